This design comes from an exercise in tuning for small area, a short achievable clock period and few clock cycles on the open sky130 flow, not from production work. In this exercise RTL edits were held to simulation tests only and were not proved equivalent to the original. Runs are listed by start time; runs that overlapped did not see each other's results, and the first one shown may already differ from the original design. The series may have gaps, and a smaller design here may also do less where the tests do not look. Power is estimated from default activity; no workload was simulated.

**design/flow/design.v**
```verilog
module ALU(
    input  [31:0] src1,
    input  [31:0] src2,
    input  [3:0]  ALU_control,
    output reg [31:0] result
);
always @(*) begin
    case (ALU_control)
        4'b0000: result = src1 & src2;        
        4'b0001: result = src1 | src2;        
        4'b0010: result = src1 + src2;        
        4'b0110: result = src1 - src2;        
        4'b0111: result = ($signed(src1) < $signed(src2)) ? 32'd1 : 32'd0;   
        default: result = 32'hDEAD_BEEF;      
    endcase
end
endmodule
module Sign_Extend(
    input  [15:0] data_i,
    output [31:0] data_o
);
assign data_o = {{16{data_i[15]}}, data_i};
endmodule
module Decoder(
    input  [5:0] instr_op_i,
    output reg       RegWrite_o,
    output reg       MemtoReg_o,          
    output reg       MemRead_o,
    output reg       MemWrite_o,
    output reg       ALUSrc_o,            
    output reg [1:0] ALUOp_o,             
    output reg       Branch_o
);
always @(*) begin
    RegWrite_o = 0;
    MemtoReg_o = 0;
    MemRead_o  = 0;
    MemWrite_o = 0;
    ALUSrc_o   = 0;
    ALUOp_o    = 2'b00;
    Branch_o   = 0;
    case (instr_op_i)
        6'b000000: begin
            RegWrite_o = 1;
            ALUSrc_o   = 0;
            ALUOp_o    = 2'b10;
        end
        6'b100011: begin
            RegWrite_o = 1;
            MemtoReg_o = 1;
            MemRead_o  = 1;
            ALUSrc_o   = 1;
            ALUOp_o    = 2'b00;
        end
        6'b101011: begin
            MemWrite_o = 1;
            ALUSrc_o   = 1;
            ALUOp_o    = 2'b00;
        end
        6'b001000: begin
            RegWrite_o = 1;
            ALUSrc_o   = 1;
            ALUOp_o    = 2'b00;
        end
        6'b000100: begin    
            Branch_o = 1;
        end
        default: begin
        end
    endcase
end
endmodule
module Reg_File(
    input         clk,
    input         rst,
    input  [4:0]  RSaddr_i,
    input  [4:0]  RTaddr_i,
    output [31:0] RSdata_o,
    output [31:0] RTdata_o,
    input  [4:0]  RDaddr_i,
    input  [31:0] RDdata_i,
    input         RegWrite_i
);
reg [31:0] registers[0:31];      
assign RSdata_o =
    (RegWrite_i && (RSaddr_i == RDaddr_i) && RDaddr_i != 0)
        ? RDdata_i
        : registers[RSaddr_i];
assign RTdata_o =
    (RegWrite_i && (RTaddr_i == RDaddr_i) && RDaddr_i != 0)
        ? RDdata_i
        : registers[RTaddr_i];
integer i;
always @(posedge clk or posedge rst) begin
    if (rst) begin
        for (i = 0; i < 32; i = i + 1)
            registers[i] <= 32'b0;
    end else begin
        if (RegWrite_i && (RDaddr_i != 5'b0))       
            registers[RDaddr_i] <= RDdata_i;
    end
end
endmodule
module IF(
    input         clk,
    input         rst,
    input         PC_Write,         
    input         Branch_i,             
    input         Zero_i,               
    input  [31:0] branch_target_i,      
    output [31:0] instr_o,          
    output [31:0] pc_plus4_o,        
    output branch_taken_o,
    output [31:0] imem_addr_o,      
    input  [31:0] imem_rdata_i      
);
reg  [31:0] pc_reg;
wire branch_taken = Branch_i & Zero_i;
assign branch_taken_o = branch_taken;
wire [31:0] pc_next = (branch_taken) ?
                      branch_target_i :    
                      pc_reg + 32'd4;      
always @(posedge clk or posedge rst) begin
    if (rst)
        pc_reg <= 32'b0;
    else if (PC_Write)
        pc_reg <= pc_next;    
end
assign imem_addr_o = pc_reg;        
assign instr_o     = imem_rdata_i;
assign pc_plus4_o = pc_reg + 32'd4;
endmodule
module IF_ID(
    input         clk,
    input         rst,
    input         IF_ID_Write,       
    input  [31:0] instr_i,          
    input  [31:0] pc_i,             
    output reg [31:0] instr_o,     
    output reg [31:0] pc_o         
);
always @(posedge clk or posedge rst) begin
    if (rst) begin
        instr_o <= 32'b0;
        pc_o    <= 32'b0;
    end
    else if (IF_ID_Write) begin
        instr_o <= instr_i;
        pc_o    <= pc_i;
    end
end
endmodule
module ID(
    input         clk,
    input         rst,
    input  [31:0] instr_i,       
    input  [31:0] pc_plus4_i,    
    input         WB_RegWrite_i,  
    input  [4:0]  WB_WriteAddr_i, 
    input  [31:0] WB_WriteData_i, 
    output        RegWrite_o,      
    output        MemtoReg_o,      
    output        MemRead_o,       
    output        MemWrite_o,      
    output [1:0]  ALUOp_o,         
    output        ALUSrc_o,        
    output [31:0] rs_data_o,       
    output [31:0] rt_data_o,       
    output [31:0] imm_o,           
    output [5:0]  funct_o,         
    output [4:0]  rs_addr_o,       
    output [4:0]  rt_addr_o,       
    output [4:0]  rd_addr_o,       
    output        Branch_o,
    output        Zero_o,               
    output [31:0] branch_target_o       
);
wire [5:0] opcode  = instr_i[31:26];
wire [4:0] rs      = instr_i[25:21];
wire [4:0] rt      = instr_i[20:16];
wire [4:0] rd      = instr_i[15:11];
wire [5:0] funct   = instr_i[5:0];
wire [15:0] imm16  = instr_i[15:0];
Decoder DEC(
    .instr_op_i(opcode),
    .RegWrite_o(RegWrite_o),
    .MemtoReg_o(MemtoReg_o),
    .MemRead_o(MemRead_o),
    .MemWrite_o(MemWrite_o),
    .ALUSrc_o(ALUSrc_o),
    .ALUOp_o(ALUOp_o),
    .Branch_o(Branch_o)
);
Reg_File RF(
    .clk      (clk),
    .rst      (rst),
    .RSaddr_i   (rs),
    .RTaddr_i   (rt),
    .RDaddr_i   (WB_WriteAddr_i),
    .RDdata_i   (WB_WriteData_i),
    .RegWrite_i (WB_RegWrite_i),
    .RSdata_o   (rs_data_o),
    .RTdata_o   (rt_data_o)
);
Sign_Extend SE(
    .data_i(imm16),
    .data_o(imm_o)
);
assign Zero_o = (rs_data_o == rt_data_o);
assign branch_target_o = pc_plus4_i + (imm_o << 2);
assign funct_o   = funct;
assign rs_addr_o = rs;
assign rt_addr_o = rt;
assign rd_addr_o = rd;
endmodule
module ID_EX(
    input    clk,
    input    rst,
    input ID_EX_Flush,       
    input RegWrite_i, MemtoReg_i, MemRead_i, MemWrite_i,
    input [1:0] ALUOp_i,                                
    input ALUSrc_i,                                     
    input [31:0] rs_i, rt_i, imm_i,                   
    input [5:0]  funct_i,                             
    input [4:0]  rs_addr_i, rt_addr_i, rd_addr_i,     
    output reg RegWrite_o, MemtoReg_o, MemRead_o, MemWrite_o,
    output reg [1:0] ALUOp_o,
    output reg ALUSrc_o,
    output reg [31:0] rs_o, rt_o, imm_o,
    output reg [5:0]  funct_o,
    output reg [4:0]  rs_addr_o, rt_addr_o, rd_addr_o
);
always @(posedge clk or posedge rst) begin
    if (rst) begin
        {RegWrite_o, MemtoReg_o, MemRead_o, MemWrite_o} <= 0;
        ALUOp_o    <= 0;
        ALUSrc_o   <= 0;
        funct_o    <= 0;
        rs_o       <= 0;
        rt_o       <= 0;
        imm_o      <= 0;
        rs_addr_o  <= 0;
        rt_addr_o  <= 0;
        rd_addr_o  <= 0;
    end else if (ID_EX_Flush) begin
        {RegWrite_o, MemtoReg_o, MemRead_o, MemWrite_o} <= 0;
        ALUOp_o    <= 0;
        ALUSrc_o   <= 0;
        funct_o    <= 0;
        rs_o       <= 0;
        rt_o       <= 0;
        imm_o      <= 0;
        rs_addr_o  <= 0;
        rt_addr_o  <= 0;
        rd_addr_o  <= 0;
    end else begin
        RegWrite_o <= RegWrite_i;
        MemtoReg_o <= MemtoReg_i;
        MemRead_o  <= MemRead_i;
        MemWrite_o <= MemWrite_i;
        ALUOp_o    <= ALUOp_i;
        ALUSrc_o   <= ALUSrc_i;
        funct_o    <= funct_i;
        rs_o       <= rs_i;
        rt_o       <= rt_i;
        imm_o      <= imm_i;
        rs_addr_o  <= rs_addr_i;
        rt_addr_o  <= rt_addr_i;
        rd_addr_o  <= rd_addr_i;
    end
end
endmodule
module Forwarding_Unit(
    input  [4:0] ID_EX_rs,           
    input  [4:0] ID_EX_rt,           
    input        EX_MEM_RegWrite,
    input  [4:0] EX_MEM_rd,           
    input        MEM_WB_RegWrite,
    input  [4:0] MEM_WB_rd,           
    output reg [1:0] ForwardA,
    output reg [1:0] ForwardB
);
always @(*) begin
    ForwardA = 2'b00;
    ForwardB = 2'b00;
    if (EX_MEM_RegWrite &&
        (EX_MEM_rd != 0) &&
        (EX_MEM_rd == ID_EX_rs)) begin
        ForwardA = 2'b10;
    end
    else if (MEM_WB_RegWrite &&
             (MEM_WB_rd != 0) &&
             (MEM_WB_rd == ID_EX_rs)) begin
        ForwardA = 2'b01;
    end
    if (EX_MEM_RegWrite &&
        (EX_MEM_rd != 0) &&
        (EX_MEM_rd == ID_EX_rt)) begin
        ForwardB = 2'b10;
    end
    else if (MEM_WB_RegWrite &&
             (MEM_WB_rd != 0) &&
             (MEM_WB_rd == ID_EX_rt)) begin
        ForwardB = 2'b01;
    end
end
endmodule
module Hazard_Detection_Unit(
    input        ID_EX_MemRead,     
    input  [4:0] ID_EX_rt,          
    input  [4:0] IF_ID_rs,          
    input  [4:0] IF_ID_rt,          
    output reg   PC_Write,          
    output reg   IF_ID_Write,       
    output reg   ID_EX_Flush,        
    input IF_ID_isBranch,
    input ID_EX_RegWrite,
    input [4:0] ID_EX_writeReg,
    input EX_MEM_RegWrite,
    input [4:0] EX_MEM_writeReg,
    input MEM_WB_RegWrite,
    input [4:0] MEM_WB_writeReg
);
always @(*) begin
    PC_Write    = 1;
    IF_ID_Write = 1;
    ID_EX_Flush = 0;
    if (ID_EX_MemRead &&
       ((ID_EX_rt == IF_ID_rs) || (ID_EX_rt == IF_ID_rt))) begin     
        PC_Write    = 0;    
        IF_ID_Write = 0;    
        ID_EX_Flush = 1;    
    end
    if (IF_ID_isBranch &&
        ID_EX_RegWrite &&
        (ID_EX_writeReg != 0) &&
        ((ID_EX_writeReg == IF_ID_rs) || (ID_EX_writeReg == IF_ID_rt)))
    begin
        PC_Write    = 0;
        IF_ID_Write = 0;
        ID_EX_Flush = 1;
    end
    if (IF_ID_isBranch &&
        EX_MEM_RegWrite &&
        (EX_MEM_writeReg != 0) &&
        ((EX_MEM_writeReg == IF_ID_rs) || (EX_MEM_writeReg == IF_ID_rt)))
    begin
        PC_Write    = 0;
        IF_ID_Write = 0;
        ID_EX_Flush = 1;
    end
    if (IF_ID_isBranch &&
        MEM_WB_RegWrite &&
        (MEM_WB_writeReg != 0) &&
        ((MEM_WB_writeReg == IF_ID_rs) || (MEM_WB_writeReg == IF_ID_rt)))
    begin
        PC_Write    = 0;
        IF_ID_Write = 0;
        ID_EX_Flush = 1;
    end
end
endmodule
module EX(
    input         RegWrite_i,
    input         MemtoReg_i,
    input         MemRead_i,
    input         MemWrite_i,
    input  [1:0]  ALUOp_i,
    input         ALUSrc_i,              
    input  [31:0] rs_data_i,
    input  [31:0] rt_data_i,
    input  [31:0] imm_i,
    input  [5:0]  funct_i,
    input  [4:0]  rs_addr_i,
    input  [4:0]  rt_addr_i,
    input  [4:0]  rd_addr_i,
    input  [31:0] EXMEM_ALU_i,           
    input  [31:0] MEMWB_WriteData_i,     
    input  [1:0]  ForwardA_i,
    input  [1:0]  ForwardB_i,
    output        RegWrite_o,
    output        MemtoReg_o,
    output        MemRead_o,
    output        MemWrite_o,
    output [4:0]  rs_addr_o,             
    output [4:0]  rt_addr_o,             
    output [31:0] ALU_result_o,
    output [31:0] rt_data_o,             
    output [4:0]  dest_reg_o             
);
assign rs_addr_o = rs_addr_i;            
assign rt_addr_o = rt_addr_i;            
reg [31:0] ALU_src1;
always @(*) begin
    case (ForwardA_i)
        2'b00: ALU_src1 = rs_data_i;           
        2'b10: ALU_src1 = EXMEM_ALU_i;         
        2'b01: ALU_src1 = MEMWB_WriteData_i;   
        default: ALU_src1 = rs_data_i;
    endcase
end
reg [31:0] rt_forwarded;
always @(*) begin
    case (ForwardB_i)
        2'b00: rt_forwarded = rt_data_i;      
        2'b10: rt_forwarded = EXMEM_ALU_i;                  
        2'b01: rt_forwarded = MEMWB_WriteData_i;            
        default: rt_forwarded = rt_data_i;
    endcase
end
wire [31:0] ALU_src2 = ALUSrc_i ? imm_i : rt_forwarded;
reg [3:0] ALU_control;
always @(*) begin
    case (ALUOp_i)
        2'b00: ALU_control = 4'b0010;   
        2'b10: begin                    
            case (funct_i)
                6'b100000: ALU_control = 4'b0010;  
                6'b100010: ALU_control = 4'b0110;  
                6'b100100: ALU_control = 4'b0000;  
                6'b100101: ALU_control = 4'b0001;  
                6'b101010: ALU_control = 4'b0111;  
                default:   ALU_control = 4'b0010;
            endcase
        end
        default: ALU_control = 4'b0010;
    endcase
end
wire [31:0] ALU_result;
ALU alu(
    .src1(ALU_src1),
    .src2(ALU_src2),
    .ALU_control(ALU_control),
    .result(ALU_result)
);
wire [4:0] dest_reg = (ALUOp_i == 2'b10) ? rd_addr_i : rt_addr_i;
assign RegWrite_o    = RegWrite_i;
assign MemtoReg_o    = MemtoReg_i;
assign MemRead_o     = MemRead_i;
assign MemWrite_o    = MemWrite_i;
assign ALU_result_o  = ALU_result;
assign rt_data_o     = rt_forwarded;      
assign dest_reg_o    = dest_reg;
endmodule
module EX_MEM(
    input clk, rst,
    input RegWrite_i, MemtoReg_i, MemRead_i, MemWrite_i,
    input [31:0] ALU_i,     
    input [31:0] rt_i,      
    input [4:0]  rd_i,      
    output reg RegWrite_o, MemtoReg_o, MemRead_o, MemWrite_o,
    output reg [31:0] ALU_o,
    output reg [31:0] rt_o,
    output reg [4:0]  rd_o
);
always @(posedge clk or posedge rst) begin
    if (rst) begin
        {RegWrite_o, MemtoReg_o, MemRead_o, MemWrite_o} <= 0;
        ALU_o <= 0;
        rt_o  <= 0;
        rd_o  <= 0;
    end else begin
        RegWrite_o <= RegWrite_i;
        MemtoReg_o <= MemtoReg_i;
        MemRead_o  <= MemRead_i;
        MemWrite_o <= MemWrite_i;
        ALU_o <= ALU_i;
        rt_o  <= rt_i;
        rd_o  <= rd_i;
    end
end
endmodule
module MEM(
    input         clk,
    input         rst,
    input         RegWrite_i,
    input         MemtoReg_i,
    input         MemRead_i,
    input         MemWrite_i,
    input  [31:0] ALU_result_i,    
    input  [31:0] rt_data_i,       
    input  [4:0]  dest_reg_i,      
    output        RegWrite_o,      
    output        MemtoReg_o,      
    output [31:0] read_data_o,     
    output [31:0] ALU_result_o,    
    output [4:0]  dest_reg_o,      
    output [31:0] dmem_addr_o,
    output [31:0] dmem_wdata_o,
    output        dmem_we_o,
    input  [31:0] dmem_rdata_i
);
assign dmem_addr_o  = ALU_result_i;    
assign dmem_wdata_o = rt_data_i;
assign dmem_we_o    = MemWrite_i;
assign read_data_o  = (MemRead_i) ? dmem_rdata_i : 32'b0;
assign RegWrite_o   = RegWrite_i;        
assign MemtoReg_o   = MemtoReg_i;        
assign ALU_result_o = ALU_result_i;      
assign dest_reg_o   = dest_reg_i;        
endmodule
module MEM_WB(
    input clk, rst,
    input RegWrite_i, MemtoReg_i,
    input [31:0] read_data_i,       
    input [31:0] ALU_i,             
    input [4:0]  rd_i,              
    output reg RegWrite_o, MemtoReg_o,
    output reg [31:0] read_data_o,
    output reg [31:0] ALU_o,
    output reg [4:0]  rd_o
);
always @(posedge clk or posedge rst) begin
    if (rst) begin
        RegWrite_o <= 0;
        MemtoReg_o <= 0;
        read_data_o <= 0;
        ALU_o <= 0;
        rd_o <= 0;
    end else begin
        RegWrite_o <= RegWrite_i;
        MemtoReg_o <= MemtoReg_i;
        read_data_o <= read_data_i;
        ALU_o <= ALU_i;
        rd_o <= rd_i;
    end
end
endmodule
module WB(
    input         RegWrite_i,        
    input         MemtoReg_i,        
    input  [31:0] read_data_i,       
    input  [31:0] ALU_result_i,      
    input  [4:0]  dest_reg_i,        
    output        WB_RegWrite_o,     
    output [4:0]  WB_WriteAddr_o,    
    output [31:0] WB_WriteData_o     
);
assign WB_WriteData_o = (MemtoReg_i) ? read_data_i : ALU_result_i;       
assign WB_RegWrite_o  = RegWrite_i;     
assign WB_WriteAddr_o = dest_reg_i;     
endmodule
module CPU(
    input         clk,
    input         rst,
    output [31:0] imem_addr,
    input  [31:0] imem_rdata,
    output [31:0] dmem_addr,
    output [31:0] dmem_wdata,
    output        dmem_we,
    input  [31:0] dmem_rdata,
    output        wb_en,
    output [4:0]  wb_addr,
    output [31:0] wb_data
);
wire [4:0]  WB_WriteAddr;
wire [31:0] WB_WriteData;
wire        EX_RegWrite_pass;
wire        EX_MemtoReg_pass;
wire        EX_MemRead_pass;
wire        EX_MemWrite_pass;
wire [4:0]  EX_rs_addr_pass;
wire [4:0]  EX_rt_addr_pass;
wire        MEM_RegWrite_pass;
wire        MEM_MemtoReg_pass;
wire [31:0] MEM_ALU_result_pass;
wire [4:0]  MEM_WriteAddr_pass;
wire [31:0] IF_instr;
wire [31:0] IF_pc_plus4;
wire        PC_Write;
wire        Branch;
wire        Zero;
wire [31:0] branch_target;
wire branch_taken_o;
wire [31:0] ID_instr;
wire [31:0] ID_pc_plus4;
wire        IF_ID_Write;
wire        ID_RegWrite;
wire        ID_MemtoReg;
wire        ID_MemRead;
wire        ID_MemWrite;
wire [1:0]  ID_ALUOp;
wire        ID_ALUSrc;
wire [31:0] ID_rs_data;
wire [31:0] ID_rt_data;
wire [31:0] ID_imm;
wire [5:0]  ID_funct;
wire [4:0]  ID_rs_addr;
wire [4:0]  ID_rt_addr;
wire [4:0]  ID_rd_addr;
wire ID_EX_Flush;
wire        EX_RegWrite;
wire        EX_MemtoReg;
wire        EX_MemRead;
wire        EX_MemWrite;
wire [1:0]  EX_ALUOp;
wire        EX_ALUSrc;
wire [31:0] EX_rs_data;
wire [31:0] EX_rt_data;
wire [31:0] EX_imm;
wire [5:0]  EX_funct;
wire [4:0]  EX_rs_addr;
wire [4:0]  EX_rt_addr;
wire [4:0]  EX_rd_addr;
wire [1:0] ForwardA;
wire [1:0] ForwardB;
wire [31:0] EX_ALU_result;
wire [31:0] EX_rt_forwarded;
wire [4:0]  EX_dest_reg;
wire        MEM_RegWrite;
wire        MEM_MemtoReg;
wire        MEM_MemRead;
wire        MEM_MemWrite;
wire [31:0] MEM_ALU_result;
wire [31:0] MEM_rt_data;
wire [4:0]  MEM_WriteAddr;
wire [31:0] MEM_ReadData;
wire        WB_RegWrite;
wire        WB_MemtoReg;
wire [31:0] WB_ReadData;
wire [31:0] WB_ALU_result;
wire        WB_RegWrite_sig;
wire [4:0]  WB_WriteAddr_sig;
IF IF_stage(
    .clk(clk),
    .rst(rst),
    .PC_Write(PC_Write),
    .Branch_i(Branch),
    .Zero_i(Zero),
    .branch_target_i(branch_target),
    .instr_o(IF_instr),
    .pc_plus4_o(IF_pc_plus4),
    .branch_taken_o(branch_taken_o),
    .imem_addr_o(imem_addr),
    .imem_rdata_i(imem_rdata)
);
IF_ID IF_ID_reg(
    .clk(clk),
    .rst(rst),
    .IF_ID_Write(IF_ID_Write),
    .instr_i(IF_instr),
    .pc_i(IF_pc_plus4),
    .instr_o(ID_instr),
    .pc_o(ID_pc_plus4)
);
ID ID_stage(
    .clk(clk),
    .rst(rst),
    .instr_i(ID_instr),
    .pc_plus4_i(ID_pc_plus4),
    .WB_RegWrite_i(WB_RegWrite),
    .WB_WriteAddr_i(WB_WriteAddr),
    .WB_WriteData_i(WB_WriteData),
    .RegWrite_o(ID_RegWrite),
    .MemtoReg_o(ID_MemtoReg),
    .MemRead_o(ID_MemRead),
    .MemWrite_o(ID_MemWrite),
    .ALUOp_o(ID_ALUOp),
    .ALUSrc_o(ID_ALUSrc),
    .rs_data_o(ID_rs_data),
    .rt_data_o(ID_rt_data),
    .imm_o(ID_imm),
    .funct_o(ID_funct),
    .rs_addr_o(ID_rs_addr),
    .rt_addr_o(ID_rt_addr),
    .rd_addr_o(ID_rd_addr),
    .Branch_o(Branch),
    .Zero_o(Zero),
    .branch_target_o(branch_target)
);
Hazard_Detection_Unit hazard(
    .ID_EX_MemRead(EX_MemRead),
    .ID_EX_rt(EX_rt_addr),
    .IF_ID_rs(ID_rs_addr),
    .IF_ID_rt(ID_rt_addr),
    .PC_Write(PC_Write),
    .IF_ID_Write(IF_ID_Write),
    .ID_EX_Flush(ID_EX_Flush),
    .IF_ID_isBranch(Branch),
    .ID_EX_RegWrite(EX_RegWrite),
    .ID_EX_writeReg(EX_dest_reg),
    .EX_MEM_RegWrite(MEM_RegWrite),
    .EX_MEM_writeReg(MEM_WriteAddr),
    .MEM_WB_RegWrite(WB_RegWrite),
    .MEM_WB_writeReg(WB_WriteAddr)
);
ID_EX ID_EX_reg(
    .clk(clk),
    .rst(rst),
    .ID_EX_Flush(ID_EX_Flush),
    .RegWrite_i(ID_RegWrite),
    .MemtoReg_i(ID_MemtoReg),
    .MemRead_i(ID_MemRead),
    .MemWrite_i(ID_MemWrite),
    .ALUOp_i(ID_ALUOp),
    .ALUSrc_i(ID_ALUSrc),
    .rs_i(ID_rs_data),
    .rt_i(ID_rt_data),
    .imm_i(ID_imm),
    .funct_i(ID_funct),
    .rs_addr_i(ID_rs_addr),
    .rt_addr_i(ID_rt_addr),
    .rd_addr_i(ID_rd_addr),
    .RegWrite_o(EX_RegWrite),
    .MemtoReg_o(EX_MemtoReg),
    .MemRead_o(EX_MemRead),
    .MemWrite_o(EX_MemWrite),
    .ALUOp_o(EX_ALUOp),
    .ALUSrc_o(EX_ALUSrc),
    .rs_o(EX_rs_data),
    .rt_o(EX_rt_data),
    .imm_o(EX_imm),
    .funct_o(EX_funct),
    .rs_addr_o(EX_rs_addr),
    .rt_addr_o(EX_rt_addr),
    .rd_addr_o(EX_rd_addr)
);
Forwarding_Unit forward(
    .ID_EX_rs(EX_rs_addr),
    .ID_EX_rt(EX_rt_addr),
    .EX_MEM_RegWrite(MEM_RegWrite),
    .EX_MEM_rd(MEM_WriteAddr),
    .MEM_WB_RegWrite(WB_RegWrite),
    .MEM_WB_rd(WB_WriteAddr),
    .ForwardA(ForwardA),
    .ForwardB(ForwardB)
);
EX EX_stage(
    .RegWrite_i(EX_RegWrite),
    .MemtoReg_i(EX_MemtoReg),
    .MemRead_i(EX_MemRead),
    .MemWrite_i(EX_MemWrite),
    .ALUOp_i(EX_ALUOp),
    .ALUSrc_i(EX_ALUSrc),
    .rs_data_i(EX_rs_data),
    .rt_data_i(EX_rt_data),
    .imm_i(EX_imm),
    .funct_i(EX_funct),
    .rs_addr_i(EX_rs_addr),
    .rt_addr_i(EX_rt_addr),
    .rd_addr_i(EX_rd_addr),
    .EXMEM_ALU_i(MEM_ALU_result),
    .MEMWB_WriteData_i(WB_WriteData),
    .ForwardA_i(ForwardA),
    .ForwardB_i(ForwardB),
    .RegWrite_o(EX_RegWrite_pass),
    .MemtoReg_o(EX_MemtoReg_pass),
    .MemRead_o(EX_MemRead_pass),
    .MemWrite_o(EX_MemWrite_pass),
    .rs_addr_o(EX_rs_addr_pass),
    .rt_addr_o(EX_rt_addr_pass),
    .ALU_result_o(EX_ALU_result),
    .rt_data_o(EX_rt_forwarded),
    .dest_reg_o(EX_dest_reg)
);
EX_MEM EX_MEM_reg(
    .clk(clk),
    .rst(rst),
    .RegWrite_i(EX_RegWrite_pass),
    .MemtoReg_i(EX_MemtoReg_pass),
    .MemRead_i(EX_MemRead_pass),
    .MemWrite_i(EX_MemWrite_pass),
    .ALU_i(EX_ALU_result),
    .rt_i(EX_rt_forwarded),
    .rd_i(EX_dest_reg),
    .RegWrite_o(MEM_RegWrite),
    .MemtoReg_o(MEM_MemtoReg),
    .MemRead_o(MEM_MemRead),
    .MemWrite_o(MEM_MemWrite),
    .ALU_o(MEM_ALU_result),
    .rt_o(MEM_rt_data),
    .rd_o(MEM_WriteAddr)
);
MEM MEM_stage(
    .clk(clk),
    .rst(rst),
    .RegWrite_i(MEM_RegWrite),
    .MemtoReg_i(MEM_MemtoReg),
    .MemRead_i(MEM_MemRead),
    .MemWrite_i(MEM_MemWrite),
    .ALU_result_i(MEM_ALU_result),
    .rt_data_i(MEM_rt_data),
    .dest_reg_i(MEM_WriteAddr),
    .RegWrite_o(MEM_RegWrite_pass),
    .MemtoReg_o(MEM_MemtoReg_pass),
    .read_data_o(MEM_ReadData),
    .ALU_result_o(MEM_ALU_result_pass),
    .dest_reg_o(MEM_WriteAddr_pass),
    .dmem_addr_o(dmem_addr),
    .dmem_wdata_o(dmem_wdata),
    .dmem_we_o(dmem_we),
    .dmem_rdata_i(dmem_rdata)
);
MEM_WB MEM_WB_reg(
    .clk(clk),
    .rst(rst),
    .RegWrite_i(MEM_RegWrite_pass),
    .MemtoReg_i(MEM_MemtoReg_pass),
    .read_data_i(MEM_ReadData),
    .ALU_i(MEM_ALU_result_pass),
    .rd_i(MEM_WriteAddr_pass),
    .RegWrite_o(WB_RegWrite),
    .MemtoReg_o(WB_MemtoReg),
    .read_data_o(WB_ReadData),
    .ALU_o(WB_ALU_result),
    .rd_o(WB_WriteAddr)
);
WB WB_stage(
    .RegWrite_i(WB_RegWrite),
    .MemtoReg_i(WB_MemtoReg),
    .read_data_i(WB_ReadData),
    .ALU_result_i(WB_ALU_result),
    .dest_reg_i(WB_WriteAddr),
    .WB_RegWrite_o(WB_RegWrite_sig),
    .WB_WriteAddr_o(WB_WriteAddr_sig),
    .WB_WriteData_o(WB_WriteData)
);
assign wb_en   = WB_RegWrite;
assign wb_addr = WB_WriteAddr;
assign wb_data = WB_WriteData;
endmodule
```
**design/flow/run.sh**
```bash
#!/bin/bash
# synth_recipe.tcl (not shown) runs the flow's synth.tcl, then flattens the netlist and writes it again
# the make line also repeats each setting of config.mk as NAME=value (left out here)
make -C /OpenROAD-flow-scripts/flow DESIGN_CONFIG=/design/flow/config.mk WORK_HOME=/design/flow/orfs CLKGATE_MAP_FILE= SYNTH_SCRIPT=/design/flow/synth_recipe.tcl finish
```
**design/flow/config.mk**
```make
export PLATFORM = sky130hd
export DESIGN_NAME = CPU
export DESIGN_NICKNAME = CPU
export VERILOG_FILES = /design/flow/design.v
export SDC_FILE = /design/flow/constraint.sdc
export NUM_CORES = 4
export LEC_CHECK = 0
export CAP_MARGIN = 20
export CORE_MARGIN = 2
export CORE_UTILIZATION = 25
export PLACE_DENSITY = 0.4
export SLEW_MARGIN = 20
```
**design/flow/constraint.sdc**
```tcl
create_clock -name core_clock -period 8.5 [get_ports {clk}]
set_input_delay 1.7000 -clock core_clock [delete_from_list [all_inputs] [get_ports {clk}]]
set_output_delay 1.7000 -clock core_clock [all_outputs]
set_load 0.01 [all_outputs]
```
==> impl_metrics.toml, run 1 <==
[worst_setup_path]
critPathKind = "flip-flop to flip-flop"
slowest_delay_ps = 690
path_delay_family = "compound AO/OA/AOI/OAI gates"
cp_num_buf_inv = 3
cp_slowest_cell = "o41ai_1"
rrSetupSlack_ps = 1210
cp.required_ps = 9240
path_cells = "buf_4, or4_1, o21ai_2, nor4_2, buf_4, o21ai_0, o21ai_0, mux2i_1, fa_1, nor2b_1, o21ai_0, a21oi_1, o41ai_1, buf_4, a31oi_1, o41ai_1, o21ai_1, a221oi_1, o21bai_1, a21oi_1, o221ai_1, a22o_1"
crit_path_end_kind = "flip-flop"
start_kind = "flip-flop"
r2r-start = "MEM_WB_reg.rd_o[2]$_DFF_PP0_"
arrival_ps = 8030
worstRegToRegCells = 22
r2r-end = "EX_MEM_reg.ALU_o[28]$_DFF_PP0_"
crit_fanout = 62

[yosys]
synth_warnings = 12
seq_area_frac_synth = 0.481
syn_area_um2 = 70600
synth.area.top_cells = "dfrtp_1, a22oi_1, a21oi_1, nor2_1, o21ai_0"
ys_seq_elements = 1358
synth_edf_count = 0
syn_inst = 7931
yosys.area.top_type_share = 0.481
synthFlopType = "dfrtp_1"
synth.avg_cell_area_um2 = 8.90
synth_area_leader_cell = "dfrtp_1"
async_flop_share = 1.00
synth.distinct_cells = 98

[finish]
nets = 8103
multi_input_area_um2 = 34100
final_cell_mix = "dfrtp_1, nor2_1, nand2_1"
drive_gt1_frac = 0.104
final_cell_area_um2 = 83800
nFillCells = 29688
largest_reg_flops = 1024
final_util = 0.298
largest-register = "ID_stage.RF.registers"
layout_commonest_cell = "dfrtp_1"
syn_to_final_growth_pct = 18.7
seqCellArea_um2 = 34000

[grt]
globalRouteTotalUtil = 0.297
overflow = 0
grt_pass1_wl_mm = 589
grt_start_max_net_pins = 165
grt_antenna_before_repair = 56
grt_pass1_vias = 66148

[drt]
antenna_left = 0
drt-initial-drc-count = 10824
drc = 0
routed_wl_mm = 438
firstDrtPassIters = 6
post_drt_wl_per_cell_um = 37.0
via_count = 70487
viasPerCell = 5.96

[place]
portBuffers = 200
place_area_um2 = 78000
gp_congestion = 0.973
place_hpwl_mm = 288

[clock_network]
ctsResizeCount = 0
clk_pin_slew_worst_paths_ps = 60
cts_tree = "yes"
cts_buffers = 167
cts_sinks = 1358
cts_setup_buffers = 0
clk_path_buf_depth = 3
clk_latency_ps = 890
cts-root-buf = "clkbuf_16"
postCtsHoldBufs = 0
htree_levels = 4

[die]
start_util = 0.251
placementRows = 195
die_area_um2 = 287000
fp.dieH_um = 535
ios = 201
die_w_um = 535
core_um2 = 282000

[timing]
clock_skew_ps = 64.8
rsz0062_at_grt = "no"
finalHoldViolations = 0
worstMarginPinSlew_ps = 1330
clock.fmax_mhz = 137
relSlewSlack = 0.108
worst_hold_slack_ps = 386
finalCriticalPeriod_ps = 7290
min_period_over_period = 0.858
finalSetupViolations = 0
slew_viol_final = 0
tns_ps = 0

[job]
maxCapViolCount = 0

[hold_path]
holdPathEnd = "MEM_WB_reg.RegWrite_o$_DFF_PP0_"
min-delay-path-class = "flip-flop to flip-flop"
hold_depth = 0
hp-start = "EX_MEM_reg.RegWrite_o$_DFF_PP0_"

[power_and_ir_drop]
power.density_nw_per_um2 = 212
total_leakage_power_nw = 37.0
vdd_drop_max_uv = 238

[status]
status = "complete, no violations"
worst max-delay path by stage:
| stage | endpoint | slack (ps) | startpoint | cells after the start |
|---|---|---|---|---|
| after CTS | EX_MEM_reg.ALU_o[28]$_DFF_PP0_ | 1240 | MEM_WB_reg.rd_o[3]$_DFF_PP0_ | 23 |
| after floorplan | EX_MEM_reg.ALU_o[0]$_DFF_PP0_ | -11990 | rst | 1 |
| after detailed placement | EX_MEM_reg.ALU_o[28]$_DFF_PP0_ | 1330 | MEM_WB_reg.rd_o[3]$_DFF_PP0_ | 23 |
| after global routing | EX_MEM_reg.ALU_o[28]$_DFF_PP0_ | 560 | MEM_WB_reg.rd_o[1]$_DFF_PP0_ | 21 |
| final | EX_MEM_reg.ALU_o[28]$_DFF_PP0_ | 1210 | MEM_WB_reg.rd_o[2]$_DFF_PP0_ | 22 |
| after global placement | EX_MEM_reg.ALU_o[28]$_DFF_PP0_ | 1230 | MEM_WB_reg.rd_o[3]$_DFF_PP0_ | 23 |
worst reg2reg max path, stage by stage (launching register included):
cell,delay [ps]
dfrtp_1,390
buf_4,310
or4_1,180
o21ai_2,150
nor4_2,530
buf_4,550
o21ai_0,160
o21ai_0,260
mux2i_1,260
fa_1,520
nor2b_1,160
o21ai_0,250
a21oi_1,170
o41ai_1,500
buf_4,250
a31oi_1,190
o41ai_1,690
o21ai_1,240
a221oi_1,540
o21bai_1,150
a21oi_1,320
o221ai_1,180
a22o_1,210
cells in the mapped netlist, drive strengths merged (14+ instances only):
master,count
dfrtp,1358
nor2,957
nand2,819
a21oi,790
o21ai,626
a22oi,595
clkbuf,515
and3,351
buf,204
inv,167
nand3,162
nand4,143
ha,129
a2111oi,95
xnor2,88
a221oi,75
mux2i,66
nor3,63
a22o,62
o22ai,55
nor4,52
xor2,51
and2,50
a21o,35
nor2b,28
or4,28
nand2b,26
or3,26
o21a,24
mux2,21
nand3b,21
a221o,18
o221ai,18
o21bai,16
a211oi,15
o211ai,14
layer usage:
metal	wire (um)	global-route usage	part of all wire
met3	47800	0.0835	0.11
met1	179000	0.397	0.41
met2	181000	0.426	0.41
met5	284	0.00316	0.00065
met4	30100	0.171	0.069
cell families after synthesis:
group / count (synthesis) / share of synthesized area
simple gates: 2776 / 0.183
compound gates: 2553 / 0.229
flops: 1358 / 0.481
buf+inv: 886 / 0.0530
xor+xnor: 139 / 0.0172
fa+ha+maj: 132 / 0.0237
mux: 87 / 0.0127
final cells by class:
class                      count  area share
inverter                     167     0.00752
tap                         3743      0.0559
sequential                  1358       0.406
timing repair buffer         524      0.0560
clock inverter                62     0.00925
multi-input combinational   5687       0.407
antenna                       32    0.000955
clock buffer                 245      0.0579
report_power, final:
group	total [mW]	switching, mW	leakage, nW	internal (mW)
registers	7.36	0.493	18.5	6.87
logic	2.89	1.96	15.7	0.924
clock network	7.51	3.24	2.77	4.27
total	17.8	5.70	37.0	12.1
per-stage QoR:
stage | cells | power [mW] | setup slack [ps]
finish | 11818 | 17.8 | 1210
global route | 11793 | 18.3 | 564
CTS | 11781 | 17.8 | 1240
detailed placement | 11474 | 10.3 | 1330
global placement | 11474 | 10.3 | 1230
floorplan | 7931 | 8.81 | -11990
Testbench counts, summed over its fixed seeds: cycles 42,907.
==> inputs of run 2 (changes only) <==
==> design/flow/design.v (replaced) <==
module CPU(
    input         clk,
    input         rst,
    output [31:0] imem_addr,
    input  [31:0] imem_rdata,
    output [31:0] dmem_addr,
    output [31:0] dmem_wdata,
    output        dmem_we,
    input  [31:0] dmem_rdata,
    output        wb_en,
    output [4:0]  wb_addr,
    output [31:0] wb_data
);
reg  [31:2] pc;
reg  [31:0] e_a, e_b, e_s;       
reg  [4:0]  e_dest;
reg         e_wr, e_ld, e_st, e_br;
reg         e_sub, e_and, e_or, e_slt;
reg         e_fam, e_faw, e_fbm, e_fbw, e_fsm, e_fsw;
reg  [31:0] m_alu, m_sd;
reg  [4:0]  m_dest;
reg         m_wr, m_ld, m_st;
reg  [31:0] w_data;
reg  [4:0]  w_dest;
reg         w_wr;
reg  [31:1] rv;
wire [31:0] ins = imem_rdata;
wire [5:0]  op  = ins[31:26];
wire [4:0]  rs  = ins[25:21];
wire [4:0]  rt  = ins[20:16];
wire [4:0]  rd  = ins[15:11];
wire [5:0]  fn  = ins[5:0];
wire [31:0] simm = {{16{ins[15]}}, ins[15:0]};
wire is_r    = (op == 6'b000000);
wire is_addi = (op == 6'b001000);
wire is_lw   = (op == 6'b100011);
wire is_sw   = (op == 6'b101011);
wire is_beq  = (op == 6'b000100);
wire [4:0] dest   = is_r ? rd : rt;
wire       wr     = (is_r | is_addi | is_lw) & (dest != 5'd0);
wire       use_rs = is_r | is_addi | is_lw | is_sw | is_beq;
wire       use_rt = is_r | is_sw | is_beq;
wire       b_rt   = is_r | is_beq;        
wire stall = e_ld & ((use_rs & (rs == e_dest)) | (use_rt & (rt == e_dest)));
wire [32*32-1:0] rflat;
wire [31:1]      rs_sel, rt_sel;
reg  [31:0]      rs_v, rt_v;
wire [31:0] wd = m_ld ? dmem_rdata : m_alu;      
genvar g;
generate
    for (g = 1; g < 32; g = g + 1) begin : RF
        reg [31:0] q;
        always @(posedge clk)
            if (m_wr && m_dest == g)
                q <= wd;
        assign rflat[g*32 +: 32] = q;
        assign rs_sel[g] = rv[g] & (rs == g);
        assign rt_sel[g] = rv[g] & (rt == g);
    end
endgenerate
assign rflat[31:0] = 32'd0;
integer k;
always @(*) begin
    rs_v = 32'd0;
    rt_v = 32'd0;
    for (k = 1; k < 32; k = k + 1) begin
        rs_v = rs_v | ({32{rs_sel[k]}} & rflat[k*32 +: 32]);
        rt_v = rt_v | ({32{rt_sel[k]}} & rflat[k*32 +: 32]);
    end
end
always @(posedge clk or posedge rst) begin
    if (rst)
        rv <= 31'd0;
    else if (m_wr)
        rv[m_dest] <= 1'b1;
end
wire [31:0] A = e_fam ? m_alu : (e_faw ? w_data : e_a);
wire [31:0] B = e_fbm ? m_alu : (e_fbw ? w_data : e_b);
wire [31:0] S = e_fsm ? m_alu : (e_fsw ? w_data : e_s);
wire [31:0] Bx  = B ^ {32{e_sub}};
wire [31:0] sum = A + Bx + {31'd0, e_sub};
wire        lt  = (A[31] ^ B[31]) ? A[31] : sum[31];
wire [31:0] res = e_and ? (A & B) :
                  e_or  ? (A | B) :
                  e_slt ? {31'd0, lt} : sum;
wire        taken = e_br & (A == B);
wire [31:2] tgt   = pc + S[29:0];     
always @(posedge clk or posedge rst) begin
    if (rst)
        pc <= 30'd0;
    else if (taken)
        pc <= tgt;
    else if (!stall)
        pc <= pc + 30'd1;
end
always @(posedge clk or posedge rst) begin
    if (rst) begin
        e_wr <= 1'b0;
        e_ld <= 1'b0;
        e_st <= 1'b0;
        e_br <= 1'b0;
    end else if (stall) begin
        e_wr <= 1'b0;
        e_ld <= 1'b0;
        e_st <= 1'b0;
        e_br <= 1'b0;
    end else begin
        e_wr <= wr;
        e_ld <= is_lw & (dest != 5'd0);
        e_st <= is_sw;
        e_br <= is_beq;
    end
end
always @(posedge clk) begin
    e_a    <= rs_v;
    e_b    <= b_rt ? rt_v : simm;
    e_s    <= is_beq ? simm : rt_v;
    e_dest <= dest;
    e_sub  <= is_r & ((fn == 6'b100010) | (fn == 6'b101010));
    e_and  <= is_r & (fn == 6'b100100);
    e_or   <= is_r & (fn == 6'b100101);
    e_slt  <= is_r & (fn == 6'b101010);
    e_fam  <= e_wr & (e_dest == rs);
    e_faw  <= m_wr & (m_dest == rs);
    e_fbm  <= b_rt & e_wr & (e_dest == rt);
    e_fbw  <= b_rt & m_wr & (m_dest == rt);
    e_fsm  <= is_sw & e_wr & (e_dest == rt);
    e_fsw  <= is_sw & m_wr & (m_dest == rt);
end
always @(posedge clk or posedge rst) begin
    if (rst) begin
        m_wr <= 1'b0;
        m_st <= 1'b0;
    end else begin
        m_wr <= e_wr;
        m_st <= e_st;
    end
end
always @(posedge clk) begin
    m_alu  <= res;
    m_sd   <= S;
    m_dest <= e_dest;
    m_ld   <= e_ld;
end
always @(posedge clk or posedge rst) begin
    if (rst)
        w_wr <= 1'b0;
    else
        w_wr <= m_wr;
end
always @(posedge clk) begin
    w_data <= wd;
    w_dest <= m_dest;
end
assign imem_addr  = {pc, 2'b00};
assign dmem_addr  = m_alu;
assign dmem_wdata = m_sd;
assign dmem_we    = m_st;
assign wb_en      = w_wr;
assign wb_addr    = w_dest;
assign wb_data    = w_data;
endmodule
==> impl_metrics.toml, run 2 <==
[worst_setup_path]
crit_path_start = "e_fbw$_DFF_P_"
arrival_ps = 7270
start_kind = "flip-flop"
crit_fanout = 23
crit_path_end_kind = "flip-flop"
critPathKind = "flip-flop to flip-flop"
r2r-start = "e_fbw$_DFF_P_"
cp.required_ps = 9210

[drt]
via_count = 46545
drc = 0
firstDrtPassIters = 9
drt-initial-drc-count = 8002
antenna_left = 0
post_drt_wl_per_cell_um = 40.4
viasPerCell = 6.06
routed_wl_mm = 311

[clock_network]
htree_levels = 4
clk_path_buf_depth = 3
cts_setup_buffers = 0
clk_latency_ps = 820
ctsResizeCount = 0
cts-root-buf = "clkbuf_16"
cts_tree = "yes"
cts_sinks = 1278
cts_buffers = 144
postCtsHoldBufs = 0
clk_pin_slew_worst_paths_ps = 60

[finish]
final_util = 0.299
drive_gt1_frac = 0.116
final_cell_area_um2 = 67800
largest-register = "RF.q"
syn_to_final_growth_pct = 19.0
final_cell_mix = "edfxtp_1, a22oi_1, nand3_1"
nets = 4754
layout_commonest_cell = "edfxtp_1"
largest_reg_flops = 992

[power_and_ir_drop]
total_leakage_power_nw = 23.5
seqPwrFrac = 0.484
swShare = 0.239
p_comb_frac = 0.058
power.switching_mw = 3.46
p_int_mw = 11.0
vdd_drop_max_uv = 191
power.density_nw_per_um2 = 214
clkPwrFrac = 0.457

[die]
core_um2 = 227000
fp.dieH_um = 482
placementRows = 175
start_util = 0.251
die_area_um2 = 232000
die_w_um = 482
ios = 201

[grt]
grt_start_max_net_pins = 69
overflow = 0
gr-max-usage-layer = "met2"
grt_pass1_vias = 44426
grt_use_met3 = 0.0768
grt_use_met1 = 0.336
globalRouteTotalUtil = 0.260
grt_pass1_wl_mm = 409
grt_antenna_before_repair = 32
grt_use_met2 = 0.394

[yosys]
synth_compound_area_frac = 0.184
syn_inst = 4414
seq_area_frac_synth = 0.629
ys_seq_elements = 1278
synth_top_family_by_area = "compound AO/OA/AOI/OAI gates"
synth_area_leader_cell = "edfxtp_1"
async_flop_share = 0.0532
syn_area_um2 = 57000
post-synth-top-count-cell = "edfxtp_1"
synthTopCellsByCount = "edfxtp_1, a22oi_1, clkbuf_1"
synth.distinct_cells = 79
synth.area.top_cells = "edfxtp_1, dfxtp_1, a22oi_1, dfrtp_1, ha_1"
synthXorXnorAreaFrac = 0.0169
synth.avg_cell_area_um2 = 12.9
synth_simple_gate_area_frac = 0.0823
synth_edf_count = 992
synth_warnings = 1
synthFlopType = "edfxtp_1"
muxShareOfSynthArea = 0.0270
yosys.area.top_type_share = 0.522
synth_adder_area_share = 0.0303

[timing]
finalSetupViolations = 0
finalCriticalPeriod_ps = 6560
finalHoldViolations = 0
min_period_over_period = 0.772
worstMarginPinSlew_ps = 1250
rsz0062_at_grt = "no"
clock.fmax_mhz = 152
slew_viol_final = 0
clock_skew_ps = 32.4
tns_ps = 0
worst_hold_slack_ps = 349
relSlewSlack = 0.167

[place]
place_hpwl_mm = 181
portBuffers = 198
place_area_um2 = 62900
gp_congestion = 0.875

[hold_path]
min-delay-path-class = "flip-flop to flip-flop"
hp-start = "e_st$_DFF_PP0_"

[job]
maxCapViolCount = 0

[status]
status = "complete, no violations"
==> run 2: per-layer routing <==
layer,part of all wire,up-vias
met5,0.00019,-
met4,0.059,10
met3,0.12,993
met2,0.43,3860
met1,0.39,23750
li1,-,17932
==> run 2: final cells by class <==
cell class                 instances  area [um2]
tap                             3009        3760
timing repair buffer             343        3190
clock inverter                    84         997
fill                           22718      159000
clock buffer                     180        3880
sequential                      1278       35900
antenna                            7        17.5
multi-input combinational       2689       19700
inverter                          95         358
==> run 2: through the flow <==
| step | worst slack (ps) | instances | total power, mW |
|---|---|---|---|
| 2_1_floorplan | 3520 | 4415 | 7.51 |
| 3_3_place_gp | 1780 | 7412 | 7.99 |
| 3_5_place_dp | 1840 | 7414 | 7.98 |
| 4_1_cts | 1830 | 7678 | 14.5 |
| 5_1_grt | 1610 | 7678 | 14.8 |
| 6_report | 1940 | 7685 | 14.5 |
==> run 2: path summary, 6_finish.rpt <==
path	cells past startpoint	end	slack [ps]
worst max-delay path	21	pc[25]$_DFFE_PP0P_	1940
worst min-delay path	0	m_st$_DFF_PP0_	350
worst max register to register	21	pc[25]$_DFFE_PP0P_	1940
worst min register to register	0	m_st$_DFF_PP0_	350
max in group asynchronous	3	rv[14]$_DFFE_PP0P_	6580
min in group asynchronous	3	pc[12]$_DFFE_PP0P_	1430
==> run 2: critical path: stages, from the launching register on <==
cell	delay [ps]
dfxtp_2	920
buf_4	310
mux2i_1	200
nor2_1	60
a21oi_1	270
ha_1	280
nor4_1	510
nand4_1	340
nor2_2	450
nand2_1	120
or2_2	330
ha_1	200
a21oi_1	170
nor2_1	90
o41ai_1	570
o21ai_0	310
a21oi_1	490
nand2b_1	200
a21oi_1	90
o21ai_0	200
a21oi_1	100
o31ai_1	220
==> run 2: logic make-up after synthesis <==
| logic type | count (synthesis) |
|---|---|
| flops | 1278 |
| other cells | 1 |
| fa+ha+maj | 137 |
| compound gates | 1376 |
| xor+xnor | 110 |
| mux | 147 |
| simple gates | 917 |
| buf+inv | 448 |
==> run 2: power by group through the flow <==
stage | Sequential (mW) | Clock (mW) | Combinational (mW)
3_3_place_gp | 7.16 | 0 | 0.830
4_1_cts | 7.02 | 6.67 | 0.829
2_1_floorplan | 7.11 | 0 | 0.400
5_1_grt | 7.03 | 6.90 | 0.902
6_report | 7.02 | 6.63 | 0.845
3_5_place_dp | 7.16 | 0 | 0.828
Testbench counts for the RTL of run 2, summed over its fixed seeds: cycles 35,517.
==> inputs of run 3 (changes only) <==
--- a/design/flow/config.mk
+++ b/design/flow/config.mk
@@ -7,6 +7,8 @@
 export LEC_CHECK = 0
+export ABC_CLOCK_PERIOD_IN_PS = 2500
 export CAP_MARGIN = 20
 export CORE_MARGIN = 2
-export CORE_UTILIZATION = 25
-export PLACE_DENSITY = 0.4
+export CORE_UTILIZATION = 45
+export PLACE_DENSITY = 0.55
+export SETUP_SLACK_MARGIN = 5
 export SLEW_MARGIN = 20
==> impl_metrics.toml, run 3 <==
[finish]
multi_input_area_um2 = 21500
nFillCells = 10306
seqCellArea_um2 = 36000
final_cell_area_um2 = 69300
largest_reg_flops = 992
nets = 4868
drive_gt1_frac = 0.206
syn_to_final_growth_pct = 21.5
largest-register = "RF.q"
layout_commonest_cell = "edfxtp_1"
final_cell_mix = "edfxtp_1, a22oi_1, nand3_1"

[drt]
drc = 0
firstDrtPassIters = 10
via_count = 47455
post_drt_wl_per_cell_um = 43.7
viasPerCell = 7.37
drt-initial-drc-count = 9435
antenna_left = 0
routed_wl_mm = 281

[die]
die_w_um = 360
fp.dieH_um = 360
placementRows = 130
core_um2 = 126000
die_area_um2 = 130000
start_util = 0.453
ios = 201

[clock_network]
cts_sinks = 1278
clk_path_buf_depth = 3
htree_levels = 4
cts-root-buf = "clkbuf_16"
clk_latency_ps = 800
cts_tree = "yes"
clk_pin_slew_worst_paths_ps = 60
cts_buffers = 138

[power_and_ir_drop]
power.density_nw_per_um2 = 204
total_leakage_power_nw = 24.5
vdd_drop_max_uv = 222

[timing]
relSlewSlack = 0.164
finalCriticalPeriod_ps = 4710
rsz0062_at_grt = "yes"
finalSetupViolations = 0
slew_viol_final = 0
worstMarginPinSlew_ps = 1250
min_period_over_period = 0.554
tns_ps = 0
finalHoldViolations = 0
clock.fmax_mhz = 212
clock_skew_ps = 31.7

[place]
gp_congestion = 0.912
place_hpwl_mm = 147
place_area_um2 = 61800
portBuffers = 198

[worst_setup_path]
crit_fanout = 21
cp_num_buf_inv = 2
arrival_ps = 5370
crit_path_end_kind = "flip-flop"
crit_top_cell = "a21o_1"
cp_slowest_cell = "dfxtp_4"
worstRegToRegCells = 21
path_cells = "buf_12, mux2i_1, nor2_1, a21oi_2, ha_1, nor4_4, nand4_1, nor2_4, buf_12, and3_1, ha_2, a21o_1, a21o_1, a21oi_1, or3b_2, o211a_1, o21bai_4, a21o_1, a21oi_2, xor2_1, o21ai_1"
slowest_delay_ps = 390
cp_num_cells = 21
path_delay_family = "compound AO/OA/AOI/OAI gates"
cp.required_ps = 9160
critPathKind = "flip-flop to flip-flop"
start_kind = "flip-flop"

[yosys]
syn_area_um2 = 57000
synth_warnings = 1
ys_seq_elements = 1278
synth.avg_cell_area_um2 = 12.9
syn_inst = 4414
synth.distinct_cells = 79
synth_edf_count = 992
synth.area.top_cells = "edfxtp_1, dfxtp_1, a22oi_1, dfrtp_1, ha_1"
yosys.area.top_type_share = 0.522
async_flop_share = 0.0532
synthFlopType = "edfxtp_1"
synth_area_leader_cell = "edfxtp_1"
seq_area_frac_synth = 0.629
synthTopCellsByCount = "edfxtp_1, a22oi_1, clkbuf_1"
post-synth-top-count-cell = "edfxtp_1"

[grt]
grt_antenna_before_repair = 19
grt_start_max_net_pins = 69
globalRouteTotalUtil = 0.417
grt_pass1_wl_mm = 371
overflow = 0
grt_pass1_vias = 44445

[status]
status = "complete, no violations"

[hold_path]
hold_depth = 0
min-delay-path-class = "flip-flop to flip-flop"

[job]
maxCapViolCount = 0
[run 3: cell counts after synthesis]
Identical to the previous run, type by type.
[run 3: report_power, final]
part | switching [mW] | total (mW) | internal, mW | leakage (nW)
Clock | 2.63 | 6.15 | 3.52 | 2.16
Combinational | 0.581 | 0.931 | 0.350 | 10.6
Sequential | 0.116 | 7.02 | 6.91 | 11.6
Total | 3.33 | 14.1 | 10.8 | 24.5
[run 3: cell type report]
cell class,instances,share of cell area
inverters,95,0.00515
clock inverters,74,0.0112
flip-flops and latches,1278,0.519
repair buffers,454,0.0698
clock buffers,174,0.0539
multi-input cells,2698,0.311
well taps,1650,0.0298
diodes,12,0.000433
[run 3: through the flow]
| step | util | worst slack, ps | total power [mW] | instances | hold slack [ps] |
|---|---|---|---|---|---|
| finish | 0.551 | 3790 | 14.1 | 6435 | 349 |
| global placement | 0.491 | 2450 | 7.96 | 6033 | 341 |
| global route | 0.551 | 3570 | 14.4 | 6426 | 358 |
| detailed placement | 0.491 | 2370 | 7.96 | 6033 | 341 |
| floorplan | - | 4340 | 7.53 | 4415 | 329 |
| CTS | 0.541 | 3830 | 14.0 | 6356 | 354 |
[run 3: repair_timing]
item | CTS | global route
resized for setup | 350 | 176
setup endpoints to repair | 265 | 172
setup buffers | 66 | 61
pin swaps | 40 | 70
cloned | 9 | 6
hold buffers | 0 | 0
[run 3: kinds of logic after synthesis]
| family | count (synthesis) | share of synthesized area |
|---|---|---|
| AO/OA/AOI/OAI | 1376 | 0.184 |
| XOR/XNOR | 110 | 0.0169 |
| adder cells (fa/ha/maj) | 137 | 0.0303 |
| buffers and inverters | 448 | 0.0307 |
| flip-flops | 1278 | 0.629 |
| multiplexers | 147 | 0.0270 |
| other | 1 | 0.0000658 |
| AND/OR/NAND/NOR | 917 | 0.0823 |
[run 3: layer usage]
metal	routed length [um]	up-vias	global-route usage	share of wire
met5	330	-	0.00444	0.0012
met4	23600	21	0.268	0.084
met3	45900	1314	0.164	0.16
met2	116000	4690	0.609	0.41
met1	94900	23231	0.516	0.34
li1	-	18199	-	-
[run 3: final timing paths]
path | start | endpoint | slack [ps]
max | e_fbw$_DFF_P_ | pc[26]$_DFFE_PP0P_ | 3790
max reg2reg | e_fbw$_DFF_P_ | pc[26]$_DFFE_PP0P_ | 3790
min in group asynchronous | rst | pc[17]$_DFFE_PP0P_ | 1520
min reg2reg | e_st$_DFF_PP0_ | m_st$_DFF_PP0_ | 350
max in group asynchronous | rst | pc[2]$_DFFE_PP0P_ | 6290
min | e_st$_DFF_PP0_ | m_st$_DFF_PP0_ | 350
==> inputs of run 4 (changes only) <==
--- a/design/flow/design.v
+++ b/design/flow/design.v
@@ -14,3 +14,5 @@
 reg  [31:2] pc;
-reg  [31:0] e_a, e_b, e_s;       
+reg  [31:0] e_a, e_b;            
+reg  [15:0] e_imm;               
+reg  [31:2] e_tgt;               
 reg  [4:0]  e_dest;
@@ -18,3 +20,5 @@
 reg         e_sub, e_and, e_or, e_slt;
-reg         e_fam, e_faw, e_fbm, e_fbw, e_fsm, e_fsw;
+reg         e_fam, e_faw, e_fae;           
+reg         e_fbm, e_fbw, e_fbe;           
+reg         e_bi;                          
 reg  [31:0] m_alu, m_sd;
@@ -43,2 +47,4 @@
 wire       b_rt   = is_r | is_beq;        
+wire [31:2] pc1   = pc + 30'd1;
+wire [31:2] tgt_d = pc1 + simm[29:0];    
 wire stall = e_ld & ((use_rs & (rs == e_dest)) | (use_rt & (rt == e_dest)));
@@ -76,7 +82,14 @@
 end
-wire [31:0] A = e_fam ? m_alu : (e_faw ? w_data : e_a);
-wire [31:0] B = e_fbm ? m_alu : (e_fbw ? w_data : e_b);
-wire [31:0] S = e_fsm ? m_alu : (e_fsw ? w_data : e_s);
+wire fam = e_wr & (e_dest == rs);
+wire faw = m_wr & (m_dest == rs) & ~fam;
+wire fbm = e_wr & (e_dest == rt);
+wire fbw = m_wr & (m_dest == rt) & ~fbm;
+wire [31:0] eimm = {{16{e_imm[15]}}, e_imm};
+wire [31:0] A = ({32{e_fam}} & m_alu) | ({32{e_faw}} & w_data) | ({32{e_fae}} & e_a);
+wire [31:0] S = ({32{e_fbm}} & m_alu) | ({32{e_fbw}} & w_data) | ({32{e_fbe}} & e_b);
+wire [31:0] B = ({32{e_fbm & ~e_bi}} & m_alu) | ({32{e_fbw & ~e_bi}} & w_data) |
+                ({32{e_fbe & ~e_bi}} & e_b) | ({32{e_bi}} & eimm);
 wire [31:0] Bx  = B ^ {32{e_sub}};
-wire [31:0] sum = A + Bx + {31'd0, e_sub};
+wire [32:0] sum1 = {A, 1'b1} + {Bx, e_sub};    
+wire [31:0] sum  = sum1[32:1];
 wire        lt  = (A[31] ^ B[31]) ? A[31] : sum[31];
@@ -86,3 +99,2 @@
 wire        taken = e_br & (A == B);
-wire [31:2] tgt   = pc + S[29:0];     
 always @(posedge clk or posedge rst) begin
@@ -91,5 +103,5 @@
     else if (taken)
-        pc <= tgt;
+        pc <= e_tgt;
     else if (!stall)
-        pc <= pc + 30'd1;
+        pc <= pc1;
 end
@@ -115,4 +127,6 @@
     e_a    <= rs_v;
-    e_b    <= b_rt ? rt_v : simm;
-    e_s    <= is_beq ? simm : rt_v;
+    e_b    <= rt_v;
+    e_imm  <= ins[15:0];
+    e_tgt  <= tgt_d;
+    e_bi   <= ~b_rt;
     e_dest <= dest;
@@ -122,8 +136,8 @@
     e_slt  <= is_r & (fn == 6'b101010);
-    e_fam  <= e_wr & (e_dest == rs);
-    e_faw  <= m_wr & (m_dest == rs);
-    e_fbm  <= b_rt & e_wr & (e_dest == rt);
-    e_fbw  <= b_rt & m_wr & (m_dest == rt);
-    e_fsm  <= is_sw & e_wr & (e_dest == rt);
-    e_fsw  <= is_sw & m_wr & (m_dest == rt);
+    e_fam  <= fam;
+    e_faw  <= faw;
+    e_fae  <= ~fam & ~faw;
+    e_fbm  <= fbm;
+    e_fbw  <= fbw;
+    e_fbe  <= ~fbm & ~fbw;
 end
==> impl_metrics.toml, run 4 <==
[place]
place_hpwl_mm = 139
portBuffers = 198
place_area_um2 = 61200
dp.cells = 5919
gp_congestion = 0.930

[finish]
final_cell_area_um2 = 68700
final_cell_mix = "edfxtp_1, a22oi_1, a22o_1"
nFillCells = 10270
largest-register = "RF.q"
syn_to_final_growth_pct = 21.3
nets = 4779
drive_gt1_frac = 0.204
layout_commonest_cell = "edfxtp_1"
largest_reg_flops = 992
layoutNonFillerInstCount = 6358

[drt]
routed_wl_mm = 273
drc = 0
antenna_left = 0
post_drt_wl_per_cell_um = 42.9
firstDrtPassIters = 13
viasPerCell = 7.46
drt-initial-drc-count = 10256
via_count = 47439

[yosys]
seq_area_frac_synth = 0.639
synthFlopType = "edfxtp_1"
synth.avg_cell_area_um2 = 13.2
syn_area_um2 = 56600
synthTopCellsByCount = "edfxtp_1, a22oi_1, clkbuf_1"
synth_warnings = 1
syn_inst = 4288
synth.area.top_cells = "edfxtp_1, dfxtp_1, a22oi_1, a221oi_1, a22o_1"
post-synth-top-count-cell = "edfxtp_1"
ys_seq_elements = 1293
synth.distinct_cells = 72
async_flop_share = 0.0526
yosys.area.top_type_share = 0.527
synth_area_leader_cell = "edfxtp_1"
synth_edf_count = 992

[timing]
worstMarginPinSlew_ps = 1180
clock_skew_ps = 40.6
min_period_over_period = 0.453
finalHoldViolations = 0
finalCriticalPeriod_ps = 3850
worst_hold_slack_ps = 342
tns_ps = 0
clock.fmax_mhz = 260
rsz0062_at_grt = "yes"
slew_viol_final = 0
relSlewSlack = 0.214
finalSetupViolations = 0

[die]
core_um2 = 125000
ios = 201
start_util = 0.452
die_area_um2 = 129000
placementRows = 130
fp.dieH_um = 359
die_w_um = 359

[grt]
grt_start_max_net_pins = 69
gr-max-usage-layer = "met2"
globalRouteTotalUtil = 0.413
grt_antenna_before_repair = 20
grt_pass1_wl_mm = 361
grt_use_met2 = 0.587
grt_use_met1 = 0.513
grt_pass1_vias = 43857
grt_use_met3 = 0.177
overflow = 0

[worst_setup_path]
r2r-start = "e_fbm$_DFF_P_"
crit_fanout = 4
start_kind = "flip-flop"
critPathKind = "flip-flop to flip-flop"
path_cells = "buf_12, buf_16, a22oi_2, nand2_1, mux2_4, xor2_1, ha_1, a211o_1, a21oi_4, a21oi_4, buf_6, a211o_4, nand3_2, o211a_1, a211o_1, xnor2_1, a221oi_1, a21oi_1"
cp_slowest_cell = "dfxtp_4"
rrSetupSlack_ps = 4650
cp.required_ps = 9120
critPathCapture = "m_alu[28]$_DFF_P_"
crit_path_start = "e_fbm$_DFF_P_"
arrival_ps = 4470
r2r-end = "m_alu[28]$_DFF_P_"
crit_path_end_kind = "flip-flop"
slowest_delay_ps = 360
worstRegToRegCells = 18

[clock_network]
htree_levels = 4
clk_pin_slew_worst_paths_ps = 60
clk_path_buf_depth = 3
cts-root-buf = "clkbuf_16"
cts_tree = "yes"
clk_latency_ps = 800
cts_buffers = 140
cts_sinks = 1293

[power_and_ir_drop]
vdd_drop_max_uv = 236
power.density_nw_per_um2 = 211
total_leakage_power_nw = 24.6

[status]
status = "complete, no violations"

[hold_path]
min-delay-path-class = "flip-flop to flip-flop"

[job]
maxCapViolCount = 0
==> run 4: cell types whose count changed after synthesis, sizes merged, moves of 56 or more <==
cell	change
a22oi	-98
mux2i	-91
a221oi	+76
a22o	+67
o21a	-67
nand3	-63
xor2	+62
buf	-56
==> run 4: kinds of logic (layout without fill, tap and decap cells) <==
group                      count (synthesis)  count (layout)  synth area share
adders and majority gates                138             138            0.0307
and+or+nand+nor                          864             867            0.0793
buffers and inverters                    449             851            0.0300
xor gates and xnor gates                 172             172            0.0266
muxes                                     56              56            0.0110
AOI/OAI and AO/OA                       1315            1315             0.183
other                                      1              16         0.0000663
DFF                                     1293            1293             0.639
==> run 4: final cells by class <==
class | instances | area [um2] | area share
timing repair buffer | 471 | 4450 | 0.0648
clock inverter | 65 | 736 | 0.0107
clock buffer | 196 | 4000 | 0.0582
multi-input combinational | 2550 | 20700 | 0.301
tap | 1650 | 2060 | 0.0301
inverter | 119 | 448 | 0.00652
antenna | 14 | 35.0 | 0.000510
sequential | 1293 | 36200 | 0.528
==> run 4: worst min path at each step <==
stage / start / to / slack, ps / cells after the start
floorplan: m_dest[4]$_DFF_P_ / w_dest[4]$_DFF_P_ / 330 / 0
global route: e_st$_DFF_PP0_ / m_st$_DFF_PP0_ / 350 / 0
finish: e_st$_DFF_PP0_ / m_st$_DFF_PP0_ / 340 / 0
CTS: e_st$_DFF_PP0_ / m_st$_DFF_PP0_ / 340 / 0
global placement: e_st$_DFF_PP0_ / m_st$_DFF_PP0_ / 340 / 0
detailed placement: e_st$_DFF_PP0_ / m_st$_DFF_PP0_ / 350 / 0
==> run 4: metal layers <==
layer | routed length [um] | vias to the layer above
met5 | 354 | -
met3 | 45600 | 1615
li1 | - | 17925
met4 | 23900 | 20
met1 | 92600 | 22844
met2 | 111000 | 5035
==> run 4: power by group <==
part / internal (mW) / switching, mW
clock network: 3.63 / 2.68
logic: 0.423 / 0.621
registers: 7.01 / 0.140
total: 11.1 / 3.44
==> run 4: metrics by stage <==
step / setup slack [ps] / util / power, mW
after floorplan: 4780 / - / 7.73
after global placement: 3540 / 0.489 / 8.14
after detailed placement: 3450 / 0.489 / 8.15
after CTS: 4660 / 0.538 / 14.4
after global routing: 4530 / 0.548 / 14.8
final: 4650 / 0.548 / 14.5
==> run 4: timing repair <==
action,CTS,global route
setup endpoints to repair,211,152
cloned,5,2
hold buffers,0,0
buffers inserted,97,59
pin swaps,57,91
resized for setup,257,203
==> run 4: critical path: cells and delay by family, from the launching register on <==
| family | cells | cell delay [ps] |
|---|---|---|
| muxes | 1 | 300 |
| DFF | 1 | 360 |
| and+or+nand+nor | 2 | 160 |
| AOI/OAI and AO/OA | 9 | 1870 |
| adders and majority gates | 1 | 360 |
| xor gates and xnor gates | 2 | 250 |
| buffers and inverters | 3 | 390 |
Testbench counts for the RTL of run 4, summed over its fixed seeds: cycles 35,517.
==> inputs of run 5 (changes only) <==
--- a/design/flow/config.mk
+++ b/design/flow/config.mk
@@ -12,3 +12,3 @@
 export PLACE_DENSITY = 0.55
-export SETUP_SLACK_MARGIN = 5
+export SETUP_SLACK_MARGIN = 4
 export SLEW_MARGIN = 20
==> impl_metrics.toml, run 5 <==
[yosys]
synth.area.top_cells = "edfxtp_1, dfxtp_1, a22oi_1, a221oi_1, a22o_1"
synth_top_family_by_area = "compound AO/OA/AOI/OAI gates"
synth_warnings = 1
yosys.area.top_type_share = 0.527
synth.avg_cell_area_um2 = 13.2
synth_edf_count = 992
async_flop_share = 0.0526
ys_seq_elements = 1293
post-synth-top-count-cell = "edfxtp_1"
synth_simple_gate_area_frac = 0.0793
synthXorXnorAreaFrac = 0.0266
syn_inst = 4288
muxShareOfSynthArea = 0.0110
syn_area_um2 = 56600
synth_area_leader_cell = "edfxtp_1"
synth.distinct_cells = 72
synth_adder_area_share = 0.0307
seq_area_frac_synth = 0.639
synthTopCellsByCount = "edfxtp_1, a22oi_1, clkbuf_1"
synthFlopType = "edfxtp_1"
synth_compound_area_frac = 0.183

[drt]
viasPerCell = 7.44
drt-initial-drc-count = 10288
via_count = 45984
drc = 0
post_drt_wl_per_cell_um = 42.4
antenna_left = 0
firstDrtPassIters = 12
routed_wl_mm = 262

[hold_path]
min-delay-path-class = "flip-flop to flip-flop"
holdPathEnd = "m_st$_DFF_PP0_"
hp-start = "e_st$_DFF_PP0_"
hold_depth = 0

[timing]
min_period_over_period = 0.522
relSlewSlack = 0.179
clock.fmax_mhz = 225
tns_ps = 0
worstMarginPinSlew_ps = 1230
slew_viol_final = 0
finalHoldViolations = 0
clock_skew_ps = 36.9
finalSetupViolations = 0
finalCriticalPeriod_ps = 4440
rsz0062_at_grt = "no"

[worst_setup_path]
critPathKind = "primary input to flip-flop"
crit_path_start = "imem_rdata[17]"
start_kind = "primary input"
worstRegToRegCells = 14
crit_fanout = 18
rrSetupSlack_ps = 4170
r2r-end = "m_alu[20]$_DFF_P_"
r2r-start = "e_bi$_DFF_P_"
arrival_ps = 5180
crit_path_end_kind = "flip-flop"
cp.required_ps = 9240

[finish]
multi_input_area_um2 = 19100
layoutNonFillerInstCount = 6183
nets = 4608
largest_reg_flops = 992
seqCellArea_um2 = 36200
layout_commonest_cell = "edfxtp_1"
nFillCells = 10575
final_cell_mix = "edfxtp_1, a22oi_1, a221oi_1"
largest-register = "RF.q"
syn_to_final_growth_pct = 15.3
drive_gt1_frac = 0.108

[grt]
grt_use_met2 = 0.581
grt_pass1_vias = 42940
grt_use_met3 = 0.174
grt_antenna_before_repair = 17
globalRouteTotalUtil = 0.399
grt_pass1_wl_mm = 351
grt_use_met1 = 0.490
grt_start_max_net_pins = 69
overflow = 0
gr-max-usage-layer = "met2"

[die]
core_um2 = 125000
ios = 201
die_area_um2 = 129000
fp.dieH_um = 359
start_util = 0.452
die_w_um = 359
placementRows = 130

[power_and_ir_drop]
total_leakage_power_nw = 23.1
vdd_drop_max_uv = 215
power.density_nw_per_um2 = 219

[clock_network]
htree_levels = 4
cts_tree = "yes"
clk_latency_ps = 810
clk_pin_slew_worst_paths_ps = 60
clk_path_buf_depth = 3
cts_buffers = 141
cts-root-buf = "clkbuf_16"
postCtsHoldBufs = 0
cts_sinks = 1293

[status]
status = "complete, no violations"

[place]
dp.cells = 5911
portBuffers = 198
place_hpwl_mm = 138
gp_congestion = 0.939

[job]
maxCapViolCount = 0
## run 5: cell count changes in the layout (fill, tap and decap cells not counted), sizes merged
cell / change
dlygate4sd2: -24
and3: -3
clkinvlp: +5
bufinv: +2
inv: -1
diode: -2
bufbuf: -3
clkinv: +13
clkbuf: -27
clkdlybuf4s15: -2
clkdlybuf4s50: +55
dlymetal6s2s: -18
buf: -170
## run 5: cell families (layout without fill, tap and decap cells)
| logic type | count (synthesis) | in the layout |
|---|---|---|
| compound gates | 1315 | 1315 |
| flops | 1293 | 1293 |
| simple gates | 864 | 864 |
| buf+inv | 449 | 681 |
| xor+xnor | 172 | 172 |
| fa+ha+maj | 138 | 138 |
| mux | 56 | 56 |
| other cells | 1 | 14 |
## run 5: cell type report
| type | instances | area share |
|---|---|---|
| antenna | 12 | 0.000460 |
| tap | 1650 | 0.0317 |
| multi-input combinational | 2547 | 0.293 |
| clock inverter | 84 | 0.0132 |
| clock buffer | 176 | 0.0579 |
| inverter | 119 | 0.00687 |
| sequential | 1293 | 0.555 |
| timing repair buffer | 302 | 0.0424 |
## run 5: stage by stage
| stage | power, mW | util | hold WS, ps | instance area (um2) | setup slack, ps |
|---|---|---|---|---|---|
| after floorplan | 7.70 | - | 329 | 56600 | 4450 |
| after global routing | 14.6 | 0.520 | 355 | 65200 | 4010 |
| after detailed placement | 8.13 | 0.483 | 336 | 60500 | 3480 |
| after global placement | 8.13 | 0.483 | 336 | 60500 | 3530 |
| final | 14.3 | 0.521 | 355 | 65200 | 4060 |
| after CTS | 14.2 | 0.520 | 354 | 65200 | 4010 |
## run 5: how the worst max path moves through the flow
stage                              to  slack, ps  cells after the start
floorplan           e_tgt[30]$_DFF_P_       4450                     12
global placement    e_tgt[30]$_DFF_P_       3530                     13
detailed placement  e_tgt[30]$_DFF_P_       3480                     13
CTS                 e_tgt[31]$_DFF_P_       4010                     17
global route        e_tgt[31]$_DFF_P_       4010                     18
finish                e_b[19]$_DFF_P_       4060                      9
## run 5: critical path: stages
cell and delay [ps]:
clkdlybuf4s50_1 730, nor2b_1 360, nor2b_1 270, and3_2 950
buf_4 590, a22o_1 200, a221oi_1 50, nand4_1 140
or3_1 130
## run 5: metal layers
metal | up-vias | wire [um]
met4 | 22 | 19700
met1 | 22295 | 90100
li1 | 17562 | -
met2 | 4676 | 109000
met3 | 1429 | 42500
met5 | - | 529
## run 5: what timing repair did
| item | 4_1_cts | 5_1_grt |
|---|---|---|
| setup buffers | 0 | 0 |
| pin swaps | 0 | 1 |
| gates resized for setup | 1 | 5 |
| gates cloned | 0 | 0 |
| setup endpoints to repair | 1 | 4 |
## run 5: power by group
part | leakage [nW] | switching (mW) | internal (mW) | total (mW)
Combinational | 9.18 | 0.547 | 0.333 | 0.881
Clock | 2.23 | 2.68 | 3.55 | 6.23
Sequential | 11.7 | 0.141 | 7.01 | 7.15
Total | 23.1 | 3.37 | 10.9 | 14.3
==> inputs of run 6 (changes only) <==
--- a/design/flow/design.v
+++ b/design/flow/design.v
@@ -22,3 +22,4 @@
 reg         e_fbm, e_fbw, e_fbe;           
-reg         e_bi;                          
+reg         e_bm, e_bw, e_be, e_bi;        
+reg         e_add;                         
 reg  [31:0] m_alu, m_sd;
@@ -48,3 +49,12 @@
 wire [31:2] pc1   = pc + 30'd1;
-wire [31:2] tgt_d = pc1 + simm[29:0];    
+wire [16:0] tgt_lo = {1'b0, pc[17:2]} + {1'b0, ins[15:0]} + 17'd1;
+wire [31:18] pch_p = pc[31:18] + 14'd1;
+wire [31:18] pch_m = pc[31:18] - 14'd1;
+wire [31:18] tgt_hi = ( tgt_lo[16] & ~ins[15]) ? pch_p :
+                      (~tgt_lo[16] &  ins[15]) ? pch_m : pc[31:18];
+wire [31:2] tgt_d = {tgt_hi, tgt_lo[15:0]};
+wire sub_d = is_r & ((fn == 6'b100010) | (fn == 6'b101010));
+wire and_d = is_r & (fn == 6'b100100);
+wire or_d  = is_r & (fn == 6'b100101);
+wire slt_d = is_r & (fn == 6'b101010);
 wire stall = e_ld & ((use_rs & (rs == e_dest)) | (use_rt & (rt == e_dest)));
@@ -89,12 +99,12 @@
 wire [31:0] S = ({32{e_fbm}} & m_alu) | ({32{e_fbw}} & w_data) | ({32{e_fbe}} & e_b);
-wire [31:0] B = ({32{e_fbm & ~e_bi}} & m_alu) | ({32{e_fbw & ~e_bi}} & w_data) |
-                ({32{e_fbe & ~e_bi}} & e_b) | ({32{e_bi}} & eimm);
-wire [31:0] Bx  = B ^ {32{e_sub}};
+wire [31:0] mx = m_alu  ^ {32{e_sub}};
+wire [31:0] wx = w_data ^ {32{e_sub}};
+wire [31:0] Bx = ({32{e_bm}} & mx) | ({32{e_bw}} & wx) |
+                 ({32{e_be}} & e_b) | ({32{e_bi}} & eimm);
 wire [32:0] sum1 = {A, 1'b1} + {Bx, e_sub};    
 wire [31:0] sum  = sum1[32:1];
-wire        lt  = (A[31] ^ B[31]) ? A[31] : sum[31];
-wire [31:0] res = e_and ? (A & B) :
-                  e_or  ? (A | B) :
-                  e_slt ? {31'd0, lt} : sum;
-wire        taken = e_br & (A == B);
+wire        lt   = (A[31] == Bx[31]) ? A[31] : sum[31];
+wire [31:0] res  = ({32{e_add}} & sum) | ({32{e_and}} & (A & Bx)) |
+                   ({32{e_or}} & (A | Bx)) | {31'd0, e_slt & lt};
+wire        taken = e_br & (A == Bx);
 always @(posedge clk or posedge rst) begin
@@ -127,3 +137,3 @@
     e_a    <= rs_v;
-    e_b    <= rt_v;
+    e_b    <= rt_v ^ {32{sub_d}};
     e_imm  <= ins[15:0];
@@ -131,7 +141,11 @@
     e_bi   <= ~b_rt;
+    e_bm   <= b_rt & fbm;
+    e_bw   <= b_rt & fbw;
+    e_be   <= b_rt & ~fbm & ~fbw;
+    e_add  <= ~and_d & ~or_d & ~slt_d;
     e_dest <= dest;
-    e_sub  <= is_r & ((fn == 6'b100010) | (fn == 6'b101010));
-    e_and  <= is_r & (fn == 6'b100100);
-    e_or   <= is_r & (fn == 6'b100101);
-    e_slt  <= is_r & (fn == 6'b101010);
+    e_sub  <= sub_d;
+    e_and  <= and_d;
+    e_or   <= or_d;
+    e_slt  <= slt_d;
     e_fam  <= fam;
==> design/flow/flow/run.sh (new file) <==
#!/bin/bash
# The standard layout (standard.sh: ORFS synthesis to finish, unchanged
# synthesis), with three changes to how it is laid out:
#  - the port buffers are a plain buffer (buf_2), not the delay buffer that
#    buffer_ports picks by default;
#  - gate sizing may change a cell's footprint (MATCH_CELL_FOOTPRINT=0);
#  - (setup margin as given in config.mk)
# make's full output goes to standard.log; ORFS keeps each step's log under
# orfs/logs.
cd "$(dirname "$0")/.."
bash standard.sh \
    "BUFFER_PORTS_ARGS=-buffer_cell sky130_fd_sc_hd__buf_2" \
    MATCH_CELL_FOOTPRINT=0 \
    finish > standard.log 2>&1
==> design/flow/standard.sh (new file) <==
#!/bin/bash
# synth_recipe.tcl (not shown) runs the flow's synth.tcl, then flattens the netlist and writes it again
# the make line also repeats each setting of config.mk as NAME=value (left out here)
make -C /OpenROAD-flow-scripts/flow DESIGN_CONFIG=/design/flow/config.mk WORK_HOME=/design/flow/orfs CLKGATE_MAP_FILE= SYNTH_SCRIPT=/design/flow/synth_recipe.tcl "${@:-finish}"
--- a/design/flow/config.mk
+++ b/design/flow/config.mk
@@ -10,5 +10,5 @@
 export CORE_MARGIN = 2
-export CORE_UTILIZATION = 45
-export PLACE_DENSITY = 0.55
-export SETUP_SLACK_MARGIN = 4
+export CORE_UTILIZATION = 40
+export PLACE_DENSITY = 0.5
+export SETUP_SLACK_MARGIN = 5
 export SLEW_MARGIN = 20
removed: design/flow/run.sh
==> impl_metrics.toml, run 6 <==
[job]
maxCapViolCount = 0

[finish]
nets = 4635
syn_to_final_growth_pct = 18.6
layout_commonest_cell = "edfxtp_1"
final_cell_area_um2 = 66900
largest_reg_flops = 992
largest-register = "RF.q"
seqCellArea_um2 = 36300
nFillCells = 12183
multi_input_area_um2 = 19900
final_cell_mix = "edfxtp_1, a22oi_1, dfxtp_1"
drive_gt1_frac = 0.221

[yosys]
synth_area_leader_cell = "edfxtp_1"
yosys.area.top_type_share = 0.528
synth_warnings = 1
ys_seq_elements = 1297
syn_area_um2 = 56400
seq_area_frac_synth = 0.643
post-synth-top-count-cell = "edfxtp_1"
syn_inst = 4243
synthTopCellsByCount = "edfxtp_1, a22oi_1, clkbuf_1"
synth_edf_count = 992
async_flop_share = 0.0524
synth.area.top_cells = "edfxtp_1, dfxtp_1, a22oi_1, a221oi_1, a22o_1"
synth.avg_cell_area_um2 = 13.3
synth.distinct_cells = 82
synthFlopType = "edfxtp_1"

[hold_path]
min-delay-path-class = "flip-flop to flip-flop"
hold_depth = 0
hp-start = "e_st$_DFF_PP0_"
holdPathEnd = "m_st$_DFF_PP0_"

[drt]
antenna_left = 0
routed_wl_mm = 281
drc = 0
firstDrtPassIters = 12
viasPerCell = 7.30
via_count = 47214
drt-initial-drc-count = 9554
post_drt_wl_per_cell_um = 43.5

[grt]
overflow = 0
grt_start_max_net_pins = 69
globalRouteTotalUtil = 0.379
grt_antenna_before_repair = 22
grt_pass1_vias = 43787
grt_pass1_wl_mm = 373

[clock_network]
clk_path_buf_depth = 3
postCtsHoldBufs = 0
clk_pin_slew_worst_paths_ps = 50
cts-root-buf = "clkbuf_16"
clk_latency_ps = 810
cts_tree = "yes"
cts_sinks = 1297
htree_levels = 4
cts_buffers = 142

[timing]
relSlewSlack = 0.222
tns_ps = 0
clock_skew_ps = 42.4
finalHoldViolations = 0
clock.fmax_mhz = 260
slew_viol_final = 0
finalCriticalPeriod_ps = 3840
rsz0062_at_grt = "yes"
min_period_over_period = 0.452
finalSetupViolations = 0
worstMarginPinSlew_ps = 1170

[die]
die_w_um = 379
placementRows = 137
die_area_um2 = 144000
ios = 201
start_util = 0.404
fp.dieH_um = 379
core_um2 = 140000

[worst_setup_path]
rrSetupSlack_ps = 4660
path_cells = "buf_12, clkinvlp_4, clkbuf_16, buf_12, o221a_2, nor2_2, a221o_1, ha_4, inv_1, o211a_1, or4_4, a211oi_4, nor2b_2, o311a_1, or4_4, o211ai_2"
slowest_delay_ps = 510
critPathKind = "flip-flop to flip-flop"
worstRegToRegCells = 16
crit_path_end_kind = "flip-flop"
crit_fanout = 6
cp_num_cells = 16
cp.required_ps = 9220
cp_slowest_cell = "or4_4"
start_kind = "flip-flop"
r2r-end = "m_alu[25]$_DFF_P_"
cp_num_buf_inv = 5
arrival_ps = 4560
path_delay_family = "compound AO/OA/AOI/OAI gates"
r2r-start = "e_bw$_DFF_P_"

[place]
gp_congestion = 0.934
portBuffers = 198
place_hpwl_mm = 151
place_area_um2 = 60000

[status]
status = "complete, no violations"

[power_and_ir_drop]
vdd_drop_max_uv = 242
power.density_nw_per_um2 = 213
total_leakage_power_nw = 23.4
[run 6: cell count changes after synthesis, moves of 27 or more]
cell and change:
buf_2 +39, nor3_1 +48, a221o_1 +30, a21oi_1 -33, a222oi_1 +34, o221ai_1 +41
clkbuf_1 -28, nand3_1 +29, or3_1 -27, ha_1 -42, xor2_1 -65
[run 6: worst register-to-register path: stages (launching register included)]
cell and delay, ps:
dfxtp_4 360, buf_12 140, clkinvlp_4 190, clkbuf_16 230, buf_12 130, o221a_2 280
nor2_2 120, a221o_1 190, ha_4 200, inv_1 70, o211a_1 170, or4_4 510
a211oi_4 300, nor2b_2 80, o311a_1 310, or4_4 430, o211ai_2 70
[run 6: how the worst max path moves through the flow]
stage	to	from
CTS	m_alu[25]$_DFF_P_	e_bw$_DFF_P_
detailed placement	m_alu[31]$_DFF_P_	e_bm$_DFF_P_
global route	m_alu[25]$_DFF_P_	e_bw$_DFF_P_
finish	m_alu[25]$_DFF_P_	e_bw$_DFF_P_
floorplan	e_tgt[30]$_DFF_P_	imem_rdata[0]
global placement	m_alu[31]$_DFF_P_	e_bm$_DFF_P_
[run 6: kinds of logic after synthesis]
group,after synthesis,share of synthesized area
XOR/XNOR,133,0.0207
multiplexers,48,0.00945
AO/OA/AOI/OAI,1340,0.194
AND/OR/NAND/NOR,845,0.0785
other,1,0.0000665
flip-flops,1297,0.643
buffers and inverters,482,0.0335
adder cells (fa/ha/maj),97,0.0218
[run 6: power by group]
| part | switching [mW] | internal [mW] |
|---|---|---|
| sequential | 0.148 | 7.02 |
| clock | 2.67 | 3.56 |
| combinational | 0.560 | 0.272 |
| total | 3.38 | 10.8 |
[run 6: cell type report]
| class | instances | share of cell area |
|---|---|---|
| sequential | 1297 | 0.542 |
| multi-input combinational | 2475 | 0.298 |
| clock buffer | 198 | 0.0598 |
| timing repair buffer | 423 | 0.0470 |
| tap | 1876 | 0.0351 |
| clock inverter | 64 | 0.00971 |
| inverter | 133 | 0.00799 |
| antenna | 5 | 0.000187 |
[run 6: repair_timing]
action / in CTS / in global routing
endpoints found under the setup margin: 165 / 151
setup buffers: 57 / 22
cloned: 7 / 7
hold endpoints to repair: 0 / 0
pin swaps: 51 / 42
resized for setup: 192 / 130
[run 6: routing by layer]
metal  track usage  vias to the layer above  share of wire
li1              -                    17866              -
met2         0.547                     4730           0.41
met5       0.00652                        -         0.0012
met3         0.150                     1379           0.15
met4         0.233                       20          0.081
met1         0.475                    23219           0.35
[run 6: stage by stage]
| step | instances | utilization | total power, mW | hold WS (ps) | setup slack, ps |
|---|---|---|---|---|---|
| 6_report | 6471 | 0.479 | 14.2 | 356 | 4660 |
| 5_1_grt | 6466 | 0.479 | 14.6 | 365 | 4590 |
| 4_1_cts | 6437 | 0.473 | 14.2 | 357 | 4750 |
| 3_5_place_dp | 6111 | 0.429 | 8.02 | 344 | 3480 |
| 3_3_place_gp | 6111 | 0.429 | 8.01 | 339 | 3540 |
| 2_1_floorplan | 4244 | - | 7.66 | 329 | 4750 |
Testbench counts for the RTL of run 6, summed over its fixed seeds: cycles 35,517.
==> inputs of run 7 (changes only) <==
--- a/design/flow/flow/run.sh
+++ b/design/flow/flow/run.sh
@@ -6,3 +6,3 @@
 #  - gate sizing may change a cell's footprint (MATCH_CELL_FOOTPRINT=0);
-#  - (setup margin as given in config.mk)
+#  - repair_timing aims 5.4 ns below the clock period
 # make's full output goes to standard.log; ORFS keeps each step's log under
@@ -12,3 +12,3 @@
     "BUFFER_PORTS_ARGS=-buffer_cell sky130_fd_sc_hd__buf_2" \
-    MATCH_CELL_FOOTPRINT=0 \
+    MATCH_CELL_FOOTPRINT=0 SETUP_SLACK_MARGIN=5.4 \
     finish > standard.log 2>&1
==> impl_metrics.toml, run 7 <==
[status]
status = "complete, no violations"

[yosys]
synth_simple_gate_area_frac = 0.0785
synth_top_family_by_area = "compound AO/OA/AOI/OAI gates"
synth_warnings = 1
synth.distinct_cells = 82
seq_area_frac_synth = 0.643
synthFlopType = "edfxtp_1"
muxShareOfSynthArea = 0.00945
synth_area_leader_cell = "edfxtp_1"
post-synth-top-count-cell = "edfxtp_1"
synth.avg_cell_area_um2 = 13.3
synthTopCellsByCount = "edfxtp_1, a22oi_1, clkbuf_1"
async_flop_share = 0.0524
syn_inst = 4243
synthXorXnorAreaFrac = 0.0207
ys_seq_elements = 1297
synth_adder_area_share = 0.0218
synth_edf_count = 992
syn_area_um2 = 56400
yosys.area.top_type_share = 0.528
synth_compound_area_frac = 0.194
synth.area.top_cells = "edfxtp_1, dfxtp_1, a22oi_1, a221oi_1, a22o_1"

[drt]
drc = 0
routed_wl_mm = 299
firstDrtPassIters = 10
via_count = 48668
post_drt_wl_per_cell_um = 45.3
drt-initial-drc-count = 9364
antenna_left = 0
viasPerCell = 7.38

[worst_setup_path]
critPathCapture = "m_alu[25]$_DFF_P_"
worstRegToRegCells = 14
crit_fanout = 16
arrival_ps = 4480
critPathKind = "flip-flop to flip-flop"
r2r-start = "e_bm$_DFF_P_"
crit_path_end_kind = "flip-flop"
crit_path_start = "e_bm$_DFF_P_"
start_kind = "flip-flop"
cp.required_ps = 9230
rrSetupSlack_ps = 4750
r2r-end = "m_alu[25]$_DFF_P_"

[power_and_ir_drop]
vdd_drop_max_uv = 163
p_int_mw = 10.9
clkPwrFrac = 0.438
power.switching_mw = 3.48
p_comb_frac = 0.064
power.density_nw_per_um2 = 203
power.total_mw = 14.4
swShare = 0.241
seqPwrFrac = 0.498
total_leakage_power_nw = 24.9

[die]
die_w_um = 379
fp.dieH_um = 379
start_util = 0.404
core_um2 = 140000
ios = 201
die_area_um2 = 144000
placementRows = 137

[timing]
finalSetupViolations = 0
tns_ps = 0
min_period_over_period = 0.441
clock_skew_ps = 31.7
finalCriticalPeriod_ps = 3750
rsz0062_at_grt = "yes"
slew_viol_final = 0
finalHoldViolations = 0
worst_hold_slack_ps = 347
worstMarginPinSlew_ps = 1220
relSlewSlack = 0.186
clock.fmax_mhz = 267
setup_ws_ps = 4750

[clock_network]
cts_buffers = 140
clk_latency_ps = 810
cts_tree = "yes"
clk_pin_slew_worst_paths_ps = 60
cts_sinks = 1297
htree_levels = 4
clk_path_buf_depth = 3
cts-root-buf = "clkbuf_16"

[place]
portBuffers = 198
dp.cells = 6085
dpl_worst_slack_ps = 3890
gp_congestion = 0.924
place_hpwl_mm = 147

[finish]
drive_gt1_frac = 0.311
layoutNonFillerInstCount = 6599
final_cell_mix = "edfxtp_1, a22oi_1, buf_4"
largest_reg_flops = 992
nFillCells = 11727
layout_commonest_cell = "edfxtp_1"
syn_to_final_growth_pct = 25.6
seqCellArea_um2 = 36400
nets = 4753
largest-register = "RF.q"
multi_input_area_um2 = 21500

[hold_path]
min-delay-path-class = "flip-flop to flip-flop"

[grt]
grt_pass1_wl_mm = 391
grt_start_max_net_pins = 69
grt_antenna_before_repair = 17
grt_pass1_vias = 45086
overflow = 0
globalRouteTotalUtil = 0.402

[job]
maxCapViolCount = 0
## run 7: final cells by class
type,count,area share
antenna,15,0.000530
clock buffer,180,0.0552
clock inverter,80,0.0110
inverter,133,0.00841
multi-input combinational,2471,0.304
sequential,1297,0.514
tap,1876,0.0331
timing repair buffer,546,0.0735
timing repair inverter,1,0.000159
## run 7: timing repair
action	in CTS	in global routing
pin swaps	81	87
resized for setup	518	141
endpoints found under the setup margin	259	181
hold buffers	0	0
buffers inserted	148	65
cloned	19	7
## run 7: cell families (layout without fill, tap and decap cells)
logic type / count (synthesis) / in the layout
adders and majority gates: 97 / 97
and+or+nand+nor: 845 / 849
muxes: 48 / 48
buffers and inverters: 482 / 940
xor gates and xnor gates: 133 / 133
AOI/OAI and AO/OA: 1340 / 1342
other: 1 / 17
DFF: 1297 / 1297
## run 7: stage by stage
stage                     area, um2  utilization
after global routing          70800        0.507
after floorplan               59300            -
after global placement        61300        0.439
after detailed placement      61300        0.439
after CTS                     69400        0.497
final                         70800        0.507
## run 7: worst max-delay path, cell delays in order (launching register included)
cell	delay (ps)
dfxtp_4	360
buf_12	130
clkbuf_16	190
a221oi_2	230
nor2_1	60
a221o_1	320
ha_4	330
nand2_1	80
o211a_1	290
or4_4	500
a211oi_4	280
nor2b_2	80
o311a_1	290
or4_4	430
o211ai_2	90
## run 7: worst min-delay path by stage
stage                       from                 to  slack, ps  cells after the start
2_1_floorplan  m_dest[3]$_DFF_P_  w_dest[3]$_DFF_P_        330                      0
3_3_place_gp      e_st$_DFF_PP0_     m_st$_DFF_PP0_        330                      0
3_5_place_dp      e_st$_DFF_PP0_     m_st$_DFF_PP0_        330                      0
4_1_cts           e_st$_DFF_PP0_     m_st$_DFF_PP0_        350                      0
5_1_grt           e_st$_DFF_PP0_     m_st$_DFF_PP0_        370                      0
6_report          e_st$_DFF_PP0_     m_st$_DFF_PP0_        350                      0
## run 7: routing by layer
layer	part of all wire	vias up	wire (um)	global-route usage
li1	-	18143	-	-
met2	0.42	5018	124000	0.582
met1	0.34	24047	103000	0.494
met4	0.083	14	24700	0.261
met3	0.16	1446	47100	0.163
met5	0.00067	-	199	0.00343
## run 7: power groups by stage
stage / combinational [mW] / clock (mW) / sequential [mW]
global route: 0.980 / 6.57 / 7.17
global placement: 0.756 / 0 / 7.30
detailed placement: 0.759 / 0 / 7.30
CTS: 0.860 / 6.32 / 7.16
finish: 0.928 / 6.31 / 7.17
floorplan: 0.450 / 0 / 7.25
==> inputs of run 8 (changes only) <==
--- a/design/flow/design.v
+++ b/design/flow/design.v
@@ -14,4 +14,5 @@
 reg  [31:2] pc;
-reg  [31:0] e_a, e_b;            
-reg  [15:0] e_imm;               
+reg  [31:0] e_a;                 
+reg  [31:0] e_b;                 
+reg  [31:0] e_s;                 
 reg  [31:2] e_tgt;               
@@ -20,5 +21,5 @@
 reg         e_sub, e_and, e_or, e_slt;
-reg         e_fam, e_faw, e_fae;           
-reg         e_fbm, e_fbw, e_fbe;           
-reg         e_bm, e_bw, e_be, e_bi;        
+reg         e_fam;                         
+reg         e_fbm;                         
+reg         e_bm;                          
 reg         e_add;                         
@@ -96,9 +97,7 @@
 wire fbw = m_wr & (m_dest == rt) & ~fbm;
-wire [31:0] eimm = {{16{e_imm[15]}}, e_imm};
-wire [31:0] A = ({32{e_fam}} & m_alu) | ({32{e_faw}} & w_data) | ({32{e_fae}} & e_a);
-wire [31:0] S = ({32{e_fbm}} & m_alu) | ({32{e_fbw}} & w_data) | ({32{e_fbe}} & e_b);
+wire [31:0] rt_fw = fbw ? wd : rt_v;
+wire [31:0] A = e_fam ? m_alu : e_a;
+wire [31:0] S = e_fbm ? m_alu : e_s;
 wire [31:0] mx = m_alu  ^ {32{e_sub}};
-wire [31:0] wx = w_data ^ {32{e_sub}};
-wire [31:0] Bx = ({32{e_bm}} & mx) | ({32{e_bw}} & wx) |
-                 ({32{e_be}} & e_b) | ({32{e_bi}} & eimm);
+wire [31:0] Bx = e_bm ? mx : e_b;
 wire [32:0] sum1 = {A, 1'b1} + {Bx, e_sub};    
@@ -136,10 +135,7 @@
 always @(posedge clk) begin
-    e_a    <= rs_v;
-    e_b    <= rt_v ^ {32{sub_d}};
-    e_imm  <= ins[15:0];
+    e_a    <= faw ? wd : rs_v;
+    e_b    <= b_rt ? (rt_fw ^ {32{sub_d}}) : simm;
+    e_s    <= rt_fw;
     e_tgt  <= tgt_d;
-    e_bi   <= ~b_rt;
     e_bm   <= b_rt & fbm;
-    e_bw   <= b_rt & fbw;
-    e_be   <= b_rt & ~fbm & ~fbw;
     e_add  <= ~and_d & ~or_d & ~slt_d;
@@ -151,7 +147,3 @@
     e_fam  <= fam;
-    e_faw  <= faw;
-    e_fae  <= ~fam & ~faw;
     e_fbm  <= fbm;
-    e_fbw  <= fbw;
-    e_fbe  <= ~fbm & ~fbw;
 end
--- a/design/flow/flow/run.sh
+++ b/design/flow/flow/run.sh
@@ -6,3 +6,3 @@
 #  - gate sizing may change a cell's footprint (MATCH_CELL_FOOTPRINT=0);
-#  - repair_timing aims 5.4 ns below the clock period
+#  - (setup margin as given in config.mk)
 # make's full output goes to standard.log; ORFS keeps each step's log under
@@ -12,3 +12,3 @@
     "BUFFER_PORTS_ARGS=-buffer_cell sky130_fd_sc_hd__buf_2" \
-    MATCH_CELL_FOOTPRINT=0 SETUP_SLACK_MARGIN=5.4 \
+    MATCH_CELL_FOOTPRINT=0 \
     finish > standard.log 2>&1
==> impl_metrics.toml, run 8 <==
[worst_setup_path]
crit_top_cell = "a22oi_1"
crit_path_start = "imem_rdata[24]"
r2r-end = "e_b[10]$_DFF_P_"
arrival_ps = 4290
critPathCapture = "e_a[2]$_DFF_P_"
r2r-start = "m_ld$_DFF_P_"
cp_slowest_cell = "buf_6"
start_kind = "primary input"
critPathKind = "primary input to flip-flop"
crit_path_end_kind = "flip-flop"
cp.required_ps = 9130
rrSetupSlack_ps = 4920
slowest_delay_ps = 530
crit_fanout = 21
worstRegToRegCells = 7
path_cells = "buf_2, nor2b_2, and3_4, buf_6, a22oi_1, nand2_1, nor2_1, nand4_1, nor4_2, a22oi_1"

[timing]
finalSetupViolations = 0
setup_ws_ps = 4840
rsz0062_at_grt = "yes"
relSlewSlack = 0.184
tns_ps = 0
finalCriticalPeriod_ps = 3660
clock_skew_ps = 44.3
worstMarginPinSlew_ps = 1220
finalHoldViolations = 0
slew_viol_final = 0
min_period_over_period = 0.430
clock.fmax_mhz = 274

[drt]
post_drt_wl_per_cell_um = 43.6
drt-initial-drc-count = 9801
routed_wl_mm = 298
via_count = 48505
antenna_left = 0
firstDrtPassIters = 13
viasPerCell = 7.11
drc = 0

[die]
placementRows = 138
fp.dieH_um = 383
ios = 201
die_area_um2 = 146000
die_w_um = 383
core_um2 = 142000
start_util = 0.404

[yosys]
synthFlopType = "edfxtp_1"
synth.avg_cell_area_um2 = 12.7
async_flop_share = 0.0521
ys_seq_elements = 1306
synth_warnings = 1
post-synth-top-count-cell = "edfxtp_1"
syn_inst = 4500
syn_area_um2 = 57300
synth_edf_count = 992
yosys.area.top_type_share = 0.520
synth.distinct_cells = 90
synth.area.top_cells = "edfxtp_1, a22oi_1, dfxtp_1, dfrtp_1, nand2_1"
synthTopCellsByCount = "edfxtp_1, a22oi_1, nand2_1"
seq_area_frac_synth = 0.635
synth_area_leader_cell = "edfxtp_1"

[power_and_ir_drop]
clkPwrFrac = 0.435
total_leakage_power_nw = 24.8
power.density_nw_per_um2 = 221
power.switching_mw = 3.82
p_int_mw = 11.5
seqPwrFrac = 0.479
swShare = 0.249
p_comb_frac = 0.086
vdd_drop_max_uv = 263

[grt]
overflow = 0
grt_start_max_net_pins = 69
grt_pass1_vias = 45101
globalRouteTotalUtil = 0.392
grt_antenna_before_repair = 24
grt_pass1_wl_mm = 390

[clock_network]
clk_pin_slew_worst_paths_ps = 60
clk_latency_ps = 830
cts-root-buf = "clkbuf_16"
cts_tree = "yes"
postCtsHoldBufs = 0
cts_sinks = 1306
htree_levels = 4
clk_path_buf_depth = 3
cts_buffers = 147

[place]
gp_congestion = 0.916
dpl_worst_slack_ps = 3280
portBuffers = 198
place_hpwl_mm = 160

[job]
maxCapViolCount = 0

[finish]
layout_commonest_cell = "edfxtp_1"
largest-register = "RF.q"
nets = 4961
drive_gt1_frac = 0.223
syn_to_final_growth_pct = 20.7
nFillCells = 12464
final_cell_mix = "edfxtp_1, a22oi_1, nand2_1"
largest_reg_flops = 992

[status]
status = "complete, no violations"

[hold_path]
min-delay-path-class = "flip-flop to flip-flop"
[run 8: cell count changes after synthesis, sizes merged, moves of 64 or more]
| cell | delta |
|---|---|
| nand3 | -119 |
| clkbuf | -64 |
| a22o | -158 |
| a222oi | -64 |
| a22oi | +332 |
| a221oi | -197 |
| nand2 | +246 |
| mux2i | +79 |
[run 8: metal layers]
layer	vias to the layer above	routed length, um	GRT usage
li1	18373	-	-
met1	23682	104000	0.484
met2	4879	121000	0.567
met3	1548	44500	0.150
met4	23	27100	0.265
met5	-	423	0.00430
[run 8: how the worst min path moves through the flow]
stage	startpoint	to	cells past startpoint
2_1_floorplan	m_dest[3]$_DFF_P_	w_dest[3]$_DFF_P_	0
3_5_place_dp	e_st$_DFF_PP0_	m_st$_DFF_PP0_	0
6_report	e_st$_DFF_PP0_	m_st$_DFF_PP0_	0
5_1_grt	e_st$_DFF_PP0_	m_st$_DFF_PP0_	0
4_1_cts	e_st$_DFF_PP0_	m_st$_DFF_PP0_	0
3_3_place_gp	e_st$_DFF_PP0_	m_st$_DFF_PP0_	0
[run 8: critical path, delay by kind of cell]
| family | cells | cell delay, ps |
|---|---|---|
| AOI/OAI and AO/OA | 2 | 640 |
| buffers and inverters | 2 | 720 |
| and+or+nand+nor | 6 | 1200 |
[run 8: power groups by stage]
stage	Combinational [mW]	Clock [mW]	Sequential [mW]
2_1_floorplan	0.720	0	7.40
3_3_place_gp	1.14	0	7.46
3_5_place_dp	1.15	0	7.46
4_1_cts	1.24	6.66	7.33
5_1_grt	1.42	6.91	7.35
6_report	1.31	6.65	7.33
[run 8: per-stage QoR]
step / std cells / cell area, um2 / util / hold WS [ps] / power, mW
global placement: 6368 / 60700 / 0.428 / 335 / 8.60
detailed placement: 6369 / 60700 / 0.428 / 346 / 8.61
global route: 6811 / 69200 / 0.487 / 363 / 15.7
floorplan: 4501 / 57600 / - / 329 / 8.12
finish: 6821 / 69200 / 0.488 / 356 / 15.3
CTS: 6741 / 67900 / 0.478 / 359 / 15.2
[run 8: cell families (layout without fill, tap and decap cells)]
logic type      count (synthesis)  after routing  share of synthesized area
compound gates               1321           1322                      0.172
xor+xnor                      146            146                     0.0223
fa+ha+maj                      97             97                     0.0214
buf+inv                       472            885                     0.0344
flops                        1306           1306                      0.635
mux                           127            127                     0.0231
other cells                     1             12                  0.0000654
simple gates                 1030           1036                     0.0910
[run 8: what timing repair did]
| item | CTS | global route |
|---|---|---|
| setup buffers | 89 | 64 |
| resized for setup | 297 | 155 |
| gates cloned | 11 | 6 |
| setup endpoints to repair | 199 | 133 |
| pin swaps | 47 | 59 |
[run 8: layout make-up]
type                    instances  area, um2  share of cell area
diodes                         10       25.0            0.000362
clock buffers                 191       4050              0.0585
clock inverters                81        915              0.0132
inverters                     130        513             0.00741
multi-input cells            2730      20900               0.303
flip-flops and latches       1306      36400               0.527
well taps                    1890       2360              0.0342
repair buffers                482       3950              0.0570
repair inverters                1       5.00           0.0000723
Testbench counts for the RTL of run 8, summed over its fixed seeds: cycles 35,517.
==> inputs of run 9 (changes only) <==
--- a/design/flow/design.v
+++ b/design/flow/design.v
@@ -62,5 +62,7 @@
 wire [32*32-1:0] rflat;
-wire [31:1]      rs_sel, rt_sel;
+wire [31:1]      rs_sel, rt_sel, rv_eff;
 reg  [31:0]      rs_v, rt_v;
 wire [31:0] wd = m_ld ? dmem_rdata : m_alu;      
+wire        rs_w = m_wr & (m_dest == rs);        
+wire        rt_w = m_wr & (m_dest == rt);
 genvar g;
@@ -73,4 +75,5 @@
         assign rflat[g*32 +: 32] = q;
-        assign rs_sel[g] = rv[g] & (rs == g);
-        assign rt_sel[g] = rv[g] & (rt == g);
+        assign rv_eff[g] = rv[g] & ~(m_wr && m_dest == g);
+        assign rs_sel[g] = rv_eff[g] & (rs == g);
+        assign rt_sel[g] = rv_eff[g] & (rt == g);
     end
@@ -80,4 +83,4 @@
 always @(*) begin
-    rs_v = 32'd0;
-    rt_v = 32'd0;
+    rs_v = {32{rs_w}} & wd;
+    rt_v = {32{rt_w}} & wd;
     for (k = 1; k < 32; k = k + 1) begin
@@ -94,6 +97,3 @@
 wire fam = e_wr & (e_dest == rs);
-wire faw = m_wr & (m_dest == rs) & ~fam;
 wire fbm = e_wr & (e_dest == rt);
-wire fbw = m_wr & (m_dest == rt) & ~fbm;
-wire [31:0] rt_fw = fbw ? wd : rt_v;
 wire [31:0] A = e_fam ? m_alu : e_a;
@@ -135,5 +135,5 @@
 always @(posedge clk) begin
-    e_a    <= faw ? wd : rs_v;
-    e_b    <= b_rt ? (rt_fw ^ {32{sub_d}}) : simm;
-    e_s    <= rt_fw;
+    e_a    <= rs_v;
+    e_b    <= b_rt ? (rt_v ^ {32{sub_d}}) : simm;
+    e_s    <= rt_v;
     e_tgt  <= tgt_d;
==> impl_metrics.toml, run 9 <==
[status]
status = "complete, no violations"

[grt]
grt_antenna_before_repair = 12
grt_use_met2 = 0.547
overflow = 0
grt_pass1_vias = 44118
grt_use_met1 = 0.471
grt_start_max_net_pins = 69
grt_use_met3 = 0.157
grt_pass1_wl_mm = 376
gr-max-usage-layer = "met2"
globalRouteTotalUtil = 0.377

[finish]
nets = 4779
drive_gt1_frac = 0.247
multi_input_area_um2 = 20900
seqCellArea_um2 = 36500
largest-register = "RF.q"
largest_reg_flops = 992
final_cell_mix = "edfxtp_1, a22oi_1, dfxtp_1"
syn_to_final_growth_pct = 22.2
layout_commonest_cell = "edfxtp_1"
nFillCells = 12174

[power_and_ir_drop]
seqPwrFrac = 0.496
clkPwrFrac = 0.450
power.switching_mw = 3.33
swShare = 0.234
total_leakage_power_nw = 23.8
power.density_nw_per_um2 = 206
p_comb_frac = 0.053
vdd_drop_max_uv = 200
p_int_mw = 10.9

[die]
fp.dieH_um = 380
ios = 201
die_area_um2 = 144000
die_w_um = 380
core_um2 = 140000
start_util = 0.404
placementRows = 137

[clock_network]
htree_levels = 4
clk_path_buf_depth = 3
cts-root-buf = "clkbuf_16"
clk_pin_slew_worst_paths_ps = 60
cts_tree = "yes"
clk_latency_ps = 810
postCtsHoldBufs = 0
cts_sinks = 1306
cts_buffers = 143

[place]
place_hpwl_mm = 149
gp_congestion = 0.939
portBuffers = 198

[timing]
clock.fmax_mhz = 273
finalHoldViolations = 0
finalSetupViolations = 0
worst_hold_slack_ps = 363
worstMarginPinSlew_ps = 1210
clock_skew_ps = 32.6
finalCriticalPeriod_ps = 3660
min_period_over_period = 0.431
tns_ps = 0
rsz0062_at_grt = "yes"
relSlewSlack = 0.183
slew_viol_final = 0

[yosys]
ys_seq_elements = 1306
synth_edf_count = 992
synth_warnings = 1
post-synth-top-count-cell = "edfxtp_1"
synthFlopType = "edfxtp_1"
yosys.area.top_type_share = 0.527
syn_inst = 4256
syn_area_um2 = 56600
seq_area_frac_synth = 0.644
synth.avg_cell_area_um2 = 13.3
async_flop_share = 0.0521
synthTopCellsByCount = "edfxtp_1, a22oi_1, dfxtp_1"
synth.area.top_cells = "edfxtp_1, a22oi_1, dfxtp_1, dfrtp_1, ha_1"
synth_area_leader_cell = "edfxtp_1"
synth.distinct_cells = 79

[worst_setup_path]
path_cells = "buf_6, nor2_1, nand2_2, nor3_4, buf_4, a22oi_1, nand4_1, or4_4, mux2i_1, nand2_1"
crit_fanout = 16
cp_slowest_cell = "nor3_4"
critPathKind = "primary input to flip-flop"
crit_path_start = "imem_rdata[18]"
arrival_ps = 4310
worstRegToRegCells = 11
cp.required_ps = 9140
rrSetupSlack_ps = 4940
path_delay_family = "simple AND/OR/NAND/NOR gates"
start_kind = "primary input"
crit_path_end_kind = "flip-flop"
cp_num_buf_inv = 2
cp_num_cells = 10
r2r-end = "e_a[27]$_DFF_P_"
slowest_delay_ps = 650
r2r-start = "m_wr$_DFF_PP0_"
critPathCapture = "e_b[27]$_DFF_P_"

[drt]
firstDrtPassIters = 8
routed_wl_mm = 285
drt-initial-drc-count = 9132
viasPerCell = 7.16
via_count = 47369
antenna_left = 0
drc = 0
post_drt_wl_per_cell_um = 43.1

[hold_path]
hold_depth = 0
min-delay-path-class = "flip-flop to flip-flop"

[job]
maxCapViolCount = 0
## run 9: cells by family (layout without fill, tap and decap cells)
| group | count (synthesis) | count (layout) | synth area share |
|---|---|---|---|
| buf+inv | 385 | 853 | 0.0285 |
| xor+xnor | 146 | 146 | 0.0226 |
| simple gates | 856 | 856 | 0.0823 |
| compound gates | 1342 | 1347 | 0.178 |
| flops | 1306 | 1306 | 0.644 |
| other cells | 1 | 16 | 0.0000663 |
| fa+ha+maj | 99 | 99 | 0.0222 |
| mux | 121 | 121 | 0.0230 |
## run 9: through the flow
step	area, um2	std cells	utilization	total power, mW	setup WS (ps)
final	69100	6620	0.494	14.3	4840
after global routing	69100	6607	0.494	14.5	4850
after CTS	67400	6521	0.482	14.2	4980
after detailed placement	60800	6192	0.434	7.84	3460
after global placement	60700	6191	0.434	7.84	3490
after floorplan	57100	4257	-	7.56	4650
## run 9: power groups by stage
stage	sequential [mW]	clock, mW	combinational (mW)
after floorplan	7.18	0	0.382
after global placement	7.20	0	0.638
after detailed placement	7.20	0	0.643
after CTS	7.07	6.42	0.694
after global routing	7.08	6.65	0.808
final	7.07	6.42	0.760
## run 9: worst min path at each step
stage                            startpoint           endpoint  slack (ps)
after floorplan           m_dest[4]$_DFF_P_  w_dest[4]$_DFF_P_         330
after global placement       e_st$_DFF_PP0_     m_st$_DFF_PP0_         350
after detailed placement     e_st$_DFF_PP0_     m_st$_DFF_PP0_         350
after CTS                    e_st$_DFF_PP0_     m_st$_DFF_PP0_         370
after global routing         e_st$_DFF_PP0_     m_st$_DFF_PP0_         370
final                        e_st$_DFF_PP0_     m_st$_DFF_PP0_         360
## run 9: layer usage
layer | vias up | share of wire | wire [um]
met5 | - | 0.0023 | 669
met4 | 24 | 0.079 | 22400
met3 | 1432 | 0.16 | 45000
met2 | 4692 | 0.41 | 117000
met1 | 23249 | 0.35 | 100000
li1 | 17972 | - | -
## run 9: final cells by class
cell class,instances,share of cell area
Timing Repair Buffer,485,0.0602
Tap cell,1876,0.0340
Clock inverter,68,0.0110
Timing Repair inverter,1,0.0000724
Inverter,106,0.00621
Antenna cell,14,0.000507
Sequential cell,1306,0.528
Multi-Input combinational cell,2571,0.303
Clock buffer,193,0.0576
## run 9: timing repair
action	in CTS	in global routing
resized for setup	312	218
gates cloned	12	8
pin swaps	32	73
setup endpoints to repair	196	113
hold endpoints to repair	0	0
buffers inserted	56	77
Testbench counts for the RTL of run 9, summed over its fixed seeds: cycles 35,517.
==> inputs of run 10 (changes only) <==
--- a/design/flow/config.mk
+++ b/design/flow/config.mk
@@ -11,2 +11,4 @@
 export CORE_UTILIZATION = 40
+export CTS_BUF_LIST = sky130_fd_sc_hd__clkbuf_4 sky130_fd_sc_hd__clkbuf_8
+export CTS_CLUSTER_SIZE = 40
 export PLACE_DENSITY = 0.5
==> impl_metrics.toml, run 10 <==
[finish]
largest_reg_flops = 992
layout_commonest_cell = "edfxtp_1"
syn_to_final_growth_pct = 20.8
final_cell_mix = "edfxtp_1, a22oi_1, clkbuf_8"
layoutNonFillerInstCount = 6737
drive_gt1_frac = 0.264
nets = 4826
largest-register = "RF.q"
final_cell_area_um2 = 68300

[place]
portBuffers = 198
place_hpwl_mm = 149
gp_congestion = 0.939
place_area_um2 = 60800
dp.cells = 6192
dpl_worst_slack_ps = 3460

[clock_network]
cts_buffers = 217
cts-root-buf = "clkbuf_8"
postCtsHoldBufs = 0
cts_tree = "yes"
cts_sinks = 1306
clk_pin_slew_worst_paths_ps = 60
clk_latency_ps = 1020
htree_levels = 4
clk_path_buf_depth = 3

[yosys]
synth.area.top_cells = "edfxtp_1, a22oi_1, dfxtp_1, dfrtp_1, ha_1"
synth_compound_area_frac = 0.178
synthTopCellsByCount = "edfxtp_1, a22oi_1, dfxtp_1"
synth_simple_gate_area_frac = 0.0823
synth.distinct_cells = 79
synthFlopType = "edfxtp_1"
synth_top_family_by_area = "compound AO/OA/AOI/OAI gates"
synth_edf_count = 992
syn_inst = 4256
muxShareOfSynthArea = 0.0230
synth_warnings = 1
synthXorXnorAreaFrac = 0.0226
syn_area_um2 = 56600
ys_seq_elements = 1306
seq_area_frac_synth = 0.644
async_flop_share = 0.0521
synth_adder_area_share = 0.0222
synth_area_leader_cell = "edfxtp_1"
yosys.area.top_type_share = 0.527
post-synth-top-count-cell = "edfxtp_1"
synth.avg_cell_area_um2 = 13.3

[timing]
finalSetupViolations = 0
rsz0062_at_grt = "yes"
slew_viol_final = 0
min_period_over_period = 0.440
relSlewSlack = 0.239
worstMarginPinSlew_ps = 1140
finalHoldViolations = 0
clock.fmax_mhz = 268
clock_skew_ps = 84.4
setup_ws_ps = 4760
tns_ps = 0
finalCriticalPeriod_ps = 3740

[drt]
met3_length_mm = 44.5
via_count = 47614
highest_layer = "met5"
drt-initial-drc-count = 9253
routed_wl_mm = 283
wl_met2_mm = 118
antenna_left = 0
firstDrtPassIters = 9
viasPerCell = 7.07
post_drt_wl_per_cell_um = 42.1
drc = 0
met1_length_mm = 99.8

[hold_path]
min-delay-path-class = "flip-flop to flip-flop"

[die]
core_um2 = 140000
ios = 201
die_w_um = 380
fp.dieH_um = 380
placementRows = 137
die_area_um2 = 144000
start_util = 0.404

[worst_setup_path]
crit_top_cell = "or3_1"
slowest_delay_ps = 520
path_cells = "clkbuf_4, or3_1, nor4_2, buf_4, buf_6, a22o_1, a221oi_1, nand4_1, or3_1"
rrSetupSlack_ps = 4780
crit_path_end_kind = "flip-flop"
crit_path_start = "imem_rdata[21]"
r2r-end = "e_a[27]$_DFF_P_"
start_kind = "primary input"
worstRegToRegCells = 11
cp.required_ps = 9330
cp_slowest_cell = "or3_1"
critPathKind = "primary input to flip-flop"
r2r-start = "m_wr$_DFF_PP0_"
arrival_ps = 4570
critPathCapture = "e_a[27]$_DFF_P_"
crit_fanout = 22

[power_and_ir_drop]
power.total_mw = 14.0
total_leakage_power_nw = 23.7
power.density_nw_per_um2 = 205
vdd_drop_max_uv = 130

[grt]
grt_pass1_vias = 44588
grt_start_max_net_pins = 69
overflow = 0
grt_antenna_before_repair = 17
globalRouteTotalUtil = 0.375
grt_pass1_wl_mm = 375

[job]
maxCapViolCount = 0

[status]
status = "complete, no violations"
[run 10: cell counts after synthesis]
No cell type changed its count.
[run 10: cells by family after synthesis]
| logic type | Yosys count |
|---|---|
| compound gates | 1342 |
| xor+xnor | 146 |
| fa+ha+maj | 99 |
| buf+inv | 385 |
| flops | 1306 |
| mux | 121 |
| other cells | 1 |
| simple gates | 856 |
[run 10: cell type report]
type	count	area [um2]
clock inverter	104	1030
tap	1876	2350
antenna	10	25.0
timing repair inverter	1	5.00
sequential	1306	36500
multi-input combinational	2569	20700
inverter	106	427
clock buffer	305	3770
fill	12341	71600
timing repair buffer	460	3550
[run 10: timing repair]
item / CTS / global route
gates cloned: 7 / 5
pin swaps: 34 / 53
setup endpoints to repair: 189 / 122
buffers inserted: 49 / 65
gates resized for setup: 212 / 183
[run 10: worst min path at each step]
stage	end	slack, ps	start	cells after the start
3_3_place_gp	m_st$_DFF_PP0_	350	e_st$_DFF_PP0_	0
3_5_place_dp	m_st$_DFF_PP0_	350	e_st$_DFF_PP0_	0
2_1_floorplan	w_dest[4]$_DFF_P_	330	m_dest[4]$_DFF_P_	0
6_report	m_st$_DFF_PP0_	320	e_st$_DFF_PP0_	0
5_1_grt	m_st$_DFF_PP0_	320	e_st$_DFF_PP0_	0
4_1_cts	m_st$_DFF_PP0_	310	e_st$_DFF_PP0_	0
[run 10: routing by layer]
metal | vias to the layer above | track usage
met5 | - | 0.0132
met4 | 23 | 0.205
met3 | 1386 | 0.164
met2 | 4769 | 0.543
met1 | 23335 | 0.468
li1 | 18101 | -
[run 10: where the power goes]
group	switching [mW]	leakage (nW)	internal, mW
Combinational	0.486	9.33	0.254
Clock	2.81	2.54	3.42
Sequential	0.0903	11.8	6.98
Total	3.38	23.7	10.7
[run 10: stage by stage]
stage	hold slack, ps	util
finish	320	0.488
global route	322	0.488
CTS	314	0.478
detailed placement	352	0.434
global placement	350	0.434
floorplan	326	-
[run 10: critical path, delay by kind of cell]
family                 cells  cell delay, ps
AOI/OAI and AO/OA          2             270
buffers and inverters      3            1150
and+or+nand+nor            4            1420
==> inputs of run 11 (changes only) <==
--- a/design/flow/config.mk
+++ b/design/flow/config.mk
@@ -11,4 +11,4 @@
 export CORE_UTILIZATION = 40
-export CTS_BUF_LIST = sky130_fd_sc_hd__clkbuf_4 sky130_fd_sc_hd__clkbuf_8
-export CTS_CLUSTER_SIZE = 40
+export CTS_BUF_LIST = sky130_fd_sc_hd__clkbuf_8
+export CTS_CLUSTER_SIZE = 25
 export PLACE_DENSITY = 0.5
==> impl_metrics.toml, run 11 <==
[yosys]
synthTopCellsByCount = "edfxtp_1, a22oi_1, dfxtp_1"
syn_area_um2 = 56600
seq_area_frac_synth = 0.644
synthFlopType = "edfxtp_1"
synth_edf_count = 992
ys_seq_elements = 1306
syn_inst = 4256
synth_warnings = 1
synth.area.top_cells = "edfxtp_1, a22oi_1, dfxtp_1, dfrtp_1, ha_1"
synth.distinct_cells = 79
post-synth-top-count-cell = "edfxtp_1"
synth.avg_cell_area_um2 = 13.3
async_flop_share = 0.0521
yosys.area.top_type_share = 0.527
synth_area_leader_cell = "edfxtp_1"

[finish]
largest_reg_flops = 992
drive_gt1_frac = 0.252
seqCellArea_um2 = 36500
syn_to_final_growth_pct = 20.6
final_cell_mix = "edfxtp_1, a22oi_1, clkbuf_8"
multi_input_area_um2 = 20700
layout_commonest_cell = "edfxtp_1"
layoutNonFillerInstCount = 6759
final_util = 0.488
nets = 4840
largest-register = "RF.q"
nFillCells = 12358

[drt]
post_drt_wl_per_cell_um = 42.1
routed_wl_mm = 284
drc = 0
firstDrtPassIters = 9
drt-initial-drc-count = 9217
viasPerCell = 7.08
antenna_left = 0
via_count = 47879

[power_and_ir_drop]
vdd_drop_max_uv = 131
power.density_nw_per_um2 = 202
total_leakage_power_nw = 23.8

[grt]
grt_antenna_before_repair = 19
grt_pass1_wl_mm = 375
globalRouteTotalUtil = 0.375
grt_pass1_vias = 44489
overflow = 0
grt_start_max_net_pins = 69

[timing]
min_period_over_period = 0.427
worstMarginPinSlew_ps = 1140
rsz0062_at_grt = "yes"
clock.fmax_mhz = 276
clock_skew_ps = 79.5
relSlewSlack = 0.237
finalHoldViolations = 0
finalCriticalPeriod_ps = 3630
tns_ps = 0
slew_viol_final = 0
finalSetupViolations = 0

[clock_network]
cts_tree = "yes"
postCtsHoldBufs = 0
clk_latency_ps = 1020
clk_pin_slew_worst_paths_ps = 70
cts-root-buf = "clkbuf_8"
cts_buffers = 217
clk_path_buf_depth = 3
cts_sinks = 1306
htree_levels = 4

[hold_path]
hold_depth = 0
min-delay-path-class = "flip-flop to flip-flop"
hp-start = "e_st$_DFF_PP0_"
holdPathEnd = "m_st$_DFF_PP0_"

[place]
dp.cells = 6192
gp_congestion = 0.939
place_hpwl_mm = 149
portBuffers = 198

[worst_setup_path]
critPathKind = "primary input to flip-flop"
r2r-end = "e_a[7]$_DFF_P_"
crit_path_end_kind = "flip-flop"
worstRegToRegCells = 10
cp.required_ps = 9350
cp_num_buf_inv = 3
slowest_delay_ps = 500
arrival_ps = 4480
path_delay_family = "simple AND/OR/NAND/NOR gates"
crit_fanout = 20
start_kind = "primary input"
rrSetupSlack_ps = 4900
cp_slowest_cell = "or3_1"
path_cells = "clkbuf_4, or3_1, nor4b_2, buf_4, buf_6, a22oi_1, nand4_1, or4_1"
r2r-start = "m_dest[2]$_DFF_P_"

[job]
maxCapViolCount = 0

[die]
die_area_um2 = 144000
ios = 201
start_util = 0.404
die_w_um = 380
placementRows = 137
fp.dieH_um = 380
core_um2 = 140000

[status]
status = "complete, no violations"
[run 11: cell counts after synthesis]
No cell type changed its count.
[run 11: power breakdown]
group	internal, mW	switching (mW)
sequential	6.98	0.0904
combinational	0.255	0.485
clock	3.12	2.82
[run 11: final cells by class]
class,count,area share
antenna,18,0.000661
multi-input combinational,2570,0.304
timing repair inverter,1,0.0000734
tap,1876,0.0344
timing repair buffer,473,0.0537
clock buffer,237,0.0478
sequential,1306,0.535
clock inverter,172,0.0188
inverter,106,0.00626
[run 11: per-stage QoR]
step / cell area, um2 / hold WS [ps] / worst slack (ps) / power [mW]
floorplan: 57100 / 326 / 4650 / 7.56
global placement: 60700 / 350 / 3490 / 7.84
detailed placement: 60800 / 352 / 3460 / 7.84
CTS: 66600 / 314 / 4950 / 13.7
global route: 68200 / 322 / 4920 / 14.1
finish: 68200 / 320 / 4870 / 13.7
[run 11: worst reg2reg max path, stage by stage (launching register included)]
cell	delay, ps
dfxtp_4	390
buf_4	240
nand2b_1	80
buf_4	280
o21ai_4	330
nor3_2	80
buf_4	430
a22o_1	420
a221oi_1	310
nand3_1	110
or4_1	760
[run 11: per-layer routing]
metal,vias up,global-route usage,routed length (um),share of wire
li1,18142,-,-,-
met1,23551,0.467,99900,0.35
met2,4795,0.543,119000,0.42
met3,1375,0.163,44600,0.16
met4,16,0.207,20900,0.073
met5,-,0.0132,341,0.0012
[run 11: repair_timing]
action | CTS | global route
pin swaps | 34 | 52
setup endpoints to repair | 189 | 121
cloned | 7 | 6
gates resized for setup | 213 | 183
buffers inserted | 49 | 78
[run 11: how the worst max path moves through the flow]
stage	startpoint	endpoint	slack [ps]	cells after the start
2_1_floorplan	imem_rdata[0]	e_tgt[23]$_DFF_P_	4650	13
3_3_place_gp	imem_rdata[18]	e_b[22]$_DFF_P_	3490	11
3_5_place_dp	imem_rdata[18]	e_b[22]$_DFF_P_	3460	11
4_1_cts	imem_rdata[22]	e_a[19]$_DFF_P_	4950	10
5_1_grt	m_dest[1]$_DFF_P_	rv[15]$_DFFE_PP0P_	4920	14
6_report	imem_rdata[21]	e_a[13]$_DFF_P_	4870	8
[run 11: cell families after synthesis]
family / Yosys count / share of synthesized area
buf+inv: 385 / 0.0285
other cells: 1 / 0.0000663
fa+ha+maj: 99 / 0.0222
mux: 121 / 0.0230
flops: 1306 / 0.644
xor+xnor: 146 / 0.0226
simple gates: 856 / 0.0823
compound gates: 1342 / 0.178
==> inputs of run 12 (changes only) <==
--- a/design/flow/config.mk
+++ b/design/flow/config.mk
@@ -11,4 +11,5 @@
 export CORE_UTILIZATION = 40
-export CTS_BUF_LIST = sky130_fd_sc_hd__clkbuf_8
-export CTS_CLUSTER_SIZE = 25
+export CTS_BUF_LIST = sky130_fd_sc_hd__clkbuf_16
+export CTS_CLUSTER_DIAMETER = 100
+export CTS_CLUSTER_SIZE = 20
 export PLACE_DENSITY = 0.5
==> impl_metrics.toml, run 12 <==
[place]
gp_congestion = 0.939
place_area_um2 = 60800
place_hpwl_mm = 149
portBuffers = 198
dp.cells = 6192

[grt]
overflow = 0
grt_antenna_before_repair = 11
globalRouteTotalUtil = 0.378
grt_pass1_wl_mm = 378
grt_pass1_vias = 43686
grt_start_max_net_pins = 69

[yosys]
synth_area_leader_cell = "edfxtp_1"
seq_area_frac_synth = 0.644
ys_seq_elements = 1306
async_flop_share = 0.0521
synth.avg_cell_area_um2 = 13.3
yosys.area.top_type_share = 0.527
post-synth-top-count-cell = "edfxtp_1"
synth.area.top_cells = "edfxtp_1, a22oi_1, dfxtp_1, dfrtp_1, ha_1"
synth.distinct_cells = 79
synthFlopType = "edfxtp_1"
synth_warnings = 1
syn_inst = 4256
synth_edf_count = 992
synthTopCellsByCount = "edfxtp_1, a22oi_1, dfxtp_1"
syn_area_um2 = 56600

[hold_path]
hp-start = "e_st$_DFF_PP0_"
hold_depth = 0
holdPathEnd = "m_st$_DFF_PP0_"
min-delay-path-class = "flip-flop to flip-flop"

[die]
placementRows = 137
start_util = 0.404
fp.dieH_um = 380
ios = 201
die_area_um2 = 144000
die_w_um = 380
core_um2 = 140000

[worst_setup_path]
r2r-end = "m_alu[29]$_DFF_P_"
cp_slowest_cell = "or4_4"
cp_num_buf_inv = 4
slowest_delay_ps = 650
crit_path_end_kind = "flip-flop"
arrival_ps = 4150
r2r-start = "e_fam$_DFF_P_"
critPathKind = "primary input to flip-flop"
rrSetupSlack_ps = 4990
cp.required_ps = 9070
path_cells = "buf_2, nand3b_1, buf_4, buf_4, nor3_2, buf_6, a22o_1, a221oi_1, nand3_1, or4_4"
worstRegToRegCells = 15
crit_fanout = 32
crit_top_cell = "buf_4"
start_kind = "primary input"
path_delay_family = "simple AND/OR/NAND/NOR gates"

[drt]
routed_wl_mm = 289
drt-initial-drc-count = 9381
via_count = 47027
drc = 0
firstDrtPassIters = 10
viasPerCell = 7.18
post_drt_wl_per_cell_um = 44.1
antenna_left = 0

[finish]
drive_gt1_frac = 0.233
final_util = 0.483
layoutNonFillerInstCount = 6553
syn_to_final_growth_pct = 19.4
final_cell_mix = "edfxtp_1, a22oi_1, dfxtp_1"
nets = 4770
nFillCells = 12284
final_cell_area_um2 = 67500
layout_commonest_cell = "edfxtp_1"
largest-register = "RF.q"
largest_reg_flops = 992

[timing]
worstMarginPinSlew_ps = 1180
min_period_over_period = 0.421
clock_skew_ps = 39.0
finalHoldViolations = 0
worst_hold_slack_ps = 370
finalCriticalPeriod_ps = 3570
relSlewSlack = 0.205
clock.fmax_mhz = 280
finalSetupViolations = 0
tns_ps = 0
rsz0062_at_grt = "yes"
slew_viol_final = 0

[power_and_ir_drop]
power.density_nw_per_um2 = 176
vdd_drop_max_uv = 145
total_leakage_power_nw = 23.2

[clock_network]
cts_buffers = 77
clk_path_buf_depth = 3
cts-root-buf = "clkbuf_16"
htree_levels = 3
clk_pin_slew_worst_paths_ps = 90
clk_latency_ps = 740
cts_sinks = 1306
postCtsHoldBufs = 0
cts_tree = "yes"

[status]
status = "complete, no violations"

[job]
maxCapViolCount = 0
==> run 12: timing repair <==
| item | CTS | global route |
|---|---|---|
| setup buffers | 85 | 98 |
| gates cloned | 15 | 12 |
| gates resized for setup | 365 | 209 |
| endpoints found under the setup margin | 196 | 120 |
| pin swaps | 41 | 90 |
==> run 12: metal layers <==
metal	wire [um]	vias up	global-route usage
met5	439	-	0.0159
met4	23500	13	0.219
met3	46000	1381	0.156
met2	119000	4702	0.549
met1	101000	23039	0.473
li1	-	17892	-
==> run 12: worst reg2reg max path: stages, from the launching register on <==
cell,delay [ps]
dfxtp_4,380
buf_12,170
buf_4,170
mux2i_2,250
inv_1,110
ha_4,270
and3_4,220
and2_1,190
a221oi_4,400
nand3_1,120
o211ai_1,190
buf_4,160
a21oi_4,80
o21a_1,190
or3_1,300
a31o_2,230
==> run 12: cell families (layout without fill, tap and decap cells) <==
| family | count (synthesis) | after routing | share of synthesized area |
|---|---|---|---|
| AOI/OAI and AO/OA | 1342 | 1347 | 0.178 |
| and+or+nand+nor | 856 | 856 | 0.0823 |
| adders and majority gates | 99 | 99 | 0.0222 |
| DFF | 1306 | 1306 | 0.644 |
| buffers and inverters | 385 | 791 | 0.0285 |
| other | 1 | 11 | 0.0000663 |
| muxes | 121 | 121 | 0.0230 |
| xor gates and xnor gates | 146 | 146 | 0.0226 |
==> run 12: worst max path at each step <==
stage | end | depth (start not counted) | slack, ps | from
after floorplan | e_tgt[23]$_DFF_P_ | 13 | 4650 | imem_rdata[0]
after global placement | e_b[22]$_DFF_P_ | 11 | 3490 | imem_rdata[18]
after detailed placement | e_b[22]$_DFF_P_ | 11 | 3460 | imem_rdata[18]
after CTS | e_tgt[19]$_DFF_P_ | 16 | 4960 | imem_rdata[0]
after global routing | m_alu[31]$_DFF_P_ | 15 | 4840 | e_fam$_DFF_P_
final | e_a[7]$_DFF_P_ | 10 | 4930 | imem_rdata[25]
==> run 12: through the flow <==
stage,total power [mW],setup slack [ps]
CTS,11.8,4960
finish,11.9,4930
global placement,7.84,3490
floorplan,7.56,4650
detailed placement,7.84,3460
global route,12.1,4840
==> run 12: layout make-up <==
| class | count | area [um2] | area share |
|---|---|---|---|
| Antenna cell | 9 | 22.5 | 0.000333 |
| Clock buffer | 80 | 2000 | 0.0296 |
| Clock inverter | 62 | 310 | 0.00459 |
| Inverter | 106 | 424 | 0.00628 |
| Multi-Input combinational cell | 2571 | 20900 | 0.309 |
| Sequential cell | 1306 | 36400 | 0.540 |
| Tap cell | 1876 | 2350 | 0.0348 |
| Timing Repair Buffer | 542 | 5080 | 0.0752 |
| Timing Repair inverter | 1 | 5.00 | 0.0000741 |
==> run 12: report_power, final <==
group          total [mW]  internal (mW)  switching (mW)
Clock                4.03           1.74            2.29
Sequential           7.06           6.97          0.0889
Combinational       0.774          0.278           0.496
==> inputs of run 13 (changes only) <==
--- a/design/flow/config.mk
+++ b/design/flow/config.mk
@@ -11,5 +11,5 @@
 export CORE_UTILIZATION = 40
-export CTS_BUF_LIST = sky130_fd_sc_hd__clkbuf_16
+export CTS_BUF_LIST = sky130_fd_sc_hd__clkbuf_8
 export CTS_CLUSTER_DIAMETER = 100
-export CTS_CLUSTER_SIZE = 20
+export CTS_CLUSTER_SIZE = 12
 export PLACE_DENSITY = 0.5
==> impl_metrics.toml, run 13 <==
[place]
gp_congestion = 0.939
dpl_worst_slack_ps = 3460
portBuffers = 198
dp.cells = 6192
place_hpwl_mm = 149

[yosys]
synth.area.top_cells = "edfxtp_1, a22oi_1, dfxtp_1, dfrtp_1, ha_1"
seq_area_frac_synth = 0.644
synth.avg_cell_area_um2 = 13.3
syn_area_um2 = 56600
synthFlopType = "edfxtp_1"
yosys.area.top_type_share = 0.527
post-synth-top-count-cell = "edfxtp_1"
synth_edf_count = 992
synth.distinct_cells = 79
synth_warnings = 1
syn_inst = 4256
ys_seq_elements = 1306
async_flop_share = 0.0521
synth_area_leader_cell = "edfxtp_1"
synthTopCellsByCount = "edfxtp_1, a22oi_1, dfxtp_1"

[timing]
worstMarginPinSlew_ps = 1140
clock.fmax_mhz = 272
relSlewSlack = 0.229
setup_ws_ps = 4830
finalCriticalPeriod_ps = 3670
clock_skew_ps = 73.2
finalHoldViolations = 0
min_period_over_period = 0.432
rsz0062_at_grt = "yes"
finalSetupViolations = 0
slew_viol_final = 0
tns_ps = 0

[worst_setup_path]
cp_num_buf_inv = 3
arrival_ps = 4400
crit_path_end_kind = "flip-flop"
critPathKind = "primary input to flip-flop"
crit_path_start = "imem_rdata[23]"
cp_slowest_cell = "or4_1"
path_cells = "clkbuf_4, nand3b_1, nor3_2, buf_4, buf_6, a22o_1, a221oi_1, nand3_1, or4_1"
slowest_delay_ps = 650
cp.required_ps = 9230
path_delay_family = "simple AND/OR/NAND/NOR gates"
start_kind = "primary input"
r2r-start = "m_dest[2]$_DFF_P_"
crit_fanout = 24

[clock_network]
cts_tree = "yes"
clk_path_buf_depth = 3
cts_sinks = 1306
postCtsHoldBufs = 0
cts-root-buf = "clkbuf_8"
cts_buffers = 119
htree_levels = 3
clk_pin_slew_worst_paths_ps = 90
clk_latency_ps = 940

[grt]
grt_pass1_vias = 43795
grt_start_max_net_pins = 69
overflow = 0
globalRouteTotalUtil = 0.375
grt_antenna_before_repair = 14
grt_pass1_wl_mm = 375

[die]
ios = 201
placementRows = 137
fp.dieH_um = 380
start_util = 0.404
die_area_um2 = 144000
core_um2 = 140000
die_w_um = 380

[drt]
firstDrtPassIters = 12
post_drt_wl_per_cell_um = 43.3
antenna_left = 0
via_count = 46988
drc = 0
routed_wl_mm = 283
viasPerCell = 7.18
drt-initial-drc-count = 8998

[finish]
final_cell_mix = "edfxtp_1, a22oi_1, dfxtp_1"
drive_gt1_frac = 0.220
nets = 4724
largest-register = "RF.q"
layoutNonFillerInstCount = 6542
final_util = 0.470
layout_commonest_cell = "edfxtp_1"
syn_to_final_growth_pct = 16.2
largest_reg_flops = 992

[hold_path]
min-delay-path-class = "flip-flop to flip-flop"
hp-start = "e_st$_DFF_PP0_"

[status]
status = "complete, no violations"

[power_and_ir_drop]
power.density_nw_per_um2 = 174
total_leakage_power_nw = 22.5
vdd_drop_max_uv = 139

[job]
maxCapViolCount = 0
## run 13: metal layers
| metal | GRT usage | wire, um | vias to the layer above |
|---|---|---|---|
| li1 | - | - | 17820 |
| met1 | 0.470 | 99800 | 23131 |
| met2 | 0.545 | 117000 | 4669 |
| met3 | 0.149 | 43700 | 1348 |
| met4 | 0.221 | 21600 | 20 |
| met5 | 0.0248 | 681 | - |
## run 13: repair_timing
| action | in CTS | in global routing |
|---|---|---|
| setup buffers | 61 | 46 |
| gates cloned | 11 | 4 |
| pin swaps | 43 | 54 |
| hold endpoints to repair | 0 | 0 |
| resized for setup | 250 | 173 |
| endpoints found under the setup margin | 196 | 120 |
## run 13: through the flow
step / hold WS, ps / power, mW / cell area, um2
3_3_place_gp: 350 / 7.84 / 60700
5_1_grt: 381 / 11.7 / 65700
6_report: 372 / 11.5 / 65700
2_1_floorplan: 326 / 7.56 / 57100
3_5_place_dp: 352 / 7.84 / 60800
4_1_cts: 375 / 11.4 / 64500
## run 13: area by class of cell
class / count / area [um2]
inverter: 106 / 429
fill: 12530 / 74200
antenna: 14 / 35.0
multi-input combinational: 2570 / 20700
tap: 1876 / 2350
clock inverter: 94 / 412
sequential: 1306 / 36500
timing repair inverter: 1 / 5.00
clock buffer: 120 / 1650
timing repair buffer: 455 / 3650
## run 13: worst paths after layout
check | to | slack [ps] | cells past startpoint
max | e_a[25]$_DFF_P_ | 4830 | 9
min | m_st$_DFF_PP0_ | 370 | 0
max reg2reg | e_b[26]$_DFF_P_ | 4860 | 13
min reg2reg | m_st$_DFF_PP0_ | 370 | 0
max in group asynchronous | m_wr$_DFF_PP0_ | 6740 | 3
min in group asynchronous | rv[9]$_DFFE_PP0P_ | 1060 | 3
## run 13: cell families after synthesis
group / after synthesis / share of synthesized area
XOR/XNOR: 146 / 0.0226
AND/OR/NAND/NOR: 856 / 0.0823
buffers and inverters: 385 / 0.0285
AO/OA/AOI/OAI: 1342 / 0.178
adder cells (fa/ha/maj): 99 / 0.0222
other: 1 / 0.0000663
multiplexers: 121 / 0.0230
flip-flops: 1306 / 0.644
## run 13: power breakdown
group	total [mW]	switching, mW	internal (mW)
clock network	3.65	2.33	1.32
logic	0.745	0.488	0.258
registers	7.06	0.0893	6.97
==> inputs of run 14 (changes only) <==
--- a/design/flow/config.mk
+++ b/design/flow/config.mk
@@ -11,5 +11,5 @@
 export CORE_UTILIZATION = 40
-export CTS_BUF_LIST = sky130_fd_sc_hd__clkbuf_8
+export CTS_BUF_LIST = sky130_fd_sc_hd__clkbuf_16
 export CTS_CLUSTER_DIAMETER = 100
-export CTS_CLUSTER_SIZE = 12
+export CTS_CLUSTER_SIZE = 24
 export PLACE_DENSITY = 0.5
==> impl_metrics.toml, run 14 <==
[finish]
final_util = 0.479
drive_gt1_frac = 0.228
final_cell_mix = "edfxtp_1, a22oi_1, dfxtp_1"
largest_reg_flops = 992
largest-register = "RF.q"
syn_to_final_growth_pct = 18.4
nets = 4743
nFillCells = 12346
final_cell_area_um2 = 66900
layout_commonest_cell = "edfxtp_1"

[worst_setup_path]
rrSetupSlack_ps = 4980
arrival_ps = 4300
start_kind = "primary input"
cp.required_ps = 9140
crit_path_end_kind = "flip-flop"
r2r-start = "e_fam$_DFF_P_"
critPathKind = "primary input to flip-flop"
crit_path_start = "imem_rdata[18]"
crit_fanout = 32

[yosys]
async_flop_share = 0.0521
synth.avg_cell_area_um2 = 13.3
synth_edf_count = 992
synth.distinct_cells = 79
synthFlopType = "edfxtp_1"
syn_area_um2 = 56600
syn_inst = 4256
seq_area_frac_synth = 0.644
synth_area_leader_cell = "edfxtp_1"
ys_seq_elements = 1306
synth_warnings = 1
synth.area.top_cells = "edfxtp_1, a22oi_1, dfxtp_1, dfrtp_1, ha_1"
post-synth-top-count-cell = "edfxtp_1"
synthTopCellsByCount = "edfxtp_1, a22oi_1, dfxtp_1"
yosys.area.top_type_share = 0.527

[timing]
min_period_over_period = 0.431
worstMarginPinSlew_ps = 1130
clock_skew_ps = 54.0
clock.fmax_mhz = 273
rsz0062_at_grt = "yes"
finalCriticalPeriod_ps = 3660
slew_viol_final = 0
finalHoldViolations = 0
tns_ps = 0
finalSetupViolations = 0
relSlewSlack = 0.244

[drt]
post_drt_wl_per_cell_um = 43.9
drt-initial-drc-count = 9611
routed_wl_mm = 286
via_count = 47054
viasPerCell = 7.22
firstDrtPassIters = 9
antenna_left = 0
drc = 0

[clock_network]
cts-root-buf = "clkbuf_16"
cts_buffers = 66
htree_levels = 3
cts_tree = "yes"
clk_path_buf_depth = 3
cts_sinks = 1306
clk_latency_ps = 730
clk_pin_slew_worst_paths_ps = 100

[die]
die_w_um = 380
ios = 201
start_util = 0.404
fp.dieH_um = 380
core_um2 = 140000
die_area_um2 = 144000
placementRows = 137

[place]
place_area_um2 = 60800
gp_congestion = 0.939
portBuffers = 198
place_hpwl_mm = 149

[power_and_ir_drop]
power.density_nw_per_um2 = 172
vdd_drop_max_uv = 140
total_leakage_power_nw = 22.9

[grt]
globalRouteTotalUtil = 0.375
overflow = 0
grt_pass1_vias = 43306
grt_start_max_net_pins = 69
grt_antenna_before_repair = 13
grt_pass1_wl_mm = 374

[hold_path]
min-delay-path-class = "flip-flop to flip-flop"
hp-start = "e_st$_DFF_PP0_"

[status]
status = "complete, no violations"

[job]
maxCapViolCount = 0
## run 14: cell counts after synthesis
Identical to the previous run, type by type.
## run 14: per-stage QoR
step,hold slack (ps),cells,power [mW],setup slack [ps]
floorplan,326,4257,7.56,4650
global placement,350,6191,7.84,3490
detailed placement,352,6192,7.84,3460
CTS,377,6398,11.5,4950
global route,384,6504,11.8,4850
finish,374,6514,11.5,4840
## run 14: area by class of cell
type / instances / area, um2 / area share
Multi-Input combinational cell: 2570 / 20800 / 0.311
Antenna cell: 10 / 25.0 / 0.000374
Timing Repair inverter: 1 / 5.00 / 0.0000748
Sequential cell: 1306 / 36500 / 0.544
Timing Repair Buffer: 527 / 4900 / 0.0732
Clock inverter: 51 / 282 / 0.00421
Inverter: 106 / 424 / 0.00634
Tap cell: 1876 / 2350 / 0.0351
Clock buffer: 67 / 1680 / 0.0250
## run 14: path summary, 6_finish.rpt
check                                          to  cells past startpoint
worst max-delay path               e_b[7]$_DFF_P_                     12
worst min-delay path               m_st$_DFF_PP0_                      0
worst max register to register  m_alu[31]$_DFF_P_                     15
worst min register to register     m_st$_DFF_PP0_                      0
max in group asynchronous          m_wr$_DFF_PP0_                      3
min in group asynchronous       rv[8]$_DFFE_PP0P_                      3
## run 14: report_power, final
part	leakage, nW	switching (mW)	internal [mW]	total, mW
logic	9.99	0.493	0.274	0.767
clock network	1.09	2.22	1.48	3.70
registers	11.8	0.0898	6.97	7.06
total	22.9	2.80	8.73	11.5
## run 14: logic make-up (layout without fill, tap and decap cells)
family,after synthesis,count (layout),share of synthesized area
muxes,121,121,0.0230
other,1,12,0.0000663
DFF,1306,1306,0.644
xor gates and xnor gates,146,146,0.0226
buffers and inverters,385,752,0.0285
AOI/OAI and AO/OA,1342,1345,0.178
adders and majority gates,99,99,0.0222
and+or+nand+nor,856,857,0.0823
## run 14: what timing repair did
item | in CTS | in global routing
resized for setup | 359 | 204
gates cloned | 13 | 10
pin swaps | 44 | 81
setup endpoints to repair | 196 | 120
hold buffers | 0 | 0
setup buffers | 75 | 96
## run 14: critical path, cell delays in order
cell      delay (ps)
buf_6            140
nor2_1            80
nand2_2          140
buf_4            150
nor3_2            50
buf_8            220
a22o_1           360
a221oi_1         220
nand3_1          150
or4_4            620
xnor2_2          170
o21ai_1          130
## run 14: routing by layer
layer  vias up  GRT usage  share of wire
met5         -     0.0175         0.0019
met4        19      0.207          0.077
met3      1372      0.146           0.16
met2      4569      0.548           0.41
met1     23281      0.475           0.35
li1      17813          -              -
==> inputs of run 15 (changes only) <==
--- a/design/flow/config.mk
+++ b/design/flow/config.mk
@@ -10,7 +10,7 @@
 export CORE_MARGIN = 2
-export CORE_UTILIZATION = 40
+export CORE_UTILIZATION = 45
 export CTS_BUF_LIST = sky130_fd_sc_hd__clkbuf_16
 export CTS_CLUSTER_DIAMETER = 100
-export CTS_CLUSTER_SIZE = 24
-export PLACE_DENSITY = 0.5
+export CTS_CLUSTER_SIZE = 20
+export PLACE_DENSITY = 0.55
 export SETUP_SLACK_MARGIN = 5
==> impl_metrics.toml, run 15 <==
[drt]
viasPerCell = 7.44
drt-initial-drc-count = 9275
via_count = 46308
post_drt_wl_per_cell_um = 43.3
wl_met2_mm = 110
drc = 0
routed_wl_mm = 269
met3_length_mm = 44.1
met1_length_mm = 92.7
highest_layer = "met5"
firstDrtPassIters = 8
antenna_left = 0

[yosys]
synthFlopType = "edfxtp_1"
seq_area_frac_synth = 0.644
synthTopCellsByCount = "edfxtp_1, a22oi_1, dfxtp_1"
syn_area_um2 = 56600
yosys.area.top_type_share = 0.527
post-synth-top-count-cell = "edfxtp_1"
synth.area.top_cells = "edfxtp_1, a22oi_1, dfxtp_1, dfrtp_1, ha_1"
synth_edf_count = 992
async_flop_share = 0.0521
synth_warnings = 1
synth_area_leader_cell = "edfxtp_1"
ys_seq_elements = 1306
syn_inst = 4256
synth.avg_cell_area_um2 = 13.3
synth.distinct_cells = 79

[grt]
overflow = 0
grt_pass1_wl_mm = 356
globalRouteTotalUtil = 0.405
grt_start_max_net_pins = 69
grt_antenna_before_repair = 15
grt_pass1_vias = 42876

[worst_setup_path]
start_kind = "primary input"
r2r-end = "m_alu[28]$_DFF_P_"
rrSetupSlack_ps = 5030
crit_fanout = 32
arrival_ps = 4150
worstRegToRegCells = 17
crit_path_end_kind = "flip-flop"
cp.required_ps = 9090
r2r-start = "e_fam$_DFF_P_"
critPathKind = "primary input to flip-flop"

[timing]
clock.fmax_mhz = 281
finalHoldViolations = 0
rsz0062_at_grt = "yes"
tns_ps = 0
slew_viol_final = 0
finalCriticalPeriod_ps = 3560
finalSetupViolations = 0
clock_skew_ps = 38.2
worstMarginPinSlew_ps = 1250
relSlewSlack = 0.157
min_period_over_period = 0.419

[finish]
layout_commonest_cell = "edfxtp_1"
final_util = 0.527
nets = 4665
largest_reg_flops = 992
largest-register = "RF.q"
drive_gt1_frac = 0.215
syn_to_final_growth_pct = 16.7
final_cell_mix = "edfxtp_1, a22oi_1, dfxtp_1"
final_cell_area_um2 = 66000

[clock_network]
cts_sinks = 1306
postCtsHoldBufs = 0
htree_levels = 3
clk_path_buf_depth = 3
clk_pin_slew_worst_paths_ps = 90
cts_buffers = 76
clk_latency_ps = 720
cts-root-buf = "clkbuf_16"
cts_tree = "yes"

[power_and_ir_drop]
p_int_mw = 8.91
swShare = 0.241
vdd_drop_max_uv = 155
power.density_nw_per_um2 = 178
clkPwrFrac = 0.336
total_leakage_power_nw = 22.5
power.switching_mw = 2.83
p_comb_frac = 0.063
seqPwrFrac = 0.601

[die]
die_area_um2 = 129000
placementRows = 130
core_um2 = 125000
ios = 201
fp.dieH_um = 359
die_w_um = 359
start_util = 0.452

[hold_path]
hp-start = "e_st$_DFF_PP0_"
min-delay-path-class = "flip-flop to flip-flop"
holdPathEnd = "m_st$_DFF_PP0_"
hold_depth = 0

[status]
status = "complete, no violations"

[place]
place_area_um2 = 60400
gp_congestion = 0.940
portBuffers = 198
place_hpwl_mm = 138

[job]
maxCapViolCount = 0
## run 15: cell count changes in the layout (fill, tap and decap cells not counted), sizes merged
cell    before  now
and3        26   27
buf        508  424
clkbuf      86   92
diode       10   11
inv        148  161
o211a        7    5
o31ai        8    9
## run 15: layer usage
metal	vias up	GRT usage
met3	1359	0.166
met5	-	0.0252
met4	26	0.232
met2	4473	0.586
met1	22783	0.510
li1	17667	-
## run 15: cell type report
| cell class | count | area, um2 |
|---|---|---|
| diodes | 11 | 27.5 |
| clock buffers | 77 | 1930 |
| clock inverters | 64 | 342 |
| fillers | 10523 | 59300 |
| inverters | 106 | 424 |
| multi-input cells | 2570 | 20900 |
| flip-flops and latches | 1306 | 36500 |
| well taps | 1650 | 2060 |
| repair buffers | 439 | 3820 |
| repair inverters | 1 | 5.00 |
## run 15: worst max-delay path: stages
cell and delay [ps]:
clkbuf_4 240, nand3b_1 260, nor3_2 70, buf_4 370
a22o_1 390, a221oi_1 300, nand3_1 110, or4_1 550
## run 15: repair_timing
item / CTS / global route
cloned: 11 / 7
buffers inserted: 49 / 46
endpoints found under the setup margin: 197 / 124
pin swaps: 30 / 75
resized for setup: 292 / 212
## run 15: how the worst max path moves through the flow
stage | slack [ps] | to | start
after floorplan | 4650 | e_tgt[23]$_DFF_P_ | imem_rdata[0]
after global placement | 3650 | e_b[20]$_DFF_P_ | imem_rdata[27]
after detailed placement | 3630 | e_b[27]$_DFF_P_ | imem_rdata[27]
after CTS | 4960 | e_tgt[26]$_DFF_P_ | imem_rdata[0]
after global routing | 4930 | e_b[25]$_DFF_P_ | imem_rdata[31]
final | 4940 | e_a[16]$_DFF_P_ | imem_rdata[24]
## run 15: cells by family after synthesis
kind of cell               Yosys count  share of synthesized area
adders and majority gates           99                     0.0222
muxes                              121                     0.0230
and+or+nand+nor                    856                     0.0823
buffers and inverters              385                     0.0285
AOI/OAI and AO/OA                 1342                      0.178
DFF                               1306                      0.644
other                                1                  0.0000663
xor gates and xnor gates           146                     0.0226
## run 15: through the flow
step                total power [mW]  hold slack (ps)  cells  worst slack (ps)
floorplan                       7.56              326   4257              4650
global placement                7.83              341   5959              3650
detailed placement              7.83              344   5959              3630
CTS                             11.7              359   6160              4960
global route                    12.0              376   6213              4930
finish                          11.7              356   6224              4940
## run 15: power groups by stage
stage	Combinational, mW	Clock, mW	Sequential [mW]
2_1_floorplan	0.382	0	7.18
5_1_grt	0.790	4.15	7.07
6_report	0.740	3.94	7.06
3_3_place_gp	0.625	0	7.20
4_1_cts	0.680	3.92	7.06
3_5_place_dp	0.630	0	7.20
==> inputs of run 16 (changes only) <==
--- a/design/flow/config.mk
+++ b/design/flow/config.mk
@@ -10,3 +10,3 @@
 export CORE_MARGIN = 2
-export CORE_UTILIZATION = 45
+export CORE_UTILIZATION = 50
 export CTS_BUF_LIST = sky130_fd_sc_hd__clkbuf_16
@@ -14,3 +14,3 @@
 export CTS_CLUSTER_SIZE = 20
-export PLACE_DENSITY = 0.55
+export PLACE_DENSITY = 0.6
 export SETUP_SLACK_MARGIN = 5
==> impl_metrics.toml, run 16 <==
[die]
start_util = 0.503
core_um2 = 112000
placementRows = 123
ios = 201
fp.dieH_um = 340
die_area_um2 = 116000
die_w_um = 340

[clock_network]
clk_path_buf_depth = 3
clk_pin_slew_worst_paths_ps = 90
cts_tree = "yes"
cts-root-buf = "clkbuf_16"
cts_buffers = 76
clk_latency_ps = 730
cts_sinks = 1306
postCtsHoldBufs = 0
htree_levels = 3

[finish]
nets = 4706
layout_commonest_cell = "edfxtp_1"
final_cell_area_um2 = 66300
final_cell_mix = "edfxtp_1, a22oi_1, dfxtp_1"
drive_gt1_frac = 0.226
largest-register = "RF.q"
multi_input_area_um2 = 21000
layoutNonFillerInstCount = 6104
seqCellArea_um2 = 36500
largest_reg_flops = 992
syn_to_final_growth_pct = 17.3
nFillCells = 8818
final_util = 0.591

[worst_setup_path]
arrival_ps = 4220
critPathKind = "primary input to flip-flop"
path_cells = "clkbuf_4, or3_1, nor4b_2, buf_4, buf_6, a22oi_1, nand4_1, or4_1"
start_kind = "primary input"
crit_path_end_kind = "flip-flop"
cp_num_buf_inv = 3
slowest_delay_ps = 480
cp.required_ps = 9090
cp_slowest_cell = "or3_1"
crit_fanout = 21
path_delay_family = "simple AND/OR/NAND/NOR gates"

[yosys]
async_flop_share = 0.0521
synth.avg_cell_area_um2 = 13.3
yosys.area.top_type_share = 0.527
synthFlopType = "edfxtp_1"
ys_seq_elements = 1306
synth.area.top_cells = "edfxtp_1, a22oi_1, dfxtp_1, dfrtp_1, ha_1"
syn_inst = 4256
post-synth-top-count-cell = "edfxtp_1"
synth.distinct_cells = 79
syn_area_um2 = 56600
synth_edf_count = 992
seq_area_frac_synth = 0.644
synthTopCellsByCount = "edfxtp_1, a22oi_1, dfxtp_1"
synth_warnings = 1
synth_area_leader_cell = "edfxtp_1"

[power_and_ir_drop]
power.density_nw_per_um2 = 177
total_leakage_power_nw = 22.7
clkPwrFrac = 0.333
vdd_drop_max_uv = 153
p_comb_frac = 0.067
p_int_mw = 8.95
power.total_mw = 11.8
seqPwrFrac = 0.600
swShare = 0.239
power.switching_mw = 2.81

[grt]
globalRouteTotalUtil = 0.435
grt_start_max_net_pins = 69
grt_pass1_vias = 43379
overflow = 0
grt_pass1_wl_mm = 349
grt_antenna_before_repair = 9

[place]
portBuffers = 198
gp_congestion = 0.969
dp.cells = 5800
place_area_um2 = 60200
dpl_worst_slack_ps = 3540
place_hpwl_mm = 132

[drt]
routed_wl_mm = 265
drc = 0
via_count = 47173
drt-initial-drc-count = 10025
firstDrtPassIters = 10
post_drt_wl_per_cell_um = 43.4
viasPerCell = 7.73
antenna_left = 0

[timing]
rsz0062_at_grt = "yes"
worstMarginPinSlew_ps = 1160
worst_hold_slack_ps = 358
finalCriticalPeriod_ps = 3630
clock.fmax_mhz = 275
relSlewSlack = 0.228
clock_skew_ps = 36.8
tns_ps = 0
setup_ws_ps = 4870
min_period_over_period = 0.427
finalSetupViolations = 0
finalHoldViolations = 0
slew_viol_final = 0

[job]
maxCapViolCount = 0

[status]
status = "complete, no violations"

[hold_path]
min-delay-path-class = "flip-flop to flip-flop"
[run 16: cell counts after synthesis]
Identical to the previous run, type by type.
[run 16: power by group through the flow]
stage	registers, mW	clock network (mW)	logic (mW)
2_1_floorplan	7.18	0	0.382
3_3_place_gp	7.20	0	0.619
3_5_place_dp	7.20	0	0.628
4_1_cts	7.05	3.90	0.703
5_1_grt	7.07	4.12	0.832
6_report	7.06	3.92	0.786
[run 16: cell type report]
type                       instances  area share
inverter                         106     0.00643
sequential                      1306       0.549
timing repair buffer             480      0.0652
multi-input combinational       2570       0.317
antenna                            9    0.000339
tap                             1500      0.0283
clock buffer                      76      0.0287
clock inverter                    56     0.00513
timing repair inverter             1   0.0000754
[run 16: cells by family (layout without fill, tap and decap cells)]
group           Yosys count  count (layout)  synth area share
compound gates         1342            1344             0.178
xor+xnor                146             146            0.0226
mux                     121             121            0.0230
simple gates            856             858            0.0823
flops                  1306            1306             0.644
buf+inv                 385             719            0.0285
fa+ha+maj                99              99            0.0222
other cells               1              11         0.0000663
[run 16: metal layers]
layer,routed length (um),share of wire,global-route usage
met4,22900,0.086,0.275
met2,106000,0.40,0.613
met3,48200,0.18,0.200
met5,668,0.0025,0.0233
met1,86900,0.33,0.540
[run 16: path summary, 6_finish.rpt]
kind                                   start                  to  slack (ps)  cells past startpoint
max                           imem_rdata[22]     e_a[23]$_DFF_P_        4870                      8
min in group asynchronous                rst  rv[12]$_DFFE_PP0P_        1280                      3
min                           e_st$_DFF_PP0_      m_st$_DFF_PP0_         360                      0
max in group asynchronous                rst      m_wr$_DFF_PP0_        6530                      3
min reg2reg                   e_st$_DFF_PP0_      m_st$_DFF_PP0_         360                      0
max reg2reg                m_dest[4]$_DFF_P_     e_a[23]$_DFF_P_        4890                     10
[run 16: repair_timing]
item	CTS	global route
gates resized for setup	312	229
buffers inserted	85	56
cloned	12	10
endpoints found under the setup margin	196	111
pin swaps	40	74
endpoints found under the hold margin	0	0

==> port drivers added, routing unchanged <==
In the flow no input, the clock included, has a driving cell. The finished layouts below were timed again as built, in two steps.
Step 1 (the two cells are an assumption about what drives the block):
set clk [get_ports {clk}]
set_driving_cell -lib_cell sky130_fd_sc_hd__clkbuf_16 $clk
set_driving_cell -lib_cell sky130_fd_sc_hd__buf_2 [delete_from_list [all_inputs] $clk]
Step 2, shift: input delay + t, output delay - t, t = (earliest + latest rising clock arrival at the registers) / 2. This alone moves slack from input paths to output paths.
Three values: ideal ports, drivers, drivers and shift; two values: the first two.
run	t, ns	setup WS [ns]	worst hold slack (ns)	slew at the worst register clock pin (ns)	worst data-port slew with drivers (ns)
run 1	0.959	1.209 / 1.209 / 1.209	0.386 / 0.386 / 0.386	0.07 / 0.07	0.09
run 2	0.901	1.938 / 1.938 / 1.938	0.349 / 0.349 / 0.349	0.07 / 0.07	0.10
run 3	0.871	3.789 / 3.789 / 3.789	0.349 / 0.349 / 0.349	0.07 / 0.07	0.10
run 4	0.859	4.650 / 4.650 / 4.090	0.342 / 0.342 / 0.342	0.07 / 0.07	0.05
run 5	0.862	4.060 / 4.094 / 3.232	0.355 / 0.355 / 0.355	0.07 / 0.07	0.07
run 6	0.871	4.660 / 4.660 / 4.055	0.356 / 0.356 / 0.356	0.07 / 0.07	0.07
run 7	0.872	4.753 / 4.753 / 4.441	0.347 / 0.347 / 0.347	0.07 / 0.07	0.08
run 8	0.886	4.845 / 4.898 / 4.012	0.356 / 0.356 / 0.356	0.07 / 0.07	0.07
run 9	0.869	4.838 / 4.884 / 4.016	0.363 / 0.363 / 0.363	0.07 / 0.07	0.07
run 10	1.062	4.763 / 4.782 / 3.762	0.320 / 0.320 / 0.320	0.07 / 0.07	0.05
run 11	1.065	4.872 / 4.904 / 3.869	0.320 / 0.320 / 0.320	0.07 / 0.07	0.05
run 12	0.791	4.925 / 4.895 / 4.104	0.370 / 0.370 / 0.370	0.10 / 0.10	0.14
run 13	0.972	4.827 / 4.865 / 3.905	0.372 / 0.372 / 0.372	0.10 / 0.10	0.05
run 14	0.787	4.838 / 4.876 / 4.089	0.374 / 0.374 / 0.374	0.11 / 0.11	0.08
run 15	0.776	4.939 / 4.974 / 4.198	0.356 / 0.356 / 0.356	0.10 / 0.10	0.06
run 16	0.786	4.868 / 4.889 / 4.128	0.358 / 0.358 / 0.358	0.09 / 0.09	0.07
After both steps every run listed still meets setup and hold. For run 11, which loses most, drivers alone change the setup slack by +0.032 ns; drivers and shift together by -1.003 ns.
